Background: an optimization exercise with open tools, aiming at small area. Do not read the settings as production practice. Where RTL was checked, it was by simulation tests only, not by an equivalence proof against the original. Order is by start time. A run may have started before the one above it ended, and the first run may already hold edits. The series may have gaps, and a smaller design here may also do less where the tests do not look. The RTL of runs 11 to 13, 15 and 18 to 24 was laid out without a check of its function. No driver is modelled on the clock port, so clocking that relies on it looks cheaper here than on a real chip.

--- run.sh ---
#!/bin/bash
# synth_recipe.tcl (not shown) runs the flow's synth.tcl, then flattens the netlist and writes it again
# the make line also repeats each setting of config.mk as NAME=value (left out here)
make -C /OpenROAD-flow-scripts/flow DESIGN_CONFIG=/design/flow/config.mk WORK_HOME=/design/flow/orfs CLKGATE_MAP_FILE= SYNTH_SCRIPT=/design/flow/synth_recipe.tcl finish
--- config.mk ---
export PLATFORM = sky130hd
export DESIGN_NAME = ts_speed
export DESIGN_NICKNAME = ts_speed
export VERILOG_FILES = /design/flow/design.v
export SDC_FILE = /design/flow/constraint.sdc
export NUM_CORES = 4
export LEC_CHECK = 0
export CAP_MARGIN = 20
export CORE_MARGIN = 2
export CORE_UTILIZATION = 40
export SLEW_MARGIN = 20
--- constraint.sdc ---
create_clock -name core_clock -period 5.0 [get_ports {clk}]
set_input_delay 1.0000 -clock core_clock [delete_from_list [all_inputs] [get_ports {clk}]]
set_output_delay 1.0000 -clock core_clock [all_outputs]
set_load 0.01 [all_outputs]
--- design.v ---
`timescale 1ns / 1ps
module ts_speed(
		clk,
		rst,
		ts_din,
		ts_din_en,
		rate_dout,
		rate_dout_en,
		rate_con_start,
		rate_con_end
    );
    input clk;
    input rst;
    input	[31:0]ts_din;
    input 	ts_din_en;
    input	rate_con_start;
    input rate_con_end;
    output [7:0]rate_dout;
    output	rate_dout_en;
    reg [7:0]rate_dout;
    reg	rate_dout_en;
    reg[23:0]rate_1;
    reg[23:0]rate_2;
    reg[23:0]rate_3;
    reg[23:0]rate_4;
    reg[23:0]rate_5;
    reg[23:0]rate_6;
    reg[23:0]rate_7;
    reg[23:0]rate_8;
    reg[23:0]rate_9;
    reg[23:0]rate_10;
    reg[23:0]rate_11;
    reg[23:0]rate_12;
    reg[23:0]rate_13;
    reg[23:0]rate_14;
    reg[23:0]rate_15;
    reg	ts_din_en_r;
		parameter SECOND=24'h400;
    reg	[23:0]second_cnt;
    reg	[7:0]send_cnt;
    reg	[1:0]rate_cstate;
    reg	[1:0]rate_nstate;
    parameter	IDLE=0,
    					RATE_START=1,
    					RATE_REC=2,
    					RATE_SEND=3;
    always@(posedge clk)begin
    	ts_din_en_r		<=	ts_din_en;	
    	if(rst)
    		rate_cstate	<=	IDLE;
    	else
    		rate_cstate	<=	rate_nstate;
    end
    always@(*)begin
    	case(rate_cstate)
    		IDLE:
    			if(rate_con_start)
    				rate_nstate	=	RATE_START;
    			else
    				rate_nstate	=	IDLE;
    		RATE_START:
    			if(rate_con_end)
    				rate_nstate	=	IDLE;
    			else
    				rate_nstate	=	RATE_REC;
    		RATE_REC:
    			if(rate_con_end)
    				rate_nstate	=	IDLE;
    			else if(second_cnt==SECOND)
    				rate_nstate	=	RATE_SEND;
    			else
    				rate_nstate	=	RATE_REC;
    		RATE_SEND:
    			if(rate_con_end)
    				rate_nstate	=	IDLE;
    			else if(send_cnt==52)
    				rate_nstate	=	RATE_START;
    			else
    				rate_nstate	=	RATE_SEND;
    		default:
    			rate_nstate	=	IDLE;    			
    	endcase
    end
    always@(posedge clk)begin
    	if(rst)
    		second_cnt	<=0;
    	else if(rate_cstate==RATE_REC)
    		second_cnt	<=second_cnt+1;
    	else
    		second_cnt	<=0;
   	end
   	always@(posedge clk)begin
   		if(rst)
   			send_cnt	<=	0;
   		else 	if(rate_cstate==RATE_SEND)
   			send_cnt	<=	send_cnt+1;
   		else
   			send_cnt	<=0;
   	end
   	always@(posedge clk)begin
   		if(rst)
   			rate_1	<=0;
   		else if(rate_cstate	==RATE_START)
   			rate_1	<=0;
   		else if(rate_cstate==RATE_REC)begin
   			if(ts_din_en&&~ts_din_en_r&&ts_din==1)
   				rate_1	<=rate_1+1;
   			else
   				rate_1	<=rate_1;
   		end
   		else
   			rate_1	<=rate_1;
   	end
   	always@(posedge clk)begin
   		if(rst)
   			rate_2	<=0;
   		else if(rate_cstate	==RATE_START)
   			rate_2	<=0;
   		else if(rate_cstate==RATE_REC)begin
   			if(ts_din_en&&~ts_din_en_r&&ts_din==2)
   				rate_2	<=rate_2+1;
   			else
   				rate_2	<=rate_2;
   		end
   		else
   			rate_2	<=rate_2;
   	end
		always@(posedge clk)begin
   		if(rst)
   			rate_3	<=0;
   		else if(rate_cstate	==RATE_START)
   			rate_3	<=0;
   		else if(rate_cstate==RATE_REC)begin
   			if(ts_din_en&&~ts_din_en_r&&ts_din==3)
   				rate_3	<=rate_3+1;
   			else
   				rate_3	<=rate_3;
   		end
   		else
   			rate_3	<=rate_3;
   	end
   	always@(posedge clk)begin
   		if(rst)
   			rate_4	<=0;
   		else if(rate_cstate	==RATE_START)
   			rate_4	<=0;
   		else if(rate_cstate==RATE_REC)begin
   			if(ts_din_en&&~ts_din_en_r&&ts_din==4)
   				rate_4	<=rate_4+1;
   			else
   				rate_4	<=rate_4;
   		end
   		else
   			rate_4	<=rate_4;
   	end
   	always@(posedge clk)begin
   		if(rst)
   			rate_5	<=0;
   		else if(rate_cstate	==RATE_START)
   			rate_5	<=0;
   		else if(rate_cstate==RATE_REC)begin
   			if(ts_din_en&&~ts_din_en_r&&ts_din==5)
   				rate_5	<=rate_5+1;
   			else
   				rate_5	<=rate_5;
   		end
   		else
   			rate_5	<=rate_5;
   	end
		always@(posedge clk)begin
   		if(rst)
   			rate_6	<=0;
   		else if(rate_cstate	==RATE_START)
   			rate_6	<=0;
   		else if(rate_cstate==RATE_REC)begin
   			if(ts_din_en&&~ts_din_en_r&&ts_din==6)
   				rate_6	<=rate_6+1;
   			else
   				rate_6	<=rate_6;
   		end
   		else
   			rate_6	<=rate_6;
   	end
		always@(posedge clk)begin
   		if(rst)
   			rate_7	<=0;
   		else if(rate_cstate	==RATE_START)
   			rate_7	<=0;
   		else if(rate_cstate==RATE_REC)begin
   			if(ts_din_en&&~ts_din_en_r&&ts_din==7)
   				rate_7	<=rate_7+1;
   			else
   				rate_7	<=rate_7;
   		end
   		else
   			rate_7	<=rate_7;
   	end
   	always@(posedge clk)begin
   		if(rst)
   			rate_8	<=0;
   		else if(rate_cstate	==RATE_START)
   			rate_8	<=0;
   		else if(rate_cstate==RATE_REC)begin
   			if(ts_din_en&&~ts_din_en_r&&ts_din==8)
   				rate_8	<=rate_8+1;
   			else
   				rate_8	<=rate_8;
   		end
   		else
   			rate_8	<=rate_8;
   	end
   	always@(posedge clk)begin
   		if(rst)
   			rate_9	<=0;
   		else if(rate_cstate	==RATE_START)
   			rate_9	<=0;
   		else if(rate_cstate==RATE_REC)begin
   			if(ts_din_en&&~ts_din_en_r&&ts_din==9)
   				rate_9	<=rate_9+1;
   			else
   				rate_9	<=rate_9;
   		end
   		else
   			rate_9	<=rate_9;
   	end
   	always@(posedge clk)begin
   		if(rst)
   			rate_10	<=0;
   		else if(rate_cstate	==RATE_START)
   			rate_10	<=0;
   		else if(rate_cstate==RATE_REC)begin
   			if(ts_din_en&&~ts_din_en_r&&ts_din==10)
   				rate_10	<=rate_10+1;
   			else
   				rate_10	<=rate_10;
   		end
   		else
   			rate_10	<=rate_10;
   	end
   	always@(posedge clk)begin
   		if(rst)
   			rate_11	<=0;
   		else if(rate_cstate	==RATE_START)
   			rate_11	<=0;
   		else if(rate_cstate==RATE_REC)begin
   			if(ts_din_en&&~ts_din_en_r&&ts_din==11)
   				rate_11	<=rate_11+1;
   			else
   				rate_11	<=rate_11;
   		end
   		else
   			rate_11	<=rate_11;
   	end
   	always@(posedge clk)begin
   		if(rst)
   			rate_12	<=0;
   		else if(rate_cstate	==RATE_START)
   			rate_12	<=0;
   		else if(rate_cstate==RATE_REC)begin
   			if(ts_din_en&&~ts_din_en_r&&ts_din==12)
   				rate_12	<=rate_12+1;
   			else
   				rate_12	<=rate_12;
   		end
   		else
   			rate_12	<=rate_12;
   	end
   	always@(posedge clk)begin
   		if(rst)
   			rate_13	<=0;
   		else if(rate_cstate	==RATE_START)
   			rate_13	<=0;
   		else if(rate_cstate==RATE_REC)begin
   			if(ts_din_en&&~ts_din_en_r&&ts_din==13)
   				rate_13	<=rate_13+1;
   			else
   				rate_13	<=rate_13;
   		end
   		else
   			rate_13	<=rate_13;
   	end
   	always@(posedge clk)begin
   		if(rst)
   			rate_14	<=0;
   		else if(rate_cstate	==RATE_START)
   			rate_14	<=0;
   		else if(rate_cstate==RATE_REC)begin
   			if(ts_din_en&&~ts_din_en_r&&ts_din==14)
   				rate_14	<=rate_14+1;
   			else
   				rate_14	<=rate_14;
   		end
   		else
   			rate_14	<=rate_14;
   	end
   	always@(posedge clk)begin
   		if(rst)
   			rate_15	<=0;
   		else if(rate_cstate	==RATE_START)
   			rate_15	<=0;
   		else if(rate_cstate==RATE_REC)begin
   			if(ts_din_en&&~ts_din_en_r&&ts_din==15)
   				rate_15	<=rate_15+1;
   			else
   				rate_15	<=rate_15;
   		end
   		else
   			rate_15	<=rate_15;
   	end
   	always@(posedge clk)begin
   		if(rst)begin
   			rate_dout			<=	0;
   			rate_dout_en	<=	0;
   		end	
   		else if(rate_cstate==RATE_SEND)begin
   				rate_dout_en	<=	1;
   			case(send_cnt)
   				0:rate_dout	<=8'h04;
   				1:rate_dout	<=8'h05;
   				2:rate_dout	<=8'h00;
   				3:rate_dout	<=8'h01;
   				4:rate_dout	<=8'h00;
   				5:rate_dout	<=8'h01;
   				6:rate_dout	<=8'h00;
   				7:rate_dout	<=8'h01;
   				8:rate_dout	<=rate_1[23:16];
   				9:rate_dout	<=rate_1[15:8];
   				10:rate_dout	<=rate_1[7:0];
   				11:rate_dout	<=rate_2[23:16];
   				12:rate_dout	<=rate_2[15:8];
   				13:rate_dout	<=rate_2[7:0];
   				14:rate_dout	<=rate_3[23:16];
   				15:rate_dout	<=rate_3[15:8];
   				16:rate_dout	<=rate_3[7:0];
   				17:rate_dout	<=rate_4[23:16];
   				18:rate_dout	<=rate_4[15:8];
   				19:rate_dout	<=rate_4[7:0];
   				20:rate_dout	<=rate_5[23:16];
   				21:rate_dout	<=rate_5[15:8];
   				22:rate_dout	<=rate_5[7:0];
   				23:rate_dout	<=rate_6[23:16];
   				24:rate_dout	<=rate_6[15:8];
   				25:rate_dout	<=rate_6[7:0];
   				26:rate_dout	<=rate_7[23:16];
   				27:rate_dout	<=rate_7[15:8];
   				28:rate_dout	<=rate_7[7:0];
   				29:rate_dout	<=rate_8[23:16];
   				30:rate_dout	<=rate_8[15:8];
   				31:rate_dout	<=rate_8[7:0];
   				32:rate_dout	<=rate_9[23:16];
   				33:rate_dout	<=rate_9[15:8];
   				34:rate_dout	<=rate_9[7:0];
   				35:rate_dout	<=rate_10[23:16];
   				36:rate_dout	<=rate_10[15:8];
   				37:rate_dout	<=rate_10[7:0];
   				38:rate_dout	<=rate_11[23:16];
   				39:rate_dout	<=rate_11[15:8];
   				40:rate_dout	<=rate_11[7:0];
   				41:rate_dout	<=rate_12[23:16];
   				42:rate_dout	<=rate_12[15:8];
   				43:rate_dout	<=rate_12[7:0];
   				44:rate_dout	<=rate_13[23:16];
   				45:rate_dout	<=rate_13[15:8];
   				46:rate_dout	<=rate_13[7:0];
   				47:rate_dout	<=rate_14[23:16];
   				48:rate_dout	<=rate_14[15:8];
   				49:rate_dout	<=rate_14[7:0];
   				50:rate_dout	<=rate_15[23:16];
   				51:rate_dout	<=rate_15[15:8];
   				52:rate_dout	<=rate_15[7:0];
   				default:begin
   					rate_dout			<=	0;
   					rate_dout_en	<=	0;
   				end
   			endcase
   		end
   		else begin
   			rate_dout			<=	0;
   			rate_dout_en	<=	0;
   		end   		
   	end
endmodule
==> results.json, run 1 <==
{
  "status": "complete, no violations",
  "total_count_of_max_transition_violations_in_the_final_report": 0,
  "clkTransAtPathRegs_ns": 0.06,
  "cp-end-kind": "flop",
  "timing.hold.worst_endpoint": "second_cnt[0]",
  "reg2reg_to": "rate_dout[6]",
  "cp-start-kind": "flop",
  "cts_inserted_buffers": 48,
  "core_region_area_sq_um": 52600,
  "syn_area_per_cell_sq_um": 8.26,
  "synth_area_sq_um": 21200,
  "synth_ff_type": "sky130_fd_sc_hd__dfxtp_1",
  "post-route-period-util_pct": 76.1,
  "detailedRoute.firstIterationViolations": 2503,
  "timing.slew.headroom_pct": 27.0,
  "timing_worst_slew_pin_value_ns": 1.09,
  "global_route_wire_length_before_repair_microns": 114000,
  "vias_per_cell": 6.09,
  "grtUsageMet2_pct": 41.8,
  "cp_cell_sequence": "inv_1 > ha_1 > and3_1 > a22o_1 > a221oi_1 > o211ai_1 > nor4_1 > a31oi_1",
  "post_synth_num_cell_types": 78,
  "hp_class": "flop to flop",
  "initial_core_utilization_pct": 40.4,
  "met1_usage_pct": 36.2,
  "syn_to_final_growth_pct": 13.0,
  "grt_overflow_total": 0,
  "regToRegSetupSlack_ns": 1.19,
  "crit_slowest_cell": "sky130_fd_sc_hd__a221oi_1",
  "crit_path_max_fanout": 14,
  "detail_route.wl_per_cell_microns": 22.8,
  "cts.path.max_buffers": 3,
  "cts_resized": 0,
  "design.portCount": 46,
  "finalWeightedCongestion": 1.01,
  "critical-path-max-stage-delay_ns": 0.79,
  "antenna_found_initial": 1,
  "dp_hpwl_microns": 54500,
  "required_ns": 5.38,
  "clkSinkCount": 404,
  "hold_buffers": 0,
  "tns_ns": 0,
  "diodes": 0,
  "clock-root-buffer": "sky130_fd_sc_hd__clkbuf_16",
  "cts_tree": "built",
  "total_wire_length_after_detailed_routing_microns": 75100,
  "cell_with_the_most_instances_after_synthesis": "sky130_fd_sc_hd__dfxtp_1",
  "timing_hold_violations_final": 0,
  "clk_lat_worst_skew_ns": 0.59,
  "synth_seq_cells": 404,
  "postCtsSetupRepairBufs": 0,
  "synthDominantCellAreaShare_pct": 38.1,
  "synth_commonest_cells": "sky130_fd_sc_hd__dfxtp_1 (404), sky130_fd_sc_hd__nor2_1 (396), sky130_fd_sc_hd__xnor2_1 (166)",
  "final_antenna_net_count": 0,
  "worstSetupPathType": "flop to flop",
  "yosys_warnings": 1,
  "first_global_vias": 18500,
  "worst-r2r-cell-count": 8,
  "cap_violations": 0,
  "grt_max_degree": 122,
  "hold_start": "second_cnt[0]",
  "die_width_microns": 234,
  "syn-num-nets": 2632,
  "std_cell_rows": 84,
  "syn-instance-count": 2573,
  "layout_min_cycle_time_ns": 3.81,
  "synth_top_cell_by_area": "sky130_fd_sc_hd__dfxtp_1",
  "netlist_top_cells_area": "sky130_fd_sc_hd__dfxtp_1 (38%), sky130_fd_sc_hd__nor2_1 (7.0%), sky130_fd_sc_hd__xnor2_1 (6.8%)",
  "finish.net_count": 2625,
  "worst_hold_path.num_cells": 1,
  "num_vias": 20000,
  "dieArea_sq_um": 55000,
  "grt_busiest_layer": "met2",
  "num-fill-cells": 5124,
  "finalClockSkew_ns": 0.0208,
  "clock.fmax_mhz": 263,
  "groute.usage.overall_pct": 27.0,
  "clock_tree.htree_level_count": 2,
  "worst_path_dominant_cell_family": "compound AO/OA/AOI/OAI gates",
  "first_pass_iters": 7,
  "unrepaired_setup_endpoints_after_global_routing": "false",
  "die-height_microns": 234,
  "async_reset_ff_share_pct": 0,
  "placement.io_buffers": 45,
  "drive_above_1_share_pct": 7.07,
  "number_of_enable_flip_flop_cells_after_synthesis": 0,
  "path_buf_inv": 1,
  "timing.critical_path.arrival_ns": 4.19,
  "worst_r2r_startpoint": "send_cnt[0]",
  "drt_drc_violations_left": 0,
  "grt_util_met3_pct": 5.89,
  "seq_area_frac_synth_pct": 38.1,
  "setup_viol": 0
}
flip-flops by register name (all words and copies together) (netlist names):
name          count
rate_13          24
rate_7           24
rate_14          24
rate_9           24
rate_11          24
rate_dout         8
rate_3           24
rate_4           24
rate_cstate       2
rate_1           24
rate_12          24
rate_15          24
rate_8           24
ts_din_en_r       1
rate_2           24
send_cnt          8
rate_5           24
rate_10          24
rate_6           24
rate_dout_en      1
second_cnt       24
logic make-up (layout without fill, tap and decap cells):
family / count (synthesis) / after routing / synth area share [%]
adder cells (fa/ha/maj): 22 / 22 / 1.30
AND/OR/NAND/NOR: 1241 / 1241 / 30.9
AO/OA/AOI/OAI: 334 / 334 / 10.8
multiplexers: 24 / 24 / 1.15
flip-flops: 404 / 404 / 38.1
buffers and inverters: 217 / 246 / 4.09
XOR/XNOR: 331 / 331 / 13.6
cell type report:
cell class	count	area [sq um]	share of cell area (%)
Multi-Input combinational cell	1952	12300	51.4
Sequential cell	404	8090	33.7
Clock buffer	76	1520	6.32
Timing Repair Buffer	96	871	3.63
Tap cell	688	861	3.58
Inverter	64	240	1.00
Clock inverter	10	103	0.427
cell usage in the layout (no fill, tap or decap), types with 14 or more instances in the layout:
cell,Yosys,layout
sky130_fd_sc_hd__ha_1,22,22
sky130_fd_sc_hd__nor3_1,92,92
sky130_fd_sc_hd__inv_1,64,64
sky130_fd_sc_hd__a31oi_1,16,16
sky130_fd_sc_hd__clkbuf_8,0,19
sky130_fd_sc_hd__nor2_1,396,396
sky130_fd_sc_hd__nand2_1,140,140
sky130_fd_sc_hd__clkbuf_16,0,49
sky130_fd_sc_hd__nand3_1,165,165
sky130_fd_sc_hd__xnor2_1,166,166
sky130_fd_sc_hd__and4_1,39,39
sky130_fd_sc_hd__a222oi_1,17,17
sky130_fd_sc_hd__nor4_1,66,66
sky130_fd_sc_hd__and2_1,22,22
sky130_fd_sc_hd__o21ai_0,51,51
sky130_fd_sc_hd__and3_1,48,48
sky130_fd_sc_hd__a21oi_1,75,75
sky130_fd_sc_hd__buf_4,4,48
sky130_fd_sc_hd__a22o_1,22,22
sky130_fd_sc_hd__mux2i_1,20,20
sky130_fd_sc_hd__a221oi_1,14,14
sky130_fd_sc_hd__or3_1,48,48
sky130_fd_sc_hd__nand4_1,124,124
sky130_fd_sc_hd__clkdlybuf4s50_1,0,45
sky130_fd_sc_hd__xor2_1,165,165
sky130_fd_sc_hd__dfxtp_1,404,403
sky130_fd_sc_hd__a22oi_1,83,83
per-stage QoR:
stage	util (%)	std cells	area, sq um	worst slack, ns	hold WS, ns
5_1_grt	45.7	3290	24000	1.23	0.501
4_1_cts	45.7	3290	24000	1.43	0.470
3_3_place_gp	42.6	3204	22400	0.928	0.458
3_5_place_dp	42.6	3204	22400	0.871	0.457
2_1_floorplan	-	2573	21200	2.10	0.438
6_report	45.7	3290	24000	1.19	0.469
worst max-delay path by stage:
| stage | slack (ns) | cells past startpoint | startpoint | endpoint |
|---|---|---|---|---|
| after CTS | 1.43 | 6 | send_cnt[3] | rate_dout[1] |
| after global routing | 1.23 | 8 | send_cnt[0] | rate_dout[6] |
| after global placement | 0.93 | 7 | ts_din[26] | rate_7[12] |
| after floorplan | 2.10 | 8 | ts_din[26] | rate_3[22] |
| final | 1.19 | 8 | send_cnt[0] | rate_dout[6] |
| after detailed placement | 0.87 | 7 | ts_din[18] | rate_7[12] |
metal layers:
layer,part of all wire (%),up-vias
li1,-,9215
met1,42,9633
met2,44,963
met3,9.6,225
met4,4.8,2
met5,0.017,-
Power of run 1 is not shown: the default activity estimate is doubtful for this run.
==> inputs of run 2 (changes only) <==
==> design.v (replaced) <==
module ts_speed(
    clk,
    rst,
    ts_din,
    ts_din_en,
    rate_dout,
    rate_dout_en,
    rate_con_start,
    rate_con_end
);
    input         clk;
    input         rst;
    input  [31:0] ts_din;
    input         ts_din_en;
    input         rate_con_start;
    input         rate_con_end;
    output [7:0]  rate_dout;
    output        rate_dout_en;
    localparam LW = 7;                   
    localparam NS = 513 >> LW;           
    localparam PW = (NS >= 8) ? 4 : (NS >= 4) ? 3 : 2;    
    localparam IDLE = 2'd0, RATE_START = 2'd1, RATE_REC = 2'd2, RATE_SEND = 2'd3;
    reg  [1:0]  st;
    reg  [1:0]  st_n;
    reg         en_r;
    reg  [10:0] cnt;         
    reg         oen;         
    reg  [LW-1:0] lo [1:15];
    reg  [3:0]    slot [0:NS-1];
    wire in_rec  = (st == RATE_REC);
    wire in_send = (st == RATE_SEND);
    wire clr     = rst | (st == RATE_START);
    wire last_byte = oen & (cnt[5:0] == 6'd51);    
    always @(*) begin
        case (st)
            IDLE:       st_n = rate_con_start ? RATE_START : IDLE;
            RATE_START: st_n = rate_con_end ? IDLE : RATE_REC;
            RATE_REC:   st_n = rate_con_end ? IDLE : (cnt[10] ? RATE_SEND : RATE_REC);
            default:    st_n = rate_con_end ? IDLE : (last_byte ? RATE_START : RATE_SEND);
        endcase
    end
    always @(posedge clk) begin
        en_r <= ts_din_en;
        if (rst) begin
            st  <= IDLE;
            oen <= 1'b0;
        end else begin
            st  <= st_n;
            oen <= in_send;
        end
        if (in_rec | (in_send & oen))
            cnt <= cnt + 11'd1;
        else
            cnt <= 11'd0;
    end
    wire [5:0] n = cnt[5:0];
    reg  [3:0] ch;
    reg  [1:0] ph;
    always @(*) begin
        ch = 4'd0;
        ph = 2'd0;
        if (n >= 6'd8) begin
            ch = (n - 6'd5) / 6'd3;
            ph = (n - 6'd5) % 6'd3;
        end
    end
    wire [3:0] sel = in_rec ? ts_din[3:0] : ch;
    reg  [LW-1:0] rd;
    integer i;
    always @(*) begin
        rd = {LW{1'bx}};
        for (i = 1; i < 16; i = i + 1)
            if (sel == i) rd = lo[i];
    end
    wire hit  = in_rec & ts_din_en & ~en_r & (ts_din[31:4] == 28'd0);
    wire wrap = hit & (&rd) & (ts_din[3:0] != 4'd0);
    wire [LW-1:0] wbus = clr ? {LW{1'b0}} : rd + 1'b1;
    genvar k;
    generate
        for (k = 1; k < 16; k = k + 1) begin : g_lo
            always @(posedge clk)
                if (clr | (hit & (ts_din[3:0] == k)))
                    lo[k] <= wbus;
        end
    endgenerate
    always @(posedge clk) begin
        if (clr | wrap) begin
            slot[0] <= clr ? 4'd0 : ts_din[3:0];
            for (i = 1; i < NS; i = i + 1)
                slot[i] <= clr ? 4'd0 : slot[i-1];
        end
    end
    reg [PW-1:0] p;
    always @(*) begin
        p = {PW{1'b0}};
        for (i = 0; i < NS; i = i + 1)
            p = p + (slot[i] == ch);
    end
    wire [9:0] cval = {p, rd};
    reg [7:0] byte_n;
    always @(*) begin
        case (n)
            6'd0: byte_n = 8'h04;
            6'd1: byte_n = 8'h05;
            6'd2, 6'd4, 6'd6: byte_n = 8'h00;
            6'd3, 6'd5, 6'd7: byte_n = 8'h01;
            default:
                case (ph)
                    2'd1:    byte_n = {6'd0, cval[9:8]};
                    2'd2:    byte_n = cval[7:0];
                    default: byte_n = 8'h00;
                endcase
        endcase
    end
    assign rate_dout    = oen ? byte_n : 8'h00;
    assign rate_dout_en = oen;
endmodule
==> run 2 against run 1 <==
Now fails the layout checks on setup timing. Maximum frequency down 44%. Clock skew down 0.013 ns. Synthesized cell count down 74%. Final cell count down 65%. Non-clock buffer count up 167. Clock-buffer cell count down 59. First-iteration DRC count down 76%. Core utilization up 15 points. Cell area down 54%. Hold slack better by 0.047 ns.
==> results.json, run 2 <==
{
  "cts.path.max_buffers": 2,
  "vias_per_cell": 5.70,
  "clkSinkCount": 136,
  "detailedRoute.firstIterationViolations": 609,
  "total_wire_length_after_detailed_routing_microns": 24200,
  "layout_min_cycle_time_ns": 6.78,
  "yosys_warnings": 3,
  "grt_overflow_total": 0,
  "regToRegSetupSlack_ns": -1.35,
  "reg2reg_to": "lo[9][6]",
  "core_region_area_sq_um": 18000,
  "drive_above_1_share_pct": 39.0,
  "syn-num-nets": 713,
  "finish.net_count": 970,
  "timing.hold.worst_endpoint": "cnt[9]",
  "top_regs": "lo: 105 flops, slot: 16 flops, cnt: 11 flops",
  "total_count_of_max_transition_violations_in_the_final_report": 0,
  "cp-start-kind": "flop",
  "worst_r2r_startpoint": "cnt[0]",
  "hold_buffers": 0,
  "violations": "setup timing",
  "cts_tree": "built",
  "cell_with_the_most_instances_after_synthesis": "sky130_fd_sc_hd__edfxtp_1",
  "netlist_top_cells_area": "sky130_fd_sc_hd__edfxtp_1 (50%), sky130_fd_sc_hd__dfxtp_1 (4.1%), sky130_fd_sc_hd__nand2_1 (2.9%)",
  "unrepaired_setup_endpoints_after_global_routing": "true",
  "worst-r2r-cell-count": 36,
  "dp_hpwl_microns": 16500,
  "placement.io_buffers": 45,
  "clock_tree.htree_level_count": 4,
  "largest_family_of_logic_cells_by_synthesized_area": "compound AO/OA/AOI/OAI gates",
  "global_route_wire_length_before_repair_microns": 36900,
  "finalWeightedCongestion": 0.952,
  "detail_route.wl_per_cell_microns": 20.9,
  "post-route-period-util_pct": 136,
  "post_synth_num_cell_types": 82,
  "final_antenna_net_count": 0,
  "cap_violations": 0,
  "timing.slew.headroom_pct": 56.8,
  "synthDominantCellAreaShare_pct": 49.6,
  "cp-end-kind": "output port",
  "die-height_microns": 139,
  "timing_worst_slew_pin_value_ns": 0.648,
  "dieArea_sq_um": 19400,
  "clock-root-buffer": "sky130_fd_sc_hd__clkbuf_16",
  "multiInputGateArea_sq_um": 3780,
  "num_vias": 6603,
  "synth_adder_area_share_pct": 2.84,
  "mostFrequentLayoutCells": "sky130_fd_sc_hd__buf_4 (183), sky130_fd_sc_hd__edfxtp_1 (121), sky130_fd_sc_hd__nand2_1 (54), sky130_fd_sc_hd__nor2_1 (49), sky130_fd_sc_hd__clkdlybuf4s50_1 (37)",
  "drt_drc_violations_left": 0,
  "first_global_vias": 6700,
  "std_cell_rows": 49,
  "holdWs_ns": 0.516,
  "crit_path_max_fanout": 5,
  "diodes": 0,
  "path_common_cell": "sky130_fd_sc_hd__ha_4",
  "synth_top_cell_by_area": "sky130_fd_sc_hd__edfxtp_1",
  "required_ns": 4.00,
  "cts_inserted_buffers": 17,
  "syn_area_per_cell_sq_um": 11.1,
  "place_worst_setup_slack_ns": -1.97,
  "die_width_microns": 139,
  "synth_commonest_cells": "sky130_fd_sc_hd__edfxtp_1 (121), sky130_fd_sc_hd__nand2_1 (57), sky130_fd_sc_hd__nor2_1 (53)",
  "layout.area.seq_sq_um": 3940,
  "initial_core_utilization_pct": 40.8,
  "timing_hold_violations_final": 0,
  "crit_slowest_cell": "sky130_fd_sc_hd__or3_4",
  "async_reset_ff_share_pct": 0,
  "grt_max_degree": 20,
  "worstSetupPathType": "flop to output port",
  "synthMuxAreaShare_pct": 2.41,
  "antenna_found_initial": 0,
  "worst_hold_path.num_cells": 2,
  "synthXorXnorAreaFrac_pct": 3.71,
  "number_of_enable_flip_flop_cells_after_synthesis": 121,
  "clock.fmax_mhz": 147,
  "worst_slack_ns": -1.78,
  "status": "failed layout checks",
  "layout.cells.most_common": "sky130_fd_sc_hd__buf_4",
  "utilization_pct": 61.2,
  "syn-instance-count": 660,
  "synth_ff_type": "sky130_fd_sc_hd__edfxtp_1",
  "synth-compound-area-share_pct": 18.2,
  "design.portCount": 46,
  "num-fill-cells": 1410,
  "largest_register_ffs": 105,
  "groute.usage.overall_pct": 24.8,
  "synth_area_sq_um": 7320,
  "seq_area_frac_synth_pct": 53.7,
  "setup_viol": 129,
  "post_synth_and_or_nand_nor_area_fraction_pct": 15.9,
  "finalClockSkew_ns": 0.00749,
  "hp_class": "flop to flop",
  "syn_to_final_growth_pct": 50.0,
  "timing.critical_path.arrival_ns": 5.78,
  "first_pass_iters": 5,
  "critical-path-max-stage-delay_ns": 0.35,
  "worst_path_dominant_cell_family": "compound AO/OA/AOI/OAI gates",
  "clk_lat_worst_skew_ns": 0.42,
  "largest_register": "lo",
  "synth_seq_cells": 136,
  "hold_start": "cnt[9]",
  "path_buf_inv": 6,
  "clkTransAtPathRegs_ns": 0.06
}
## run 2: final cells by class
cell class	instances	share of cell area (%)
inverters	24	0.911
clock buffers	17	3.87
multi-input cells	475	34.4
flip-flops and latches	136	35.9
well taps	229	2.61
clock inverters	14	1.22
repair buffers	263	21.1
## run 2: logic make-up (layout without fill, tap and decap cells)
group                      after synthesis  after routing
AOI/OAI and AO/OA                      178            181
and+or+nand+nor                        230            230
muxes                                   17             17
buffers and inverters                   52            318
adders and majority gates               16             16
DFF                                    136            136
xor gates and xnor gates                31             31
## run 2: timing repair
action                                  4_1_cts  5_1_grt
pin swaps                                    49       22
endpoints found under the setup margin      129      129
setup buffers                                32       11
gates cloned                                  4        2
gates resized for setup                     122       18
## run 2: how the worst max path moves through the flow
stage	start	endpoint	slack (ns)	cells after the start
3_3_place_gp	cnt[1]	rate_dout[0]	-1.75	30
4_1_cts	cnt[4]	rate_dout[0]	-1.84	30
5_1_grt	cnt[0]	rate_dout[0]	-2.03	31
3_5_place_dp	cnt[1]	rate_dout[0]	-1.97	30
2_1_floorplan	cnt[4]	rate_dout[0]	-1.62	31
6_report	cnt[0]	rate_dout[0]	-1.78	32
## run 2: metal layers
metal	global-route usage, %	routed length, microns	vias up	part of all wire, %
met1	30.0	9510	3233	39
li1	-	-	3039	-
met3	5.23	1630	80	6.8
met5	0	0	-	0
met2	42.1	12000	251	49
met4	12.2	1100	0	4.5
## run 2: worst reg2reg max path: cells and delay by family, from the launching register on
kind	cells	cell delay, ns
compound gates	11	1.90
xor+xnor	1	0.17
fa+ha+maj	5	0.85
buf+inv	9	1.04
flops	1	0.32
mux	2	0.37
simple gates	8	1.45
## run 2: per-stage QoR
stage               cells  setup TNS (ns)  instance area [sq um]
floorplan             660         -117.24                   7550
global placement     1078         -146.16                   9470
detailed placement   1079         -180.56                   9480
CTS                  1145         -150.79                  10800
global route         1158         -177.41                  11000
finish               1158         -150.49                  11000
Power of run 2 is not shown: the default activity estimate is doubtful for this run.
==> inputs of run 3 (changes only) <==
==> design.v (replaced) <==
module ts_speed(
    clk,
    rst,
    ts_din,
    ts_din_en,
    rate_dout,
    rate_dout_en,
    rate_con_start,
    rate_con_end
);
    input         clk;
    input         rst;
    input  [31:0] ts_din;
    input         ts_din_en;
    input         rate_con_start;
    input         rate_con_end;
    output [7:0]  rate_dout;
    output        rate_dout_en;
    localparam IDLE = 2'd0, RATE_START = 2'd1, RATE_REC = 2'd2, RATE_SEND = 2'd3;
    localparam [10:0] CNT_START = {9'd200, 2'd1};    
    localparam [10:0] REC_END   = {9'd29,  2'd2};    
    localparam [10:0] SEND_END  = {9'd47,  2'd1};    
    reg  [1:0]  st;
    reg         en_r;
    reg  [10:0] cnt;
    reg         oen;         
    reg  [6:0]  lo [1:15];
    reg  [3:0]  slot0, slot1, slot2, slot3;
    wire in_start = (st == RATE_START);
    wire in_rec   = (st == RATE_REC);
    wire clr      = rst | in_start;
    always @(posedge clk) begin
        en_r <= ts_din_en;
        if (rst)
            st <= IDLE;
        else case (st)
            IDLE:       st <= rate_con_start ? RATE_START : IDLE;
            RATE_START: st <= rate_con_end ? IDLE : RATE_REC;
            RATE_REC:   st <= rate_con_end ? IDLE : (cnt == REC_END) ? RATE_SEND : RATE_REC;
            default:    st <= rate_con_end ? IDLE : (cnt == SEND_END) ? RATE_START : RATE_SEND;
        endcase
        oen <= ~rst & (st == RATE_SEND);
        if (in_start)
            cnt <= CNT_START;
        else begin
            cnt[1:0]  <= cnt[1] ? 2'd0 : cnt[1:0] + 2'd1;
            cnt[10:2] <= cnt[10:2] + cnt[1];
        end
    end
    wire [3:0] sel = in_rec ? ts_din[3:0] : cnt[5:2];
    reg  [6:0] rd;
    integer i;
    always @(*) begin
        rd = 7'd0;
        for (i = 1; i < 16; i = i + 1)
            if (sel == i) rd = lo[i];
    end
    wire hit  = in_rec & ts_din_en & ~en_r & (ts_din[31:4] == 28'd0);
    wire wrap = hit & (&rd);
    wire [6:0] wbus = clr ? 7'd0 : rd + 7'd1;
    genvar k;
    generate
        for (k = 1; k < 16; k = k + 1) begin : g_lo
            always @(posedge clk)
                if (clr | (hit & (sel == k)))
                    lo[k] <= wbus;
        end
    endgenerate
    always @(posedge clk) begin
        if (clr | wrap) begin
            slot0 <= clr ? 4'd0 : sel;
            slot1 <= clr ? 4'd0 : slot0;
            slot2 <= clr ? 4'd0 : slot1;
            slot3 <= clr ? 4'd0 : slot2;
        end
    end
    wire [2:0] p = (slot0 == sel) + (slot1 == sel) + (slot2 == sel) + (slot3 == sel);
    wire [9:0] cval = {p, rd};
    wire [5:0] up = cnt[7:2];
    wire [1:0] ph = cnt[1:0];
    reg  [7:0] byte_n;
    always @(*) begin
        if (up[5] & (up[3:0] != 4'd0))
            case (ph)
                2'd1:    byte_n = {6'd0, cval[9:8]};
                2'd2:    byte_n = cval[7:0];
                default: byte_n = 8'h00;
            endcase
        else if (~up[5] & ~up[0])                
            byte_n = {5'd0, 1'b1, 1'b0, ph[1]};
        else if (~up[5])                         
            byte_n = {7'd0, ph == 2'd1};
        else                                     
            byte_n = {7'd0, ph != 2'd1};
    end
    assign rate_dout    = oen ? byte_n : 8'h00;
    assign rate_dout_en = oen;
endmodule
--- a/config.mk
+++ b/config.mk
@@ -6,4 +6,5 @@
 export NUM_CORES = 4
 export LEC_CHECK = 0
+export ABC_AREA = 1
 export CAP_MARGIN = 20
 export CORE_MARGIN = 2
==> run 3 against run 2 <==
Now clean on timing, DRC and antenna. Sequential share of layout area grew 14 points. Clock-buffer cell count grew 1. Global-route usage shrank 6.5 points. Highest routed layer unchanged. Clock skew grew 0.0014 ns. Via count shrank 32%. Maximum frequency grew 42%. Core utilization shrank 11 points. Critical endpoint unchanged. Final cell count shrank 21%. Non-clock buffer count shrank 182. First-iteration DRC count shrank 53%. Cell area shrank 28%. Register-to-register slack gained 2.6 ns.
==> results.json, run 3 <==
{
  "postCtsSetupRepairBufs": 0,
  "required_ns": 4.00,
  "std_cell_rows": 46,
  "clk_lat_worst_skew_ns": 0.42,
  "dp_hpwl_microns": 10300,
  "detailedRoute.firstIterationViolations": 288,
  "cp-end-kind": "output port",
  "num_vias": 4467,
  "syn-num-nets": 643,
  "first_global_vias": 4447,
  "syn-instance-count": 597,
  "first_pass_iters": 5,
  "synth_commonest_cells": "sky130_fd_sc_hd__edfxtp_1 (121), sky130_fd_sc_hd__nand2_1 (109), sky130_fd_sc_hd__nor2_1 (76)",
  "worstSetupPathType": "input pin to output port",
  "holdWs_ns": 0.492,
  "synth_seq_cells": 136,
  "cts.path.max_buffers": 2,
  "timing_hold_violations_final": 0,
  "post-route-period-util_pct": 95.8,
  "cp-start-kind": "input pin",
  "cap_violations": 0,
  "total_wire_length_after_detailed_routing_microns": 14500,
  "number_of_enable_flip_flop_cells_after_synthesis": 121,
  "setup_viol": 0,
  "core_region_area_sq_um": 15800,
  "path_common_cell": "sky130_fd_sc_hd__nand2_1",
  "netlist_top_cells_area": "sky130_fd_sc_hd__edfxtp_1 (57%), sky130_fd_sc_hd__nand2_1 (6.4%), sky130_fd_sc_hd__dfxtp_1 (4.7%)",
  "path_buf_inv": 3,
  "cp_cell_sequence": "clkdlybuf4s50_1 > nand3_2 > nand2_8 > nand2_1 > a21oi_1 > nand4_1 > fa_1 > inv_1 > ha_1 > ha_1 > nand2_1 > o21ai_0 > nand2_1 > a21oi_1 > dlygate4sd2_1",
  "detail_route.wl_per_cell_microns": 15.8,
  "die_width_microns": 131,
  "layout.cells.most_common": "sky130_fd_sc_hd__edfxtp_1",
  "synth_ff_type": "sky130_fd_sc_hd__edfxtp_1",
  "largest_register_ffs": 105,
  "mostFrequentLayoutCells": "sky130_fd_sc_hd__edfxtp_1 (121), sky130_fd_sc_hd__nand2_1 (109), sky130_fd_sc_hd__nor2_1 (73), sky130_fd_sc_hd__inv_1 (59), sky130_fd_sc_hd__clkdlybuf4s50_1 (43)",
  "cell_with_the_most_instances_after_synthesis": "sky130_fd_sc_hd__edfxtp_1",
  "die-height_microns": 131,
  "total_count_of_max_transition_violations_in_the_final_report": 0,
  "grt_max_degree": 22,
  "finalClockSkew_ns": 0.00894,
  "final_antenna_net_count": 0,
  "timing.critical_path.arrival_ns": 3.79,
  "hp_class": "flop to flop",
  "largest_register": "lo",
  "async_reset_ff_share_pct": 0,
  "yosys_warnings": 2,
  "crit_path_max_fanout": 5,
  "synth_top_cell_by_area": "sky130_fd_sc_hd__edfxtp_1",
  "synth_area_sq_um": 6420,
  "top_regs": "lo: 105 flops, cnt: 11 flops",
  "global_route_wire_length_before_repair_microns": 23100,
  "groute.usage.overall_pct": 18.3,
  "grt_overflow_total": 0,
  "diodes": 0,
  "design.portCount": 46,
  "initial_core_utilization_pct": 40.7,
  "vias_per_cell": 4.87,
  "syn_area_per_cell_sq_um": 10.7,
  "crit_slowest_cell": "sky130_fd_sc_hd__fa_1",
  "finish.net_count": 735,
  "clock_tree.htree_level_count": 4,
  "unrepaired_setup_endpoints_after_global_routing": "false",
  "layout_min_cycle_time_ns": 4.79,
  "clock-root-buffer": "sky130_fd_sc_hd__clkbuf_16",
  "cts_tree": "built",
  "placement.io_buffers": 45,
  "worst_path_dominant_cell_family": "adder cells",
  "antenna_found_initial": 0,
  "seq_area_frac_synth_pct": 61.3,
  "status": "complete, no violations",
  "syn_to_final_growth_pct": 23.8,
  "clkTransAtPathRegs_ns": 0.06,
  "timing.slew.headroom_pct": 46.1,
  "drt_drc_violations_left": 0,
  "post_synth_num_cell_types": 47,
  "dieArea_sq_um": 17100,
  "utilization_pct": 50.3,
  "clkSinkCount": 136,
  "drive_above_1_share_pct": 19.8,
  "synthDominantCellAreaShare_pct": 56.6,
  "clock.fmax_mhz": 209,
  "timing_worst_slew_pin_value_ns": 0.808,
  "critical-path-max-stage-delay_ns": 0.57,
  "cts_inserted_buffers": 17,
  "finalWeightedCongestion": 0.882
}
-- run 3: cells by family (layout without fill, tap and decap cells) --
group,after synthesis,after routing,synth area share (%)
XOR/XNOR,16,16,2.18
flip-flops,136,136,61.3
AND/OR/NAND/NOR,307,307,25.1
AO/OA/AOI/OAI,46,46,4.29
adder cells (fa/ha/maj),9,9,1.87
buffers and inverters,83,188,5.27
-- run 3: final cells by class --
type | count | area, sq um
Fill cell | 1437 | 7830
Clock inverter | 14 | 144
Tap cell | 216 | 270
Inverter | 75 | 289
Multi-Input combinational cell | 378 | 2150
Timing Repair Buffer | 81 | 722
Clock buffer | 18 | 429
Sequential cell | 136 | 3930
-- run 3: per-stage QoR --
| stage | area [sq um] | cells | setup TNS, ns | worst slack, ns |
|---|---|---|---|---|
| after CTS | 7930 | 918 | 0 | 0.132 |
| after floorplan | 6420 | 597 | 0 | 1.05 |
| after global routing | 7940 | 918 | 0 | 0.00989 |
| final | 7940 | 918 | 0 | 0.209 |
| after detailed placement | 7360 | 886 | -0.0751 | -0.0751 |
| after global placement | 7360 | 886 | 0 | 0.00587 |
-- run 3: worst reg2reg max path, stage by stage, from the launching register on --
cell                      delay (ns)
sky130_fd_sc_hd__dfxtp_1        0.69
sky130_fd_sc_hd__nand2_8        0.14
sky130_fd_sc_hd__nand2_4        0.11
sky130_fd_sc_hd__nand2_8        0.06
sky130_fd_sc_hd__buf_4          0.18
sky130_fd_sc_hd__nand2_4        0.13
sky130_fd_sc_hd__inv_2          0.06
sky130_fd_sc_hd__nand2_2        0.11
sky130_fd_sc_hd__nor2_1         0.05
sky130_fd_sc_hd__nor2_1         0.17
sky130_fd_sc_hd__nand4_1        0.10
sky130_fd_sc_hd__nand2_1        0.09
sky130_fd_sc_hd__nand4_1        0.11
sky130_fd_sc_hd__nor2_1         0.16
sky130_fd_sc_hd__nand4_1        0.12
sky130_fd_sc_hd__nand2_1        0.14
sky130_fd_sc_hd__inv_1          0.10
sky130_fd_sc_hd__ha_1           0.28
sky130_fd_sc_hd__inv_1          0.04
sky130_fd_sc_hd__nor2_2         0.63
-- run 3: path summary, 6_finish.rpt --
check / cells after the start / from / to / slack, ns
min: 1 / cnt[1] / cnt[1] / 0.49
max: 15 / ts_din[1] / rate_dout[0] / 0.21
min reg2reg: 1 / cnt[1] / cnt[1] / 0.49
max reg2reg: 19 / st[1] / lo[8][1] / 1.20
-- run 3: per-layer routing --
metal	GRT usage [%]	routed length, microns	vias up
met2	31.3	7230	101
met4	7.20	299	0
met3	4.40	680	20
met5	0	0	-
li1	-	-	2229
met1	22.5	6320	2117
-- run 3: what timing repair did --
item / 4_1_cts / 5_1_grt
endpoints found under the setup margin: 1 / 3
gates resized for setup: 1 / 3
hold buffers: 0 / 0
endpoints found under the hold margin: 0 / 0
Power of run 3 is not shown: the default activity estimate is doubtful for this run.
==> inputs of run 4 (changes only) <==
--- a/config.mk
+++ b/config.mk
@@ -6,5 +6,4 @@
 export NUM_CORES = 4
 export LEC_CHECK = 0
-export ABC_AREA = 1
 export CAP_MARGIN = 20
 export CORE_MARGIN = 2
==> run 4 against run 3 <==
Still clean. Non-clock buffer count increased by 31. Via count up 1.5%. Critical path depth is 4 lower. First-iteration DRC count rose by 110%. Sequential cell count stayed put. Largest cell class unchanged.
==> results.json, run 4 <==
{
  "status": "complete, no violations",
  "mostFrequentLayoutCells": "sky130_fd_sc_hd__edfxtp_1 (121), sky130_fd_sc_hd__buf_4 (66), sky130_fd_sc_hd__clkdlybuf4s50_1 (43), sky130_fd_sc_hd__nor2_1 (30), sky130_fd_sc_hd__a21oi_1 (20)",
  "std_cell_rows": 46,
  "vias_per_cell": 5.59,
  "die_width_microns": 130,
  "finish.net_count": 628,
  "final_antenna_net_count": 0,
  "clock_tree.htree_level_count": 4,
  "num_vias": 4533,
  "number_of_enable_flip_flop_cells_after_synthesis": 121,
  "grt_max_degree": 20,
  "hp_class": "flop to flop",
  "syn_area_per_cell_sq_um": 13.4,
  "detail_route.wl_per_cell_microns": 20.3,
  "syn_to_final_growth_pct": 27.6,
  "post_synth_num_cell_types": 72,
  "first_pass_iters": 7,
  "clkTransAtPathRegs_ns": 0.06,
  "drive_above_1_share_pct": 24.4,
  "initial_core_utilization_pct": 40.5,
  "groute.usage.overall_pct": 20.0,
  "seq_area_frac_synth_pct": 61.6,
  "total_count_of_max_transition_violations_in_the_final_report": 0,
  "async_reset_ff_share_pct": 0,
  "cts.path.max_buffers": 2,
  "synthMuxAreaShare_pct": 3.41,
  "timing_hold_violations_final": 0,
  "synth_commonest_cells": "sky130_fd_sc_hd__edfxtp_1 (121), sky130_fd_sc_hd__nor2_1 (34), sky130_fd_sc_hd__a21oi_1 (20)",
  "timing.hold.worst_endpoint": "cnt[10]",
  "num-fill-cells": 1345,
  "cap_violations": 0,
  "placement.io_buffers": 45,
  "synth_top_cell_by_area": "sky130_fd_sc_hd__edfxtp_1",
  "yosys_warnings": 2,
  "hold_start": "cnt[10]",
  "diodes": 0,
  "timing.slew.headroom_pct": 48.1,
  "total_wire_length_after_detailed_routing_microns": 16500,
  "synth_ff_type": "sky130_fd_sc_hd__edfxtp_1",
  "global_route_wire_length_before_repair_microns": 24800,
  "syn-instance-count": 476,
  "hold_buffers": 0,
  "finalWeightedCongestion": 0.839,
  "clkSinkCount": 136,
  "cell_with_the_most_instances_after_synthesis": "sky130_fd_sc_hd__edfxtp_1",
  "detailedRoute.firstIterationViolations": 611,
  "worst_r2r_startpoint": "st[0]",
  "post_synth_and_or_nand_nor_area_fraction_pct": 12.2,
  "cts_inserted_buffers": 17,
  "synth_area_sq_um": 6390,
  "finalClockSkew_ns": 0.00897,
  "layout.cells.most_common": "sky130_fd_sc_hd__edfxtp_1",
  "setup_viol": 0,
  "drt_drc_violations_left": 0,
  "timing_worst_slew_pin_value_ns": 0.778,
  "synth_adder_area_share_pct": 1.88,
  "regToRegSetupSlack_ns": 1.14,
  "synth-compound-area-share_pct": 14.6,
  "first_global_vias": 4571,
  "cp-start-kind": "input pin",
  "post-route-period-util_pct": 98.7,
  "cp-end-kind": "output port",
  "reg2reg_to": "lo[7][2]",
  "synthXorXnorAreaFrac_pct": 3.29,
  "required_ns": 4.00,
  "syn-num-nets": 522,
  "worst-r2r-cell-count": 12,
  "clock-root-buffer": "sky130_fd_sc_hd__clkbuf_16",
  "design.portCount": 46,
  "worst_hold_path.num_cells": 2,
  "synth_seq_cells": 136,
  "largest_family_of_logic_cells_by_synthesized_area": "compound AO/OA/AOI/OAI gates",
  "clk_lat_worst_skew_ns": 0.43,
  "crit_path_max_fanout": 4,
  "grt_overflow_total": 0,
  "holdWs_ns": 0.531,
  "dieArea_sq_um": 17000,
  "core_region_area_sq_um": 15800,
  "top_regs": "lo: 105 flops, cnt: 11 flops",
  "largest_register_ffs": 105,
  "synthDominantCellAreaShare_pct": 56.9,
  "die-height_microns": 130,
  "timing.critical_path.arrival_ns": 3.94,
  "worstSetupPathType": "input pin to output port",
  "cts_tree": "built",
  "netlist_top_cells_area": "sky130_fd_sc_hd__edfxtp_1 (57%), sky130_fd_sc_hd__dfxtp_1 (4.7%), sky130_fd_sc_hd__nor2_1 (2.0%)",
  "clock.fmax_mhz": 203,
  "dp_hpwl_microns": 11600,
  "largest_register": "lo",
  "antenna_found_initial": 0,
  "layout_min_cycle_time_ns": 4.94
}
run 4: changes by cell type in the layout (fill, tap and decap cells not counted), sizes merged, moves of 11 or more:
cell    change
nand3      -18
nor2       -60
a22oi      +14
or2        -13
o22ai      +17
xnor2      +11
nand2b     +11
inv        -65
nand2     -112
buf        +31
and2       +16
nand4      -16
run 4: worst max path at each step:
stage	from	end	slack, ns	cells after the start
after floorplan	ts_din[0]	rate_dout[0]	0.79	10
after global placement	ts_din[2]	rate_dout[0]	-0.08	12
after detailed placement	ts_din[2]	rate_dout[0]	-0.14	12
after CTS	ts_din[3]	rate_dout[1]	0.02	12
after global routing	ts_din[0]	rate_dout[0]	-0.005	11
final	ts_din[0]	rate_dout[0]	0.06	11
run 4: final cells by class:
cell class / count / area, sq um / area share, %
clock buffers: 17 / 425 / 5.22
clock inverters: 15 / 210 / 2.58
multi-input cells: 308 / 2320 / 28.5
inverters: 7 / 26.3 / 0.322
well taps: 216 / 270 / 3.31
repair buffers: 112 / 967 / 11.9
flip-flops and latches: 136 / 3930 / 48.2
run 4: metrics by stage:
stage	std cells	utilization [%]	area, sq um	setup TNS [ns]	setup WS [ns]
2_1_floorplan	476	-	6390	0	0.789
3_3_place_gp	775	47.1	7430	-0.0808	-0.0808
3_5_place_dp	775	47.1	7430	-0.139	-0.139
4_1_cts	807	51.2	8070	0	0.0193
5_1_grt	811	51.7	8160	-0.00543	-0.00543
6_report	811	51.7	8160	0	0.0649
run 4: metal layers:
| metal | up-vias | GRT usage, % | wire, microns |
|---|---|---|---|
| met5 | - | 0 | 0 |
| met4 | 0 | 7.70 | 286 |
| met3 | 24 | 4.56 | 1170 |
| met2 | 179 | 33.8 | 8040 |
| met1 | 2233 | 25.2 | 7000 |
| li1 | 2097 | - | - |
run 4: worst max-delay path, stage by stage:
cell and delay [ns]:
sky130_fd_sc_hd__clkdlybuf4s50_1 0.43, sky130_fd_sc_hd__mux2_2 0.36, sky130_fd_sc_hd__xnor2_2 0.19, sky130_fd_sc_hd__nand4_1 0.16, sky130_fd_sc_hd__fa_1 0.56, sky130_fd_sc_hd__inv_1 0.05
sky130_fd_sc_hd__ha_1 0.19, sky130_fd_sc_hd__ha_1 0.27, sky130_fd_sc_hd__a22o_1 0.23, sky130_fd_sc_hd__a22o_1 0.23, sky130_fd_sc_hd__dlygate4sd2_1 0.28
run 4: cell families after synthesis:
group	count (synthesis)
and+or+nand+nor	134
DFF	136
buffers and inverters	32
AOI/OAI and AO/OA	123
xor gates and xnor gates	24
adders and majority gates	9
muxes	18
run 4: repair_timing:
item / 4_1_cts / 5_1_grt
gates cloned: 0 / 0
setup buffers: 0 / 4
pin swaps: 0 / 4
setup endpoints to repair: 1 / 4
resized for setup: 1 / 10
Power of run 4 is not shown: the default activity estimate is doubtful for this run.
==> inputs of run 5 (changes only) <==
--- a/config.mk
+++ b/config.mk
@@ -6,6 +6,11 @@
 export NUM_CORES = 4
 export LEC_CHECK = 0
+export ABC_AREA = 1
 export CAP_MARGIN = 20
 export CORE_MARGIN = 2
-export CORE_UTILIZATION = 40
+export CORE_UTILIZATION = 60
+export CTS_BUF_LIST = sky130_fd_sc_hd__clkbuf_8
+export CTS_CLUSTER_DIAMETER = 100
+export CTS_CLUSTER_SIZE = 50
+export GPL_TIMING_DRIVEN = 0
 export SLEW_MARGIN = 20
==> run 5 against run 4 <==
Register-to-register slack worse by 0.15 ns. Synthesized cell count increased by 25%. Hold slack got worse by 0.038 ns. Clock-buffer cell count stayed put. Maximum frequency up 2.5%. Sequential share of layout area increased by 4.3 points. Clock skew increased by 0.0098 ns. Cell area shrank 8.2%. Critical path depth grew 6. Critical path type unchanged.
==> results.json, run 5 <==
{
  "status": "complete, no violations",
  "antenna_found_initial": 0,
  "synth_ff_type": "sky130_fd_sc_hd__edfxtp_1",
  "first_pass_iters": 5,
  "setup_viol": 0,
  "post-route-period-util_pct": 96.3,
  "num-fill-cells": 734,
  "timing.hold.worst_endpoint": "cnt[1]",
  "synth_top_cell_by_area": "sky130_fd_sc_hd__edfxtp_1",
  "regToRegSetupSlack_ns": 0.99,
  "clk_lat_worst_skew_ns": 0.45,
  "core_region_area_sq_um": 10400,
  "dieArea_sq_um": 11500,
  "synth_area_sq_um": 6420,
  "mostFrequentLayoutCells": "sky130_fd_sc_hd__edfxtp_1 (121), sky130_fd_sc_hd__nand2_1 (109), sky130_fd_sc_hd__nor2_1 (73), sky130_fd_sc_hd__inv_1 (59), sky130_fd_sc_hd__clkdlybuf4s50_1 (43)",
  "tns_ns": 0,
  "first_global_vias": 4400,
  "seq_area_frac_synth_pct": 61.3,
  "timing.slew.headroom_pct": 26.5,
  "layout_min_cycle_time_ns": 4.81,
  "clock_tree.htree_level_count": 4,
  "syn-instance-count": 597,
  "netlist_top_cells_area": "sky130_fd_sc_hd__edfxtp_1 (57%), sky130_fd_sc_hd__nand2_1 (6.4%), sky130_fd_sc_hd__dfxtp_1 (4.7%)",
  "cap_violations": 0,
  "diodes": 0,
  "dp_hpwl_microns": 9220,
  "drt_drc_violations_left": 0,
  "syn-num-nets": 643,
  "hold_buffers": 0,
  "yosys_warnings": 2,
  "layout.area.seq_sq_um": 3930,
  "required_ns": 4.00,
  "cts_tree": "built",
  "syn_to_final_growth_pct": 16.7,
  "num_vias": 4433,
  "syn_area_per_cell_sq_um": 10.7,
  "cell_with_the_most_instances_after_synthesis": "sky130_fd_sc_hd__edfxtp_1",
  "async_reset_ff_share_pct": 0,
  "die_width_microns": 107,
  "largest_register": "lo",
  "placedInstanceArea_sq_um": 7060,
  "placement.io_buffers": 45,
  "stdcell_area_sq_um": 7490,
  "std_cell_rows": 37,
  "timing_hold_violations_final": 0,
  "number_of_enable_flip_flop_cells_after_synthesis": 121,
  "design.portCount": 46,
  "clock.fmax_mhz": 208,
  "crit_path_max_fanout": 7,
  "detailedRoute.firstIterationViolations": 372,
  "multiInputGateArea_sq_um": 2180,
  "finalWeightedCongestion": 0.865,
  "post_synth_num_cell_types": 47,
  "hp_class": "flop to flop",
  "synth_seq_cells": 136,
  "finish.net_count": 710,
  "grt_max_degree": 17,
  "hold_start": "cnt[1]",
  "final_antenna_net_count": 0,
  "groute.usage.overall_pct": 25.5,
  "grt_overflow_total": 0,
  "vias_per_cell": 5.45,
  "top_regs": "lo: 105 flops, cnt: 11 flops",
  "total_wire_length_after_detailed_routing_microns": 13500,
  "worstSetupPathType": "input pin to output port",
  "global_route_wire_length_before_repair_microns": 21800,
  "synth_commonest_cells": "sky130_fd_sc_hd__edfxtp_1 (121), sky130_fd_sc_hd__nand2_1 (109), sky130_fd_sc_hd__nor2_1 (76)",
  "clkTransAtPathRegs_ns": 0.09,
  "detail_route.wl_per_cell_microns": 16.6,
  "synthDominantCellAreaShare_pct": 56.6,
  "clkSinkCount": 136,
  "largest_register_ffs": 105,
  "timing_worst_slew_pin_value_ns": 1.09,
  "cts.path.max_buffers": 2,
  "total_count_of_max_transition_violations_in_the_final_report": 0,
  "initial_core_utilization_pct": 61.9,
  "worst-r2r-cell-count": 21,
  "cp-end-kind": "output port",
  "timing.critical_path.arrival_ns": 3.81,
  "reg2reg_to": "lo[2][2]",
  "finalClockSkew_ns": 0.0188,
  "worst_hold_path.num_cells": 1,
  "drive_above_1_share_pct": 17.6,
  "worst_r2r_startpoint": "st[0]",
  "cts_inserted_buffers": 17,
  "die-height_microns": 107,
  "clock-root-buffer": "sky130_fd_sc_hd__clkbuf_8",
  "unrepaired_setup_endpoints_after_global_routing": "false",
  "layout.cells.most_common": "sky130_fd_sc_hd__edfxtp_1",
  "cp-start-kind": "input pin"
}
[run 5: cell count changes in the layout (fill, tap and decap cells not counted), sizes merged, moves of 16 or more]
cell   previous run  this run
nand2            16       128
inv              13        82
nor2             35        95
buf              67         8
nand3             7        25
o22ai            19         2
and2             16         0
nand4             9        25
[run 5: stage by stage]
stage	setup WS, ns	hold slack, ns	util [%]	cells
finish	0.186	0.494	72.2	813
global route	0.0437	0.517	72.2	813
CTS	0.0509	0.498	71.8	810
detailed placement	-0.205	0.485	68.1	778
global placement	-0.154	0.472	67.9	778
floorplan	1.05	0.450	-	597
[run 5: how the worst max path moves through the flow]
stage / cells after the start / to / from / slack, ns
2_1_floorplan: 13 / rate_dout[0] / ts_din[1] / 1.05
3_3_place_gp: 15 / rate_dout[0] / ts_din[0] / -0.15
3_5_place_dp: 15 / rate_dout[0] / ts_din[0] / -0.21
4_1_cts: 15 / rate_dout[0] / ts_din[0] / 0.05
5_1_grt: 17 / rate_dout[3] / ts_din[0] / 0.04
6_report: 17 / rate_dout[3] / ts_din[0] / 0.19
[run 5: critical path, cell delays in order]
cell and delay, ns:
sky130_fd_sc_hd__clkdlybuf4s50_1 0.45, sky130_fd_sc_hd__nand3_2 0.14, sky130_fd_sc_hd__nand2_8 0.07, sky130_fd_sc_hd__buf_4 0.17, sky130_fd_sc_hd__nand2_4 0.12, sky130_fd_sc_hd__inv_2 0.05, sky130_fd_sc_hd__nand2_2 0.12, sky130_fd_sc_hd__nor2_1 0.05
sky130_fd_sc_hd__nor2_1 0.14, sky130_fd_sc_hd__nand4_1 0.15, sky130_fd_sc_hd__nor2_1 0.20, sky130_fd_sc_hd__nand4_1 0.11, sky130_fd_sc_hd__nor2_1 0.16, sky130_fd_sc_hd__nand4_1 0.14, sky130_fd_sc_hd__nand2_2 0.17, sky130_fd_sc_hd__nor2_1 0.08
sky130_fd_sc_hd__clkdlybuf4s50_1 0.48
[run 5: cell type report]
class	instances	share of cell area (%)
Inverter	75	3.86
Clock buffer	17	3.13
Multi-Input combinational cell	378	29.1
Clock inverter	15	2.11
Tap cell	136	2.27
Sequential cell	136	52.5
Buffer	8	0.652
Timing Repair Buffer	48	6.28
[run 5: metal layers]
| metal | share of wire [%] | track usage [%] | vias up |
|---|---|---|---|
| met5 | 0 | 0 | - |
| met4 | 3.0 | 11.4 | 0 |
| met3 | 4.6 | 5.21 | 35 |
| met2 | 49 | 41.9 | 140 |
| met1 | 44 | 32.9 | 2089 |
| li1 | - | - | 2169 |
[run 5: kinds of logic (layout without fill, tap and decap cells)]
family | after synthesis | in the layout | share of synthesized area [%]
and+or+nand+nor | 307 | 307 | 25.1
xor gates and xnor gates | 16 | 16 | 2.18
buffers and inverters | 83 | 163 | 5.27
DFF | 136 | 136 | 61.3
AOI/OAI and AO/OA | 46 | 46 | 4.29
adders and majority gates | 9 | 9 | 1.87
[run 5: what timing repair did]
item	CTS	global route
resized for setup	1	4
endpoints found under the setup margin	1	2
pin swaps	0	1
buffers inserted	0	3
Power of run 5 is not shown: the default activity estimate is doubtful for this run.
==> inputs of run 6 (changes only) <==
==> flow/run.sh (new file) <==
#!/bin/bash
# Layout flow: the standard ORFS flow (standard.sh, standard synthesis
# unchanged) with two changes to how the layout is built:
#  - port buffers use sky130_fd_sc_hd__buf_1 instead of the flow's default;
#  - clock tree synthesis inserts no dummy loads.
# The make output goes to standard.log; each ORFS step keeps its own log
# under orfs/logs/.
set -euo pipefail
bash standard.sh \
  "BUFFER_PORTS_ARGS=-buffer_cell sky130_fd_sc_hd__buf_1" \
  "CTS_ARGS=-sink_clustering_enable -repair_clock_nets -sink_clustering_size 50 -sink_clustering_max_diameter 100 -buf_list sky130_fd_sc_hd__clkbuf_8 -dont_use_dummy_load" \
  finish > standard.log 2>&1
==> standard.sh (new file) <==
#!/bin/bash
# synth_recipe.tcl (not shown) runs the flow's synth.tcl, then flattens the netlist and writes it again
# the make line also repeats each setting of config.mk as NAME=value (left out here)
make -C /OpenROAD-flow-scripts/flow DESIGN_CONFIG=/design/flow/config.mk WORK_HOME=/design/flow/orfs CLKGATE_MAP_FILE= SYNTH_SCRIPT=/design/flow/synth_recipe.tcl "${@:-finish}"
removed: run.sh
==> run 6 against run 5 <==
Still clean on timing, DRC and antenna. Wire length is 3.2% lower. Register-to-register slack better by 0.17 ns. Clock skew is 0.0040 ns higher. Clock-buffer cell count stayed put. Sequential cell count stayed put. Worst setup slack better by 0.41 ns. Area after synthesis stayed put. Maximum frequency is 9.4% higher. Highest routed layer unchanged.
==> results.json, run 6 <==
{
  "hold_buffers": 0,
  "crit_path_max_fanout": 10,
  "core_region_area_sq_um": 10400,
  "finalWeightedCongestion": 0.883,
  "placement.io_buffers": 45,
  "syn-instance-count": 597,
  "top_regs": "lo: 105 flops, cnt: 11 flops",
  "clk_lat_worst_skew_ns": 0.43,
  "total_wire_length_after_detailed_routing_microns": 13100,
  "synth_ff_type": "sky130_fd_sc_hd__edfxtp_1",
  "synth_seq_cells": 136,
  "total_count_of_max_transition_violations_in_the_final_report": 0,
  "drt_drc_violations_left": 0,
  "seq_area_frac_synth_pct": 61.3,
  "yosys_warnings": 2,
  "finalClockSkew_ns": 0.0228,
  "initial_core_utilization_pct": 61.9,
  "crit_slowest_cell": "sky130_fd_sc_hd__fa_1",
  "utilization_pct": 67.8,
  "synth_top_cell_by_area": "sky130_fd_sc_hd__edfxtp_1",
  "worstSetupPathType": "input pin to output port",
  "cap_violations": 0,
  "cp_cell_sequence": "buf_1 > nand3_2 > nand2_8 > xor2_1 > a21oi_1 > nand4_1 > fa_1 > inv_1 > ha_1 > ha_1 > nand2_1 > o21ai_0 > nand2_1 > a21oi_1 > buf_1",
  "final_antenna_net_count": 0,
  "detail_route.wl_per_cell_microns": 16.4,
  "clkSinkCount": 136,
  "largest_register_ffs": 105,
  "finish.net_count": 708,
  "post_synth_num_cell_types": 47,
  "dp_hpwl_microns": 9280,
  "dieArea_sq_um": 11500,
  "cts_resized": 0,
  "syn_to_final_growth_pct": 9.59,
  "clkTransAtPathRegs_ns": 0.07,
  "post-route-period-util_pct": 88.0,
  "design.portCount": 46,
  "layout.cells.most_common": "sky130_fd_sc_hd__edfxtp_1",
  "clock_tree.htree_level_count": 4,
  "critical-path-max-stage-delay_ns": 0.56,
  "die-height_microns": 107,
  "hold_start": "cnt[1]",
  "cts_inserted_buffers": 17,
  "std_cell_rows": 37,
  "clock.fmax_mhz": 227,
  "status": "complete, no violations",
  "groute.usage.overall_pct": 24.6,
  "netlist_top_cells_area": "sky130_fd_sc_hd__edfxtp_1 (57%), sky130_fd_sc_hd__nand2_1 (6.4%), sky130_fd_sc_hd__dfxtp_1 (4.7%)",
  "timing_worst_slew_pin_value_ns": 1.04,
  "grt_overflow_total": 0,
  "diodes": 0,
  "worst_setup_path_startpoint": "ts_din[0]",
  "regToRegSetupSlack_ns": 1.16,
  "detailedRoute.firstIterationViolations": 306,
  "timing.slew.headroom_pct": 30.2,
  "async_reset_ff_share_pct": 0,
  "timing_hold_violations_final": 0,
  "clock-root-buffer": "sky130_fd_sc_hd__clkbuf_8",
  "vias_per_cell": 5.39,
  "worst_r2r_startpoint": "st[1]",
  "cp-start-kind": "input pin",
  "synthDominantCellAreaShare_pct": 56.6,
  "required_ns": 4.00,
  "antenna_found_initial": 0,
  "setup_viol": 0,
  "cts.path.max_buffers": 2,
  "hp_class": "flop to flop",
  "drive_above_1_share_pct": 15.3,
  "unrepaired_setup_endpoints_after_global_routing": "false",
  "syn-num-nets": 643,
  "num_vias": 4294,
  "first_global_vias": 4147,
  "first_pass_iters": 5,
  "timing.critical_path.arrival_ns": 3.40,
  "cts_tree": "built",
  "cp-end-kind": "output port",
  "grt_max_degree": 17,
  "syn_area_per_cell_sq_um": 10.7,
  "cell_with_the_most_instances_after_synthesis": "sky130_fd_sc_hd__edfxtp_1",
  "mostFrequentLayoutCells": "sky130_fd_sc_hd__edfxtp_1 (121), sky130_fd_sc_hd__nand2_1 (109), sky130_fd_sc_hd__nor2_1 (73), sky130_fd_sc_hd__inv_1 (59), sky130_fd_sc_hd__buf_1 (45)",
  "layout_min_cycle_time_ns": 4.40,
  "synth_commonest_cells": "sky130_fd_sc_hd__edfxtp_1 (121), sky130_fd_sc_hd__nand2_1 (109), sky130_fd_sc_hd__nor2_1 (76)",
  "synth_area_sq_um": 6420,
  "global_route_wire_length_before_repair_microns": 20900,
  "die_width_microns": 107,
  "tns_ns": 0,
  "number_of_enable_flip_flop_cells_after_synthesis": 121,
  "postCtsSetupRepairBufs": 0,
  "largest_register": "lo"
}
-- run 6: per-layer routing --
layer  up-vias  wire (microns)  track usage [%]
met5         -               0                0
met4         0             215             8.06
met2       127            6510             41.5
li1       2145               -                -
met3        18             612             4.84
met1      2004            5750             32.1
-- run 6: path summary, 6_finish.rpt --
check / to / depth (start not counted)
hold reg to reg: cnt[1] / 1
setup / recovery: rate_dout[0] / 15
hold / removal: cnt[1] / 1
setup reg to reg: slot3[1] / 20
-- run 6: layout make-up --
class,count,area [sq um]
fillers,818,3340
well taps,136,170
inverters,75,289
repair buffers,46,174
clock buffers,17,234
flip-flops and latches,136,3930
multi-input cells,378,2180
plain buffers,8,48.8
-- run 6: cells by family (layout without fill, tap and decap cells) --
logic type	Yosys count	after routing	synth area share, %
buffers and inverters	83	146	5.27
adders and majority gates	9	9	1.87
DFF	136	136	61.3
xor gates and xnor gates	16	16	2.18
AOI/OAI and AO/OA	46	46	4.29
and+or+nand+nor	307	307	25.1
-- run 6: worst max-delay path: cells and delay by family --
| family | cells | cell delay [ns] |
|---|---|---|
| simple gates | 5 | 0.58 |
| compound gates | 3 | 0.35 |
| buf+inv | 3 | 0.33 |
| xor+xnor | 1 | 0.08 |
| fa+ha+maj | 3 | 1.04 |
-- run 6: through the flow --
| step | cells | hold WS, ns | area [sq um] | worst slack [ns] |
|---|---|---|---|---|
| finish | 796 | 0.501 | 7030 | 0.600 |
| global route | 796 | 0.526 | 7030 | 0.413 |
| floorplan | 597 | 0.450 | 6420 | 1.05 |
| global placement | 778 | 0.481 | 6760 | 0.354 |
| detailed placement | 779 | 0.489 | 6780 | 0.565 |
| CTS | 796 | 0.505 | 7010 | 0.557 |
Power of run 6 is not shown: the default activity estimate is doubtful for this run.
==> inputs of run 7 (changes only) <==
==> flow/run.sh (replaced) <==
#!/bin/bash
# Layout flow: the standard ORFS flow (standard.sh with synth_recipe.tcl)
# with these changes to how the layout is built:
#  - synthesis maps the logic with an area-oriented ABC script
#    (flow/abc_area.script, used through ABC_AREA=1 from a copy of ORFS's
#    scripts folder that differs only in that file); flip-flop mapping,
#    flattening and naming are the standard synthesis's;
#  - port buffers use sky130_fd_sc_hd__buf_1;
#  - clock tree synthesis inserts no dummy loads.
# The make output goes to standard.log; each ORFS step keeps its own log
# under orfs/logs/.
set -euo pipefail
rm -rf myscripts
cp -r "$FLOW_HOME/scripts" myscripts
chmod -R u+w myscripts
cp -f flow/abc_area.script myscripts/abc_area.script
bash standard.sh \
  "SCRIPTS_DIR=$PWD/myscripts" \
  "BUFFER_PORTS_ARGS=-buffer_cell sky130_fd_sc_hd__buf_1" \
  "CTS_ARGS=-sink_clustering_enable -repair_clock_nets -sink_clustering_size 50 -sink_clustering_max_diameter 100 -buf_list sky130_fd_sc_hd__clkbuf_8 -dont_use_dummy_load" \
  finish > standard.log 2>&1
==> flow/abc_area.script (new file) <==
strash
dch -f
amap
strash
dch -f
amap
strash
dch -f
amap
topo
==> run 7 against run 6 <==
Non-clock buffer count down 4. Hold slack got worse by 0.0073 ns. Clock-buffer cell count unchanged. Via count fell by 9.7%. First-iteration DRC count up 24%. Synthesized cell count is 26% lower. Still clean on timing, DRC and antenna. Highest routed layer unchanged. Critical path depth is 1 higher. Global-route usage increased by 2.3 points. Core utilization is 1.3 points higher. Maximum frequency down 5.8%. Critical endpoint unchanged. Sequential share of layout area up 6.0 points. Wire length shrank 2.9%.
==> results.json, run 7 <==
{
  "top_regs": "lo: 105 flops, cnt: 11 flops",
  "initial_core_utilization_pct": 61.3,
  "cts_inserted_buffers": 17,
  "required_ns": 4.00,
  "async_reset_ff_share_pct": 0,
  "worst-r2r-cell-count": 20,
  "die-height_microns": 101,
  "synthDominantCellAreaShare_pct": 64.5,
  "first_global_vias": 3830,
  "synth_top_cell_by_area": "sky130_fd_sc_hd__edfxtp_1",
  "syn-instance-count": 444,
  "largest_register": "lo",
  "cp-end-kind": "output port",
  "timing.critical_path.arrival_ns": 3.67,
  "clock-root-buffer": "sky130_fd_sc_hd__clkbuf_8",
  "drive_above_1_share_pct": 8.41,
  "groute.usage.overall_pct": 26.9,
  "total_wire_length_after_detailed_routing_microns": 12700,
  "status": "complete, no violations",
  "design.portCount": 46,
  "timing_hold_violations_final": 0,
  "layout_min_cycle_time_ns": 4.67,
  "global_route_wire_length_before_repair_microns": 20000,
  "total_count_of_max_transition_violations_in_the_final_report": 0,
  "cp-start-kind": "flop",
  "finish.net_count": 559,
  "setup_viol": 0,
  "finalWeightedCongestion": 0.885,
  "std_cell_rows": 35,
  "placement.io_buffers": 45,
  "seq_area_frac_synth_pct": 69.8,
  "regToRegSetupSlack_ns": 0.62,
  "crit_path_max_fanout": 9,
  "clkTransAtPathRegs_ns": 0.05,
  "syn-num-nets": 490,
  "num_vias": 3877,
  "synth_ff_type": "sky130_fd_sc_hd__edfxtp_1",
  "diodes": 0,
  "hold_start": "cnt[10]",
  "post_synth_num_cell_types": 35,
  "antenna_found_initial": 0,
  "grt_overflow_total": 0,
  "timing.hold.worst_endpoint": "cnt[10]",
  "synth_seq_cells": 136,
  "vias_per_cell": 6.23,
  "clock.fmax_mhz": 214,
  "synth_area_sq_um": 5640,
  "reg2reg_to": "slot3[1]",
  "worstSetupPathType": "flop to output port",
  "cap_violations": 0,
  "stdcell_count": 622,
  "clk_lat_worst_skew_ns": 0.43,
  "timing_worst_slew_pin_value_ns": 0.962,
  "layout.cells.most_common": "sky130_fd_sc_hd__edfxtp_1",
  "number_of_enable_flip_flop_cells_after_synthesis": 121,
  "final_antenna_net_count": 0,
  "hp_class": "flop to flop",
  "worst_hold_path.num_cells": 1,
  "timing.slew.headroom_pct": 35.6,
  "syn_to_final_growth_pct": 12.8,
  "mostFrequentLayoutCells": "sky130_fd_sc_hd__edfxtp_1 (121), sky130_fd_sc_hd__nor2_1 (85), sky130_fd_sc_hd__buf_1 (45), sky130_fd_sc_hd__clkinv_1 (34), sky130_fd_sc_hd__nand2_1 (28)",
  "cell_with_the_most_instances_after_synthesis": "sky130_fd_sc_hd__edfxtp_1",
  "drt_drc_violations_left": 0,
  "finalClockSkew_ns": 0.0263,
  "synth_commonest_cells": "sky130_fd_sc_hd__edfxtp_1 (121), sky130_fd_sc_hd__nor2_1 (90), sky130_fd_sc_hd__clkinv_1 (40)",
  "yosys_warnings": 2,
  "dieArea_sq_um": 10200,
  "hold_buffers": 0,
  "first_pass_iters": 5,
  "netlist_top_cells_area": "sky130_fd_sc_hd__edfxtp_1 (64%), sky130_fd_sc_hd__nor2_1 (6.0%), sky130_fd_sc_hd__dfxtp_1 (5.3%)",
  "post-route-period-util_pct": 93.5,
  "core_region_area_sq_um": 9200,
  "detailedRoute.firstIterationViolations": 378,
  "syn_area_per_cell_sq_um": 12.7,
  "worst_r2r_startpoint": "st[1]",
  "die_width_microns": 101,
  "largest_register_ffs": 105,
  "detail_route.wl_per_cell_microns": 20.4,
  "placedCellCount": 603,
  "clock_tree.htree_level_count": 4,
  "grt_max_degree": 40,
  "unrepaired_setup_endpoints_after_global_routing": "false",
  "dp_hpwl_microns": 8620,
  "clkSinkCount": 136,
  "cts.path.max_buffers": 2,
  "cts_tree": "built"
}
[run 7: cell types whose count changed after synthesis, moves of 13 or more]
| cell | before | now |
|---|---|---|
| sky130_fd_sc_hd__clkinv_1 | 2 | 40 |
| sky130_fd_sc_hd__inv_1 | 59 | 0 |
| sky130_fd_sc_hd__nand2_1 | 109 | 28 |
| sky130_fd_sc_hd__nand4_1 | 23 | 5 |
| sky130_fd_sc_hd__nor2_1 | 76 | 90 |
| sky130_fd_sc_hd__nor2_2 | 13 | 0 |
| sky130_fd_sc_hd__o22ai_1 | 2 | 18 |
| sky130_fd_sc_hd__xor2_1 | 13 | 0 |
[run 7: cell type report]
cell class,count,area (sq um)
Sequential cell,136,3930
Inverter,40,156
Multi-Input combinational cell,268,1660
Fill cell,677,2840
Clock buffer,17,234
Tap cell,111,139
Timing Repair Buffer,50,231
[run 7: how the worst max path moves through the flow]
stage               from           end  depth (start not counted)
2_1_floorplan  ts_din[0]  rate_dout[0]                         13
3_3_place_gp   ts_din[0]      lo[9][5]                         12
3_5_place_dp   ts_din[0]      lo[1][4]                         17
4_1_cts            st[1]  rate_dout[0]                         17
5_1_grt            st[1]  rate_dout[0]                         16
6_report           st[1]  rate_dout[0]                         16
[run 7: cell families after synthesis]
| kind of cell | synth area share (%) |
|---|---|
| AO/OA/AOI/OAI | 12.6 |
| adder cells (fa/ha/maj) | 2.13 |
| buffers and inverters | 2.66 |
| AND/OR/NAND/NOR | 12.8 |
| flip-flops | 69.8 |
[run 7: worst max-delay path, cell delays in order, from the launching register on]
cell	delay (ns)
sky130_fd_sc_hd__dfxtp_1	0.36
sky130_fd_sc_hd__inv_2	0.07
sky130_fd_sc_hd__nor2_4	0.14
sky130_fd_sc_hd__buf_4	0.19
sky130_fd_sc_hd__o22ai_4	0.13
sky130_fd_sc_hd__a221oi_1	0.29
sky130_fd_sc_hd__o221ai_1	0.17
sky130_fd_sc_hd__a221oi_1	0.23
sky130_fd_sc_hd__o21ai_1	0.14
sky130_fd_sc_hd__fa_1	0.50
sky130_fd_sc_hd__clkinv_1	0.06
sky130_fd_sc_hd__ha_1	0.19
sky130_fd_sc_hd__ha_1	0.27
sky130_fd_sc_hd__a22oi_1	0.06
sky130_fd_sc_hd__o32a_1	0.16
sky130_fd_sc_hd__nor2_1	0.13
sky130_fd_sc_hd__buf_1	0.17
[run 7: per-layer routing]
layer / global-route usage, % / vias to the layer above / wire length [microns]
li1: - / 1844 / -
met1: 35.6 / 1855 / 5230
met2: 44.3 / 152 / 6240
met3: 4.72 / 26 / 866
met4: 11.2 / 0 / 359
met5: 0 / - / 0
[run 7: what timing repair did]
| item | in CTS | in global routing |
|---|---|---|
| gates resized for setup | 15 | 9 |
| setup endpoints to repair | 97 | 32 |
| buffers inserted | 1 | 1 |
| pin swaps | 1 | 1 |
[run 7: per-stage QoR]
step	util [%]	setup TNS (ns)	cell area, sq um	hold WS, ns	setup WS, ns
final	69.1	0	6350	0.494	0.326
after global routing	69.1	0	6350	0.511	0.0400
after CTS	68.6	0	6310	0.492	0.0152
after detailed placement	65.2	-37.77	5990	0.473	-0.742
after global placement	64.6	-56.81	5940	0.467	-0.751
after floorplan	-	0	5640	0.448	0.485
Power of run 7 is not shown: the default activity estimate is doubtful for this run.
==> inputs of run 8 (changes only) <==
--- a/flow/run.sh
+++ b/flow/run.sh
@@ -7,5 +7,7 @@
 #    flattening and naming are the standard synthesis's;
 #  - port buffers use sky130_fd_sc_hd__buf_1;
-#  - clock tree synthesis inserts no dummy loads.
+#  - clock tree synthesis inserts no dummy loads, and afterwards each clock
+#    buffer is shrunk to the smallest size that keeps every flip-flop clock
+#    pin's slew under 95 ps (flow/post_cts.tcl).
 # The make output goes to standard.log; each ORFS step keeps its own log
 # under orfs/logs/.
@@ -17,4 +19,5 @@
 bash standard.sh \
   "SCRIPTS_DIR=$PWD/myscripts" \
+  "POST_CTS_TCL=$PWD/flow/post_cts.tcl" \
   "BUFFER_PORTS_ARGS=-buffer_cell sky130_fd_sc_hd__buf_1" \
   "CTS_ARGS=-sink_clustering_enable -repair_clock_nets -sink_clustering_size 50 -sink_clustering_max_diameter 100 -buf_list sky130_fd_sc_hd__clkbuf_8 -dont_use_dummy_load" \
==> flow/post_cts.tcl (new file) <==
set clk_slew_target 0.095
if { [info exists ::env(CLK_SLEW_TARGET)] } { set clk_slew_target $::env(CLK_SLEW_TARGET) }
set clkbuf_sizes {sky130_fd_sc_hd__clkbuf_2 sky130_fd_sc_hd__clkbuf_4 sky130_fd_sc_hd__clkbuf_8 sky130_fd_sc_hd__clkbuf_16}

proc worst_clock_pin_slew {} {
  set worst 0.0
  foreach pin [get_pins -hierarchical */CLK] {
    foreach prop {slew_max_rise slew_max_fall} {
      set s [get_property $pin $prop]
      if { $s > $worst } { set worst $s }
    }
  }
  return $worst
}

estimate_parasitics -placement
puts "clock buffer resize: worst flip-flop clock slew before [worst_clock_pin_slew]"
set bufs {}
foreach inst [get_cells clkbuf_*] {
  lappend bufs [get_full_name $inst]
}
# Leaves (names with more levels) first, root (clkbuf_0_*) last.
set bufs [lsort -decreasing -dictionary $bufs]
foreach name $bufs {
  set inst [get_cells $name]
  set orig [get_property [get_lib_cells -of_objects $inst] name]
  set kept $orig
  foreach size $clkbuf_sizes {
    if { $size eq $orig } { break }
    replace_cell $inst $size
    if { [worst_clock_pin_slew] <= $clk_slew_target } {
      set kept $size
      break
    }
  }
  if { $kept ne [get_property [get_lib_cells -of_objects $inst] name] } {
    replace_cell $inst $kept
  }
  puts "clock buffer resize: $name $orig -> $kept"
}
puts "clock buffer resize: worst flip-flop clock slew after [worst_clock_pin_slew]"
detailed_placement
check_placement -verbose
==> run 8 against run 7 <==
Sequential cell count unchanged. Die area did not move. Non-clock buffer count is 5 higher. Sequential share of layout area hardly changed. Cell area is essentially flat. Critical endpoint unchanged. Largest cell class unchanged. Highest routed layer unchanged.
==> results.json, run 8 <==
{
  "syn-instance-count": 444,
  "regToRegSetupSlack_ns": 0.71,
  "clock.fmax_mhz": 207,
  "detail_route.wl_per_cell_microns": 20.3,
  "cp-end-kind": "output port",
  "grt_max_degree": 40,
  "hold_start": "ts_din_en",
  "grt_overflow_total": 0,
  "post-route-period-util_pct": 96.6,
  "antenna_found_initial": 0,
  "syn_area_per_cell_sq_um": 12.7,
  "num-fill-cells": 676,
  "largest_register": "lo",
  "groute.usage.overall_pct": 26.8,
  "final_antenna_net_count": 0,
  "path_buf_inv": 4,
  "top_regs": "lo: 105 flops, cnt: 11 flops",
  "cp-start-kind": "flop",
  "async_reset_ff_share_pct": 0,
  "status": "complete, no violations",
  "hp_class": "input pin to flop",
  "total_wire_length_after_detailed_routing_microns": 12800,
  "yosys_warnings": 2,
  "finish.net_count": 564,
  "timing.slew.headroom_pct": 34.1,
  "timing_worst_slew_pin_value_ns": 0.985,
  "finalClockSkew_ns": 0.0322,
  "cap_violations": 0,
  "placedCellCount": 603,
  "worst_path_dominant_cell_family": "compound AO/OA/AOI/OAI gates",
  "reg2reg_to": "slot2[2]",
  "worst_setup_path_startpoint": "st[1]",
  "clkTransAtPathRegs_ns": 0.10,
  "worst_hold_path.num_cells": 1,
  "detailedRoute.firstIterationViolations": 337,
  "dp_hpwl_microns": 8620,
  "clkSinkCount": 136,
  "seq_area_frac_synth_pct": 69.8,
  "syn-num-nets": 490,
  "vias_per_cell": 6.25,
  "drt_drc_violations_left": 0,
  "layout.cells.most_common": "sky130_fd_sc_hd__edfxtp_1",
  "synthDominantCellAreaShare_pct": 64.5,
  "cts_tree": "built",
  "worst-r2r-cell-count": 21,
  "synth_ff_type": "sky130_fd_sc_hd__edfxtp_1",
  "std_cell_rows": 35,
  "diodes": 0,
  "stdcell_area_sq_um": 6360,
  "design.portCount": 46,
  "mostFrequentLayoutCells": "sky130_fd_sc_hd__edfxtp_1 (121), sky130_fd_sc_hd__nor2_1 (83), sky130_fd_sc_hd__buf_1 (44), sky130_fd_sc_hd__clkinv_1 (33), sky130_fd_sc_hd__nand2_1 (28)",
  "timing.hold.worst_endpoint": "en_r",
  "netlist_top_cells_area": "sky130_fd_sc_hd__edfxtp_1 (64%), sky130_fd_sc_hd__nor2_1 (6.0%), sky130_fd_sc_hd__dfxtp_1 (5.3%)",
  "setup_viol": 0,
  "synth_top_cell_by_area": "sky130_fd_sc_hd__edfxtp_1",
  "finalWeightedCongestion": 0.885,
  "timing.critical_path.arrival_ns": 3.83,
  "die-height_microns": 101,
  "total_count_of_max_transition_violations_in_the_final_report": 0,
  "synth_area_sq_um": 5640,
  "worst_r2r_startpoint": "st[1]",
  "clk_lat_worst_skew_ns": 0.67,
  "worstSetupPathType": "flop to output port",
  "stdcell_count": 627,
  "post_synth_num_cell_types": 35,
  "placedInstanceArea_sq_um": 5990,
  "largest_register_ffs": 105,
  "cell_with_the_most_instances_after_synthesis": "sky130_fd_sc_hd__edfxtp_1",
  "timing_hold_violations_final": 0,
  "initial_core_utilization_pct": 61.3,
  "crit_path_max_fanout": 6,
  "dieArea_sq_um": 10200,
  "routedLengthMet1_microns": 5430,
  "core_region_area_sq_um": 9200,
  "num_vias": 3920,
  "die_width_microns": 101,
  "first_pass_iters": 7,
  "critical-path-max-stage-delay_ns": 0.53,
  "dr_wl_met2_microns": 6230,
  "drive_above_1_share_pct": 10.9,
  "layout_min_cycle_time_ns": 4.83,
  "syn_to_final_growth_pct": 12.8,
  "top_routing_layer_in_use": "met4",
  "first_global_vias": 3828,
  "detailroute.wirelength.met3_microns": 779,
  "global_route_wire_length_before_repair_microns": 20000,
  "placement.io_buffers": 45,
  "crit_slowest_cell": "sky130_fd_sc_hd__fa_1",
  "synth_commonest_cells": "sky130_fd_sc_hd__edfxtp_1 (121), sky130_fd_sc_hd__nor2_1 (90), sky130_fd_sc_hd__clkinv_1 (40)",
  "required_ns": 4.00,
  "cp_cell_sequence": "inv_2 > nor2_4 > clkinv_4 > o22ai_4 > nor2_1 > a221oi_1 > o221ai_1 > a221oi_1 > o21ai_1 > fa_1 > inv_2 > ha_4 > ha_4 > a22oi_2 > o32a_1 > nor2_1 > buf_2",
  "number_of_enable_flip_flop_cells_after_synthesis": 121,
  "synth_seq_cells": 136
}
[run 8: worst register-to-register path: stages (launching register included)]
cell	delay, ns
sky130_fd_sc_hd__dfxtp_2	0.34
sky130_fd_sc_hd__inv_2	0.05
sky130_fd_sc_hd__nor2_4	0.13
sky130_fd_sc_hd__buf_6	0.16
sky130_fd_sc_hd__o22ai_4	0.10
sky130_fd_sc_hd__buf_12	0.15
sky130_fd_sc_hd__inv_2	0.09
sky130_fd_sc_hd__nand2_1	0.12
sky130_fd_sc_hd__nor2_1	0.57
sky130_fd_sc_hd__a22oi_1	0.15
sky130_fd_sc_hd__nand2_1	0.19
sky130_fd_sc_hd__a2111oi_4	0.06
sky130_fd_sc_hd__nand3_1	0.20
sky130_fd_sc_hd__o21ai_2	0.10
sky130_fd_sc_hd__clkinv_1	0.10
sky130_fd_sc_hd__ha_1	0.17
sky130_fd_sc_hd__nand2_1	0.06
sky130_fd_sc_hd__nor2_1	0.12
sky130_fd_sc_hd__nand2_1	0.08
sky130_fd_sc_hd__nor2_1	0.18
sky130_fd_sc_hd__a21oi_1	0.13
sky130_fd_sc_hd__nor2_2	0.65
[run 8: layout make-up]
| cell class | count | area [sq um] | share of cell area (%) |
|---|---|---|---|
| flip-flops and latches | 136 | 3940 | 61.9 |
| repair buffers | 55 | 274 | 4.31 |
| inverters | 40 | 156 | 2.46 |
| clock buffers | 17 | 156 | 2.46 |
| well taps | 111 | 139 | 2.19 |
| multi-input cells | 268 | 1700 | 26.7 |
[run 8: cell families after synthesis]
logic type	Yosys count	share of synthesized area (%)
AND/OR/NAND/NOR	165	12.8
AO/OA/AOI/OAI	94	12.6
adder cells (fa/ha/maj)	9	2.13
flip-flops	136	69.8
buffers and inverters	40	2.66
[run 8: worst max path at each step]
| stage | slack (ns) | end | depth (start not counted) |
|---|---|---|---|
| floorplan | 0.49 | rate_dout[0] | 13 |
| global placement | -0.75 | lo[9][5] | 12 |
| detailed placement | -0.74 | lo[1][4] | 17 |
| global route | -0.05 | rate_dout[0] | 17 |
| finish | 0.17 | rate_dout[0] | 17 |
[run 8: routing by layer]
layer	up-vias	global-route usage, %
li1	1856	-
met1	1902	35.7
met2	140	44.2
met3	22	4.92
met4	0	10.3
met5	-	0
[run 8: metrics by stage]
| step | hold WS, ns | TNS, ns | utilization, % | setup slack, ns |
|---|---|---|---|---|
| final | 0.449 | 0 | 69.1 | 0.170 |
| after global routing | 0.431 | -0.0517 | 69.1 | -0.0517 |
| after detailed placement | 0.473 | -37.77 | 65.2 | -0.742 |
| after global placement | 0.467 | -56.81 | 64.6 | -0.751 |
| after floorplan | 0.448 | 0 | - | 0.485 |
Power of run 8 is not shown: the default activity estimate is doubtful for this run.
==> inputs of run 9 (changes only) <==
--- a/design.v
+++ b/design.v
@@ -69,5 +69,5 @@
     always @(posedge clk) begin
         if (clr | wrap) begin
-            slot0 <= clr ? 4'd0 : sel;
+            slot0 <= clr ? 4'd0 : ts_din[3:0];
             slot1 <= clr ? 4'd0 : slot0;
             slot2 <= clr ? 4'd0 : slot1;
@@ -75,5 +75,6 @@
         end
     end
-    wire [2:0] p = (slot0 == sel) + (slot1 == sel) + (slot2 == sel) + (slot3 == sel);
+    wire [3:0] ch = cnt[5:2];    
+    wire [2:0] p = (slot0 == ch) + (slot1 == ch) + (slot2 == ch) + (slot3 == ch);
     wire [9:0] cval = {p, rd};
     wire [5:0] up = cnt[7:2];
--- a/flow/run.sh
+++ b/flow/run.sh
@@ -7,6 +7,6 @@
 #    flattening and naming are the standard synthesis's;
 #  - port buffers use sky130_fd_sc_hd__buf_1;
-#  - clock tree synthesis inserts no dummy loads, and afterwards each clock
-#    buffer is shrunk to the smallest size that keeps every flip-flop clock
+#  - clock tree synthesis inserts no dummy loads, and afterwards each leaf
+#    clock buffer is shrunk to the smallest size that keeps every flip-flop clock
 #    pin's slew under 95 ps (flow/post_cts.tcl).
 # The make output goes to standard.log; each ORFS step keeps its own log
--- a/flow/post_cts.tcl
+++ b/flow/post_cts.tcl
@@ -18,7 +18,9 @@
 set bufs {}
 foreach inst [get_cells clkbuf_*] {
+  # The root buffer (clkbuf_0_*) keeps its size, so the clock's insertion
+  # delay stays as CTS made it.
+  if { [string match clkbuf_0_* [get_full_name $inst]] } { continue }
   lappend bufs [get_full_name $inst]
 }
-# Leaves (names with more levels) first, root (clkbuf_0_*) last.
 set bufs [lsort -decreasing -dictionary $bufs]
 foreach name $bufs {
--- a/config.mk
+++ b/config.mk
@@ -7,5 +7,5 @@
 export LEC_CHECK = 0
 export ABC_AREA = 1
-export CAP_MARGIN = 20
+export CAP_MARGIN = 0
 export CORE_MARGIN = 2
 export CORE_UTILIZATION = 60
@@ -14,3 +14,3 @@
 export CTS_CLUSTER_SIZE = 50
 export GPL_TIMING_DRIVEN = 0
-export SLEW_MARGIN = 20
+export SLEW_MARGIN = 0
==> run 9 against run 8 <==
Die area barely moved. Hold slack improved by 0.062 ns. Still clean on timing, DRC and antenna. Synthesized cell count rose by 0.68%. Global-route usage rose by 0.96 points. Via count rose by 1.5%. Clock-buffer cell count did not move. Register-to-register slack got worse by 0.12 ns. Clock skew fell by 0.0060 ns. Non-clock buffer count fell by 7. Area after synthesis barely moved. Maximum frequency rose by 1.9%.
==> results.json, run 9 <==
{
  "status": "complete, no violations",
  "timing.critical_path.arrival_ns": 3.74,
  "timing.slew.headroom_pct": 22.2,
  "mostFrequentLayoutCells": "sky130_fd_sc_hd__edfxtp_1 (121), sky130_fd_sc_hd__nor2_1 (56), sky130_fd_sc_hd__buf_1 (45), sky130_fd_sc_hd__clkinv_1 (41), sky130_fd_sc_hd__nand2_1 (39)",
  "cp_cell_sequence": "clkinvlp_4 > o22ai_1 > o221ai_1 > a221oi_1 > o221ai_1 > fa_1 > clkinv_1 > ha_1 > ha_1 > a22oi_1 > o21a_1 > a31oi_1 > o311a_1 > buf_1",
  "grt_overflow_total": 0,
  "syn_to_final_growth_pct": 11.0,
  "layout.cells.most_common": "sky130_fd_sc_hd__edfxtp_1",
  "clkTransAtPathRegs_ns": 0.08,
  "required_ns": 4.00,
  "reg2reg_to": "lo[2][4]",
  "global_route_wire_length_before_repair_microns": 20500,
  "die-height_microns": 101,
  "detailedRoute.firstIterationViolations": 392,
  "worst_setup_path_startpoint": "cnt[2]",
  "largest_register": "lo",
  "finalWeightedCongestion": 0.905,
  "timing_worst_slew_pin_value_ns": 1.16,
  "total_count_of_max_transition_violations_in_the_final_report": 0,
  "cp-start-kind": "flop",
  "grt_max_degree": 33,
  "crit_path_max_fanout": 8,
  "layout_min_cycle_time_ns": 4.74,
  "async_reset_ff_share_pct": 0,
  "cap_violations": 0,
  "std_cell_rows": 35,
  "tns_ns": 0,
  "worstSetupPathType": "flop to output port",
  "post_synth_num_cell_types": 36,
  "die_width_microns": 101,
  "first_pass_iters": 5,
  "drt_drc_violations_left": 0,
  "core_region_area_sq_um": 9200,
  "vias_per_cell": 6.39,
  "netlist_top_cells_area": "sky130_fd_sc_hd__edfxtp_1 (64%), sky130_fd_sc_hd__dfxtp_1 (5.3%), sky130_fd_sc_hd__nor2_1 (4.7%)",
  "detail_route.wl_per_cell_microns": 21.5,
  "utilization_pct": 68.1,
  "initial_core_utilization_pct": 61.3,
  "clkSinkCount": 136,
  "cell_with_the_most_instances_after_synthesis": "sky130_fd_sc_hd__edfxtp_1",
  "syn-instance-count": 447,
  "synthDominantCellAreaShare_pct": 64.4,
  "timing_hold_violations_final": 0,
  "synth_seq_cells": 136,
  "diodes": 0,
  "setup_viol": 0,
  "hp_class": "flop to flop",
  "drive_above_1_share_pct": 8.79,
  "synth_commonest_cells": "sky130_fd_sc_hd__edfxtp_1 (121), sky130_fd_sc_hd__nor2_1 (71), sky130_fd_sc_hd__clkinv_1 (44)",
  "regToRegSetupSlack_ns": 0.59,
  "largest_register_ffs": 105,
  "clock.fmax_mhz": 211,
  "antenna_found_initial": 0,
  "crit_slowest_cell": "sky130_fd_sc_hd__fa_1",
  "post-route-period-util_pct": 94.8,
  "finalClockSkew_ns": 0.0262,
  "dieArea_sq_um": 10200,
  "worst-r2r-cell-count": 17,
  "timing.hold.worst_endpoint": "cnt[1]",
  "placement.io_buffers": 45,
  "synth_area_sq_um": 5640,
  "number_of_enable_flip_flop_cells_after_synthesis": 121,
  "clk_lat_worst_skew_ns": 0.41,
  "num_vias": 3978,
  "total_wire_length_after_detailed_routing_microns": 13400,
  "hold_start": "cnt[1]",
  "final_antenna_net_count": 0,
  "syn-num-nets": 493,
  "synth_top_cell_by_area": "sky130_fd_sc_hd__edfxtp_1",
  "num-fill-cells": 723,
  "yosys_warnings": 2,
  "groute.usage.overall_pct": 27.7,
  "cts_tree": "built",
  "seq_area_frac_synth_pct": 69.8,
  "unrepaired_setup_endpoints_after_global_routing": "false",
  "design.portCount": 46,
  "first_global_vias": 3796,
  "critical-path-max-stage-delay_ns": 0.57,
  "dp_hpwl_microns": 9120,
  "cp-end-kind": "output port",
  "worst_r2r_startpoint": "st[1]",
  "synth_ff_type": "sky130_fd_sc_hd__edfxtp_1",
  "top_regs": "lo: 105 flops, cnt: 11 flops",
  "syn_area_per_cell_sq_um": 12.6,
  "worst_hold_path.num_cells": 1,
  "finish.net_count": 560
}
## run 9: worst max-delay path by stage
stage	to	slack, ns	cells past startpoint
2_1_floorplan	slot0[0]	0.92	16
3_3_place_gp	lo[9][5]	-0.39	13
3_5_place_dp	slot3[3]	-0.25	17
5_1_grt	rate_dout[0]	0.03	14
6_report	rate_dout[0]	0.26	14
## run 9: area by class of cell
type                            count  area, sq um  area share (%)
Multi-Input combinational cell    267         1640            26.2
Clock buffer                       17          178            2.84
Tap cell                          111          139            2.22
Timing Repair Buffer               48          195            3.12
Inverter                           44          173            2.76
Sequential cell                   136         3940            62.8
## run 9: metal layers
layer | global-route usage (%) | vias to the layer above | wire length (microns) | share of wire (%)
met5 | 0 | - | 0 | 0
met4 | 9.36 | 0 | 380 | 2.8
met3 | 6.52 | 22 | 807 | 6.0
met2 | 47.0 | 149 | 6830 | 51
met1 | 35.4 | 1957 | 5370 | 40
li1 | - | 1850 | - | -
## run 9: worst max-delay path, delay by kind of cell, from the launching register on
family,cells,cell delay (ns)
fa+ha+maj,3,1.03
flops,1,0.46
buf+inv,3,0.46
compound gates,8,1.39
## run 9: kinds of logic after synthesis
kind of cell | count (synthesis) | share of synthesized area, %
adders and majority gates | 9 | 2.13
AOI/OAI and AO/OA | 94 | 12.3
and+or+nand+nor | 164 | 12.9
DFF | 136 | 69.8
buffers and inverters | 44 | 2.93
## run 9: stage by stage
step	std cells	area, sq um	worst slack [ns]	hold WS [ns]
2_1_floorplan	447	5640	0.921	0.458
3_3_place_gp	603	5950	-0.390	0.478
3_5_place_dp	604	5960	-0.251	0.485
5_1_grt	623	6260	0.0255	0.560
6_report	623	6260	0.261	0.512
Power of run 9 is not shown: the default activity estimate is doubtful for this run.
==> inputs of run 10 (changes only) <==
--- a/config.mk
+++ b/config.mk
@@ -7,5 +7,5 @@
 export LEC_CHECK = 0
 export ABC_AREA = 1
-export CAP_MARGIN = 0
+export CAP_MARGIN = 20
 export CORE_MARGIN = 2
 export CORE_UTILIZATION = 60
@@ -14,3 +14,3 @@
 export CTS_CLUSTER_SIZE = 50
 export GPL_TIMING_DRIVEN = 0
-export SLEW_MARGIN = 0
+export SLEW_MARGIN = 20
==> run 10 against run 9 <==
Still clean. Hold slack improved by 0.023 ns. First-iteration DRC count is 2.6% higher. Global-route usage grew 0.72 points. Maximum frequency shrank 1.6%. Core utilization down 0.19 points. Synthesized cell count stayed put. Via count fell by 0.25%. Area after synthesis unchanged.
==> results.json, run 10 <==
{
  "syn_area_per_cell_sq_um": 12.6,
  "syn-num-nets": 493,
  "largest_register_ffs": 105,
  "std_cell_rows": 35,
  "timing.slew.headroom_pct": 28.0,
  "syn-instance-count": 447,
  "num-fill-cells": 684,
  "detail_route.wl_per_cell_microns": 21.7,
  "async_reset_ff_share_pct": 0,
  "clkSinkCount": 136,
  "drt_drc_violations_left": 0,
  "cell_with_the_most_instances_after_synthesis": "sky130_fd_sc_hd__edfxtp_1",
  "dp_hpwl_microns": 9150,
  "finalClockSkew_ns": 0.0325,
  "synth_top_cell_by_area": "sky130_fd_sc_hd__edfxtp_1",
  "die_width_microns": 101,
  "finalWeightedCongestion": 0.905,
  "worst_hold_path.num_cells": 1,
  "timing_hold_violations_final": 0,
  "netlist_top_cells_area": "sky130_fd_sc_hd__edfxtp_1 (64%), sky130_fd_sc_hd__dfxtp_1 (5.3%), sky130_fd_sc_hd__nor2_1 (4.7%)",
  "synth_seq_cells": 136,
  "diodes": 0,
  "crit_path_max_fanout": 8,
  "total_count_of_max_transition_violations_in_the_final_report": 0,
  "grt_overflow_total": 0,
  "layout.cells.most_common": "sky130_fd_sc_hd__edfxtp_1",
  "clock.fmax_mhz": 208,
  "final_antenna_net_count": 0,
  "grt_max_degree": 33,
  "cp_cell_sequence": "clkinv_1 > nor2_4 > clkinv_1 > o22ai_1 > nand2_1 > nor2_2 > a221oi_1 > nand4_1 > o22ai_1 > nand2_1 > a22oi_1 > o21a_1 > a31oi_1 > o311a_1 > buf_1",
  "synth_ff_type": "sky130_fd_sc_hd__edfxtp_1",
  "layout.area.seq_sq_um": 3940,
  "place_worst_setup_slack_ns": 0.0920,
  "worstSetupPathType": "flop to output port",
  "tns_ns": 0,
  "vias_per_cell": 6.39,
  "antenna_found_initial": 0,
  "detailedRoute.firstIterationViolations": 402,
  "cts_tree": "built",
  "syn_to_final_growth_pct": 10.7,
  "core_region_area_sq_um": 9200,
  "placedCellCount": 604,
  "first_global_vias": 3826,
  "status": "complete, no violations",
  "timing.critical_path.arrival_ns": 3.82,
  "groute.usage.overall_pct": 28.5,
  "initial_core_utilization_pct": 61.3,
  "setup_viol": 0,
  "number_of_enable_flip_flop_cells_after_synthesis": 121,
  "post_synth_num_cell_types": 36,
  "synthDominantCellAreaShare_pct": 64.4,
  "hp_class": "flop to flop",
  "synth_area_sq_um": 5640,
  "first_pass_iters": 6,
  "clkTransAtPathRegs_ns": 0.10,
  "cp-start-kind": "flop",
  "finish.net_count": 558,
  "drive_above_1_share_pct": 8.24,
  "multiInputGateArea_sq_um": 1650,
  "unrepaired_setup_endpoints_after_global_routing": "true",
  "cap_violations": 0,
  "die-height_microns": 101,
  "layout_min_cycle_time_ns": 4.82,
  "design.portCount": 46,
  "num_vias": 3968,
  "placement.io_buffers": 45,
  "dieArea_sq_um": 10200,
  "total_wire_length_after_detailed_routing_microns": 13500,
  "post-route-period-util_pct": 96.3,
  "required_ns": 4.00,
  "top_regs": "lo: 105 flops, cnt: 11 flops",
  "yosys_warnings": 2,
  "cp-end-kind": "output port",
  "largest_register": "lo",
  "worst_slack_ns": 0.185,
  "stdcell_count": 621,
  "crit_slowest_cell": "sky130_fd_sc_hd__nor2_2",
  "seq_area_frac_synth_pct": 69.8,
  "timing_worst_slew_pin_value_ns": 1.08,
  "synth_commonest_cells": "sky130_fd_sc_hd__edfxtp_1 (121), sky130_fd_sc_hd__nor2_1 (71), sky130_fd_sc_hd__clkinv_1 (44)",
  "critical-path-max-stage-delay_ns": 0.50,
  "clk_lat_worst_skew_ns": 0.42,
  "mostFrequentLayoutCells": "sky130_fd_sc_hd__edfxtp_1 (121), sky130_fd_sc_hd__nor2_1 (56), sky130_fd_sc_hd__buf_1 (45), sky130_fd_sc_hd__clkinv_1 (42), sky130_fd_sc_hd__nand2_1 (39)",
  "worst-r2r-cell-count": 18,
  "global_route_wire_length_before_repair_microns": 20900
}
[run 10: layer usage]
layer  vias up  share of wire [%]  global-route usage [%]
li1       1839                  -                       -
met1      1928                 39                    36.3
met2       166                 50                    46.6
met3        35                6.6                    6.93
met4         0                4.0                    12.5
met5         -                  0                       0
[run 10: final timing paths]
check         start            to  slack, ns
min          cnt[1]        cnt[1]       0.53
max reg2reg   st[1]      lo[3][6]       0.52
min reg2reg  cnt[1]        cnt[1]       0.53
max           st[1]  rate_dout[0]       0.18
[run 10: stage by stage]
stage | instance area, sq um | hold WS [ns] | util (%)
3_5_place_dp | 5960 | 0.485 | 64.8
3_3_place_gp | 5950 | 0.478 | 64.7
5_1_grt | 6240 | 0.553 | 67.9
6_report | 6240 | 0.535 | 67.9
2_1_floorplan | 5640 | 0.458 | -
[run 10: worst max-delay path: cells and delay by family (launching register included)]
family | cells | cell delay (ns)
AO/OA/AOI/OAI | 7 | 1.15
buffers and inverters | 3 | 0.54
flip-flops | 1 | 0.34
AND/OR/NAND/NOR | 5 | 1.37
[run 10: kinds of logic (layout without fill, tap and decap cells)]
| logic type | Yosys count | after routing | share of synthesized area, % |
|---|---|---|---|
| adders and majority gates | 9 | 9 | 2.13 |
| buffers and inverters | 44 | 107 | 2.93 |
| AOI/OAI and AO/OA | 94 | 94 | 12.3 |
| DFF | 136 | 136 | 69.8 |
| and+or+nand+nor | 164 | 164 | 12.9 |
[run 10: cell type report]
| type | instances | share of cell area [%] |
|---|---|---|
| Multi-Input combinational cell | 267 | 26.5 |
| Timing Repair Buffer | 46 | 2.83 |
| Inverter | 44 | 2.71 |
| Tap cell | 111 | 2.22 |
| Sequential cell | 136 | 63.0 |
| Clock buffer | 17 | 2.75 |
Power of run 10 is not shown: the default activity estimate is doubtful for this run.
==> inputs of run 11 (changes only) <==
--- a/design.v
+++ b/design.v
@@ -48,5 +48,11 @@
         end
     end
-    wire [3:0] sel = in_rec ? ts_din[3:0] : cnt[5:2];
+    reg        hit_r;
+    reg  [3:0] idx_r;
+    always @(posedge clk) begin
+        hit_r <= in_rec & ts_din_en & ~en_r & (ts_din[31:4] == 28'd0);
+        idx_r <= ts_din[3:0];
+    end
+    wire [3:0] sel = hit_r ? idx_r : cnt[5:2];
     reg  [6:0] rd;
     integer i;
@@ -56,5 +62,5 @@
             if (sel == i) rd = lo[i];
     end
-    wire hit  = in_rec & ts_din_en & ~en_r & (ts_din[31:4] == 28'd0);
+    wire hit  = hit_r;
     wire wrap = hit & (&rd);
     wire [6:0] wbus = clr ? 7'd0 : rd + 7'd1;
@@ -69,5 +75,5 @@
     always @(posedge clk) begin
         if (clr | wrap) begin
-            slot0 <= clr ? 4'd0 : ts_din[3:0];
+            slot0 <= clr ? 4'd0 : idx_r;
             slot1 <= clr ? 4'd0 : slot0;
             slot2 <= clr ? 4'd0 : slot1;
==> run 11 against run 10 <==
Worst setup slack improved by 0.049 ns. Largest cell class unchanged. Clock-buffer cell count unchanged. Register-to-register slack worse by 0.23 ns. Highest routed layer unchanged. Critical endpoint is now rate_dout[5]. Non-clock buffer count up 9.
==> results.json, run 11 <==
{
  "diodes": 0,
  "synth_commonest_cells": "sky130_fd_sc_hd__edfxtp_1 (121), sky130_fd_sc_hd__nand2_1 (44), sky130_fd_sc_hd__clkinv_1 (42)",
  "die_width_microns": 102,
  "die-height_microns": 102,
  "drt_drc_violations_left": 0,
  "worst_slack_ns": 0.234,
  "clock.fmax_mhz": 210,
  "grt_max_degree": 26,
  "hp_class": "flop to flop",
  "async_reset_ff_share_pct": 0,
  "netlist_top_cells_area": "sky130_fd_sc_hd__edfxtp_1 (63%), sky130_fd_sc_hd__dfxtp_1 (7.0%), sky130_fd_sc_hd__nand2_1 (2.9%)",
  "dieArea_sq_um": 10300,
  "cts_tree": "built",
  "largest_register_ffs": 105,
  "top_regs": "lo: 105 flops, cnt: 11 flops",
  "synth_ff_type": "sky130_fd_sc_hd__edfxtp_1",
  "setup_viol": 0,
  "timing_hold_violations_final": 0,
  "timing.critical_path.arrival_ns": 3.77,
  "finalWeightedCongestion": 0.851,
  "worstSetupPathType": "flop to output port",
  "place_worst_setup_slack_ns": -0.806,
  "drive_above_1_share_pct": 11.2,
  "reg2reg_to": "lo[5][6]",
  "num_vias": 3985,
  "grt_overflow_total": 0,
  "total_count_of_max_transition_violations_in_the_final_report": 0,
  "worst-r2r-cell-count": 17,
  "core_region_area_sq_um": 9240,
  "finish.net_count": 557,
  "first_pass_iters": 7,
  "synth_top_cell_by_area": "sky130_fd_sc_hd__edfxtp_1",
  "endpoint": "rate_dout[5]",
  "initial_core_utilization_pct": 62.0,
  "worst_r2r_startpoint": "hit_r",
  "groute.usage.overall_pct": 28.1,
  "synthDominantCellAreaShare_pct": 63.5,
  "crit_path_max_fanout": 18,
  "clkTransAtPathRegs_ns": 0.07,
  "timing.slew.headroom_pct": 28.6,
  "dp_hpwl_microns": 9230,
  "cp-end-kind": "output port",
  "post_synth_num_cell_types": 34,
  "synth_seq_cells": 141,
  "required_ns": 4.00,
  "clk_lat_worst_skew_ns": 0.41,
  "std_cell_rows": 35,
  "largest_register": "lo",
  "final_antenna_net_count": 0,
  "clkSinkCount": 141,
  "post-route-period-util_pct": 95.3,
  "yosys_warnings": 2,
  "mostFrequentLayoutCells": "sky130_fd_sc_hd__edfxtp_1 (121), sky130_fd_sc_hd__buf_1 (45), sky130_fd_sc_hd__nand2_1 (44), sky130_fd_sc_hd__nor2_1 (39), sky130_fd_sc_hd__clkinv_1 (37)",
  "syn_to_final_growth_pct": 14.3,
  "hold_start": "cnt[10]",
  "detail_route.wl_per_cell_microns": 21.0,
  "regToRegSetupSlack_ns": 0.29,
  "global_route_wire_length_before_repair_microns": 20800,
  "syn-instance-count": 437,
  "placement.io_buffers": 45,
  "layout.cells.most_common": "sky130_fd_sc_hd__edfxtp_1",
  "vias_per_cell": 6.25,
  "status": "complete, no violations",
  "cp-start-kind": "flop",
  "synth_area_sq_um": 5730,
  "worst_setup_path_startpoint": "hit_r",
  "cell_with_the_most_instances_after_synthesis": "sky130_fd_sc_hd__edfxtp_1",
  "layout_min_cycle_time_ns": 4.77,
  "cap_violations": 0,
  "timing_worst_slew_pin_value_ns": 1.07,
  "total_wire_length_after_detailed_routing_microns": 13400,
  "finalClockSkew_ns": 0.0308,
  "syn_area_per_cell_sq_um": 13.1,
  "number_of_enable_flip_flop_cells_after_synthesis": 121,
  "first_global_vias": 3785,
  "detailedRoute.firstIterationViolations": 334,
  "antenna_found_initial": 0,
  "design.portCount": 46,
  "seq_area_frac_synth_pct": 70.5,
  "syn-num-nets": 483
}
-- run 11: changes by cell type in the layout (fill, tap and decap cells not counted), moves of 6 or more --
cell	delta
sky130_fd_sc_hd__buf_2	+6
sky130_fd_sc_hd__nor2_1	-17
sky130_fd_sc_hd__nor2_4	-10
sky130_fd_sc_hd__nor3_1	-6
sky130_fd_sc_hd__nor4_4	+6
-- run 11: cell type report --
cell class | instances | area, sq um
sequential | 141 | 4040
inverter | 42 | 164
multi-input combinational | 254 | 1760
timing repair buffer | 55 | 233
clock buffer | 17 | 188
fill | 655 | 2700
tap | 129 | 161
-- run 11: kinds of logic (layout without fill, tap and decap cells) --
kind of cell | after synthesis | after routing | synth area share [%]
DFF | 141 | 141 | 70.5
adders and majority gates | 9 | 9 | 2.10
and+or+nand+nor | 147 | 147 | 11.9
buffers and inverters | 42 | 114 | 2.75
AOI/OAI and AO/OA | 98 | 98 | 12.8
-- run 11: worst min path at each step --
stage | endpoint | slack (ns) | depth (start not counted)
2_1_floorplan | cnt[10] | 0.43 | 1
3_3_place_gp | cnt[10] | 0.44 | 1
3_5_place_dp | cnt[10] | 0.46 | 1
5_1_grt | cnt[10] | 0.51 | 1
6_report | cnt[10] | 0.47 | 1
-- run 11: critical path, stage by stage (launching register included) --
cell	delay, ns
sky130_fd_sc_hd__dfxtp_4	0.54
sky130_fd_sc_hd__clkinv_2	0.29
sky130_fd_sc_hd__o22ai_4	0.38
sky130_fd_sc_hd__clkinv_2	0.30
sky130_fd_sc_hd__nand2_1	0.26
sky130_fd_sc_hd__nor3_2	0.16
sky130_fd_sc_hd__a222oi_1	0.61
sky130_fd_sc_hd__nand4_1	0.28
sky130_fd_sc_hd__o22ai_1	0.32
sky130_fd_sc_hd__nor2_1	0.08
sky130_fd_sc_hd__buf_1	0.13
-- run 11: stage by stage --
step                      hold WS (ns)  instance area (sq um)  instances  setup TNS (ns)  utilization (%)
final                            0.470                   6540        638               0             70.8
after global routing             0.509                   6540        638        -0.00152             70.8
after detailed placement         0.462                   6170        619          -51.68             66.8
after global placement           0.444                   6060        611         -109.61             65.5
after floorplan                  0.428                   5730        437               0                -
-- run 11: routing by layer --
metal	vias up	GRT usage (%)	share of wire, %
li1	1858	-	-
met1	1936	36.6	40
met2	174	47.9	52
met3	17	5.52	7.4
met4	0	8.73	1.4
met5	-	0	0
Power of run 11 is not shown: the default activity estimate is doubtful for this run.
==> inputs of run 12 (changes only) <==
--- a/design.v
+++ b/design.v
@@ -48,11 +48,5 @@
         end
     end
-    reg        hit_r;
-    reg  [3:0] idx_r;
-    always @(posedge clk) begin
-        hit_r <= in_rec & ts_din_en & ~en_r & (ts_din[31:4] == 28'd0);
-        idx_r <= ts_din[3:0];
-    end
-    wire [3:0] sel = hit_r ? idx_r : cnt[5:2];
+    wire [3:0] sel = oen ? cnt[5:2] : ts_din[3:0];
     reg  [6:0] rd;
     integer i;
@@ -62,5 +56,5 @@
             if (sel == i) rd = lo[i];
     end
-    wire hit  = hit_r;
+    wire hit  = in_rec & ts_din_en & ~en_r & (ts_din[31:4] == 28'd0);
     wire wrap = hit & (&rd);
     wire [6:0] wbus = clr ? 7'd0 : rd + 7'd1;
@@ -75,5 +69,5 @@
     always @(posedge clk) begin
         if (clr | wrap) begin
-            slot0 <= clr ? 4'd0 : idx_r;
+            slot0 <= clr ? 4'd0 : ts_din[3:0];
             slot1 <= clr ? 4'd0 : slot0;
             slot2 <= clr ? 4'd0 : slot1;
==> run 12 against run 11 <==
Still clean on timing, DRC and antenna. Synthesized cell count up 2.1%. Critical path depth increased by 4. Clock-buffer cell count unchanged. Final cell count down 2.5%. Register-to-register slack improved by 0.17 ns. Wire length down 1.1%.
==> results.json, run 12 <==
{
  "vias_per_cell": 6.33,
  "finalWeightedCongestion": 0.883,
  "timing.critical_path.arrival_ns": 3.74,
  "cp-end-kind": "output port",
  "layout.cells.most_common": "sky130_fd_sc_hd__edfxtp_1",
  "placedCellCount": 604,
  "synthDominantCellAreaShare_pct": 64.4,
  "netlist_top_cells_area": "sky130_fd_sc_hd__edfxtp_1 (64%), sky130_fd_sc_hd__nor2_1 (5.5%), sky130_fd_sc_hd__dfxtp_1 (5.3%)",
  "syn_to_final_growth_pct": 9.65,
  "syn-num-nets": 492,
  "synth_ff_type": "sky130_fd_sc_hd__edfxtp_1",
  "clk_lat_worst_skew_ns": 0.41,
  "grt_max_degree": 29,
  "total_wire_length_after_detailed_routing_microns": 13200,
  "cap_violations": 0,
  "clock.fmax_mhz": 211,
  "status": "complete, no violations",
  "dp_hpwl_microns": 9030,
  "design.portCount": 46,
  "cp-start-kind": "flop",
  "timing.slew.headroom_pct": 33.0,
  "timing_worst_slew_pin_value_ns": 1.00,
  "diodes": 0,
  "setup_viol": 0,
  "grt_overflow_total": 0,
  "antenna_found_initial": 0,
  "placement.io_buffers": 45,
  "syn_area_per_cell_sq_um": 12.6,
  "number_of_enable_flip_flop_cells_after_synthesis": 121,
  "top_regs": "lo: 105 flops, cnt: 11 flops",
  "required_ns": 4.00,
  "detailedRoute.firstIterationViolations": 318,
  "finish.net_count": 559,
  "synth_seq_cells": 136,
  "initial_core_utilization_pct": 61.3,
  "drive_above_1_share_pct": 5.48,
  "dieArea_sq_um": 10200,
  "synth_area_sq_um": 5640,
  "mostFrequentLayoutCells": "sky130_fd_sc_hd__edfxtp_1 (121), sky130_fd_sc_hd__nor2_1 (78), sky130_fd_sc_hd__buf_1 (45), sky130_fd_sc_hd__clkinv_1 (40), sky130_fd_sc_hd__nand2_1 (39)",
  "post_synth_num_cell_types": 34,
  "num_vias": 3935,
  "holdWs_ns": 0.478,
  "die-height_microns": 101,
  "crit_path_max_fanout": 8,
  "timing_hold_violations_final": 0,
  "die_width_microns": 101,
  "clkSinkCount": 136,
  "first_pass_iters": 5,
  "drt_drc_violations_left": 0,
  "std_cell_rows": 35,
  "first_global_vias": 3831,
  "layout_min_cycle_time_ns": 4.74,
  "core_region_area_sq_um": 9200,
  "cts_tree": "built",
  "yosys_warnings": 2,
  "seq_area_frac_synth_pct": 69.8,
  "finalClockSkew_ns": 0.0344,
  "tns_ns": 0,
  "largest_register_ffs": 105,
  "largest_register": "lo",
  "stdcell_count": 622,
  "detail_route.wl_per_cell_microns": 21.3,
  "final_antenna_net_count": 0,
  "synth_commonest_cells": "sky130_fd_sc_hd__edfxtp_1 (121), sky130_fd_sc_hd__nor2_1 (82), sky130_fd_sc_hd__clkinv_1 (40)",
  "groute.usage.overall_pct": 28.1,
  "synth_top_cell_by_area": "sky130_fd_sc_hd__edfxtp_1",
  "cell_with_the_most_instances_after_synthesis": "sky130_fd_sc_hd__edfxtp_1",
  "global_route_wire_length_before_repair_microns": 20500,
  "utilization_pct": 67.2,
  "total_count_of_max_transition_violations_in_the_final_report": 0,
  "async_reset_ff_share_pct": 0,
  "syn-instance-count": 446,
  "post-route-period-util_pct": 94.7,
  "hp_class": "flop to flop",
  "clkTransAtPathRegs_ns": 0.07,
  "worstSetupPathType": "flop to output port",
  "regToRegSetupSlack_ns": 0.46
}
==> run 12: worst max-delay path, stage by stage, from the launching register on <==
cell,delay (ns)
sky130_fd_sc_hd__dfxtp_1,0.51
sky130_fd_sc_hd__clkinv_1,0.29
sky130_fd_sc_hd__nand2_1,0.15
sky130_fd_sc_hd__o21ai_0,0.15
sky130_fd_sc_hd__or2_0,0.35
sky130_fd_sc_hd__nor2_1,0.64
sky130_fd_sc_hd__nand2_1,0.13
sky130_fd_sc_hd__nand4_1,0.12
sky130_fd_sc_hd__a221o_1,0.18
sky130_fd_sc_hd__o22ai_1,0.11
sky130_fd_sc_hd__nand2_1,0.19
sky130_fd_sc_hd__a22oi_1,0.10
sky130_fd_sc_hd__o32a_1,0.16
sky130_fd_sc_hd__nor2_1,0.10
sky130_fd_sc_hd__buf_1,0.17
==> run 12: cell families after synthesis <==
group                    count (synthesis)  share of synthesized area, %
AO/OA/AOI/OAI                           89                          12.1
buffers and inverters                   40                          2.66
flip-flops                             136                          69.8
adder cells (fa/ha/maj)                  9                          2.13
AND/OR/NAND/NOR                        172                          13.3
==> run 12: layout make-up <==
type | count | area (sq um)
multi-input combinational | 270 | 1580
inverter | 40 | 150
fill | 685 | 3010
clock buffer | 17 | 165
sequential | 136 | 3930
tap | 111 | 139
timing repair buffer | 48 | 211
==> run 12: stage by stage <==
stage                     setup slack (ns)  area (sq um)
after floorplan                      0.885          5640
after global placement              -0.579          5950
after detailed placement            -0.286          6000
after global routing              -0.00547          6180
final                                0.263          6180
==> run 12: worst paths after layout <==
kind / start / to / cells past startpoint
worst max-delay path: cnt[2] / rate_dout[0] / 14
worst min-delay path: cnt[10] / cnt[10] / 1
worst max register to register: cnt[2] / slot2[2] / 17
worst min register to register: cnt[10] / cnt[10] / 1
==> run 12: layer usage <==
layer,part of all wire (%),global-route usage (%),wire [microns],vias to the layer above
li1,-,-,-,1839
met1,40,36.4,5350,1895
met2,49,45.5,6490,168
met3,7.1,7.14,943,33
met4,3.3,11.5,438,0
met5,0,0,0,-
Power of run 12 is not shown: the default activity estimate is doubtful for this run.
==> inputs of run 13 (changes only) <==
--- a/config.mk
+++ b/config.mk
@@ -9,5 +9,5 @@
 export CAP_MARGIN = 20
 export CORE_MARGIN = 2
-export CORE_UTILIZATION = 60
+export CORE_UTILIZATION = 72
 export CTS_BUF_LIST = sky130_fd_sc_hd__clkbuf_8
 export CTS_CLUSTER_DIAMETER = 100
==> run 13 against run 12 <==
Clock-buffer cell count did not move. Wire length increased by 0.21%. Still clean. First-iteration DRC count is 81% higher. Cell area up 0.14%. Die area fell by 16%. Non-clock buffer count did not move.
==> results.json, run 13 <==
{
  "yosys_warnings": 2,
  "syn-num-nets": 492,
  "die-height_microns": 92.5,
  "cp_cell_sequence": "clkinv_1 > o22ai_1 > o221ai_1 > a221oi_1 > o221ai_1 > fa_1 > clkinv_1 > ha_1 > ha_1 > a22oi_1 > o32a_1 > nor2_1 > buf_1",
  "critical_path_cell_count": 13,
  "first_global_vias": 4023,
  "num_vias": 4094,
  "detail_route.wl_per_cell_microns": 21.6,
  "global_route_wire_length_before_repair_microns": 20900,
  "critical-path-max-stage-delay_ns": 0.57,
  "worst_r2r_startpoint": "oen",
  "synth_seq_cells": 136,
  "timing.slew.headroom_pct": 29.5,
  "antenna_found_initial": 0,
  "grt_overflow_total": 0,
  "drt_drc_violations_left": 0,
  "timing_worst_slew_pin_value_ns": 1.05,
  "syn-instance-count": 446,
  "synthDominantCellAreaShare_pct": 64.4,
  "number_of_enable_flip_flop_cells_after_synthesis": 121,
  "layout_min_cycle_time_ns": 4.73,
  "worst_path_dominant_cell_family": "compound AO/OA/AOI/OAI gates",
  "path_buf_inv": 3,
  "diodes": 0,
  "required_ns": 4.00,
  "netlist_top_cells_area": "sky130_fd_sc_hd__edfxtp_1 (64%), sky130_fd_sc_hd__nor2_1 (5.5%), sky130_fd_sc_hd__dfxtp_1 (5.3%)",
  "finalClockSkew_ns": 0.0238,
  "drive_above_1_share_pct": 6.46,
  "clk_lat_worst_skew_ns": 0.41,
  "groute.usage.overall_pct": 33.4,
  "utilization_pct": 81.0,
  "place_worst_setup_slack_ns": -0.259,
  "synth_ff_type": "sky130_fd_sc_hd__edfxtp_1",
  "worstSetupPathType": "flop to output port",
  "endpoint": "rate_dout[0]",
  "synth_top_cell_by_area": "sky130_fd_sc_hd__edfxtp_1",
  "finalWeightedCongestion": 0.941,
  "holdWs_ns": 0.470,
  "cell_with_the_most_instances_after_synthesis": "sky130_fd_sc_hd__edfxtp_1",
  "synth_area_sq_um": 5640,
  "status": "complete, no violations",
  "design.portCount": 46,
  "hp_class": "flop to flop",
  "cap_violations": 0,
  "syn_to_final_growth_pct": 9.81,
  "worst_slack_ns": 0.268,
  "crit_slowest_cell": "sky130_fd_sc_hd__fa_1",
  "reg2reg_to": "lo[8][1]",
  "num-fill-cells": 445,
  "detailedRoute.firstIterationViolations": 574,
  "core_region_area_sq_um": 7650,
  "cp-start-kind": "flop",
  "regToRegSetupSlack_ns": 0.43,
  "placement.io_buffers": 45,
  "post-route-period-util_pct": 94.6,
  "grt_max_degree": 29,
  "setup_viol": 0,
  "crit_path_max_fanout": 8,
  "cp-end-kind": "output port",
  "largest_register": "lo",
  "cts_tree": "built",
  "largest_register_ffs": 105,
  "die_width_microns": 92.5,
  "timing_hold_violations_final": 0,
  "layout.cells.most_common": "sky130_fd_sc_hd__edfxtp_1",
  "std_cell_rows": 32,
  "post_synth_num_cell_types": 34,
  "final_antenna_net_count": 0,
  "unrepaired_setup_endpoints_after_global_routing": "false",
  "total_count_of_max_transition_violations_in_the_final_report": 0,
  "top_regs": "lo: 105 flops, cnt: 11 flops",
  "worst_setup_path_startpoint": "cnt[2]",
  "clock.fmax_mhz": 211,
  "seq_area_frac_synth_pct": 69.8,
  "timing.critical_path.arrival_ns": 3.73,
  "synth_commonest_cells": "sky130_fd_sc_hd__edfxtp_1 (121), sky130_fd_sc_hd__nor2_1 (82), sky130_fd_sc_hd__clkinv_1 (40)",
  "initial_core_utilization_pct": 73.7,
  "worst-r2r-cell-count": 12,
  "vias_per_cell": 6.68,
  "mostFrequentLayoutCells": "sky130_fd_sc_hd__edfxtp_1 (121), sky130_fd_sc_hd__nor2_1 (73), sky130_fd_sc_hd__buf_1 (45), sky130_fd_sc_hd__clkinv_1 (40), sky130_fd_sc_hd__nand2_1 (39)",
  "async_reset_ff_share_pct": 0,
  "syn_area_per_cell_sq_um": 12.6,
  "total_wire_length_after_detailed_routing_microns": 13200,
  "finish.net_count": 559,
  "clkTransAtPathRegs_ns": 0.08,
  "dieArea_sq_um": 8550,
  "dp_hpwl_microns": 9050,
  "clkSinkCount": 136,
  "first_pass_iters": 5
}
## run 13: changes by cell type in the layout (fill, tap and decap cells not counted), moves of 2 or more
cell and change:
sky130_fd_sc_hd__nor2_2 +5, sky130_fd_sc_hd__clkbuf_4 -2, sky130_fd_sc_hd__clkbuf_8 +2, sky130_fd_sc_hd__nor2_1 -5
## run 13: cell type report
type                            count  area (sq um)  area share, %
Timing Repair Buffer               48           211           3.42
Inverter                           40           150           2.43
Tap cell                          102           128           2.06
Sequential cell                   136          3930           63.5
Clock buffer                       17           178           2.87
Multi-Input combinational cell    270          1590           25.7
## run 13: cell families after synthesis
| logic type | Yosys count | share of synthesized area, % |
|---|---|---|
| compound gates | 89 | 12.1 |
| flops | 136 | 69.8 |
| fa+ha+maj | 9 | 2.13 |
| buf+inv | 40 | 2.66 |
| simple gates | 172 | 13.3 |
## run 13: per-layer routing
layer / track usage (%) / wire length (microns) / up-vias
li1: - / - / 1828
met1: 41.5 / 4710 / 1934
met2: 55.3 / 6630 / 287
met3: 8.54 / 1380 / 45
met4: 16.3 / 523 / 0
met5: 0 / 0 / -
## run 13: how the worst min path moves through the flow
stage,endpoint,cells after the start,start,slack [ns]
5_1_grt,cnt[10],1,cnt[10],0.49
2_1_floorplan,cnt[10],1,cnt[10],0.44
6_report,cnt[10],1,cnt[10],0.47
3_3_place_gp,cnt[10],1,cnt[10],0.45
3_5_place_dp,cnt[10],1,cnt[10],0.46
## run 13: worst register-to-register path, stage by stage, from the launching register on
cell and delay [ns]:
sky130_fd_sc_hd__dfxtp_1 0.48, sky130_fd_sc_hd__clkinv_1 0.22, sky130_fd_sc_hd__o22ai_1 0.31, sky130_fd_sc_hd__clkinv_1 0.14, sky130_fd_sc_hd__nand2_1 0.18, sky130_fd_sc_hd__nor2_1 0.23, sky130_fd_sc_hd__a22o_1 0.31, sky130_fd_sc_hd__a221oi_1 0.23
sky130_fd_sc_hd__nand2_1 0.15, sky130_fd_sc_hd__a2111oi_1 0.66, sky130_fd_sc_hd__clkinv_1 0.23, sky130_fd_sc_hd__ha_1 0.33, sky130_fd_sc_hd__nor2b_1 0.76
## run 13: per-stage QoR
stage	cell area, sq um	setup TNS (ns)	std cells
2_1_floorplan	5640	0	446
3_3_place_gp	5930	-20.55	593
3_5_place_dp	5990	-8.82	596
5_1_grt	6190	0	613
6_report	6190	0	613
Power of run 13 is not shown: the default activity estimate is doubtful for this run.
==> inputs of run 14 (changes only) <==
--- a/design.v
+++ b/design.v
@@ -78,22 +78,17 @@
     wire [2:0] p = (slot0 == ch) + (slot1 == ch) + (slot2 == ch) + (slot3 == ch);
     wire [9:0] cval = {p, rd};
-    wire [5:0] up = cnt[7:2];
-    wire [1:0] ph = cnt[1:0];
-    reg  [7:0] byte_n;
-    always @(*) begin
-        if (up[5] & (up[3:0] != 4'd0))
-            case (ph)
-                2'd1:    byte_n = {6'd0, cval[9:8]};
-                2'd2:    byte_n = cval[7:0];
-                default: byte_n = 8'h00;
-            endcase
-        else if (~up[5] & ~up[0])                
-            byte_n = {5'd0, 1'b1, 1'b0, ph[1]};
-        else if (~up[5])                         
-            byte_n = {7'd0, ph == 2'd1};
-        else                                     
-            byte_n = {7'd0, ph != 2'd1};
-    end
-    assign rate_dout    = oen ? byte_n : 8'h00;
+    wire [5:0] up     = cnt[7:2];
+    wire [1:0] ph     = cnt[1:0];
+    wire       is_cnt = up[5] & (up[3:0] != 4'd0);
+    wire       lo_b   = oen & is_cnt & ph[1];       
+    wire       mid_b  = oen & is_cnt & ph[0];       
+    wire       h30    = oen & ~up[5] & ~up[0];      
+    wire       h31    = oen & ~up[5] &  up[0];      
+    wire       h32    = oen &  up[5] & (up[3:0] == 4'd0);   
+    assign rate_dout[7:3] = {5{lo_b}} & cval[7:3];
+    assign rate_dout[2]   = (lo_b & cval[2]) | h30;
+    assign rate_dout[1]   = (lo_b & cval[1]) | (mid_b & cval[9]);
+    assign rate_dout[0]   = (lo_b & cval[0]) | (mid_b & cval[8]) | (h30 & ph[1]) |
+                            (h31 & ph[0]) | (h32 & ~ph[0]);
     assign rate_dout_en = oen;
 endmodule
--- a/config.mk
+++ b/config.mk
@@ -9,5 +9,5 @@
 export CAP_MARGIN = 20
 export CORE_MARGIN = 2
-export CORE_UTILIZATION = 72
+export CORE_UTILIZATION = 60
 export CTS_BUF_LIST = sky130_fd_sc_hd__clkbuf_8
 export CTS_CLUSTER_DIAMETER = 100
==> run 14 against run 13 <==
Clock-buffer cell count unchanged. Global-route usage is 6.2 points lower. Synthesized cell count is 2.2% lower. Largest cell class unchanged. Worst setup slack better by 0.075 ns. Still clean on timing, DRC and antenna. Maximum frequency increased by 1.6%.
==> results.json, run 14 <==
{
  "seq_area_frac_synth_pct": 70.2,
  "post_synth_num_cell_types": 32,
  "number_of_enable_flip_flop_cells_after_synthesis": 121,
  "hold_start": "cnt[10]",
  "timing_hold_violations_final": 0,
  "largest_register_ffs": 105,
  "global_route_wire_length_before_repair_microns": 19800,
  "drt_drc_violations_left": 0,
  "synth_area_sq_um": 5610,
  "first_global_vias": 3666,
  "grt_overflow_total": 0,
  "clk_lat_worst_skew_ns": 0.41,
  "total_count_of_max_transition_violations_in_the_final_report": 0,
  "dp_hpwl_microns": 8840,
  "cp-end-kind": "output port",
  "num_vias": 3887,
  "placement.io_buffers": 45,
  "std_cell_rows": 35,
  "cap_violations": 0,
  "syn_area_per_cell_sq_um": 12.9,
  "required_ns": 4.00,
  "antenna_found_initial": 0,
  "drive_above_1_share_pct": 5.40,
  "cts_tree": "built",
  "unrepaired_setup_endpoints_after_global_routing": "false",
  "vias_per_cell": 6.36,
  "grt_busiest_layer": "met2",
  "finalClockSkew_ns": 0.0357,
  "grtUsageMet2_pct": 45.2,
  "syn_to_final_growth_pct": 9.35,
  "clock.fmax_mhz": 215,
  "post-route-period-util_pct": 93.1,
  "timing_worst_slew_pin_value_ns": 1.24,
  "placedCellCount": 594,
  "worst_setup_path_startpoint": "cnt[2]",
  "detail_route.wl_per_cell_microns": 21.4,
  "synth_ff_type": "sky130_fd_sc_hd__edfxtp_1",
  "path_buf_inv": 3,
  "total_wire_length_after_detailed_routing_microns": 13100,
  "met1_usage_pct": 34.6,
  "critical-path-max-stage-delay_ns": 0.57,
  "grt_max_degree": 24,
  "first_pass_iters": 6,
  "diodes": 0,
  "synth_seq_cells": 136,
  "synthDominantCellAreaShare_pct": 64.8,
  "syn-instance-count": 436,
  "clkTransAtPathRegs_ns": 0.09,
  "mostFrequentLayoutCells": "sky130_fd_sc_hd__edfxtp_1 (121), sky130_fd_sc_hd__nand2_1 (51), sky130_fd_sc_hd__nor2_1 (46), sky130_fd_sc_hd__buf_1 (45), sky130_fd_sc_hd__clkinv_1 (41)",
  "synth_top_cell_by_area": "sky130_fd_sc_hd__edfxtp_1",
  "synth_commonest_cells": "sky130_fd_sc_hd__edfxtp_1 (121), sky130_fd_sc_hd__nand2_1 (51), sky130_fd_sc_hd__nor2_1 (49)",
  "syn-num-nets": 482,
  "timing.critical_path.arrival_ns": 3.66,
  "die-height_microns": 101,
  "netlist_top_cells_area": "sky130_fd_sc_hd__edfxtp_1 (65%), sky130_fd_sc_hd__dfxtp_1 (5.4%), sky130_fd_sc_hd__nand2_1 (3.4%)",
  "grt_util_met3_pct": 7.42,
  "crit_path_max_fanout": 8,
  "timing.slew.headroom_pct": 17.0,
  "worstSetupPathType": "flop to output port",
  "cell_with_the_most_instances_after_synthesis": "sky130_fd_sc_hd__edfxtp_1",
  "finish.net_count": 548,
  "worst_path_dominant_cell_family": "compound AO/OA/AOI/OAI gates",
  "die_width_microns": 101,
  "stdcell_count": 611,
  "core_region_area_sq_um": 9150,
  "design.portCount": 46,
  "detailedRoute.firstIterationViolations": 427,
  "async_reset_ff_share_pct": 0,
  "clkSinkCount": 136,
  "yosys_warnings": 2,
  "groute.usage.overall_pct": 27.2,
  "final_antenna_net_count": 0,
  "top_regs": "lo: 105 flops, cnt: 11 flops",
  "crit_slowest_cell": "sky130_fd_sc_hd__fa_1",
  "setup_viol": 0,
  "layout_min_cycle_time_ns": 4.66,
  "cp-start-kind": "flop",
  "worst_r2r_startpoint": "oen",
  "layout.cells.most_common": "sky130_fd_sc_hd__edfxtp_1",
  "finalWeightedCongestion": 0.867,
  "cp_cell_sequence": "clkinv_1 > o22ai_1 > o221ai_1 > a221oi_1 > o221ai_1 > fa_1 > clkinv_1 > ha_1 > ha_1 > a211oi_1 > o21ai_0 > buf_1",
  "largest_register": "lo",
  "status": "complete, no violations",
  "initial_core_utilization_pct": 61.2,
  "dieArea_sq_um": 10100,
  "hp_class": "flop to flop",
  "tns_ns": 0
}
==> run 14: area by class of cell <==
cell class | instances | area [sq um]
sequential | 136 | 3930
fill | 692 | 3020
multi-input combinational | 259 | 1550
timing repair buffer | 47 | 185
clock buffer | 17 | 169
inverter | 41 | 154
tap | 111 | 139
==> run 14: final timing paths <==
path	end	slack, ns	cells past startpoint
worst max-delay path	rate_dout[0]	0.34	12
worst min-delay path	cnt[10]	0.48	1
worst max register to register	lo[8][6]	0.47	14
worst min register to register	cnt[10]	0.48	1
==> run 14: logic make-up (layout without fill, tap and decap cells) <==
kind of cell	after synthesis	after routing	share of synthesized area (%)
AOI/OAI and AO/OA	92	92	12.0
adders and majority gates	9	9	2.14
buffers and inverters	41	105	2.75
DFF	136	136	70.2
and+or+nand+nor	158	158	13.0
==> run 14: routing by layer <==
layer	vias to the layer above	share of wire (%)
met5	-	0
li1	1816	-
met4	0	2.6
met2	167	51
met3	32	8.2
met1	1872	39
==> run 14: per-stage QoR <==
stage               utilization (%)  instance area, sq um  hold slack (ns)  setup slack (ns)
floorplan                         -                  5610            0.438             0.584
global placement               64.6                  5910            0.461             -1.18
detailed placement             65.0                  5950            0.477            -0.202
global route                   67.0                  6130            0.499            0.0733
finish                         67.0                  6130            0.481             0.343
Power of run 14 is not shown: the default activity estimate is doubtful for this run.
==> inputs of run 15 (changes only) <==
--- a/design.v
+++ b/design.v
@@ -19,6 +19,6 @@
     localparam IDLE = 2'd0, RATE_START = 2'd1, RATE_REC = 2'd2, RATE_SEND = 2'd3;
     localparam [10:0] CNT_START = {9'd200, 2'd1};    
-    localparam [10:0] REC_END   = {9'd29,  2'd2};    
-    localparam [10:0] SEND_END  = {9'd47,  2'd1};    
+    wire rec_end  = ~cnt[10] & ~cnt[9] & cnt[6] & cnt[5] & cnt[4] & cnt[2] & cnt[1];
+    wire send_end = cnt[7] & cnt[5] & cnt[4] & cnt[3] & cnt[2] & cnt[0];
     reg  [1:0]  st;
     reg         en_r;
@@ -37,6 +37,6 @@
             IDLE:       st <= rate_con_start ? RATE_START : IDLE;
             RATE_START: st <= rate_con_end ? IDLE : RATE_REC;
-            RATE_REC:   st <= rate_con_end ? IDLE : (cnt == REC_END) ? RATE_SEND : RATE_REC;
-            default:    st <= rate_con_end ? IDLE : (cnt == SEND_END) ? RATE_START : RATE_SEND;
+            RATE_REC:   st <= rate_con_end ? IDLE : rec_end ? RATE_SEND : RATE_REC;
+            default:    st <= rate_con_end ? IDLE : send_end ? RATE_START : RATE_SEND;
         endcase
         oen <= ~rst & (st == RATE_SEND);
==> run 15 against run 14 <==
First-iteration DRC count is 9.4% lower. Sequential share of layout area is 0.50 points lower. Hold slack better by 0.0079 ns. Final cell count is 1.1% higher. Critical endpoint is now rate_dout[2].
==> results.json, run 15 <==
{
  "netlist_top_cells_area": "sky130_fd_sc_hd__edfxtp_1 (65%), sky130_fd_sc_hd__nor2_1 (5.8%), sky130_fd_sc_hd__dfxtp_1 (5.4%)",
  "utilization_pct": 67.5,
  "dieArea_sq_um": 10100,
  "antenna_found_initial": 0,
  "core_region_area_sq_um": 9150,
  "clk_lat_worst_skew_ns": 0.41,
  "placedCellCount": 601,
  "dp_hpwl_microns": 8850,
  "finalClockSkew_ns": 0.0245,
  "post-route-period-util_pct": 95.6,
  "unrepaired_setup_endpoints_after_global_routing": "false",
  "detailedRoute.firstIterationViolations": 387,
  "cap_violations": 0,
  "timing.hold.worst_endpoint": "cnt[10]",
  "first_pass_iters": 5,
  "regToRegSetupSlack_ns": 0.62,
  "groute.usage.overall_pct": 27.3,
  "worst_hold_path.num_cells": 1,
  "timing.critical_path.arrival_ns": 3.78,
  "std_cell_rows": 35,
  "hold_start": "cnt[10]",
  "worst_setup_path_startpoint": "ts_din[0]",
  "num-fill-cells": 717,
  "design.portCount": 46,
  "synthDominantCellAreaShare_pct": 64.9,
  "placement.io_buffers": 45,
  "syn-instance-count": 441,
  "timing_hold_violations_final": 0,
  "multiInputGateArea_sq_um": 1560,
  "total_count_of_max_transition_violations_in_the_final_report": 0,
  "cp-start-kind": "input pin",
  "initial_core_utilization_pct": 61.2,
  "layout_min_cycle_time_ns": 4.78,
  "total_wire_length_after_detailed_routing_microns": 12800,
  "async_reset_ff_share_pct": 0,
  "crit_path_max_fanout": 8,
  "mostFrequentLayoutCells": "sky130_fd_sc_hd__edfxtp_1 (121), sky130_fd_sc_hd__nor2_1 (85), sky130_fd_sc_hd__buf_1 (45), sky130_fd_sc_hd__clkinv_1 (39), sky130_fd_sc_hd__a22oi_1 (24)",
  "synth_ff_type": "sky130_fd_sc_hd__edfxtp_1",
  "worst-r2r-cell-count": 13,
  "synth_top_cell_by_area": "sky130_fd_sc_hd__edfxtp_1",
  "timing_worst_slew_pin_value_ns": 1.07,
  "status": "complete, no violations",
  "stdcell_area_sq_um": 6180,
  "grt_overflow_total": 0,
  "largest_register_ffs": 105,
  "required_ns": 4.00,
  "number_of_enable_flip_flop_cells_after_synthesis": 121,
  "diodes": 0,
  "setup_viol": 0,
  "finish.net_count": 553,
  "post_synth_num_cell_types": 33,
  "drive_above_1_share_pct": 6.11,
  "drt_drc_violations_left": 0,
  "worstSetupPathType": "input pin to output port",
  "synth_area_sq_um": 5600,
  "num_vias": 3859,
  "die-height_microns": 101,
  "timing.slew.headroom_pct": 28.7,
  "worst_r2r_startpoint": "oen",
  "first_global_vias": 3739,
  "cell_with_the_most_instances_after_synthesis": "sky130_fd_sc_hd__edfxtp_1",
  "clock.fmax_mhz": 209,
  "top_regs": "lo: 105 flops, cnt: 11 flops",
  "clkSinkCount": 136,
  "detail_route.wl_per_cell_microns": 20.7,
  "layout.cells.most_common": "sky130_fd_sc_hd__edfxtp_1",
  "final_antenna_net_count": 0,
  "syn_area_per_cell_sq_um": 12.7,
  "placedInstanceArea_sq_um": 5990,
  "global_route_wire_length_before_repair_microns": 20100,
  "vias_per_cell": 6.24,
  "seq_area_frac_synth_pct": 70.3,
  "synth_seq_cells": 136,
  "cts_tree": "built",
  "layout.area.seq_sq_um": 3940,
  "hp_class": "flop to flop",
  "stdcell_count": 618,
  "syn-num-nets": 485,
  "syn_to_final_growth_pct": 10.4,
  "cp-end-kind": "output port",
  "clkTransAtPathRegs_ns": 0.08,
  "largest_register": "lo",
  "reg2reg_to": "lo[14][3]",
  "synth_commonest_cells": "sky130_fd_sc_hd__edfxtp_1 (121), sky130_fd_sc_hd__nor2_1 (87), sky130_fd_sc_hd__clkinv_1 (40)",
  "die_width_microns": 101,
  "yosys_warnings": 2,
  "finalWeightedCongestion": 0.843,
  "grt_max_degree": 30
}
==> run 15: worst max-delay path by stage <==
stage / to / depth (start not counted)
5_1_grt: rate_dout[2] / 11
6_report: rate_dout[2] / 11
3_5_place_dp: lo[5][6] / 14
2_1_floorplan: slot0[0] / 4
3_3_place_gp: slot3[2] / 4
==> run 15: cell families after synthesis <==
group	count (synthesis)	synth area share (%)
AOI/OAI and AO/OA	96	12.5
adders and majority gates	7	1.70
and+or+nand+nor	162	12.8
buffers and inverters	40	2.68
DFF	136	70.3
==> run 15: worst max-delay path: stages <==
cell	delay, ns
sky130_fd_sc_hd__buf_1	0.10
sky130_fd_sc_hd__o21ai_0	0.31
sky130_fd_sc_hd__clkinv_1	0.15
sky130_fd_sc_hd__nand2_1	0.16
sky130_fd_sc_hd__nor2_1	0.20
sky130_fd_sc_hd__a222oi_1	0.36
sky130_fd_sc_hd__a31oi_1	0.18
sky130_fd_sc_hd__or4_1	0.56
sky130_fd_sc_hd__o32ai_2	0.43
sky130_fd_sc_hd__o22ai_1	0.16
sky130_fd_sc_hd__buf_1	0.15
==> run 15: cell type report <==
cell class,count,share of cell area [%]
Clock buffer,17,2.88
Multi-Input combinational cell,265,25.2
Inverter,40,2.43
Sequential cell,136,63.7
Tap cell,111,2.25
Timing Repair Buffer,49,3.60
==> run 15: metrics by stage <==
step                      setup TNS (ns)  worst slack, ns  hold WS [ns]
final                                  0            0.219         0.489
after detailed placement           -3.53           -0.168         0.480
after floorplan                        0            0.411         0.450
after global routing                   0           0.0853         0.527
after global placement           -250.03            -1.96         0.472
==> run 15: layer usage <==
metal  global-route usage [%]  part of all wire, %
met3                     5.41                  5.7
met5                        0                    0
met2                     45.4                   50
met4                     10.1                  2.2
met1                     35.8                   42
Power of run 15 is not shown: the default activity estimate is doubtful for this run.
==> inputs of run 16 (changes only) <==
--- a/design.v
+++ b/design.v
@@ -29,5 +29,5 @@
     wire in_start = (st == RATE_START);
     wire in_rec   = (st == RATE_REC);
-    wire clr      = rst | in_start;
+    wire clr      = in_start;
     always @(posedge clk) begin
         en_r <= ts_din_en;
==> run 16 against run 15 <==
Still clean. Non-clock buffer count decreased by 2. Clock skew up 0.0040 ns. Sequential share of layout area is 0.76 points higher. Wire length rose by 2.0%. Core utilization down 0.47 points. First-iteration DRC count is 10% lower. Final cell count fell by 1.9%. Maximum frequency increased by 0.27%. Sequential cell count unchanged. Register-to-register slack got worse by 0.13 ns. Hold slack gained 0.0057 ns. Global-route usage up 0.87 points.
==> results.json, run 16 <==
{
  "status": "complete, no violations",
  "drive_above_1_share_pct": 6.26,
  "cp-start-kind": "input pin",
  "stdcell_count": 606,
  "diodes": 0,
  "clkTransAtPathRegs_ns": 0.09,
  "cp-end-kind": "output port",
  "antenna_found_initial": 0,
  "timing.slew.headroom_pct": 27.2,
  "clock.fmax_mhz": 210,
  "syn-instance-count": 431,
  "cap_violations": 0,
  "vias_per_cell": 6.38,
  "grt_busiest_layer": "met2",
  "clkSinkCount": 136,
  "crit_slowest_cell": "sky130_fd_sc_hd__a222oi_1",
  "finish.net_count": 541,
  "grtUsageMet2_pct": 46.4,
  "placement.io_buffers": 45,
  "global_route_wire_length_before_repair_microns": 20400,
  "placedCellCount": 589,
  "std_cell_rows": 35,
  "initial_core_utilization_pct": 61.1,
  "finalClockSkew_ns": 0.0285,
  "grt_max_degree": 34,
  "synth_ff_type": "sky130_fd_sc_hd__edfxtp_1",
  "async_reset_ff_share_pct": 0,
  "first_global_vias": 3762,
  "num_vias": 3864,
  "critical-path-max-stage-delay_ns": 0.46,
  "total_wire_length_after_detailed_routing_microns": 13000,
  "post-route-period-util_pct": 95.4,
  "detailedRoute.firstIterationViolations": 347,
  "grt_overflow_total": 0,
  "layout.cells.most_common": "sky130_fd_sc_hd__edfxtp_1",
  "crit_path_max_fanout": 8,
  "synthDominantCellAreaShare_pct": 65.3,
  "timing_hold_violations_final": 0,
  "finalWeightedCongestion": 0.878,
  "synth_area_sq_um": 5560,
  "mostFrequentLayoutCells": "sky130_fd_sc_hd__edfxtp_1 (121), sky130_fd_sc_hd__nand2_1 (51), sky130_fd_sc_hd__buf_1 (45), sky130_fd_sc_hd__nor2_1 (44), sky130_fd_sc_hd__clkinv_1 (38)",
  "cts_tree": "built",
  "cp_cell_sequence": "buf_1 > o22ai_1 > clkinv_1 > nand2_1 > nor2_1 > a222oi_1 > nand4_1 > a221o_1 > a221o_1 > o21ai_0 > a21boi_1 > nor2_1 > buf_1",
  "design.portCount": 46,
  "seq_area_frac_synth_pct": 70.7,
  "dp_hpwl_microns": 8920,
  "final_antenna_net_count": 0,
  "die-height_microns": 100,
  "hp_class": "flop to flop",
  "cell_with_the_most_instances_after_synthesis": "sky130_fd_sc_hd__edfxtp_1",
  "met1_usage_pct": 35.3,
  "top_regs": "lo: 105 flops, cnt: 11 flops",
  "netlist_top_cells_area": "sky130_fd_sc_hd__edfxtp_1 (65%), sky130_fd_sc_hd__dfxtp_1 (5.4%), sky130_fd_sc_hd__nand2_1 (3.4%)",
  "synth_seq_cells": 136,
  "path_buf_inv": 3,
  "core_region_area_sq_um": 9110,
  "drt_drc_violations_left": 0,
  "setup_viol": 0,
  "number_of_enable_flip_flop_cells_after_synthesis": 121,
  "largest_register_ffs": 105,
  "timing_worst_slew_pin_value_ns": 1.09,
  "layout_min_cycle_time_ns": 4.77,
  "post_synth_num_cell_types": 34,
  "synth_commonest_cells": "sky130_fd_sc_hd__edfxtp_1 (121), sky130_fd_sc_hd__nand2_1 (51), sky130_fd_sc_hd__nor2_1 (50)",
  "syn-num-nets": 475,
  "synth_top_cell_by_area": "sky130_fd_sc_hd__edfxtp_1",
  "groute.usage.overall_pct": 28.1,
  "timing.critical_path.arrival_ns": 3.77,
  "largest_register": "lo",
  "dieArea_sq_um": 10100,
  "total_count_of_max_transition_violations_in_the_final_report": 0,
  "die_width_microns": 100,
  "detail_route.wl_per_cell_microns": 21.5,
  "yosys_warnings": 2,
  "worstSetupPathType": "input pin to output port",
  "required_ns": 4.00,
  "grt_util_met3_pct": 8.84,
  "first_pass_iters": 7,
  "syn_area_per_cell_sq_um": 12.9,
  "syn_to_final_growth_pct": 9.81,
  "worst_path_dominant_cell_family": "compound AO/OA/AOI/OAI gates",
  "clk_lat_worst_skew_ns": 0.41
}
[run 16: changes by cell type after synthesis, moves of 5 or more]
| cell | delta |
|---|---|
| sky130_fd_sc_hd__a22oi_1 | -7 |
| sky130_fd_sc_hd__a221oi_1 | +5 |
| sky130_fd_sc_hd__nor2_1 | -37 |
| sky130_fd_sc_hd__nand3_1 | -7 |
| sky130_fd_sc_hd__nand2_1 | +30 |
| sky130_fd_sc_hd__o21ai_0 | +7 |
[run 16: per-stage QoR]
stage | utilization [%] | setup TNS, ns | hold WS, ns | instance area (sq um) | setup WS, ns
3_3_place_gp | 64.4 | -13.62 | 0.466 | 5870 | -0.501
5_1_grt | 67.0 | -0.0326 | 0.543 | 6110 | -0.0246
6_report | 67.0 | 0 | 0.495 | 6110 | 0.232
3_5_place_dp | 64.8 | -4.09 | 0.475 | 5910 | -0.201
2_1_floorplan | - | 0 | 0.450 | 5560 | 0.895
[run 16: cells by family (layout without fill, tap and decap cells)]
group	Yosys count	count (layout)	share of synthesized area, %
simple gates	150	150	12.0
flops	136	136	70.7
compound gates	99	99	12.9
buf+inv	39	103	2.63
fa+ha+maj	7	7	1.71
[run 16: final timing paths]
check	startpoint	endpoint	slack [ns]	depth (start not counted)
max	ts_din[2]	rate_dout[5]	0.23	13
min	cnt[10]	cnt[10]	0.49	1
max reg2reg	cnt[2]	lo[14][6]	0.49	17
min reg2reg	cnt[10]	cnt[10]	0.49	1
[run 16: area by class of cell]
class	instances	area (sq um)
timing repair buffer	47	184
fill	667	3000
clock buffer	17	175
inverter	39	150
sequential	136	3940
multi-input combinational	256	1520
tap	111	139
[run 16: metal layers]
layer / wire (microns) / part of all wire, % / vias up
met5: 0 / 0 / -
met2: 6570 / 50 / 175
met4: 329 / 2.5 / 0
li1: - / - / 1794
met1: 5140 / 39 / 1863
met3: 985 / 7.6 / 32
Power of run 16 is not shown: the default activity estimate is doubtful for this run.
==> inputs of run 17 (changes only) <==
--- a/flow/run.sh
+++ b/flow/run.sh
@@ -9,5 +9,5 @@
 #  - clock tree synthesis inserts no dummy loads, and afterwards each leaf
 #    clock buffer is shrunk to the smallest size that keeps every flip-flop clock
-#    pin's slew under 95 ps (flow/post_cts.tcl).
+#    pin's slew under 110 ps (flow/post_cts.tcl).
 # The make output goes to standard.log; each ORFS step keeps its own log
 # under orfs/logs/.
--- a/flow/post_cts.tcl
+++ b/flow/post_cts.tcl
@@ -1,3 +1,3 @@
-set clk_slew_target 0.095
+set clk_slew_target 0.110
 if { [info exists ::env(CLK_SLEW_TARGET)] } { set clk_slew_target $::env(CLK_SLEW_TARGET) }
 set clkbuf_sizes {sky130_fd_sc_hd__clkbuf_2 sky130_fd_sc_hd__clkbuf_4 sky130_fd_sc_hd__clkbuf_8 sky130_fd_sc_hd__clkbuf_16}
==> run 17 against run 16 <==
Still clean. Clock-buffer cell count stayed put. Via count up 0.57%. Global-route usage about the same. Synthesized cell count did not move. Die area is the same. Worst setup slack is essentially flat. Maximum frequency is essentially flat. Area after synthesis did not move. Clock skew up 0.016 ns. Register-to-register slack lost 0.03 ns. Core utilization is 0.37 points lower. Critical path type unchanged.
==> results.json, run 17 <==
{
  "status": "complete, no violations",
  "timing.hold.worst_endpoint": "cnt[10]",
  "placedInstanceArea_sq_um": 5910,
  "placedCellCount": 589,
  "clk_lat_worst_skew_ns": 0.41,
  "first_pass_iters": 5,
  "num-fill-cells": 672,
  "total_count_of_max_transition_violations_in_the_final_report": 0,
  "reg2reg_to": "lo[1][6]",
  "final_antenna_net_count": 0,
  "cp-end-kind": "output port",
  "syn-num-nets": 475,
  "first_global_vias": 3763,
  "diodes": 0,
  "finalWeightedCongestion": 0.878,
  "cap_violations": 0,
  "synth_ff_type": "sky130_fd_sc_hd__edfxtp_1",
  "netlist_top_cells_area": "sky130_fd_sc_hd__edfxtp_1 (65%), sky130_fd_sc_hd__dfxtp_1 (5.4%), sky130_fd_sc_hd__nand2_1 (3.4%)",
  "num_vias": 3886,
  "multiInputGateArea_sq_um": 1520,
  "vias_per_cell": 6.41,
  "die_width_microns": 100,
  "routedLengthMet1_microns": 5230,
  "worst_hold_path.num_cells": 1,
  "detail_route.wl_per_cell_microns": 21.5,
  "layout_min_cycle_time_ns": 4.77,
  "setup_viol": 0,
  "post-route-period-util_pct": 95.4,
  "top_routing_layer_in_use": "met4",
  "largest_register_ffs": 105,
  "initial_core_utilization_pct": 61.1,
  "antenna_found_initial": 0,
  "synth_area_sq_um": 5560,
  "finish.net_count": 541,
  "global_route_wire_length_before_repair_microns": 20400,
  "yosys_warnings": 2,
  "synth_top_cell_by_area": "sky130_fd_sc_hd__edfxtp_1",
  "worstSetupPathType": "input pin to output port",
  "detailedRoute.firstIterationViolations": 381,
  "finalClockSkew_ns": 0.0443,
  "regToRegSetupSlack_ns": 0.46,
  "layout.cells.most_common": "sky130_fd_sc_hd__edfxtp_1",
  "worst-r2r-cell-count": 17,
  "timing.critical_path.arrival_ns": 3.77,
  "timing.slew.headroom_pct": 31.8,
  "syn-instance-count": 431,
  "utilization_pct": 66.7,
  "dieArea_sq_um": 10100,
  "synth_commonest_cells": "sky130_fd_sc_hd__edfxtp_1 (121), sky130_fd_sc_hd__nand2_1 (51), sky130_fd_sc_hd__nor2_1 (50)",
  "cell_with_the_most_instances_after_synthesis": "sky130_fd_sc_hd__edfxtp_1",
  "dr_wl_met2_microns": 6580,
  "detailroute.wirelength.met3_microns": 898,
  "timing_hold_violations_final": 0,
  "timing_worst_slew_pin_value_ns": 1.02,
  "drt_drc_violations_left": 0,
  "core_region_area_sq_um": 9110,
  "design.portCount": 46,
  "async_reset_ff_share_pct": 0,
  "drive_above_1_share_pct": 6.26,
  "syn_area_per_cell_sq_um": 12.9,
  "std_cell_rows": 35,
  "grt_max_degree": 34,
  "required_ns": 4.00,
  "cts_tree": "built",
  "clock.fmax_mhz": 210,
  "layout.area.seq_sq_um": 3940,
  "synth_seq_cells": 136,
  "post_synth_num_cell_types": 34,
  "crit_path_max_fanout": 8,
  "cp-start-kind": "input pin",
  "syn_to_final_growth_pct": 9.20,
  "seq_area_frac_synth_pct": 70.7,
  "stdcell_area_sq_um": 6070,
  "die-height_microns": 100,
  "largest_register": "lo",
  "total_wire_length_after_detailed_routing_microns": 13000,
  "placement.io_buffers": 45,
  "clkSinkCount": 136,
  "clkTransAtPathRegs_ns": 0.09,
  "hp_class": "flop to flop",
  "synthDominantCellAreaShare_pct": 65.3,
  "stdcell_count": 606,
  "hold_start": "cnt[10]",
  "groute.usage.overall_pct": 28.1,
  "dp_hpwl_microns": 8920,
  "worst_r2r_startpoint": "cnt[2]",
  "top_regs": "lo: 105 flops, cnt: 11 flops",
  "mostFrequentLayoutCells": "sky130_fd_sc_hd__edfxtp_1 (121), sky130_fd_sc_hd__nand2_1 (51), sky130_fd_sc_hd__buf_1 (45), sky130_fd_sc_hd__nor2_1 (44), sky130_fd_sc_hd__clkinv_1 (38)",
  "grt_overflow_total": 0,
  "number_of_enable_flip_flop_cells_after_synthesis": 121
}
-- run 17: cell counts after synthesis --
Identical to the previous run, type by type.
-- run 17: cell families (layout without fill, tap and decap cells) --
logic type,Yosys count,count (layout),share of synthesized area [%]
compound gates,99,99,12.9
fa+ha+maj,7,7,1.71
buf+inv,39,103,2.63
simple gates,150,150,12.0
flops,136,136,70.7
-- run 17: metrics by stage --
| stage | hold WS [ns] | setup TNS (ns) | worst slack (ns) |
|---|---|---|---|
| floorplan | 0.450 | 0 | 0.895 |
| global placement | 0.466 | -13.62 | -0.501 |
| detailed placement | 0.475 | -4.09 | -0.201 |
| global route | 0.543 | -0.00770 | -0.00770 |
| finish | 0.495 | 0 | 0.232 |
-- run 17: worst max-delay path by stage --
stage	startpoint	end	slack [ns]	cells past startpoint
2_1_floorplan	ts_din[0]	slot0[0]	0.90	13
3_3_place_gp	ts_din[0]	lo[4][5]	-0.50	13
3_5_place_dp	ts_din[0]	lo[9][4]	-0.20	14
5_1_grt	cnt[2]	rate_dout[0]	-0.008	13
6_report	ts_din[2]	rate_dout[5]	0.23	13
-- run 17: critical path, stage by stage --
cell and delay [ns]:
sky130_fd_sc_hd__buf_1 0.09, sky130_fd_sc_hd__o22ai_1 0.31, sky130_fd_sc_hd__clkinv_1 0.14, sky130_fd_sc_hd__nand2_1 0.14
sky130_fd_sc_hd__nor2_1 0.17, sky130_fd_sc_hd__a222oi_1 0.46, sky130_fd_sc_hd__nand4_1 0.27, sky130_fd_sc_hd__a221o_1 0.33
sky130_fd_sc_hd__a221o_1 0.26, sky130_fd_sc_hd__o21ai_0 0.08, sky130_fd_sc_hd__a21boi_1 0.31, sky130_fd_sc_hd__nor2_1 0.07
sky130_fd_sc_hd__buf_1 0.14
-- run 17: layout make-up --
cell class | instances | area share [%]
inverters | 39 | 2.47
repair buffers | 47 | 3.03
clock buffers | 17 | 2.33
multi-input cells | 256 | 25.1
flip-flops and latches | 136 | 64.8
well taps | 111 | 2.29
-- run 17: per-layer routing --
metal,vias to the layer above,global-route usage [%]
met1,1895,35.3
li1,1799,-
met5,-,0
met3,26,8.84
met2,166,46.4
met4,0,10.1
Power of run 17 is not shown: the default activity estimate is doubtful for this run.
==> inputs of run 18 (changes only) <==
--- a/design.v
+++ b/design.v
@@ -26,5 +26,6 @@
     reg         oen;         
     reg  [6:0]  lo [1:15];
-    reg  [3:0]  slot0, slot1, slot2, slot3;
+    reg  [3:0]  slot0, slot1, slot2;
+    reg         f4;          
     wire in_start = (st == RATE_START);
     wire in_rec   = (st == RATE_REC);
@@ -57,6 +58,8 @@
     end
     wire hit  = in_rec & ts_din_en & ~en_r & (ts_din[31:4] == 28'd0);
-    wire wrap = hit & (&rd);
-    wire [6:0] wbus = clr ? 7'd0 : rd + 7'd1;
+    wire wrap  = hit & (&rd);
+    wire full  = (slot2 != 4'd0);
+    wire [6:0] inc  = rd + 7'd1;
+    wire [6:0] wbus = clr ? 7'd0 : {inc[6] | (wrap & full), inc[5:0]};
     genvar k;
     generate
@@ -68,14 +71,17 @@
     endgenerate
     always @(posedge clk) begin
-        if (clr | wrap) begin
+        if (clr | (wrap & ~full)) begin
             slot0 <= clr ? 4'd0 : ts_din[3:0];
             slot1 <= clr ? 4'd0 : slot0;
             slot2 <= clr ? 4'd0 : slot1;
-            slot3 <= clr ? 4'd0 : slot2;
         end
+        if (clr | (wrap & full))
+            f4 <= ~clr;
     end
     wire [3:0] ch = cnt[5:2];    
-    wire [2:0] p = (slot0 == ch) + (slot1 == ch) + (slot2 == ch) + (slot3 == ch);
-    wire [9:0] cval = {p, rd};
+    wire [1:0] p3 = (slot0 == ch) + (slot1 == ch) + (slot2 == ch);
+    wire       m4 = f4 & rd[6];
+    wire [2:0] p  = {p3[1] & p3[0] & m4, p3[1] ^ (p3[0] & m4), p3[0] ^ m4};
+    wire [9:0] cval = {p, rd[6] & ~f4, rd[5:0]};
     wire [5:0] up     = cnt[7:2];
     wire [1:0] ph     = cnt[1:0];
==> run 18 against run 17 <==
Sequential share of layout area decreased by 4.1 points. Synthesized cell count shrank 4.9%. Still clean on timing, DRC and antenna. Critical endpoint is now rate_dout[0]. Maximum frequency decreased by 1.4%. Hold slack lost 0.029 ns.
==> results.json, run 18 <==
{
  "cp-end-kind": "output port",
  "dieArea_sq_um": 9900,
  "utilization_pct": 72.4,
  "netlist_top_cells_area": "sky130_fd_sc_hd__edfxtp_1 (65%), sky130_fd_sc_hd__dfxtp_1 (5.5%), sky130_fd_sc_hd__clkinv_1 (3.1%)",
  "timing_hold_violations_final": 0,
  "diodes": 0,
  "synth_ff_type": "sky130_fd_sc_hd__edfxtp_1",
  "number_of_enable_flip_flop_cells_after_synthesis": 118,
  "post-route-period-util_pct": 96.7,
  "synth_commonest_cells": "sky130_fd_sc_hd__edfxtp_1 (118), sky130_fd_sc_hd__clkinv_1 (45), sky130_fd_sc_hd__nor2_1 (34)",
  "clock.fmax_mhz": 207,
  "drive_above_1_share_pct": 14.3,
  "layout.cells.most_common": "sky130_fd_sc_hd__edfxtp_1",
  "synth_seq_cells": 133,
  "synth_top_cell_by_area": "sky130_fd_sc_hd__edfxtp_1",
  "timing.critical_path.arrival_ns": 3.83,
  "finalWeightedCongestion": 0.893,
  "std_cell_rows": 34,
  "die-height_microns": 99.5,
  "post_synth_num_cell_types": 39,
  "clkTransAtPathRegs_ns": 0.08,
  "design.portCount": 46,
  "cts_tree": "built",
  "timing_worst_slew_pin_value_ns": 1.09,
  "detailedRoute.firstIterationViolations": 289,
  "grt_overflow_total": 0,
  "crit_path_max_fanout": 8,
  "first_global_vias": 3770,
  "groute.usage.overall_pct": 27.5,
  "syn_to_final_growth_pct": 15.9,
  "syn-num-nets": 453,
  "die_width_microns": 99.5,
  "initial_core_utilization_pct": 62.5,
  "grt_max_degree": 22,
  "timing.slew.headroom_pct": 27.3,
  "top_regs": "lo: 105 flops, cnt: 11 flops",
  "finish.net_count": 536,
  "mostFrequentLayoutCells": "sky130_fd_sc_hd__edfxtp_1 (118), sky130_fd_sc_hd__buf_1 (45), sky130_fd_sc_hd__clkinv_1 (41), sky130_fd_sc_hd__nor2_1 (30), sky130_fd_sc_hd__nand2_1 (22)",
  "cp-start-kind": "flop",
  "vias_per_cell": 6.53,
  "synth_area_sq_um": 5470,
  "global_route_wire_length_before_repair_microns": 20100,
  "status": "complete, no violations",
  "first_pass_iters": 5,
  "largest_register_ffs": 105,
  "async_reset_ff_share_pct": 0,
  "place_worst_setup_slack_ns": -1.29,
  "num_vias": 3913,
  "placement.io_buffers": 45,
  "antenna_found_initial": 0,
  "final_antenna_net_count": 0,
  "total_count_of_max_transition_violations_in_the_final_report": 0,
  "detail_route.wl_per_cell_microns": 21.9,
  "setup_viol": 0,
  "synthDominantCellAreaShare_pct": 64.7,
  "syn-instance-count": 410,
  "total_wire_length_after_detailed_routing_microns": 13100,
  "core_region_area_sq_um": 8760,
  "clk_lat_worst_skew_ns": 0.41,
  "finalClockSkew_ns": 0.0528,
  "layout_min_cycle_time_ns": 4.83,
  "worstSetupPathType": "flop to output port",
  "cap_violations": 0,
  "cell_with_the_most_instances_after_synthesis": "sky130_fd_sc_hd__edfxtp_1",
  "syn_area_per_cell_sq_um": 13.3,
  "required_ns": 4.00,
  "hp_class": "flop to flop",
  "yosys_warnings": 2,
  "seq_area_frac_synth_pct": 70.2,
  "largest_register": "lo",
  "worst_slack_ns": 0.167,
  "dp_hpwl_microns": 8520,
  "clkSinkCount": 133,
  "drt_drc_violations_left": 0
}
==> run 18: cell types whose count changed in the layout (fill, tap and decap cells not counted), sizes merged, moves of 7 or more <==
| cell | before | now |
|---|---|---|
| buf | 47 | 64 |
| nor3 | 9 | 16 |
| a21oi | 14 | 7 |
| nand2 | 51 | 23 |
| or4 | 1 | 10 |
| nor2 | 50 | 34 |
==> run 18: layer usage <==
layer	track usage [%]	share of wire, %
met5	0	0
met4	10.1	2.6
met3	6.04	8.6
met2	44.0	49
met1	37.6	40
==> run 18: final timing paths <==
path,startpoint,end,slack [ns],cells after the start
max,cnt[5],rate_dout[0],0.17,14
min,cnt[10],cnt[10],0.47,1
max reg2reg,cnt[5],lo[14][6],0.34,20
min reg2reg,cnt[10],cnt[10],0.47,1
==> run 18: kinds of logic (layout without fill, tap and decap cells) <==
group / Yosys count / count (layout) / share of synthesized area [%]
AOI/OAI and AO/OA: 103 / 103 / 13.8
adders and majority gates: 6 / 6 / 1.51
buffers and inverters: 45 / 126 / 3.09
DFF: 133 / 133 / 70.2
and+or+nand+nor: 123 / 123 / 11.3
==> run 18: worst max-delay path, cell delays in order, from the launching register on <==
cell and delay [ns]:
sky130_fd_sc_hd__dfxtp_1 0.51, sky130_fd_sc_hd__clkinv_1 0.30, sky130_fd_sc_hd__a21oi_4 0.33, sky130_fd_sc_hd__buf_4 0.20, sky130_fd_sc_hd__nand2_1 0.24, sky130_fd_sc_hd__nor3_2 0.55, sky130_fd_sc_hd__a21oi_1 0.18, sky130_fd_sc_hd__nand4_1 0.13
sky130_fd_sc_hd__o22a_1 0.23, sky130_fd_sc_hd__and2_0 0.18, sky130_fd_sc_hd__ha_1 0.17, sky130_fd_sc_hd__nor2_1 0.04, sky130_fd_sc_hd__a21oi_1 0.11, sky130_fd_sc_hd__o221ai_1 0.11, sky130_fd_sc_hd__buf_1 0.15
==> run 18: per-stage QoR <==
stage	instance area (sq um)	hold WS [ns]	TNS [ns]	cells
floorplan	5470	0.430	0	410
finish	6340	0.466	0	599
detailed placement	5880	0.458	-91.42	568
global route	6340	0.521	-0.113	599
global placement	5780	0.457	-128.35	563
==> run 18: area by class of cell <==
class / instances / area (sq um)
multi-input combinational: 232 / 1700
tap: 108 / 135
timing repair buffer: 64 / 342
sequential: 133 / 3850
fill: 608 / 2420
clock buffer: 17 / 139
inverter: 45 / 179
Power of run 18 is not shown: the default activity estimate is doubtful for this run.
==> inputs of run 19 (changes only) <==
--- a/design.v
+++ b/design.v
@@ -81,6 +81,6 @@
     wire [3:0] ch = cnt[5:2];    
     wire [1:0] p3 = (slot0 == ch) + (slot1 == ch) + (slot2 == ch);
-    wire       m4 = f4 & rd[6];
-    wire [2:0] p  = {p3[1] & p3[0] & m4, p3[1] ^ (p3[0] & m4), p3[0] ^ m4};
+    wire [2:0] p3i = f4 ? {p3[1] & p3[0], p3[1] ^ p3[0], ~p3[0]} : {1'b0, p3};
+    wire [2:0] p   = rd[6] ? p3i : {1'b0, p3};
     wire [9:0] cval = {p, rd[6] & ~f4, rd[5:0]};
     wire [5:0] up     = cnt[7:2];
==> run 19 against run 18 <==
Largest cell class unchanged. Critical path depth is 2 lower. Non-clock buffer count shrank 4. Wire length is 1.4% higher. Synthesized cell count up 3.4%. Register-to-register slack gained 0.03 ns. Clock skew is 0.0095 ns lower. Still clean on timing, DRC and antenna. Via count grew 0.26%. Critical endpoint is now rate_dout[1]. Final cell count up 1.7%. First-iteration DRC count is 70% higher. Area after synthesis up 0.27%. Die area rose by 0.26%. Maximum frequency down 0.86%.
==> results.json, run 19 <==
{
  "timing_worst_slew_pin_value_ns": 1.11,
  "first_global_vias": 3602,
  "die_width_microns": 99.6,
  "drt_drc_violations_left": 0,
  "diodes": 0,
  "critical-path-max-stage-delay_ns": 0.51,
  "largest_family_of_logic_cells_by_synthesized_area": "compound AO/OA/AOI/OAI gates",
  "num_vias": 3923,
  "synth_commonest_cells": "sky130_fd_sc_hd__edfxtp_1 (118), sky130_fd_sc_hd__clkinv_1 (47), sky130_fd_sc_hd__nor2_1 (38)",
  "num-fill-cells": 624,
  "finalWeightedCongestion": 0.919,
  "synth_top_cell_by_area": "sky130_fd_sc_hd__edfxtp_1",
  "clk_lat_worst_skew_ns": 0.42,
  "std_cell_rows": 34,
  "die-height_microns": 99.6,
  "detail_route.wl_per_cell_microns": 21.9,
  "required_ns": 4.00,
  "cp_cell_sequence": "buf_1 > o22ai_4 > buf_4 > nand2_1 > nor3_2 > a222oi_1 > nand3_1 > a221oi_1 > nand4_1 > o22ai_1 > o22ai_1 > buf_1",
  "dp_hpwl_microns": 8580,
  "timing.slew.headroom_pct": 25.5,
  "mostFrequentLayoutCells": "sky130_fd_sc_hd__edfxtp_1 (118), sky130_fd_sc_hd__buf_1 (45), sky130_fd_sc_hd__clkinv_1 (41), sky130_fd_sc_hd__nor2_1 (34), sky130_fd_sc_hd__nand2_1 (24)",
  "worst_path_dominant_cell_family": "compound AO/OA/AOI/OAI gates",
  "finish.net_count": 546,
  "path_buf_inv": 3,
  "synth_adder_area_share_pct": 1.50,
  "placement.io_buffers": 45,
  "seq_area_frac_synth_pct": 70.0,
  "syn_to_final_growth_pct": 14.2,
  "vias_per_cell": 6.44,
  "synthXorXnorAreaFrac_pct": 0,
  "clock.fmax_mhz": 205,
  "clkSinkCount": 133,
  "cp-end-kind": "output port",
  "unrepaired_setup_endpoints_after_global_routing": "false",
  "top_regs": "lo: 105 flops, cnt: 11 flops",
  "netlist_top_cells_area": "sky130_fd_sc_hd__edfxtp_1 (65%), sky130_fd_sc_hd__dfxtp_1 (5.5%), sky130_fd_sc_hd__clkinv_1 (3.2%)",
  "number_of_enable_flip_flop_cells_after_synthesis": 118,
  "post-route-period-util_pct": 97.5,
  "setup_viol": 0,
  "synth-compound-area-share_pct": 13.4,
  "initial_core_utilization_pct": 62.3,
  "syn-num-nets": 467,
  "synth_seq_cells": 133,
  "hp_class": "flop to flop",
  "tns_ns": 0,
  "timing_hold_violations_final": 0,
  "syn-instance-count": 424,
  "layout.cells.most_common": "sky130_fd_sc_hd__edfxtp_1",
  "first_pass_iters": 5,
  "final_antenna_net_count": 0,
  "status": "complete, no violations",
  "yosys_warnings": 2,
  "detailedRoute.firstIterationViolations": 492,
  "total_wire_length_after_detailed_routing_microns": 13300,
  "crit_slowest_cell": "sky130_fd_sc_hd__a222oi_1",
  "cp-start-kind": "input pin",
  "design.portCount": 46,
  "synth_area_sq_um": 5490,
  "finalClockSkew_ns": 0.0433,
  "layout_min_cycle_time_ns": 4.88,
  "synth_ff_type": "sky130_fd_sc_hd__edfxtp_1",
  "synthDominantCellAreaShare_pct": 64.6,
  "async_reset_ff_share_pct": 0,
  "cell_with_the_most_instances_after_synthesis": "sky130_fd_sc_hd__edfxtp_1",
  "dieArea_sq_um": 9930,
  "groute.usage.overall_pct": 27.8,
  "post_synth_num_cell_types": 38,
  "grt_max_degree": 30,
  "post_synth_and_or_nand_nor_area_fraction_pct": 11.8,
  "clkTransAtPathRegs_ns": 0.09,
  "grt_overflow_total": 0,
  "global_route_wire_length_before_repair_microns": 20100,
  "cts_tree": "built",
  "antenna_found_initial": 0,
  "synthMuxAreaShare_pct": 0,
  "worstSetupPathType": "input pin to output port",
  "total_count_of_max_transition_violations_in_the_final_report": 0,
  "cap_violations": 0,
  "syn_area_per_cell_sq_um": 12.9,
  "drive_above_1_share_pct": 13.2,
  "core_region_area_sq_um": 8810,
  "largest_register_ffs": 105,
  "crit_path_max_fanout": 8,
  "largest_register": "lo",
  "timing.critical_path.arrival_ns": 3.88
}
==> run 19: cell types whose count changed after synthesis, sizes merged, moves of 3 or more <==
| cell | delta |
|---|---|
| a22o | -6 |
| nor2 | +4 |
| nor2b | +5 |
| o21ai | +6 |
| a31oi | +3 |
| nand2 | +5 |
| a222oi | +3 |
| or4 | -3 |
| a221oi | -3 |
| a21oi | +4 |
| a22oi | -8 |
==> run 19: final timing paths <==
check,startpoint,to,slack (ns),depth (start not counted)
setup / recovery,ts_din[3],rate_dout[1],0.12,12
setup reg to reg,oen,lo[2][6],0.37,20
hold / removal,cnt[6],cnt[6],0.53,2
hold reg to reg,cnt[6],cnt[6],0.53,2
==> run 19: area by class of cell <==
type | count | area (sq um) | share of cell area, %
sequential | 133 | 3850 | 61.4
multi-input combinational | 244 | 1660 | 26.5
timing repair buffer | 60 | 277 | 4.41
inverter | 47 | 196 | 3.14
clock buffer | 17 | 148 | 2.36
tap | 108 | 135 | 2.16
==> run 19: worst register-to-register path, delay by kind of cell (launching register included) <==
family,cells,cell delay [ns]
buf+inv,3,0.55
simple gates,10,1.28
flops,1,0.45
compound gates,6,1.79
fa+ha+maj,1,0.23
==> run 19: routing by layer <==
| metal | routed length [microns] | GRT usage (%) | vias up |
|---|---|---|---|
| li1 | - | - | 1821 |
| met1 | 5310 | 36.2 | 1863 |
| met2 | 6560 | 44.8 | 202 |
| met3 | 1010 | 7.80 | 37 |
| met4 | 447 | 11.0 | 0 |
| met5 | 0 | 0 | - |
==> run 19: cells by family after synthesis <==
logic type,count (synthesis)
adder cells (fa/ha/maj),6
AO/OA/AOI/OAI,105
flip-flops,133
AND/OR/NAND/NOR,133
buffers and inverters,47
==> run 19: stage by stage <==
stage | hold WS [ns] | cells | utilization [%] | cell area [sq um] | setup slack, ns
6_report | 0.527 | 609 | 71.1 | 6260 | 0.125
5_1_grt | 0.571 | 609 | 71.1 | 6260 | 0.0444
3_5_place_dp | 0.517 | 579 | 66.5 | 5850 | -1.25
3_3_place_gp | 0.508 | 577 | 65.8 | 5790 | -1.46
2_1_floorplan | 0.466 | 424 | - | 5490 | 0.117
Power of run 19 is not shown: the default activity estimate is doubtful for this run.
==> inputs of run 20 (changes only) <==
--- a/design.v
+++ b/design.v
@@ -26,6 +26,5 @@
     reg         oen;         
     reg  [6:0]  lo [1:15];
-    reg  [3:0]  slot0, slot1, slot2;
-    reg         f4;          
+    reg  [3:0]  slot0, slot1, slot2, slot3;
     wire in_start = (st == RATE_START);
     wire in_rec   = (st == RATE_REC);
@@ -49,5 +48,11 @@
         end
     end
-    wire [3:0] sel = oen ? cnt[5:2] : ts_din[3:0];
+    reg        hit_r;
+    reg  [3:0] idx_r;
+    always @(posedge clk) begin
+        hit_r <= in_rec & ts_din_en & ~en_r & (ts_din[31:4] == 28'd0);
+        idx_r <= ts_din[3:0];
+    end
+    wire [3:0] sel = hit_r ? idx_r : cnt[5:2];
     reg  [6:0] rd;
     integer i;
@@ -57,9 +62,7 @@
             if (sel == i) rd = lo[i];
     end
-    wire hit  = in_rec & ts_din_en & ~en_r & (ts_din[31:4] == 28'd0);
-    wire wrap  = hit & (&rd);
-    wire full  = (slot2 != 4'd0);
-    wire [6:0] inc  = rd + 7'd1;
-    wire [6:0] wbus = clr ? 7'd0 : {inc[6] | (wrap & full), inc[5:0]};
+    wire hit  = hit_r;
+    wire wrap = hit & (&rd);
+    wire [6:0] wbus = clr ? 7'd0 : rd + 7'd1;
     genvar k;
     generate
@@ -71,17 +74,14 @@
     endgenerate
     always @(posedge clk) begin
-        if (clr | (wrap & ~full)) begin
-            slot0 <= clr ? 4'd0 : ts_din[3:0];
+        if (clr | wrap) begin
+            slot0 <= clr ? 4'd0 : idx_r;
             slot1 <= clr ? 4'd0 : slot0;
             slot2 <= clr ? 4'd0 : slot1;
+            slot3 <= clr ? 4'd0 : slot2;
         end
-        if (clr | (wrap & full))
-            f4 <= ~clr;
     end
     wire [3:0] ch = cnt[5:2];    
-    wire [1:0] p3 = (slot0 == ch) + (slot1 == ch) + (slot2 == ch);
-    wire [2:0] p3i = f4 ? {p3[1] & p3[0], p3[1] ^ p3[0], ~p3[0]} : {1'b0, p3};
-    wire [2:0] p   = rd[6] ? p3i : {1'b0, p3};
-    wire [9:0] cval = {p, rd[6] & ~f4, rd[5:0]};
+    wire [2:0] p = (slot0 == ch) + (slot1 == ch) + (slot2 == ch) + (slot3 == ch);
+    wire [9:0] cval = {p, rd};
     wire [5:0] up     = cnt[7:2];
     wire [1:0] ph     = cnt[1:0];
==> run 20 against run 19 <==
Clock skew rose by 0.0029 ns. Critical path depth fell by 1. Wire length fell by 1.9%.
==> results.json, run 20 <==
{
  "worst_r2r_startpoint": "hit_r",
  "crit_path_max_fanout": 17,
  "required_ns": 4.00,
  "clkSinkCount": 141,
  "die-height_microns": 102,
  "syn-num-nets": 489,
  "synth_commonest_cells": "sky130_fd_sc_hd__edfxtp_1 (121), sky130_fd_sc_hd__clkinv_1 (50), sky130_fd_sc_hd__nand2_1 (37)",
  "timing_worst_slew_pin_value_ns": 1.07,
  "die_width_microns": 102,
  "groute.usage.overall_pct": 26.2,
  "antenna_found_initial": 0,
  "synth_area_sq_um": 5740,
  "synth-compound-area-share_pct": 13.2,
  "largest_register": "lo",
  "cp-end-kind": "output port",
  "async_reset_ff_share_pct": 0,
  "synthDominantCellAreaShare_pct": 63.3,
  "syn_area_per_cell_sq_um": 12.9,
  "synth_ff_type": "sky130_fd_sc_hd__edfxtp_1",
  "worst_slack_ns": 0.137,
  "mostFrequentLayoutCells": "sky130_fd_sc_hd__edfxtp_1 (121), sky130_fd_sc_hd__clkinv_1 (47), sky130_fd_sc_hd__buf_1 (45), sky130_fd_sc_hd__nand2_1 (37), sky130_fd_sc_hd__nor2_1 (33)",
  "largest_register_ffs": 105,
  "std_cell_rows": 35,
  "hp_class": "flop to flop",
  "yosys_warnings": 2,
  "finish.net_count": 561,
  "largest_family_of_logic_cells_by_synthesized_area": "compound AO/OA/AOI/OAI gates",
  "worst-r2r-cell-count": 15,
  "num_vias": 3997,
  "post_synth_num_cell_types": 34,
  "grt_max_degree": 32,
  "initial_core_utilization_pct": 62.1,
  "post_synth_and_or_nand_nor_area_fraction_pct": 11.6,
  "post-route-period-util_pct": 97.3,
  "synth_seq_cells": 141,
  "drive_above_1_share_pct": 11.8,
  "critical-path-max-stage-delay_ns": 0.60,
  "global_route_wire_length_before_repair_microns": 19500,
  "detail_route.wl_per_cell_microns": 20.3,
  "cp_cell_sequence": "clkinv_4 > o22ai_4 > clkinv_1 > nor4_4 > a222oi_1 > nand3_1 > o22ai_1 > a21oi_1 > o22ai_2 > o22ai_1 > buf_1",
  "crit_slowest_cell": "sky130_fd_sc_hd__nor4_4",
  "synthMuxAreaShare_pct": 0,
  "diodes": 0,
  "hold_start": "st[0]",
  "first_pass_iters": 5,
  "synth_top_cell_by_area": "sky130_fd_sc_hd__edfxtp_1",
  "detailedRoute.firstIterationViolations": 294,
  "number_of_enable_flip_flop_cells_after_synthesis": 121,
  "clkTransAtPathRegs_ns": 0.07,
  "layout.cells.most_common": "sky130_fd_sc_hd__edfxtp_1",
  "setup_viol": 0,
  "vias_per_cell": 6.21,
  "drt_drc_violations_left": 0,
  "timing.critical_path.arrival_ns": 3.86,
  "cap_violations": 0,
  "syn_to_final_growth_pct": 14.0,
  "holdWs_ns": 0.486,
  "timing.slew.headroom_pct": 27.7,
  "cts_tree": "built",
  "placement.io_buffers": 45,
  "cp-start-kind": "flop",
  "utilization_pct": 70.8,
  "finalClockSkew_ns": 0.0462,
  "path_common_cell": "sky130_fd_sc_hd__o22ai_1",
  "first_global_vias": 3710,
  "netlist_top_cells_area": "sky130_fd_sc_hd__edfxtp_1 (63%), sky130_fd_sc_hd__dfxtp_1 (7.0%), sky130_fd_sc_hd__clkinv_1 (3.3%)",
  "worstSetupPathType": "flop to output port",
  "layout_min_cycle_time_ns": 4.86,
  "dieArea_sq_um": 10400,
  "seq_area_frac_synth_pct": 70.3,
  "dp_hpwl_microns": 8590,
  "synth_adder_area_share_pct": 1.66,
  "final_antenna_net_count": 0,
  "place_worst_setup_slack_ns": -0.996,
  "tns_ns": 0,
  "status": "complete, no violations",
  "grt_overflow_total": 0,
  "design.portCount": 46,
  "total_count_of_max_transition_violations_in_the_final_report": 0,
  "timing.hold.worst_endpoint": "oen",
  "clock.fmax_mhz": 206,
  "clk_lat_worst_skew_ns": 0.43,
  "core_region_area_sq_um": 9240,
  "syn-instance-count": 445,
  "worst_hold_path.num_cells": 2,
  "regToRegSetupSlack_ns": 0.25,
  "timing_hold_violations_final": 0,
  "finalWeightedCongestion": 0.856,
  "synthXorXnorAreaFrac_pct": 0,
  "cell_with_the_most_instances_after_synthesis": "sky130_fd_sc_hd__edfxtp_1",
  "reg2reg_to": "lo[4][4]",
  "total_wire_length_after_detailed_routing_microns": 13100,
  "top_regs": "lo: 105 flops, cnt: 11 flops"
}
-- run 20: cell types whose count changed after synthesis, moves of 4 or more --
cell and delta:
sky130_fd_sc_hd__a2111oi_0 +4, sky130_fd_sc_hd__a21oi_1 +4, sky130_fd_sc_hd__a222oi_1 -4, sky130_fd_sc_hd__a22o_1 +5, sky130_fd_sc_hd__a22oi_1 -5, sky130_fd_sc_hd__dfxtp_1 +5
sky130_fd_sc_hd__nand2_1 +9, sky130_fd_sc_hd__nor2b_1 +4, sky130_fd_sc_hd__o21ai_0 -4, sky130_fd_sc_hd__or4_1 -5
-- run 20: worst max-delay path: cells and delay by family, from the launching register on --
kind / cells / cell delay, ns
simple gates: 2 / 0.78
flops: 1 / 0.48
compound gates: 6 / 1.44
buf+inv: 3 / 0.74
-- run 20: cell families (layout without fill, tap and decap cells) --
kind of cell	count (synthesis)	after routing
DFF	141	141
AOI/OAI and AO/OA	107	107
and+or+nand+nor	140	140
adders and majority gates	7	7
buffers and inverters	50	120
-- run 20: stage by stage --
stage,instance area (sq um),cells
final,6550,644
after global placement,6070,619
after detailed placement,6150,622
after floorplan,5740,445
after global routing,6550,644
-- run 20: metal layers --
layer	GRT usage [%]	vias to the layer above	routed length, microns
li1	-	1863	-
met1	33.4	1951	5430
met2	43.2	153	6510
met3	6.36	30	759
met4	11.3	0	361
met5	0	-	0
-- run 20: worst max path at each step --
stage | start | endpoint | slack [ns]
after global placement | hit_r | slot3[0] | -1.66
after detailed placement | hit_r | slot3[0] | -1.0
after global routing | hit_r | lo[4][4] | -0.04
after floorplan | hit_r | slot0[0] | 0.29
final | hit_r | rate_dout[1] | 0.14
-- run 20: final cells by class --
cell class                 instances  area (sq um)
clock buffer                      17           148
fill                             635          2700
inverter                          50           199
multi-input combinational        254          1750
sequential                       141          4040
tap                              129           161
timing repair buffer              53           251
Power of run 20 is not shown: the default activity estimate is doubtful for this run.
==> inputs of run 21 (changes only) <==
--- a/design.v
+++ b/design.v
@@ -26,5 +26,6 @@
     reg         oen;         
     reg  [6:0]  lo [1:15];
-    reg  [3:0]  slot0, slot1, slot2, slot3;
+    reg  [3:0]  slot0, slot1, slot2;
+    reg         f4;          
     wire in_start = (st == RATE_START);
     wire in_rec   = (st == RATE_REC);
@@ -48,11 +49,5 @@
         end
     end
-    reg        hit_r;
-    reg  [3:0] idx_r;
-    always @(posedge clk) begin
-        hit_r <= in_rec & ts_din_en & ~en_r & (ts_din[31:4] == 28'd0);
-        idx_r <= ts_din[3:0];
-    end
-    wire [3:0] sel = hit_r ? idx_r : cnt[5:2];
+    wire [3:0] sel = oen ? cnt[5:2] : ts_din[3:0];
     reg  [6:0] rd;
     integer i;
@@ -62,7 +57,9 @@
             if (sel == i) rd = lo[i];
     end
-    wire hit  = hit_r;
-    wire wrap = hit & (&rd);
-    wire [6:0] wbus = clr ? 7'd0 : rd + 7'd1;
+    wire hit  = in_rec & ts_din_en & ~en_r & (ts_din[31:4] == 28'd0);
+    wire wrap  = hit & (&rd);
+    wire full  = (slot2 != 4'd0);
+    wire [6:0] inc  = rd + 7'd1;
+    wire [6:0] wbus = clr ? 7'd0 : {inc[6] | (wrap & full), inc[5:0]};
     genvar k;
     generate
@@ -74,14 +71,20 @@
     endgenerate
     always @(posedge clk) begin
-        if (clr | wrap) begin
-            slot0 <= clr ? 4'd0 : idx_r;
+        if (clr | (wrap & ~full)) begin
+            slot0 <= clr ? 4'd0 : ts_din[3:0];
             slot1 <= clr ? 4'd0 : slot0;
             slot2 <= clr ? 4'd0 : slot1;
-            slot3 <= clr ? 4'd0 : slot2;
         end
+        if (clr | (wrap & full))
+            f4 <= ~clr;
     end
     wire [3:0] ch = cnt[5:2];    
-    wire [2:0] p = (slot0 == ch) + (slot1 == ch) + (slot2 == ch) + (slot3 == ch);
-    wire [9:0] cval = {p, rd};
+    wire [1:0] p3 = (slot0 == ch) + (slot1 == ch) + (slot2 == ch);
+    wire       m4 = f4 & rd[6];
+    wire [2:0] p  = p3 + m4;
+    reg  [2:0] p_r;
+    always @(posedge clk)
+        p_r <= p;
+    wire [9:0] cval = {p_r, rd[6] & ~f4, rd[5:0]};
     wire [5:0] up     = cnt[7:2];
     wire [1:0] ph     = cnt[1:0];
==> run 21 against run 20 <==
Sequential cell count fell by 5. Synthesized cell count down 5.8%. Clock-buffer cell count unchanged. Largest cell class unchanged. Global-route usage is 0.32 points higher.
==> results.json, run 21 <==
{
  "placedCellCount": 578,
  "unrepaired_setup_endpoints_after_global_routing": "false",
  "die_width_microns": 100,
  "cap_violations": 0,
  "status": "complete, no violations",
  "synth_commonest_cells": "sky130_fd_sc_hd__edfxtp_1 (118), sky130_fd_sc_hd__clkinv_1 (44), sky130_fd_sc_hd__nor2_1 (36)",
  "timing.critical_path.arrival_ns": 3.74,
  "layout.cells.most_common": "sky130_fd_sc_hd__edfxtp_1",
  "grt_max_degree": 22,
  "synthDominantCellAreaShare_pct": 63.9,
  "netlist_top_cells_area": "sky130_fd_sc_hd__edfxtp_1 (64%), sky130_fd_sc_hd__dfxtp_1 (6.5%), sky130_fd_sc_hd__clkinv_1 (3.0%)",
  "stdcell_area_sq_um": 6150,
  "placedInstanceArea_sq_um": 5910,
  "clkSinkCount": 136,
  "drive_above_1_share_pct": 9.69,
  "mostFrequentLayoutCells": "sky130_fd_sc_hd__edfxtp_1 (118), sky130_fd_sc_hd__buf_1 (45), sky130_fd_sc_hd__clkinv_1 (43), sky130_fd_sc_hd__nor2_1 (32), sky130_fd_sc_hd__nand2_1 (21)",
  "syn-instance-count": 419,
  "placement.io_buffers": 45,
  "largest_register": "lo",
  "worst_slack_ns": 0.261,
  "reg2reg_to": "lo[6][6]",
  "antenna_found_initial": 0,
  "async_reset_ff_share_pct": 0,
  "timing.slew.headroom_pct": 26.1,
  "syn_to_final_growth_pct": 10.8,
  "cell_with_the_most_instances_after_synthesis": "sky130_fd_sc_hd__edfxtp_1",
  "design.portCount": 46,
  "syn_area_per_cell_sq_um": 13.2,
  "path_common_cell": "sky130_fd_sc_hd__clkinv_1",
  "cts_tree": "built",
  "critical_path_cell_count": 13,
  "utilization_pct": 67.5,
  "cp_cell_sequence": "clkinv_1 > o22ai_2 > clkinv_1 > nand2_1 > or3_1 > clkinv_1 > a22o_1 > a221oi_1 > nand3_1 > o32ai_1 > a21boi_2 > nor2_1 > buf_1",
  "post-route-period-util_pct": 94.8,
  "timing_hold_violations_final": 0,
  "timing_worst_slew_pin_value_ns": 1.10,
  "global_route_wire_length_before_repair_microns": 19300,
  "top_regs": "lo: 105 flops, cnt: 11 flops",
  "diodes": 0,
  "finalWeightedCongestion": 0.829,
  "synth_area_sq_um": 5550,
  "synth_top_cell_by_area": "sky130_fd_sc_hd__edfxtp_1",
  "regToRegSetupSlack_ns": 0.36,
  "clk_lat_worst_skew_ns": 0.42,
  "yosys_warnings": 2,
  "finish.net_count": 531,
  "cp-start-kind": "flop",
  "worst_r2r_startpoint": "oen",
  "std_cell_rows": 35,
  "hold_start": "cnt[10]",
  "syn-num-nets": 463,
  "detail_route.wl_per_cell_microns": 21.2,
  "first_pass_iters": 7,
  "drt_drc_violations_left": 0,
  "groute.usage.overall_pct": 26.5,
  "finalClockSkew_ns": 0.0521,
  "seq_area_frac_synth_pct": 70.4,
  "layout_min_cycle_time_ns": 4.74,
  "path_buf_inv": 4,
  "synth_ff_type": "sky130_fd_sc_hd__edfxtp_1",
  "dieArea_sq_um": 10000,
  "clock.fmax_mhz": 211,
  "critical-path-max-stage-delay_ns": 0.45,
  "largest_register_ffs": 105,
  "number_of_enable_flip_flop_cells_after_synthesis": 118,
  "total_count_of_max_transition_violations_in_the_final_report": 0,
  "synth_seq_cells": 136,
  "crit_slowest_cell": "sky130_fd_sc_hd__dfxtp_2",
  "worstSetupPathType": "flop to output port",
  "worst-r2r-cell-count": 18,
  "die-height_microns": 100,
  "crit_path_max_fanout": 8,
  "hp_class": "flop to flop",
  "num_vias": 3909,
  "place_worst_setup_slack_ns": -0.830,
  "cp-end-kind": "output port",
  "final_antenna_net_count": 0,
  "timing.hold.worst_endpoint": "cnt[10]",
  "worst_path_dominant_cell_family": "compound AO/OA/AOI/OAI gates",
  "clkTransAtPathRegs_ns": 0.09,
  "detailedRoute.firstIterationViolations": 446,
  "first_global_vias": 3505,
  "worst_hold_path.num_cells": 1,
  "post_synth_num_cell_types": 37,
  "core_region_area_sq_um": 9110,
  "stdcell_count": 596,
  "grt_overflow_total": 0,
  "dp_hpwl_microns": 8600,
  "setup_viol": 0,
  "required_ns": 4.00,
  "initial_core_utilization_pct": 60.9,
  "total_wire_length_after_detailed_routing_microns": 12600,
  "vias_per_cell": 6.56
}
## run 21: cell count changes after synthesis, sizes merged, moves of 5 or more
| cell | before | now |
|---|---|---|
| nor2b | 17 | 12 |
| nor4 | 13 | 5 |
| a21oi | 15 | 9 |
| or4 | 2 | 8 |
| clkinv | 50 | 44 |
| nand2 | 37 | 23 |
## run 21: final cells by class
class	instances	area, sq um
clock buffer	17	139
sequential	136	3910
fill	706	2960
inverter	44	165
tap	111	139
multi-input combinational	239	1600
timing repair buffer	49	200
## run 21: worst max path at each step
stage,from,to
5_1_grt,oen,rate_dout[5]
3_3_place_gp,ts_din[0],slot0[0]
2_1_floorplan,ts_din[2],slot0[0]
3_5_place_dp,ts_din[0],lo[1][6]
6_report,oen,rate_dout[5]
## run 21: cells by family after synthesis
group | after synthesis | share of synthesized area [%]
compound gates | 108 | 13.9
buf+inv | 44 | 2.98
flops | 136 | 70.4
fa+ha+maj | 7 | 1.71
simple gates | 124 | 11.0
## run 21: per-layer routing
layer | up-vias | wire length [microns] | global-route usage [%]
met3 | 17 | 1220 | 7.24
met5 | - | 0 | 0
met4 | 0 | 228 | 8.96
met1 | 1911 | 5630 | 41.3
met2 | 203 | 5570 | 36.3
li1 | 1778 | - | -
## run 21: per-stage QoR
stage	hold WS, ns	TNS (ns)
after floorplan	0.438	0
after global placement	0.456	-53.01
after detailed placement	0.513	-28.17
after global routing	0.547	0
final	0.512	0
Power of run 21 is not shown: the default activity estimate is doubtful for this run.
==> inputs of run 22 (changes only) <==
--- a/design.v
+++ b/design.v
@@ -26,6 +26,5 @@
     reg         oen;         
     reg  [6:0]  lo [1:15];
-    reg  [3:0]  slot0, slot1, slot2;
-    reg         f4;          
+    reg  [3:0]  slot0, slot1, slot2, slot3;
     wire in_start = (st == RATE_START);
     wire in_rec   = (st == RATE_REC);
@@ -58,8 +57,6 @@
     end
     wire hit  = in_rec & ts_din_en & ~en_r & (ts_din[31:4] == 28'd0);
-    wire wrap  = hit & (&rd);
-    wire full  = (slot2 != 4'd0);
-    wire [6:0] inc  = rd + 7'd1;
-    wire [6:0] wbus = clr ? 7'd0 : {inc[6] | (wrap & full), inc[5:0]};
+    wire wrap = hit & (&rd);
+    wire [6:0] wbus = clr ? 7'd0 : rd + 7'd1;
     genvar k;
     generate
@@ -71,20 +68,17 @@
     endgenerate
     always @(posedge clk) begin
-        if (clr | (wrap & ~full)) begin
+        if (clr | wrap) begin
             slot0 <= clr ? 4'd0 : ts_din[3:0];
             slot1 <= clr ? 4'd0 : slot0;
             slot2 <= clr ? 4'd0 : slot1;
+            slot3 <= clr ? 4'd0 : slot2;
         end
-        if (clr | (wrap & full))
-            f4 <= ~clr;
     end
     wire [3:0] ch = cnt[5:2];    
-    wire [1:0] p3 = (slot0 == ch) + (slot1 == ch) + (slot2 == ch);
-    wire       m4 = f4 & rd[6];
-    wire [2:0] p  = p3 + m4;
+    wire [2:0] p = (slot0 == ch) + (slot1 == ch) + (slot2 == ch) + (slot3 == ch);
     reg  [2:0] p_r;
     always @(posedge clk)
         p_r <= p;
-    wire [9:0] cval = {p_r, rd[6] & ~f4, rd[5:0]};
+    wire [9:0] cval = {p_r, rd};
     wire [5:0] up     = cnt[7:2];
     wire [1:0] ph     = cnt[1:0];
==> run 22 against run 21 <==
Sequential cell count rose by 3. Clock skew is 0.021 ns lower. Register-to-register slack improved by 0.26 ns. Via count up 0.46%. Critical path depth fell by 4. Sequential share of layout area grew 1.3 points. Die area increased by 1.6%. Cell area grew 0.16%. Global-route usage up 0.73 points. Non-clock buffer count fell by 1. Area after synthesis rose by 1.7%. Final cell count grew 3.9%.
==> results.json, run 22 <==
{
  "clock.fmax_mhz": 219,
  "vias_per_cell": 6.34,
  "grt_max_degree": 26,
  "layout_min_cycle_time_ns": 4.57,
  "global_route_wire_length_before_repair_microns": 19900,
  "worstSetupPathType": "input pin to output port",
  "reg2reg_to": "lo[2][3]",
  "placement.io_buffers": 45,
  "syn-instance-count": 443,
  "cell_with_the_most_instances_after_synthesis": "sky130_fd_sc_hd__edfxtp_1",
  "first_global_vias": 3827,
  "unrepaired_setup_endpoints_after_global_routing": "false",
  "timing_hold_violations_final": 0,
  "netlist_top_cells_area": "sky130_fd_sc_hd__edfxtp_1 (64%), sky130_fd_sc_hd__dfxtp_1 (6.4%), sky130_fd_sc_hd__nand2_1 (3.7%)",
  "cp-end-kind": "output port",
  "antenna_found_initial": 0,
  "async_reset_ff_share_pct": 0,
  "critical-path-max-stage-delay_ns": 0.69,
  "design.portCount": 46,
  "cp-start-kind": "input pin",
  "synth_seq_cells": 139,
  "die_width_microns": 101,
  "std_cell_rows": 35,
  "layout.area.seq_sq_um": 3990,
  "groute.usage.overall_pct": 27.2,
  "place_worst_setup_slack_ns": 0.212,
  "hp_class": "flop to flop",
  "timing.critical_path.arrival_ns": 3.57,
  "number_of_enable_flip_flop_cells_after_synthesis": 121,
  "worst_hold_path.num_cells": 1,
  "syn_to_final_growth_pct": 9.21,
  "regToRegSetupSlack_ns": 0.62,
  "top_regs": "lo: 105 flops, cnt: 11 flops",
  "required_ns": 4.00,
  "layout.cells.most_common": "sky130_fd_sc_hd__edfxtp_1",
  "clkSinkCount": 139,
  "worst_slack_ns": 0.430,
  "crit_path_max_fanout": 8,
  "setup_viol": 0,
  "drive_above_1_share_pct": 4.72,
  "num_vias": 3927,
  "synth_commonest_cells": "sky130_fd_sc_hd__edfxtp_1 (121), sky130_fd_sc_hd__nand2_1 (56), sky130_fd_sc_hd__nor2_1 (53)",
  "clkTransAtPathRegs_ns": 0.08,
  "finalClockSkew_ns": 0.0306,
  "synthDominantCellAreaShare_pct": 64.4,
  "status": "complete, no violations",
  "timing.hold.worst_endpoint": "cnt[10]",
  "final_antenna_net_count": 0,
  "timing_worst_slew_pin_value_ns": 1.09,
  "cts_tree": "built",
  "total_wire_length_after_detailed_routing_microns": 12900,
  "finish.net_count": 554,
  "stdcell_count": 619,
  "crit_slowest_cell": "sky130_fd_sc_hd__nor2_1",
  "dieArea_sq_um": 10200,
  "multiInputGateArea_sq_um": 1510,
  "post-route-period-util_pct": 91.4,
  "die-height_microns": 101,
  "syn-num-nets": 487,
  "total_count_of_max_transition_violations_in_the_final_report": 0,
  "tns_ns": 0,
  "synth_ff_type": "sky130_fd_sc_hd__edfxtp_1",
  "mostFrequentLayoutCells": "sky130_fd_sc_hd__edfxtp_1 (121), sky130_fd_sc_hd__nand2_1 (56), sky130_fd_sc_hd__nor2_1 (51), sky130_fd_sc_hd__buf_1 (45), sky130_fd_sc_hd__clkinv_1 (42)",
  "first_pass_iters": 5,
  "drt_drc_violations_left": 0,
  "placedCellCount": 602,
  "clk_lat_worst_skew_ns": 0.41,
  "post_synth_num_cell_types": 33,
  "cap_violations": 0,
  "detail_route.wl_per_cell_microns": 20.9,
  "diodes": 0,
  "seq_area_frac_synth_pct": 70.8,
  "core_region_area_sq_um": 9200,
  "worst_r2r_startpoint": "cnt[2]",
  "cp_cell_sequence": "buf_1 > o21ai_0 > nand2_1 > nor2_1 > clkinv_1 > o22ai_1 > a21boi_0 > nor2_1 > buf_1",
  "initial_core_utilization_pct": 61.3,
  "hold_start": "cnt[10]",
  "syn_area_per_cell_sq_um": 12.7,
  "largest_register": "lo",
  "synth_top_cell_by_area": "sky130_fd_sc_hd__edfxtp_1",
  "worst_path_dominant_cell_family": "compound AO/OA/AOI/OAI gates",
  "num-fill-cells": 720,
  "largest_register_ffs": 105,
  "detailedRoute.firstIterationViolations": 273,
  "yosys_warnings": 2,
  "path_buf_inv": 3,
  "grt_overflow_total": 0,
  "worst-r2r-cell-count": 16,
  "synth_area_sq_um": 5640,
  "dp_hpwl_microns": 8790,
  "finalWeightedCongestion": 0.861,
  "timing.slew.headroom_pct": 27.1
}
==> run 22: cell count changes after synthesis, sizes merged, moves of 4 or more <==
cell | previous run | this run
nor2 | 36 | 53
or3 | 5 | 1
o21ai | 24 | 12
a22oi | 11 | 18
or4 | 8 | 1
o31ai | 4 | 0
nand2 | 23 | 56
nor3 | 17 | 10
nor4 | 5 | 9
a21oi | 9 | 13
a22o | 10 | 4
nor2b | 12 | 8
o221ai | 0 | 5
==> run 22: worst reg2reg max path, stage by stage (launching register included) <==
cell and delay, ns:
sky130_fd_sc_hd__dfxtp_1 0.46, sky130_fd_sc_hd__clkinv_1 0.27, sky130_fd_sc_hd__nand2_1 0.14, sky130_fd_sc_hd__o21ai_0 0.16, sky130_fd_sc_hd__clkinv_1 0.10, sky130_fd_sc_hd__nand2_1 0.11
sky130_fd_sc_hd__nor2_1 0.65, sky130_fd_sc_hd__clkinv_1 0.21, sky130_fd_sc_hd__nor2_1 0.13, sky130_fd_sc_hd__a41oi_1 0.07, sky130_fd_sc_hd__a221oi_1 0.27, sky130_fd_sc_hd__nand3_1 0.11
sky130_fd_sc_hd__o21ai_0 0.16, sky130_fd_sc_hd__clkinv_1 0.14, sky130_fd_sc_hd__nand2_1 0.11, sky130_fd_sc_hd__o21ai_0 0.09, sky130_fd_sc_hd__nor2_1 0.82
==> run 22: cells by family after synthesis <==
| family | count (synthesis) | share of synthesized area [%] |
|---|---|---|
| DFF | 139 | 70.8 |
| buffers and inverters | 42 | 2.80 |
| AOI/OAI and AO/OA | 97 | 12.4 |
| adders and majority gates | 7 | 1.69 |
| and+or+nand+nor | 158 | 12.4 |
==> run 22: layer usage <==
metal / wire, microns / track usage, % / part of all wire (%)
met1: 5160 / 33.4 / 40
met5: 0 / 0 / 0
met4: 391 / 9.88 / 3.0
met3: 929 / 6.31 / 7.2
met2: 6470 / 47.4 / 50
==> run 22: cell type report <==
| class | count | share of cell area (%) |
|---|---|---|
| multi-input combinational | 262 | 24.5 |
| inverter | 42 | 2.56 |
| clock buffer | 17 | 2.44 |
| sequential | 139 | 64.8 |
| tap | 111 | 2.25 |
| timing repair buffer | 48 | 3.39 |
==> run 22: how the worst max path moves through the flow <==
stage	start	to	slack (ns)	depth (start not counted)
2_1_floorplan	ts_din[3]	slot0[0]	1.04	14
3_3_place_gp	ts_din[0]	lo[7][5]	-0.65	15
3_5_place_dp	ts_din[0]	lo[10][3]	0.21	15
5_1_grt	cnt[2]	rate_dout[3]	0.18	14
6_report	ts_din[0]	rate_dout[5]	0.43	9
==> run 22: per-stage QoR <==
step           hold WS (ns)  utilization (%)  cell area, sq um
2_1_floorplan         0.450                -              5640
3_3_place_gp          0.467             64.7              5950
3_5_place_dp          0.491             65.3              6010
5_1_grt               0.546             67.0              6160
6_report              0.503             67.0              6160
Power of run 22 is not shown: the default activity estimate is doubtful for this run.
==> inputs of run 23 (changes only) <==
--- a/design.v
+++ b/design.v
@@ -26,5 +26,6 @@
     reg         oen;         
     reg  [6:0]  lo [1:15];
-    reg  [3:0]  slot0, slot1, slot2, slot3;
+    reg  [3:0]  slot0, slot1, slot2;
+    reg         f4;          
     wire in_start = (st == RATE_START);
     wire in_rec   = (st == RATE_REC);
@@ -57,6 +58,8 @@
     end
     wire hit  = in_rec & ts_din_en & ~en_r & (ts_din[31:4] == 28'd0);
-    wire wrap = hit & (&rd);
-    wire [6:0] wbus = clr ? 7'd0 : rd + 7'd1;
+    wire wrap  = hit & (&rd);
+    wire full  = (slot2 != 4'd0);
+    wire [6:0] inc  = rd + 7'd1;
+    wire [6:0] wbus = clr ? 7'd0 : {inc[6] | (wrap & full), inc[5:0]};
     genvar k;
     generate
@@ -68,17 +71,19 @@
     endgenerate
     always @(posedge clk) begin
-        if (clr | wrap) begin
+        if (clr | (wrap & ~full)) begin
             slot0 <= clr ? 4'd0 : ts_din[3:0];
             slot1 <= clr ? 4'd0 : slot0;
             slot2 <= clr ? 4'd0 : slot1;
-            slot3 <= clr ? 4'd0 : slot2;
         end
+        if (clr | (wrap & full))
+            f4 <= ~clr;
     end
     wire [3:0] ch = cnt[5:2];    
-    wire [2:0] p = (slot0 == ch) + (slot1 == ch) + (slot2 == ch) + (slot3 == ch);
-    reg  [2:0] p_r;
+    reg  [1:0] p3_r;
     always @(posedge clk)
-        p_r <= p;
-    wire [9:0] cval = {p_r, rd};
+        p3_r <= (slot0 == ch) + (slot1 == ch) + (slot2 == ch);
+    wire [2:0] p3i = f4 ? {p3_r[1] & p3_r[0], p3_r[1] ^ p3_r[0], ~p3_r[0]} : {1'b0, p3_r};
+    wire [2:0] p   = rd[6] ? p3i : {1'b0, p3_r};
+    wire [9:0] cval = {p, rd[6] & ~f4, rd[5:0]};
     wire [5:0] up     = cnt[7:2];
     wire [1:0] ph     = cnt[1:0];
==> run 23 against run 22 <==
Still clean. Hold slack got worse by 0.032 ns. Final cell count fell by 2.1%. Via count decreased by 0.76%. Register-to-register slack lost 0.15 ns. Critical endpoint is now rate_dout[2].
==> results.json, run 23 <==
{
  "status": "complete, no violations",
  "worst_r2r_startpoint": "cnt[2]",
  "dp_hpwl_microns": 8720,
  "number_of_enable_flip_flop_cells_after_synthesis": 118,
  "dieArea_sq_um": 9960,
  "placedCellCount": 576,
  "total_wire_length_after_detailed_routing_microns": 13100,
  "first_pass_iters": 8,
  "finalWeightedCongestion": 0.887,
  "yosys_warnings": 2,
  "layout.cells.most_common": "sky130_fd_sc_hd__edfxtp_1",
  "die_width_microns": 99.8,
  "initial_core_utilization_pct": 62.5,
  "num-fill-cells": 587,
  "detailroute.wirelength.met3_microns": 984,
  "post-route-period-util_pct": 97.7,
  "clk_lat_worst_skew_ns": 0.42,
  "clkSinkCount": 135,
  "cp_cell_sequence": "buf_1 > o22ai_4 > nand2_2 > nor3_2 > a222oi_1 > a31oi_1 > clkinv_1 > a31oi_1 > clkinv_1 > o22ai_1 > buf_1",
  "timing_hold_violations_final": 0,
  "critical_path_cell_count": 11,
  "synth-compound-area-share_pct": 13.5,
  "largest_family_of_logic_cells_by_synthesized_area": "compound AO/OA/AOI/OAI gates",
  "reg2reg_to": "slot0[2]",
  "synth_commonest_cells": "sky130_fd_sc_hd__edfxtp_1 (118), sky130_fd_sc_hd__clkinv_1 (50), sky130_fd_sc_hd__nor2_1 (38)",
  "worst_setup_path_startpoint": "ts_din[2]",
  "clkTransAtPathRegs_ns": 0.10,
  "path_buf_inv": 4,
  "timing_worst_slew_pin_value_ns": 1.12,
  "timing.slew.headroom_pct": 24.6,
  "crit_path_max_fanout": 8,
  "routedLengthMet1_microns": 5250,
  "netlist_top_cells_area": "sky130_fd_sc_hd__edfxtp_1 (64%), sky130_fd_sc_hd__dfxtp_1 (6.2%), sky130_fd_sc_hd__clkinv_1 (3.4%)",
  "seq_area_frac_synth_pct": 70.6,
  "detailedRoute.firstIterationViolations": 407,
  "global_route_wire_length_before_repair_microns": 19500,
  "syn_to_final_growth_pct": 15.5,
  "dr_wl_met2_microns": 6520,
  "synth_adder_area_share_pct": 1.50,
  "synth_top_cell_by_area": "sky130_fd_sc_hd__edfxtp_1",
  "post_synth_num_cell_types": 34,
  "top_regs": "lo: 105 flops, cnt: 11 flops",
  "clock.fmax_mhz": 205,
  "layout_min_cycle_time_ns": 4.88,
  "antenna_found_initial": 0,
  "synth_seq_cells": 135,
  "required_ns": 4.00,
  "vias_per_cell": 6.43,
  "holdWs_ns": 0.471,
  "post_synth_and_or_nand_nor_area_fraction_pct": 11.0,
  "largest_register": "lo",
  "utilization_pct": 72.2,
  "syn-num-nets": 460,
  "mostFrequentLayoutCells": "sky130_fd_sc_hd__edfxtp_1 (118), sky130_fd_sc_hd__buf_1 (45), sky130_fd_sc_hd__clkinv_1 (43), sky130_fd_sc_hd__nor2_1 (34), sky130_fd_sc_hd__nand2_1 (17)",
  "cp-end-kind": "output port",
  "design.portCount": 46,
  "async_reset_ff_share_pct": 0,
  "cp-start-kind": "input pin",
  "placement.io_buffers": 45,
  "worstSetupPathType": "input pin to output port",
  "cap_violations": 0,
  "grt_overflow_total": 0,
  "synthMuxAreaShare_pct": 0,
  "largest_register_ffs": 105,
  "synth_area_sq_um": 5500,
  "syn_area_per_cell_sq_um": 13.2,
  "worst-r2r-cell-count": 15,
  "detail_route.wl_per_cell_microns": 21.7,
  "finish.net_count": 543,
  "groute.usage.overall_pct": 26.8,
  "regToRegSetupSlack_ns": 0.47,
  "core_region_area_sq_um": 8810,
  "crit_slowest_cell": "sky130_fd_sc_hd__nor3_2",
  "setup_viol": 0,
  "endpoint": "rate_dout[2]",
  "hp_class": "flop to flop",
  "grt_max_degree": 23,
  "drt_drc_violations_left": 0,
  "timing.critical_path.arrival_ns": 3.88,
  "total_count_of_max_transition_violations_in_the_final_report": 0,
  "num_vias": 3897,
  "std_cell_rows": 34,
  "drive_above_1_share_pct": 14.7,
  "diodes": 0,
  "first_global_vias": 3665,
  "die-height_microns": 99.8,
  "synth_ff_type": "sky130_fd_sc_hd__edfxtp_1",
  "final_antenna_net_count": 0,
  "finalClockSkew_ns": 0.0488,
  "stdcell_count": 606,
  "top_routing_layer_in_use": "met4",
  "synthXorXnorAreaFrac_pct": 0,
  "worst_path_dominant_cell_family": "compound AO/OA/AOI/OAI gates",
  "critical-path-max-stage-delay_ns": 0.55,
  "syn-instance-count": 417,
  "cell_with_the_most_instances_after_synthesis": "sky130_fd_sc_hd__edfxtp_1",
  "cts_tree": "built",
  "synthDominantCellAreaShare_pct": 64.4
}
[run 23: worst min-delay path by stage]
stage / startpoint / to / slack, ns / cells past startpoint
global placement: cnt[10] / cnt[10] / 0.46 / 2
detailed placement: cnt[10] / cnt[10] / 0.46 / 2
global route: cnt[10] / cnt[10] / 0.50 / 2
floorplan: cnt[10] / cnt[10] / 0.44 / 2
finish: cnt[10] / cnt[10] / 0.47 / 2
[run 23: kinds of logic (layout without fill, tap and decap cells)]
family | Yosys count | in the layout
compound gates | 104 | 105
fa+ha+maj | 6 | 6
flops | 135 | 135
buf+inv | 50 | 130
simple gates | 122 | 122
[run 23: area by class of cell]
cell class / instances / area, sq um / area share (%)
clock buffers: 17 / 139 / 2.19
well taps: 108 / 135 / 2.13
multi-input cells: 233 / 1680 / 26.4
inverters: 50 / 210 / 3.31
repair buffers: 63 / 305 / 4.80
flip-flops and latches: 135 / 3890 / 61.2
[run 23: metrics by stage]
step / area, sq um / setup WS, ns / TNS [ns]
2_1_floorplan: 5500 / 0.225 / 0
3_3_place_gp: 5810 / -1.57 / -109.19
3_5_place_dp: 5920 / -1.31 / -97.92
5_1_grt: 6360 / -0.0481 / -0.0573
6_report: 6360 / 0.117 / 0
[run 23: worst reg2reg max path, cell delays in order (launching register included)]
cell,delay [ns]
sky130_fd_sc_hd__dfxtp_1,0.46
sky130_fd_sc_hd__clkinvlp_4,0.24
sky130_fd_sc_hd__nand2_1,0.20
sky130_fd_sc_hd__o21ai_4,0.13
sky130_fd_sc_hd__buf_4,0.15
sky130_fd_sc_hd__nor4_2,0.40
sky130_fd_sc_hd__buf_2,0.27
sky130_fd_sc_hd__a222oi_1,0.14
sky130_fd_sc_hd__a31oi_1,0.35
sky130_fd_sc_hd__clkinv_1,0.11
sky130_fd_sc_hd__a31oi_1,0.38
sky130_fd_sc_hd__nand3_1,0.21
sky130_fd_sc_hd__nor2_1,0.24
sky130_fd_sc_hd__nand2_1,0.10
sky130_fd_sc_hd__or2_0,0.25
sky130_fd_sc_hd__o21ai_2,0.55
[run 23: routing by layer]
layer  track usage [%]  vias to the layer above
met5                 0                        -
met4              11.4                        0
met3              5.08                       29
met2              42.4                      194
met1              37.0                     1861
li1                  -                     1813
Power of run 23 is not shown: the default activity estimate is doubtful for this run.
==> inputs of run 24 (changes only) <==
--- a/flow/run.sh
+++ b/flow/run.sh
@@ -7,4 +7,6 @@
 #    flattening and naming are the standard synthesis's;
 #  - port buffers use sky130_fd_sc_hd__buf_1;
+#  - after global routing, gates on paths with positive slack are
+#    downsized (RECOVER_POWER=100);
 #  - clock tree synthesis inserts no dummy loads, and afterwards each leaf
 #    clock buffer is shrunk to the smallest size that keeps every flip-flop clock
@@ -20,4 +22,5 @@
   "SCRIPTS_DIR=$PWD/myscripts" \
   "POST_CTS_TCL=$PWD/flow/post_cts.tcl" \
+  "RECOVER_POWER=100" \
   "BUFFER_PORTS_ARGS=-buffer_cell sky130_fd_sc_hd__buf_1" \
   "CTS_ARGS=-sink_clustering_enable -repair_clock_nets -sink_clustering_size 50 -sink_clustering_max_diameter 100 -buf_list sky130_fd_sc_hd__clkbuf_8 -dont_use_dummy_load" \
==> run 24 against run 23 <==
Cell area is 0.33% lower. Non-clock buffer count stayed put. Wire length is 0.21% higher. Die area stayed put. Core utilization is 0.24 points lower. Via count is 0.49% lower. Area after synthesis stayed put.
==> results.json, run 24 <==
{
  "endpoint": "rate_dout[2]",
  "design.portCount": 46,
  "cp-end-kind": "output port",
  "worst_r2r_startpoint": "cnt[2]",
  "drt_drc_violations_left": 0,
  "timing.critical_path.arrival_ns": 3.87,
  "syn-instance-count": 417,
  "clkSinkCount": 135,
  "first_global_vias": 3665,
  "grtUsageMet2_pct": 42.4,
  "hp_class": "flop to flop",
  "tns_ns": 0,
  "worst_slack_ns": 0.131,
  "cell_with_the_most_instances_after_synthesis": "sky130_fd_sc_hd__edfxtp_1",
  "drive_above_1_share_pct": 13.9,
  "grt_max_degree": 23,
  "cts_tree": "built",
  "worst-r2r-cell-count": 16,
  "placement.io_buffers": 45,
  "antenna_found_initial": 0,
  "post-route-period-util_pct": 97.4,
  "timing_worst_slew_pin_value_ns": 1.29,
  "place_worst_setup_slack_ns": -1.31,
  "required_ns": 4.00,
  "core_region_area_sq_um": 8810,
  "grt_overflow_total": 0,
  "finalClockSkew_ns": 0.0514,
  "top_regs": "lo: 105 flops, cnt: 11 flops",
  "layout.cells.most_common": "sky130_fd_sc_hd__edfxtp_1",
  "layout_min_cycle_time_ns": 4.87,
  "final_antenna_net_count": 0,
  "syn_area_per_cell_sq_um": 13.2,
  "largest_register_ffs": 105,
  "grt_util_met3_pct": 5.08,
  "post_synth_num_cell_types": 34,
  "largest_register": "lo",
  "syn_to_final_growth_pct": 15.1,
  "synthDominantCellAreaShare_pct": 64.4,
  "total_wire_length_after_detailed_routing_microns": 13200,
  "synth_area_sq_um": 5500,
  "utilization_pct": 71.9,
  "first_pass_iters": 8,
  "worstSetupPathType": "input pin to output port",
  "synth_seq_cells": 135,
  "status": "complete, no violations",
  "met1_usage_pct": 37.0,
  "seq_area_frac_synth_pct": 70.6,
  "clkTransAtPathRegs_ns": 0.10,
  "async_reset_ff_share_pct": 0,
  "initial_core_utilization_pct": 62.5,
  "netlist_top_cells_area": "sky130_fd_sc_hd__edfxtp_1 (64%), sky130_fd_sc_hd__dfxtp_1 (6.2%), sky130_fd_sc_hd__clkinv_1 (3.4%)",
  "synth_commonest_cells": "sky130_fd_sc_hd__edfxtp_1 (118), sky130_fd_sc_hd__clkinv_1 (50), sky130_fd_sc_hd__nor2_1 (38)",
  "grt_busiest_layer": "met2",
  "crit_path_max_fanout": 8,
  "reg2reg_to": "lo[9][5]",
  "num_vias": 3878,
  "die_width_microns": 99.8,
  "vias_per_cell": 6.40,
  "yosys_warnings": 2,
  "cap_violations": 0,
  "synth_ff_type": "sky130_fd_sc_hd__edfxtp_1",
  "detailedRoute.firstIterationViolations": 401,
  "std_cell_rows": 34,
  "global_route_wire_length_before_repair_microns": 19500,
  "finish.net_count": 543,
  "regToRegSetupSlack_ns": 0.47,
  "syn-num-nets": 460,
  "groute.usage.overall_pct": 26.8,
  "mostFrequentLayoutCells": "sky130_fd_sc_hd__edfxtp_1 (118), sky130_fd_sc_hd__buf_1 (45), sky130_fd_sc_hd__clkinv_1 (43), sky130_fd_sc_hd__nor2_1 (35), sky130_fd_sc_hd__o21ai_0 (24)",
  "worst_setup_path_startpoint": "ts_din[2]",
  "dp_hpwl_microns": 8720,
  "detail_route.wl_per_cell_microns": 21.7,
  "diodes": 0,
  "die-height_microns": 99.8,
  "synth_top_cell_by_area": "sky130_fd_sc_hd__edfxtp_1",
  "number_of_enable_flip_flop_cells_after_synthesis": 118,
  "setup_viol": 0,
  "timing_hold_violations_final": 0,
  "timing.slew.headroom_pct": 12.8,
  "finalWeightedCongestion": 0.887,
  "total_count_of_max_transition_violations_in_the_final_report": 0,
  "cp-start-kind": "input pin",
  "clk_lat_worst_skew_ns": 0.41,
  "dieArea_sq_um": 9960,
  "clock.fmax_mhz": 205
}
run 24: cell counts after synthesis:
No cell type changed its count.
run 24: per-layer routing:
metal	vias up	part of all wire [%]	wire length (microns)
li1	1814	-	-
met5	-	0	0
met4	0	2.6	339
met2	169	50	6540
met3	23	6.3	824
met1	1872	41	5460
run 24: cells by family after synthesis:
kind of cell,share of synthesized area [%]
buf+inv,3.41
simple gates,11.0
flops,70.6
compound gates,13.5
fa+ha+maj,1.50
run 24: area by class of cell:
| class | count | area (sq um) |
|---|---|---|
| clock buffer | 17 | 139 |
| inverter | 50 | 210 |
| multi-input combinational | 233 | 1670 |
| fill | 592 | 2470 |
| sequential | 135 | 3890 |
| timing repair buffer | 63 | 294 |
| tap | 108 | 135 |
run 24: metrics by stage:
| stage | hold WS (ns) | std cells | area (sq um) |
|---|---|---|---|
| 2_1_floorplan | 0.438 | 417 | 5500 |
| 3_3_place_gp | 0.462 | 570 | 5810 |
| 3_5_place_dp | 0.462 | 576 | 5920 |
| 5_1_grt | 0.504 | 606 | 6330 |
| 6_report | 0.471 | 606 | 6330 |
run 24: worst min-delay path by stage:
stage / startpoint / end / slack, ns / cells after the start
6_report: cnt[10] / cnt[10] / 0.47 / 2
5_1_grt: cnt[10] / cnt[10] / 0.50 / 2
3_3_place_gp: cnt[10] / cnt[10] / 0.46 / 2
3_5_place_dp: cnt[10] / cnt[10] / 0.46 / 2
2_1_floorplan: cnt[10] / cnt[10] / 0.44 / 2
run 24: worst max-delay path, stage by stage:
cell	delay (ns)
sky130_fd_sc_hd__buf_1	0.23
sky130_fd_sc_hd__o22ai_2	0.22
sky130_fd_sc_hd__buf_4	0.21
sky130_fd_sc_hd__nor4_4	0.55
sky130_fd_sc_hd__a22o_1	0.23
sky130_fd_sc_hd__a211oi_1	0.05
sky130_fd_sc_hd__a31oi_1	0.33
sky130_fd_sc_hd__clkinv_1	0.11
sky130_fd_sc_hd__a31oi_1	0.37
sky130_fd_sc_hd__clkinv_1	0.20
sky130_fd_sc_hd__o22ai_1	0.18
sky130_fd_sc_hd__buf_1	0.17
Power of run 24 is not shown: the default activity estimate is doubtful for this run.
==> inputs of run 25 (changes only) <==
--- a/design.v
+++ b/design.v
@@ -26,6 +26,5 @@
     reg         oen;         
     reg  [6:0]  lo [1:15];
-    reg  [3:0]  slot0, slot1, slot2;
-    reg         f4;          
+    reg  [3:0]  slot0, slot1, slot2, slot3;
     wire in_start = (st == RATE_START);
     wire in_rec   = (st == RATE_REC);
@@ -58,8 +57,6 @@
     end
     wire hit  = in_rec & ts_din_en & ~en_r & (ts_din[31:4] == 28'd0);
-    wire wrap  = hit & (&rd);
-    wire full  = (slot2 != 4'd0);
-    wire [6:0] inc  = rd + 7'd1;
-    wire [6:0] wbus = clr ? 7'd0 : {inc[6] | (wrap & full), inc[5:0]};
+    wire wrap = hit & (&rd);
+    wire [6:0] wbus = clr ? 7'd0 : rd + 7'd1;
     genvar k;
     generate
@@ -71,19 +68,14 @@
     endgenerate
     always @(posedge clk) begin
-        if (clr | (wrap & ~full)) begin
+        if (clr | wrap) begin
             slot0 <= clr ? 4'd0 : ts_din[3:0];
             slot1 <= clr ? 4'd0 : slot0;
             slot2 <= clr ? 4'd0 : slot1;
+            slot3 <= clr ? 4'd0 : slot2;
         end
-        if (clr | (wrap & full))
-            f4 <= ~clr;
     end
     wire [3:0] ch = cnt[5:2];    
-    reg  [1:0] p3_r;
-    always @(posedge clk)
-        p3_r <= (slot0 == ch) + (slot1 == ch) + (slot2 == ch);
-    wire [2:0] p3i = f4 ? {p3_r[1] & p3_r[0], p3_r[1] ^ p3_r[0], ~p3_r[0]} : {1'b0, p3_r};
-    wire [2:0] p   = rd[6] ? p3i : {1'b0, p3_r};
-    wire [9:0] cval = {p, rd[6] & ~f4, rd[5:0]};
+    wire [2:0] p = (slot0 == ch) + (slot1 == ch) + (slot2 == ch) + (slot3 == ch);
+    wire [9:0] cval = {p, rd};
     wire [5:0] up     = cnt[7:2];
     wire [1:0] ph     = cnt[1:0];
==> run 25 against run 24 <==
Cell area fell by 4.3%. Maximum frequency rose by 2.0%. Register-to-register slack worse by 0.04 ns. Critical path depth grew 1. Core utilization decreased by 5.4 points.
==> results.json, run 25 <==
{
  "cts_tree": "built",
  "cp-start-kind": "input pin",
  "detailedRoute.firstIterationViolations": 390,
  "grt_busiest_layer": "met2",
  "setup_viol": 0,
  "number_of_enable_flip_flop_cells_after_synthesis": 121,
  "core_region_area_sq_um": 9110,
  "vias_per_cell": 6.37,
  "timing_worst_slew_pin_value_ns": 1.26,
  "synth_area_sq_um": 5560,
  "drive_above_1_share_pct": 5.86,
  "num_vias": 3860,
  "crit_slowest_cell": "sky130_fd_sc_hd__a222oi_1",
  "grt_max_degree": 34,
  "die_width_microns": 100,
  "cap_violations": 0,
  "synthMuxAreaShare_pct": 0,
  "grtUsageMet2_pct": 46.4,
  "finish.net_count": 541,
  "clkTransAtPathRegs_ns": 0.09,
  "hold_start": "cnt[10]",
  "yosys_warnings": 2,
  "antenna_found_initial": 0,
  "design.portCount": 46,
  "total_count_of_max_transition_violations_in_the_final_report": 0,
  "diodes": 0,
  "first_global_vias": 3763,
  "async_reset_ff_share_pct": 0,
  "timing.hold.worst_endpoint": "cnt[10]",
  "hp_class": "flop to flop",
  "total_wire_length_after_detailed_routing_microns": 13000,
  "top_regs": "lo: 105 flops, cnt: 11 flops",
  "die-height_microns": 100,
  "largest_register": "lo",
  "timing.critical_path.arrival_ns": 3.77,
  "final_antenna_net_count": 0,
  "synthDominantCellAreaShare_pct": 65.3,
  "finalClockSkew_ns": 0.0418,
  "dieArea_sq_um": 10100,
  "critical-path-max-stage-delay_ns": 0.46,
  "placement.io_buffers": 45,
  "largest_register_ffs": 105,
  "syn_area_per_cell_sq_um": 12.9,
  "grt_util_met3_pct": 8.84,
  "post_synth_num_cell_types": 34,
  "layout.cells.most_common": "sky130_fd_sc_hd__edfxtp_1",
  "synth_seq_cells": 136,
  "std_cell_rows": 35,
  "layout_min_cycle_time_ns": 4.77,
  "worst-r2r-cell-count": 17,
  "clock.fmax_mhz": 210,
  "mostFrequentLayoutCells": "sky130_fd_sc_hd__edfxtp_1 (121), sky130_fd_sc_hd__nand2_1 (51), sky130_fd_sc_hd__buf_1 (45), sky130_fd_sc_hd__nor2_1 (44), sky130_fd_sc_hd__clkinv_1 (38)",
  "synth_ff_type": "sky130_fd_sc_hd__edfxtp_1",
  "synthXorXnorAreaFrac_pct": 0,
  "synth_top_cell_by_area": "sky130_fd_sc_hd__edfxtp_1",
  "synth_adder_area_share_pct": 1.71,
  "cell_with_the_most_instances_after_synthesis": "sky130_fd_sc_hd__edfxtp_1",
  "detail_route.wl_per_cell_microns": 21.5,
  "seq_area_frac_synth_pct": 70.7,
  "clkSinkCount": 136,
  "cp-end-kind": "output port",
  "cp_cell_sequence": "buf_1 > o22ai_1 > clkinv_1 > nand2_1 > nor2_1 > a222oi_1 > nand4_1 > a221o_1 > a221o_1 > o21ai_0 > a21boi_1 > nor2_1 > buf_1",
  "syn-num-nets": 475,
  "first_pass_iters": 8,
  "syn_to_final_growth_pct": 9.02,
  "netlist_top_cells_area": "sky130_fd_sc_hd__edfxtp_1 (65%), sky130_fd_sc_hd__dfxtp_1 (5.4%), sky130_fd_sc_hd__nand2_1 (3.4%)",
  "met1_usage_pct": 35.3,
  "synth-compound-area-share_pct": 12.9,
  "post_synth_and_or_nand_nor_area_fraction_pct": 12.0,
  "crit_path_max_fanout": 8,
  "syn-instance-count": 431,
  "worst_path_dominant_cell_family": "compound AO/OA/AOI/OAI gates",
  "worst_hold_path.num_cells": 1,
  "placedCellCount": 589,
  "worst_r2r_startpoint": "oen",
  "finalWeightedCongestion": 0.878,
  "stdcell_count": 606,
  "post-route-period-util_pct": 95.5,
  "groute.usage.overall_pct": 28.1,
  "required_ns": 4.00,
  "timing_hold_violations_final": 0,
  "global_route_wire_length_before_repair_microns": 20400,
  "timing.slew.headroom_pct": 15.4,
  "reg2reg_to": "lo[9][6]",
  "drt_drc_violations_left": 0,
  "synth_commonest_cells": "sky130_fd_sc_hd__edfxtp_1 (121), sky130_fd_sc_hd__nand2_1 (51), sky130_fd_sc_hd__nor2_1 (50)",
  "path_buf_inv": 3,
  "worstSetupPathType": "input pin to output port",
  "regToRegSetupSlack_ns": 0.43,
  "dp_hpwl_microns": 8920,
  "clk_lat_worst_skew_ns": 0.41,
  "largest_family_of_logic_cells_by_synthesized_area": "compound AO/OA/AOI/OAI gates",
  "initial_core_utilization_pct": 61.1,
  "status": "complete, no violations",
  "grt_overflow_total": 0
}
## run 25: stage by stage
stage / hold slack [ns] / setup TNS [ns] / cell area, sq um / util, % / setup WS (ns)
finish: 0.495 / 0 / 6060 / 66.6 / 0.227
global route: 0.543 / -0.00770 / 6060 / 66.6 / -0.00770
detailed placement: 0.475 / -4.09 / 5910 / 64.8 / -0.201
global placement: 0.466 / -13.62 / 5870 / 64.4 / -0.501
floorplan: 0.450 / 0 / 5560 / - / 0.895
## run 25: kinds of logic (layout without fill, tap and decap cells)
family	Yosys count	after routing
simple gates	150	150
flops	136	136
compound gates	99	99
buf+inv	39	103
fa+ha+maj	7	7
## run 25: worst max-delay path by stage
stage / from / end / slack (ns) / cells past startpoint
6_report: ts_din[2] / rate_dout[5] / 0.23 / 13
3_5_place_dp: ts_din[0] / lo[9][4] / -0.20 / 14
2_1_floorplan: ts_din[0] / slot0[0] / 0.90 / 13
3_3_place_gp: ts_din[0] / lo[4][5] / -0.50 / 13
5_1_grt: cnt[2] / rate_dout[0] / -0.008 / 13
## run 25: worst reg2reg max path, stage by stage (launching register included)
cell	delay, ns
sky130_fd_sc_hd__dfxtp_2	0.44
sky130_fd_sc_hd__clkinv_1	0.19
sky130_fd_sc_hd__o22ai_1	0.30
sky130_fd_sc_hd__clkinv_1	0.14
sky130_fd_sc_hd__nand2_1	0.16
sky130_fd_sc_hd__nor2_1	0.22
sky130_fd_sc_hd__a222oi_1	0.41
sky130_fd_sc_hd__nand3_1	0.13
sky130_fd_sc_hd__o22a_1	0.18
sky130_fd_sc_hd__a221oi_1	0.38
sky130_fd_sc_hd__nand3_1	0.13
sky130_fd_sc_hd__o21ai_0	0.22
sky130_fd_sc_hd__clkinv_1	0.21
sky130_fd_sc_hd__and3_1	0.22
sky130_fd_sc_hd__nand2_1	0.08
sky130_fd_sc_hd__nor2_1	0.05
sky130_fd_sc_hd__a21oi_1	0.22
sky130_fd_sc_hd__o21a_1	0.58
## run 25: layout make-up
cell class / count / area [sq um]
flip-flops and latches: 136 / 3940
fillers: 673 / 3050
multi-input cells: 256 / 1520
repair buffers: 47 / 180
inverters: 39 / 150
clock buffers: 17 / 141
well taps: 111 / 139
## run 25: layer usage
| layer | part of all wire (%) | up-vias |
|---|---|---|
| met5 | 0 | - |
| met4 | 2.2 | 0 |
| met3 | 6.9 | 25 |
| met2 | 50 | 149 |
| met1 | 40 | 1891 |
| li1 | - | 1795 |
Power of run 25 is not shown: the default activity estimate is doubtful for this run.

[afterwards: timing with drivers on the ports]
No port has a modelled driver above. Below, the same layouts with a new extraction and two added sets of constraints. Step 1 sets driving cells, clkbuf_16 on the clock port and buf_2 on the other inputs (assumed; they add their load-dependent delay and slew). Step 2 times the ports against the registers' clock, not the clock port: input delays grow and output delays shrink by t, the midpoint of the rising clock arrivals with the driver on. Three values: no drivers, after step 1, after step 2; two values: the first two.
run | t, ns | setup slack, ns | worst setup path at the end | worst slew at a driven data input, ns | cell pins on the clock port's net
run 1 | 0.639 | 1.194 / 1.194 / 0.843 | input to register | 0.07 | 1
run 2 | 0.459 | -1.784 / -1.825 / -1.366 | register to output | 0.04 | 1
run 3 | 0.456 | 0.209 / 0.181 / 0.181 | input to output | 0.04 | 1
run 4 | 0.472 | 0.065 / 0.041 / 0.041 | input to output | 0.04 | 1
run 5 | 0.478 | 0.186 / 0.158 / 0.092 | input to register | 0.05 | 1
run 6 | 0.452 | 0.600 / 0.576 / 0.576 | input to output | 0.05 | 1
run 7 | 0.450 | 0.326 / 0.292 / 0.184 | input to register | 0.03 | 1
run 8 | 0.681 | 0.170 / 0.139 / 0.244 | input to register | 0.03 | 1
run 9 | 0.433 | 0.261 / 0.225 / 0.270 | input to register | 0.04 | 1
run 10 | 0.446 | 0.185 / 0.147 / 0.245 | input to register | 0.04 | 1
run 11 | 0.433 | 0.234 / 0.200 / 0.290 | register to register | 0.04 | 1
run 12 | 0.430 | 0.263 / 0.230 / -0.027 | input to register | 0.04 | 1
run 13 | 0.434 | 0.268 / 0.233 / 0.005 | input to register | 0.04 | 1
run 14 | 0.432 | 0.343 / 0.307 / 0.136 | input to register | 0.04 | 1
run 15 | 0.435 | 0.219 / 0.196 / 0.058 | input to register | 0.04 | 1
run 16 | 0.431 | 0.232 / 0.209 / 0.014 | input to register | 0.04 | 1
run 17 | 0.420 | 0.232 / 0.208 / -0.020 | input to register | 0.04 | 1
run 18 | 0.414 | 0.167 / 0.137 / -0.168 | input to register | 0.04 | 1
run 19 | 0.432 | 0.125 / 0.101 / -0.179 | input to register | 0.03 | 1
run 20 | 0.442 | 0.137 / 0.102 / 0.252 | register to register | 0.04 | 1
run 21 | 0.415 | 0.261 / 0.235 / -0.068 | input to register | 0.03 | 1
run 22 | 0.430 | 0.430 / 0.405 / 0.211 | input to register | 0.04 | 1
run 23 | 0.422 | 0.117 / 0.095 / -0.076 | input to register | 0.04 | 1
run 24 | 0.416 | 0.131 / 0.107 / -0.072 | input to register | 0.04 | 1
run 25 | 0.422 | 0.227 / 0.203 / -0.038 | input to register | 0.04 | 1
Met with ideal ports but missed after step 2: setup timing in 8 of these runs. For run 1, which loses most, drivers alone change the setup slack by 0.000 ns; drivers and shift together by -0.351 ns.
